What follows belongs to an exercise in optimizing a design on an open flow for small area; a production flow would make more cautious choices. At most, simulation tests tie the RTL to the original design; equivalence was not proved. Runs are listed by start time; runs that overlapped did not see each other's results, and the first one shown may already differ from the original design. Not every run is shown, and edits may drop behaviour that the tests do not exercise. For run 2, only the layout was checked, not whether the RTL still works. Power figures rest on the tool's default switching activity, not on a simulated workload.

===== config.mk =====
export PLATFORM = sky130hd
export DESIGN_NAME = ProcAltVRTL
export DESIGN_NICKNAME = ProcAltVRTL
export VERILOG_FILES = /design/flow/design.v
export SDC_FILE = /design/flow/constraint.sdc
export NUM_CORES = 8
export LEC_CHECK = 0
export CAP_MARGIN = 20
export CORE_MARGIN = 2
export CORE_UTILIZATION = 30
export PLACE_DENSITY = 0.35
export SLEW_MARGIN = 20

===== constraint.sdc =====
create_clock -name core_clock -period 20.0 [get_ports {clk}]
set_input_delay 4.0000 -clock core_clock [delete_from_list [all_inputs] [get_ports {clk}]]
set_output_delay 4.0000 -clock core_clock [all_outputs]
set_load 0.01 [all_outputs]

===== design.v =====
module rv2isa_InstUnpack
(
  input  [32-1:0]        inst,
  output [7-1:0] opcode,
  output [5-1:0]     rd,
  output [5-1:0]    rs1,
  output [5-1:0]    rs2,
  output [3-1:0] funct3,
  output [7-1:0] funct7,
  output [12-1:0]    csr
);
  assign opcode   = inst[6:0];
  assign rd       = inst[11:7];
  assign rs1      = inst[19:15];
  assign rs2      = inst[24:20];
  assign funct3   = inst[14:12];
  assign funct7   = inst[31:25];
  assign csr      = inst[31:20];
endmodule
module PRF (
    input clk,
    input reset,
    input stall,
    input [5:0] prs1_rfread_alu,
    input [5:0] prs2_rfread_alu,
    output wire [31:0] datars1_ex_alu,
    output wire [31:0] datars2_ex_alu,
    input [5:0] prs1_rfread_jmp,
    input [5:0] prs2_rfread_jmp,
    output wire [31:0] datars1_ex_jmp,
    output wire [31:0] datars2_ex_jmp,
    input req_alu_wb,
    input [31:0] result_alu_wb,
    input [5:0] prd_alu_wb,
    input req_jmp_wb,
    input rd_valid_jmp_wb,
    input [31:0] result_jmp_wb,
    input [5:0] prd_jmp_wb,
    input pc_recover_jmp,
    input [31:0] new_pc_jmp,
    output wire [31:0] cur_pc
);
reg [31:0] RF [0:63];
reg [31:0] PC;
integer i;
assign cur_pc = PC;
assign datars1_ex_alu = RF[prs1_rfread_alu];
assign datars2_ex_alu = RF[prs2_rfread_alu];
assign datars1_ex_jmp = RF[prs1_rfread_jmp];
assign datars2_ex_jmp = RF[prs2_rfread_jmp];
always @(posedge clk ) begin
    if (reset) begin
        for (i = 0; i < 64; i++ ) begin
            RF[i] <= 32'b0;
        end
        PC <= 32'h200;
    end else begin
        if (pc_recover_jmp) begin
            PC <= new_pc_jmp;
        end else if (!stall) begin
            PC <= PC + 32'b1000;   
        end
        if (req_alu_wb) begin
            RF[prd_alu_wb] <= result_alu_wb;
        end
        if (req_jmp_wb && rd_valid_jmp_wb) begin
            RF[prd_jmp_wb] <= result_jmp_wb;
        end
    end
end
endmodule
module RAT (
    input clk,
    input reset,
    input stall_RAT,
    input flush_iq,
    input [1:0] update_aRAT,
    input [4:0] update_pos_aRAT1,
    input [4:0] update_pos_aRAT2,
    input [5:0] update_data_aRAT1,
    input [5:0] update_data_aRAT2,
    input [4:0] raddrRATsr11,
    output wire [5:0] rdataRATsr11,
    input [4:0] raddrRATsr21,
    output wire [5:0] rdataRATsr21,
    input [4:0] raddrRATdest1,
    output wire [5:0] rdataRATdest1,
    input wenRATdest1,
    input [4:0] waddrRATdest1,
    input [5:0] wdataRATdest1,
    input [4:0] raddrRATsr12,
    output wire [5:0] rdataRATsr12,
    input [4:0] raddrRATsr22,
    output wire [5:0] rdataRATsr22,
    input [4:0] raddrRATdest2,
    output wire [5:0] rdataRATdest2,
    input wenRATdest2,
    input [4:0] waddrRATdest2,
    input [5:0] wdataRATdest2
);
reg [5:0] ARAT [0:31];
reg [5:0] SRAT [0:31];
integer i;
assign rdataRATsr11 = SRAT[raddrRATsr11];
assign rdataRATsr21 = SRAT[raddrRATsr21];
assign rdataRATdest1 = SRAT[raddrRATdest1];
assign rdataRATsr12 = SRAT[raddrRATsr12];
assign rdataRATsr22 = SRAT[raddrRATsr22];
assign rdataRATdest2 = SRAT[raddrRATdest2];
always @(posedge clk ) begin
    if (reset) begin
        for (i = 0; i<32 ;i++ ) begin   
            SRAT[i] <= i;
            ARAT[i] <= i;
        end
    end else begin
        if (update_aRAT == 2'b01) begin
            ARAT[update_pos_aRAT1] <= update_data_aRAT1;
        end else if (update_aRAT == 2'b10) begin
            ARAT[update_pos_aRAT1] <= update_data_aRAT1;
            ARAT[update_pos_aRAT2] <= update_data_aRAT2;
        end
        if (!stall_RAT) begin
            if (wenRATdest1) begin
                SRAT[waddrRATdest1] <= wdataRATdest1;
            end
            if (wenRATdest2) begin
                SRAT[waddrRATdest2] <= wdataRATdest2;
            end
        end
        if (flush_iq) begin
            for (i = 0; i < 32; i++) begin
                if (i == update_pos_aRAT1) begin
                    SRAT[update_pos_aRAT1] <= (update_aRAT==2'b01 | update_aRAT==2'b10)?update_data_aRAT1:ARAT[i];
                end else if (i == update_pos_aRAT2) begin
                    SRAT[update_pos_aRAT1] <= (update_aRAT==2'b10)?update_data_aRAT2:ARAT[i];
                end else begin
                    SRAT[i] <= ARAT[i];
                end
            end
        end
    end
end
endmodule
module freelist_RAT (
    input clk,
    input reset,
    input stall_freelist_RAT,
    input flush_iq,
    output wire no_free_pr,
    output wire one_free_pr,   
    input [1:0] pop_fl_RAT,
    output wire [5:0] pop_data_fl_RAT1,
    output wire [5:0] pop_data_fl_RAT2,
    input [1:0] push_fl_RAT,   
    input [5:0] push_data_fl_RAT1,
    input [5:0] push_data_fl_RAT2
);
reg [5:0] aheadp;
integer j;
reg [5:0] freelist [0:63];  
reg [5:0] headp;   
reg [5:0] tailp;   
wire [5:0] headp_next;
wire [5:0] tailp_next;
assign headp_next = headp+6'd1;
assign tailp_next = tailp+6'd1;
integer i;
assign no_free_pr = (headp == tailp)?1'b1:1'b0;
assign one_free_pr = (headp_next == tailp)?1'b1:1'b0;
assign pop_data_fl_RAT1 = freelist[headp];
assign pop_data_fl_RAT2 = freelist[headp_next];
always @(posedge clk ) begin
    if (reset) begin
        for (i = 0;i < 64 ;i++ ) begin
            freelist[i] <= 32+i;
        end
        headp <= 6'b0;
        tailp <= 6'b100000;
        aheadp <= 6'b0;
    end else begin
        if (flush_iq) begin
            if (push_fl_RAT == 2'b01) begin
                headp <= aheadp + 6'd1;
            end else if (push_fl_RAT == 2'b10) begin
                headp <= aheadp + 6'd2;
            end else begin
                headp <= aheadp;
            end
        end
        if (!stall_freelist_RAT) begin
            if (pop_fl_RAT == 2'b01) begin
                headp <= headp + 6'd1;
            end else if (pop_fl_RAT == 2'b10) begin
                headp <= headp + 6'd2;
            end
        end
        if (push_fl_RAT == 2'b01) begin
            freelist[tailp] <= push_data_fl_RAT1;
            tailp <= tailp + 6'd1;
            aheadp <= aheadp + 6'd1;
        end else if (push_fl_RAT == 2'b10) begin
            freelist[tailp] <= push_data_fl_RAT1;
            freelist[tailp_next] <= push_data_fl_RAT2;
            tailp <= tailp + 6'd2;
            aheadp <= aheadp + 6'd2;
        end
    end
end
endmodule
module ROB (
    input clk,
    input reset,
    output wire no_free_rob,
    output wire one_free_rob,   
    input [1:0] ins_valid_rob,
    input rd_valid1_rob,
    input [1:0] type1_rob,
    input [4:0] rd1_rob,
    input [5:0] prd1_rob,
    input [5:0] oprd1_rob,
    input [31:0] pc1_rob,
    input rd_valid2_rob,
    input [1:0] type2_rob,
    input [4:0] rd2_rob,
    input [5:0] prd2_rob,
    input [5:0] oprd2_rob,
    input [31:0] pc2_rob,
    output wire [5:0] pos1_rob,
    output wire [5:0] pos2_rob,
    input req_alu_wb,
    input [5:0] pos_alu_wb,
    input req_jmp_wb,
    input pc_recover_jmp_wb,
    input [5:0] pos_jmp_wb,
    output reg flush_iq,
    output reg [1:0] push_fl_RAT,
    output reg [5:0] push_data_fl_RAT1,
    output reg [5:0] push_data_fl_RAT2,
    output reg [4:0] update_pos_aRAT1,
    output reg [4:0] update_pos_aRAT2,
    output reg [5:0] update_data_aRAT1,
    output reg [5:0] update_data_aRAT2
);
reg Posbit [0:31];
reg [1:0] Type [0:31];
reg [4:0] Areg [0:31];
reg [5:0] Preg [0:31];
reg [5:0] OPreg [0:31];
reg RegVal [0:31];
reg [31:0] PC [0:31];
reg Exception [0:31];
reg Complete [0:31];
reg [5:0] headp;
reg [5:0] tailp;
wire [5:0] headp_next;
wire [5:0] tailp_next;
wire [5:0] headp_next_next;
wire [5:0] tailp_next_next;
assign no_free_rob = (headp[4:0]==tailp[4:0] && headp[5]!=tailp[5])?1'b1:1'b0;
assign one_free_rob = (headp[4:0]==tailp_next[4:0])?1'b1:1'b0;
assign pos1_rob = tailp;
assign pos2_rob = tailp+6'd1;
assign headp_next = headp+6'd1;
assign tailp_next = tailp+6'd1;
assign headp_next_next = headp+6'd2;
assign tailp_next_next = tailp+6'd2;
integer i;
always @(posedge clk ) begin
    if (reset) begin
        for (i = 0; i < 32; i++) begin
            Posbit[i] <= 1'b0;
            Type[i] <= 2'b0;
            Areg[i] <= 5'b0;
            Preg[i] <= 6'b0;
            OPreg[i] <= 6'b0;
            RegVal[i] <= 1'b0;
            Exception[i] <= 1'b0;
            Complete[i] <= 1'b0;
        end
        push_data_fl_RAT1 <= 6'b0;
        push_data_fl_RAT2 <= 6'b0;
        update_pos_aRAT1 <= 5'b0;
        update_pos_aRAT2 <= 5'b0;
        update_data_aRAT1 <= 6'b0;
        update_data_aRAT2 <= 6'b0;
        headp <= 6'b0;
        tailp <= 6'b0;
        push_fl_RAT <= 2'b0;
        Complete[0] <= 1'b0;
        flush_iq <= 1'b0;
    end else begin
        if (ins_valid_rob==2'b01) begin
            Posbit[tailp[4:0]] <= tailp[5];
            Type[tailp[4:0]] <= type1_rob;
            Areg[tailp[4:0]] <= rd1_rob;
            Preg[tailp[4:0]] <= prd1_rob;
            OPreg[tailp[4:0]] <= oprd1_rob;
            RegVal[tailp[4:0]] <= rd_valid1_rob;
            PC[tailp[4:0]] <= pc1_rob;
            Exception[tailp[4:0]] <= 1'b0;
            Complete[tailp[4:0]] <= 1'b0;
            tailp <= tailp + 6'd1;
            Complete[tailp_next[4:0]] <= 1'b0;
        end else if (ins_valid_rob==2'b10) begin
            Posbit[tailp[4:0]] <= tailp[5];
            Type[tailp[4:0]] <= type1_rob;
            Areg[tailp[4:0]] <= rd1_rob;
            Preg[tailp[4:0]] <= prd1_rob;
            OPreg[tailp[4:0]] <= oprd1_rob;
            RegVal[tailp[4:0]] <= rd_valid1_rob;
            PC[tailp[4:0]] <= pc1_rob;
            Exception[tailp[4:0]] <= 1'b0;
            Complete[tailp[4:0]] <= 1'b0;
            Posbit[tailp_next[4:0]] <= tailp_next[5];
            Type[tailp_next[4:0]] <= type2_rob;
            Areg[tailp_next[4:0]] <= rd2_rob;
            Preg[tailp_next[4:0]] <= prd2_rob;
            OPreg[tailp_next[4:0]] <= oprd2_rob;
            RegVal[tailp_next[4:0]] <= rd_valid2_rob;
            PC[tailp_next[4:0]] <= pc2_rob;
            Exception[tailp_next[4:0]] <= 1'b0;
            Complete[tailp_next[4:0]] <= 1'b0;
            tailp <= tailp + 6'd2;
            Complete[tailp_next_next[4:0]] <= 1'b0;
        end
        if (req_alu_wb) begin
            Complete[pos_alu_wb[4:0]] <= 1'b1;
        end
        if (req_jmp_wb) begin
            Complete[pos_jmp_wb[4:0]] <= 1'b1;
            if (pc_recover_jmp_wb) begin
                Exception[pos_jmp_wb[4:0]] <= 1'b1;
            end
        end
        if (Complete[headp[4:0]] == 1'b1) begin
            if (Exception[headp[4:0]] == 1'b1) begin
                flush_iq <= 1'b1;
                headp <= headp_next;
                tailp <= headp_next;
                if (RegVal[headp[4:0]] == 1'b1) begin
                    push_fl_RAT <= 2'b01;
                    push_data_fl_RAT1 <= OPreg[headp[4:0]];
                    update_pos_aRAT1 <= Areg[headp[4:0]];
                    update_data_aRAT1 <= Preg[headp[4:0]];
                end else begin
                    push_fl_RAT <= 2'b00;   
                end        
                Complete[headp_next[4:0]] <= 1'b0;
            end
            else if (Complete[headp_next[4:0]] == 1'b1) begin
                headp <= headp_next_next;
                if (RegVal[headp[4:0]] && RegVal[headp_next[4:0]]) begin
                    push_fl_RAT <= 2'b10;
                    push_data_fl_RAT1 <= OPreg[headp[4:0]];
                    push_data_fl_RAT2 <= OPreg[headp_next[4:0]];
                    update_pos_aRAT1 <= Areg[headp[4:0]];
                    update_pos_aRAT2 <= Areg[headp_next[4:0]];
                    update_data_aRAT1 <= Preg[headp[4:0]];
                    update_data_aRAT2 <= Preg[headp_next[4:0]];
                end else if (RegVal[headp[4:0]] && !RegVal[headp_next[4:0]]) begin
                    push_fl_RAT <= 2'b01;
                    push_data_fl_RAT1 <= OPreg[headp[4:0]];
                    update_pos_aRAT1 <= Areg[headp[4:0]];
                    update_data_aRAT1 <= Preg[headp[4:0]];
                end else if (!RegVal[headp[4:0]] && RegVal[headp_next[4:0]]) begin
                    push_fl_RAT <= 2'b01;
                    push_data_fl_RAT1 <= OPreg[headp_next[4:0]];
                    update_pos_aRAT1 <= Areg[headp_next[4:0]];
                    update_data_aRAT1 <= Preg[headp_next[4:0]];
                end else begin
                    push_fl_RAT <= 2'b00;
                end
                if (Exception[headp_next[4:0]] == 1'b1) begin
                    flush_iq <= 1'b1;
                    tailp <= headp_next_next;
                    Complete[headp_next_next[4:0]] <= 1'b0;   
                end else begin
                    flush_iq <= 1'b0;
                end
            end else begin
                headp <= headp + 6'd1;
                flush_iq <= 1'b0;
                if (RegVal[headp[4:0]]) begin
                    push_fl_RAT <= 2'b01;
                    push_data_fl_RAT1 <= OPreg[headp[4:0]];
                    update_pos_aRAT1 <= Areg[headp[4:0]];
                    update_data_aRAT1 <= Preg[headp[4:0]];
                end else begin
                    push_fl_RAT <= 2'b00;
                end
            end
        end else begin
            push_fl_RAT <= 2'b0;
            flush_iq <= 1'b0;
        end
    end
end
endmodule
module iq_alu (
    input clk,
    input reset,
    input flush_iq,
    output wire no_free_iq_alu,
    output wire one_free_iq_alu,
    input ins_valid1_alu,
    input [5:0] pos1_alu,
    input [5:0] prd1_alu,
    input [5:0] prs11_alu,
    input prs1_valid1_alu,
    input [5:0] prs21_alu,
    input prs2_valid1_alu,
    input [2:0] funct31_alu,
    input [6:0] funct71_alu,
    input isauipc1_alu,
    input [4:0] rs11_alu,
    input [4:0] rs21_alu,
    input [31:0] pc1_alu,
    input ins_valid2_alu,
    input [5:0] pos2_alu,
    input [5:0] prd2_alu,
    input [5:0] prs12_alu,
    input prs1_valid2_alu,
    input [5:0] prs22_alu,
    input prs2_valid2_alu,
    input [2:0] funct32_alu,
    input [6:0] funct72_alu,
    input isauipc2_alu,
    input [4:0] rs12_alu,
    input [4:0] rs22_alu,
    input [31:0] pc2_alu,
    input [5:0] prd1_lsq,
    input ins_valid1_lsq,
    input [5:0] prd2_lsq,
    input ins_valid2_lsq,
    input [5:0] prd1_jmp,
    input ins_valid1_jmp,
    input rd_valid1_jmp,
    input [5:0] prd2_jmp,
    input rd_valid2_jmp,
    input ins_valid2_jmp,
    input req_issue_jmp,
    input [5:0] prd_issue_jmp,
    output reg req_issue,
    output reg [5:0] pos_issue,
    output reg [5:0] prd_issue,
    output reg [5:0] prs1_issue,
    output reg prs1_valid_issue,
    output reg [5:0] prs2_issue,
    output reg prs2_valid_issue,
    output reg [2:0] funct3_issue,
    output reg [6:0] funct7_issue,
    output reg isauipc_issue,
    output reg [4:0] rs1_issue,
    output reg [4:0] rs2_issue,
    output reg [31:0] pc_issue,
    output reg alubypass1_issue,
    output reg alubypass2_issue,
    output reg jmpbypass1_issue,
    output reg jmpbypass2_issue
);
reg [5:0] Pos [0:7];
reg [5:0] Src1 [0:7];
reg Val1 [0:7];
reg Rdy1 [0:7];
reg [5:0] Src2 [0:7];
reg Val2 [0:7];
reg Rdy2 [0:7];
reg [5:0] Dest [0:7];
reg Issued [0:7];
reg [2:0] Funct3 [0:7];
reg [6:0] Funct7 [0:7];
reg Isauipc [0:7];
reg [4:0] RS1 [0:7];
reg [4:0] RS2 [0:7];
reg [31:0] PC [0:7];
integer k;
reg [2:0] FL [0:7];
reg [3:0] headp;   
reg [3:0] tailp;
wire [3:0] headp_next;
integer i;
reg [63:0] RdyTable;
reg [63:0] RdyAluBypass;
reg [63:0] RdyJmpBypass;
integer j, n;
reg Req [0:7];
integer m, s1, s2;
reg req_stage1 [0:3];
reg req_stage2 [0:1];
reg [5:0] age_stage1 [0:3];
reg [5:0] age_stage2 [0:1];
reg [2:0] p_stage1 [0:3];
reg [2:0] p_stage2 [0:1];
reg [2:0] p_issue;
wire [2:0] debug_pin1, debug_pin2;
assign debug_pin1 = FL[headp[2:0]];
assign debug_pin2 = FL[headp_next[2:0]];
wire [2:0] p_stage11,p_stage12,p_stage13,p_stage14;
assign p_stage11 = p_stage1[0];
assign p_stage12 = p_stage1[1];
assign p_stage13 = p_stage1[2];
assign p_stage14 = p_stage1[3];
wire [2:0] p_stage21,p_stage22;
assign p_stage21 = p_stage2[0];
assign p_stage22 = p_stage2[1];
wire [5:0] age_stage11,age_stage12,age_stage13,age_stage14;
assign age_stage11 = age_stage1[0];
assign age_stage12 = age_stage1[1];
assign age_stage13 = age_stage1[2];
assign age_stage14 = age_stage1[3];
wire [5:0] age_stage21,age_stage22;
assign age_stage21 = age_stage2[0];
assign age_stage22 = age_stage2[1];
wire req_stage11,req_stage12,req_stage13,req_stage14;
assign req_stage11 = req_stage1[0];
assign req_stage12 = req_stage1[1];
assign req_stage13 = req_stage1[2];
assign req_stage14 = req_stage1[3];
wire req_stage21,req_stage22;
assign req_stage21 = req_stage2[0];
assign req_stage22 = req_stage2[1];
reg [7:0] debug_val1, debug_val2, debug_req, debug_issued, debug_rdy1, debug_rdy2;
reg [7:0] debug_src1, debug_src2;
integer debug_i;
always @(*) begin
    for (debug_i = 0;debug_i < 8;debug_i++ ) begin
        debug_val1[debug_i] = Val1[debug_i];
        debug_val2[debug_i] = Val2[debug_i];
        debug_req[debug_i] = Req[debug_i];
        debug_issued[debug_i] = Issued[debug_i];
        debug_rdy1[debug_i] = Rdy1[debug_i];
        debug_rdy2[debug_i] = Rdy2[debug_i];
        debug_src1[debug_i] = Src1[debug_i];
        debug_src2[debug_i] = Src2[debug_i];
    end
end
assign no_free_iq_alu = (headp == tailp)?1'b1:1'b0;
assign one_free_iq_alu = (headp+4'd1 == tailp)?1'b1:1'b0;
always @(*) begin
    for (k = 0;k < 8; k++) begin
        Rdy1[k] = RdyTable[Src1[k]];
        Rdy2[k] = RdyTable[Src2[k]];
    end
end
always @(*) begin
    for (m = 0; m < 8; m++) begin
        Req[m] = !Issued[m] & (!Val1[m]|Rdy1[m]) & (!Val2[m]|Rdy2[m]);
    end
    for (s1 = 0; s1 < 4; s1++) begin
        if(Req[s1*2] && !Req[s1*2+1]) begin
            req_stage1[s1] = Req[s1*2];
            age_stage1[s1] = Pos[s1*2];
            p_stage1[s1] = s1*2;
        end
        else if(!Req[s1*2] && Req[s1*2+1]) begin
            req_stage1[s1] = Req[s1*2+1];
            age_stage1[s1] = Pos[s1*2+1];
            p_stage1[s1] = s1*2+1;
        end else begin
            if (Pos[s1*2][5] == Pos[s1*2+1][5]) begin
                req_stage1[s1] = (Pos[s1*2][4:0] < Pos[s1*2+1][4:0])?Req[s1*2]:Req[s1*2+1];
                age_stage1[s1] = (Pos[s1*2][4:0] < Pos[s1*2+1][4:0])?Pos[s1*2]:Pos[s1*2+1];
                p_stage1[s1] = (Pos[s1*2][4:0] < Pos[s1*2+1][4:0])?s1*2:s1*2+1;
            end else begin
                req_stage1[s1] = (Pos[s1*2][4:0] < Pos[s1*2+1][4:0])?Req[s1*2+1]:Req[s1*2];
                age_stage1[s1] = (Pos[s1*2][4:0] < Pos[s1*2+1][4:0])?Pos[s1*2+1]:Pos[s1*2];
                p_stage1[s1] = (Pos[s1*2][4:0] < Pos[s1*2+1][4:0])?s1*2+1:s1*2;
            end
        end
    end
    for (s2 = 0; s2 < 2; s2++) begin
        if(req_stage1[s2*2] && !req_stage1[s2*2+1]) begin
            req_stage2[s2] = req_stage1[s2*2];
            age_stage2[s2] = age_stage1[s2*2];
            p_stage2[s2] = p_stage1[s2*2];
        end else if(!req_stage1[s2*2] && req_stage1[s2*2+1]) begin
            req_stage2[s2] = req_stage1[s2*2+1];
            age_stage2[s2] = age_stage1[s2*2+1];
            p_stage2[s2] = p_stage1[s2*2+1];
        end else begin
            if (age_stage1[s2*2][5] == age_stage1[s2*2+1][5]) begin
                req_stage2[s2] = (age_stage1[s2*2][4:0] < age_stage1[s2*2+1][4:0])?req_stage1[s2*2]:req_stage1[s2*2+1];
                age_stage2[s2] = (age_stage1[s2*2][4:0] < age_stage1[s2*2+1][4:0])?age_stage1[s2*2]:age_stage1[s2*2+1];
                p_stage2[s2] = (age_stage1[s2*2][4:0] < age_stage1[s2*2+1][4:0])?p_stage1[s2*2]:p_stage1[s2*2+1];
            end else begin
                req_stage2[s2] = (age_stage1[s2*2][4:0] < age_stage1[s2*2+1][4:0])?req_stage1[s2*2+1]:req_stage1[s2*2];
                age_stage2[s2] = (age_stage1[s2*2][4:0] < age_stage1[s2*2+1][4:0])?age_stage1[s2*2+1]:age_stage1[s2*2];
                p_stage2[s2] = (age_stage1[s2*2][4:0] < age_stage1[s2*2+1][4:0])?p_stage1[s2*2+1]:p_stage1[s2*2];
            end
        end
    end
    if(req_stage2[0] && !req_stage2[1]) begin
        req_issue = req_stage2[0];
        p_issue = p_stage2[0];
    end else if(!req_stage2[0] && req_stage2[1]) begin
        req_issue = req_stage2[1];
        p_issue = p_stage2[1];
    end else begin
        if (age_stage2[0][5] == age_stage2[1][5]) begin
            req_issue = (age_stage2[0][4:0] < age_stage2[1][4:0])?req_stage2[0]:req_stage2[1];
            p_issue = (age_stage2[0][4:0] < age_stage2[1][4:0])?p_stage2[0]:p_stage2[1];
        end else begin
            req_issue = (age_stage2[0][4:0] < age_stage2[1][4:0])?req_stage2[1]:req_stage2[0];
            p_issue = (age_stage2[0][4:0] < age_stage2[1][4:0])?p_stage2[1]:p_stage2[0];
        end
    end
end
always @(*) begin
    pos_issue = Pos[p_issue];
    prd_issue = Dest[p_issue];
    prs1_issue = Src1[p_issue];
    prs1_valid_issue = Val1[p_issue];
    prs2_issue = Src2[p_issue];
    prs2_valid_issue = Val2[p_issue];
    funct3_issue = Funct3[p_issue];
    funct7_issue = Funct7[p_issue];
    isauipc_issue = Isauipc[p_issue];
    rs1_issue = RS1[p_issue];
    rs2_issue = RS2[p_issue];
    pc_issue = PC[p_issue];
    alubypass1_issue = RdyAluBypass[Src1[p_issue]];
    alubypass2_issue = RdyAluBypass[Src2[p_issue]];
    jmpbypass1_issue = RdyJmpBypass[Src1[p_issue]];
    jmpbypass2_issue = RdyJmpBypass[Src2[p_issue]];
end
assign headp_next = headp+4'd1;
always @(posedge clk ) begin
    if (reset | flush_iq) begin
        if (reset) begin
            for (i = 0; i < 8; i++) begin
                Pos[i] <= 6'b0;
                Src1[i] <= 6'b0;
                Val1[i] <= 1'b0;
                Src2[i] <= 6'b0;
                Val2[i] <= 1'b0;
                Dest[i] <= 6'b0;
                Funct3[i] <= 3'b0;
                Funct7[i] <= 7'b0;
                RS1[i] <= 5'b0;
                RS2[i] <= 5'b0;
                PC[i] <= 32'b0;
                Isauipc[i] <= 1'b0;
            end
        end
        for (i = 0; i < 8; i++) begin
            FL[i] <= i;
            Issued[i] <= 1'b1;
        end
        headp <= 4'b0;
        tailp <= 4'b1000;
        for (j = 0;j < 64; j++) begin
            RdyTable[j] <= 1'b1;
            RdyAluBypass[j] <= 1'b0;
            RdyJmpBypass[j] <= 1'b0;
        end
    end
    else begin
        if (ins_valid1_jmp && rd_valid1_jmp) begin
            RdyTable[prd1_jmp] <= 1'b0;
        end
        if (ins_valid2_jmp && rd_valid2_jmp) begin
            RdyTable[prd2_jmp] <= 1'b0;
        end
        if (req_issue_jmp) begin
            RdyTable[prd_issue_jmp] <= 1'b1;
            RdyJmpBypass[prd_issue_jmp] <= 1'b1;
        end
        if(ins_valid1_alu==1'b1 && ins_valid2_alu==1'b0) begin
            Pos[FL[headp[2:0]]] <= pos1_alu;
            Src1[FL[headp[2:0]]] <= prs11_alu;
            Val1[FL[headp[2:0]]] <= prs1_valid1_alu;
            Src2[FL[headp[2:0]]] <= prs21_alu;
            Val2[FL[headp[2:0]]] <= prs2_valid1_alu;
            Dest[FL[headp[2:0]]] <= prd1_alu;
            Issued[FL[headp[2:0]]] <= 1'b0;
            Funct3[FL[headp[2:0]]] <= funct31_alu;
            Funct7[FL[headp[2:0]]] <= funct71_alu;
            Isauipc[FL[headp[2:0]]] <= isauipc1_alu;
            RS1[FL[headp[2:0]]] <= rs11_alu;
            RS2[FL[headp[2:0]]] <= rs21_alu;
            PC[FL[headp[2:0]]] <= pc1_alu;
            RdyTable[prd1_alu] <= 1'b0;   
            headp <= headp + 4'd1;
        end else if(ins_valid1_alu==1'b0 && ins_valid2_alu==1'b1) begin
            Pos[FL[headp[2:0]]] <= pos2_alu;
            Src1[FL[headp[2:0]]] <= prs12_alu;
            Val1[FL[headp[2:0]]] <= prs1_valid2_alu;
            Src2[FL[headp[2:0]]] <= prs22_alu;
            Val2[FL[headp[2:0]]] <= prs2_valid2_alu;
            Dest[FL[headp[2:0]]] <= prd2_alu;
            Issued[FL[headp[2:0]]] <= 1'b0;
            Funct3[FL[headp[2:0]]] <= funct32_alu;
            Funct7[FL[headp[2:0]]] <= funct72_alu;
            Isauipc[FL[headp[2:0]]] <= isauipc2_alu;
            RS1[FL[headp[2:0]]] <= rs12_alu;
            RS2[FL[headp[2:0]]] <= rs22_alu;
            PC[FL[headp[2:0]]] <= pc2_alu;
            RdyTable[prd2_alu] <= 1'b0;
            headp <= headp + 4'd1;
        end else if (ins_valid1_alu==1'b1 && ins_valid2_alu==1'b1) begin
            Pos[FL[headp[2:0]]] <= pos1_alu;
            Src1[FL[headp[2:0]]] <= prs11_alu;
            Val1[FL[headp[2:0]]] <= prs1_valid1_alu;
            Src2[FL[headp[2:0]]] <= prs21_alu;
            Val2[FL[headp[2:0]]] <= prs2_valid1_alu;
            Dest[FL[headp[2:0]]] <= prd1_alu;
            Issued[FL[headp[2:0]]] <= 1'b0;
            Funct3[FL[headp[2:0]]] <= funct31_alu;
            Funct7[FL[headp[2:0]]] <= funct71_alu;
            Isauipc[FL[headp[2:0]]] <= isauipc1_alu;
            RS1[FL[headp[2:0]]] <= rs11_alu;
            RS2[FL[headp[2:0]]] <= rs21_alu;
            PC[FL[headp[2:0]]] <= pc1_alu;
            RdyTable[prd1_alu] <= 1'b0;
            Pos[FL[headp_next[2:0]]] <= pos2_alu;
            Src1[FL[headp_next[2:0]]] <= prs12_alu;
            Val1[FL[headp_next[2:0]]] <= prs1_valid2_alu;
            Src2[FL[headp_next[2:0]]] <= prs22_alu;
            Val2[FL[headp_next[2:0]]] <= prs2_valid2_alu;
            Dest[FL[headp_next[2:0]]] <= prd2_alu;
            Issued[FL[headp_next[2:0]]] <= 1'b0;
            Funct3[FL[headp_next[2:0]]] <= funct32_alu;
            Funct7[FL[headp_next[2:0]]] <= funct72_alu;
            Isauipc[FL[headp_next[2:0]]] <= isauipc2_alu;
            RS1[FL[headp_next[2:0]]] <= rs12_alu;
            RS2[FL[headp_next[2:0]]] <= rs22_alu;
            PC[FL[headp_next[2:0]]] <= pc2_alu;
            RdyTable[prd2_alu] <= 1'b0;
            headp <= headp + 4'd2;
        end
    end
    if (req_issue && !reset) begin
        RdyTable[Dest[p_issue]] <= 1'b1;
        RdyAluBypass[Dest[p_issue]] <= 1'b1;
    end
    for (n = 0; n < 64; n++) begin
        if (RdyAluBypass[n] == 1'b1) begin
            RdyAluBypass[n] <= 1'b0;
        end
        if (RdyJmpBypass[n] == 1'b1) begin
            RdyJmpBypass[n] <= 1'b0;
        end
    end
    if (req_issue && !reset) begin
        Issued[p_issue] <= 1'b1;
        FL[tailp[2:0]] <= p_issue;
        tailp <= tailp + 4'd1;
    end
end
endmodule
module iq_jmp (
    input clk,
    input reset,
    input flush_iq,
    output wire no_free_iq_jmp,
    output wire one_free_iq_jmp,
    input ins_valid1_jmp,
    input rd_valid1_jmp,
    input [5:0] pos1_jmp,
    input [5:0] prd1_jmp,
    input [5:0] prs11_jmp,
    input prs1_valid1_jmp,
    input [5:0] prs21_jmp,
    input prs2_valid1_jmp,
    input [2:0] funct31_jmp,
    input [6:0] funct71_jmp,
    input [4:0] rs11_jmp,
    input [4:0] rs21_jmp,
    input [4:0] rd1_jmp,
    input [31:0] pc1_jmp,
    input ins_valid2_jmp,
    input rd_valid2_jmp,
    input [5:0] pos2_jmp,
    input [5:0] prd2_jmp,
    input [5:0] prs12_jmp,
    input prs1_valid2_jmp,
    input [5:0] prs22_jmp,
    input prs2_valid2_jmp,
    input [2:0] funct32_jmp,
    input [6:0] funct72_jmp,
    input [4:0] rs12_jmp,
    input [4:0] rs22_jmp,
    input [4:0] rd2_jmp,
    input [31:0] pc2_jmp,
    input pc_grant,
    input [5:0] prd1_alu,
    input ins_valid1_alu,
    input [5:0] prd2_alu,
    input ins_valid2_alu,
    input [5:0] prd1_lsq,
    input ins_valid1_lsq,
    input [5:0] prd2_lsq,
    input ins_valid2_lsq,
    input req_issue_alu,
    input [5:0] prd_issue_alu,
    output reg req_issue,
    output reg [5:0] pos_issue,
    output reg [5:0] prd_issue,
    output reg [5:0] prs1_issue,
    output reg prs1_valid_issue,
    output reg [5:0] prs2_issue,
    output reg prs2_valid_issue,
    output reg [2:0] funct3_issue,
    output reg [6:0] funct7_issue,
    output reg [4:0] rs1_issue,
    output reg [4:0] rs2_issue,
    output reg [4:0] rd_issue,
    output reg [31:0] pc_issue,
    output reg alubypass1_issue,
    output reg alubypass2_issue,
    output reg jmpbypass1_issue,
    output reg jmpbypass2_issue
);
reg issue_grant;
reg [5:0] Pos [0:7];
reg [5:0] Src1 [0:7];
reg Val1 [0:7];
reg Rdy1 [0:7];
reg [5:0] Src2 [0:7];
reg Val2 [0:7];
reg Rdy2 [0:7];
reg [5:0] Dest [0:7];
reg [2:0] Funct3 [0:7];
reg [6:0] Funct7 [0:7];
reg [4:0] RS1 [0:7];
reg [4:0] RS2 [0:7];
reg [4:0] RD [0:7];
reg [31:0] PC [0:7];
integer k;
reg [3:0] headp;   
reg [3:0] tailp;   
wire [3:0] headp_next;
reg empty_free_iq_jmp;
assign headp_next = headp+4'd1;
reg [63:0] RdyTable;
reg [63:0] RdyAluBypass;
reg [63:0] RdyJmpBypass;
integer j, n;
integer i;
assign no_free_iq_jmp = (headp[3]!=tailp[3] && headp[2:0]==tailp[2:0])?1'b1:1'b0;
assign one_free_iq_jmp = (headp_next[2:0] == tailp[2:0])?1'b1:1'b0;
assign empty_free_iq_jmp = (headp == tailp)?1'b1:1'b0;
always @(*) begin
    for (k = 0;k < 8; k++) begin
        Rdy1[k] = RdyTable[Src1[k]];
        Rdy2[k] = RdyTable[Src2[k]];
    end
end
always @(*) begin
    req_issue = (!Val1[tailp]|Rdy1[tailp]) && (!Val2[tailp]|Rdy2[tailp]) && !empty_free_iq_jmp && issue_grant;
    pos_issue = Pos[tailp];
    prd_issue = Dest[tailp];
    prs1_issue = Src1[tailp];
    prs1_valid_issue = Val1[tailp];
    prs2_issue = Src2[tailp];
    prs2_valid_issue = Val2[tailp];
    funct3_issue = Funct3[tailp];
    funct7_issue = Funct7[tailp];
    rs1_issue = RS1[tailp];
    rs2_issue = RS2[tailp];
    rd_issue = RD[tailp];
    pc_issue = PC[tailp];
    alubypass1_issue = RdyAluBypass[Src1[tailp]];
    alubypass2_issue = RdyAluBypass[Src2[tailp]];
    jmpbypass1_issue = RdyJmpBypass[Src1[tailp]];
    jmpbypass2_issue = RdyJmpBypass[Src2[tailp]];
end
always @(posedge clk ) begin
    if (reset | flush_iq) begin
        if (reset) begin
            for (i = 0; i < 8; i++) begin
                Pos[i] <= 6'b0;
                Src1[i] <= 6'b0;
                Val1[i] <= 1'b0;
                Src2[i] <= 6'b0;
                Val2[i] <= 1'b0;
                Dest[i] <= 6'b0;
                Funct3[i] <= 3'b0;
                Funct7[i] <= 7'b0;
                RS1[i] <= 5'b0;
                RS2[i] <= 5'b0;
                PC[i] <= 32'b0;
                RD[i] <= 5'b0;
            end
        end
        headp <= 4'b0;
        tailp <= 4'b0;
        for (j = 0;j < 64; j++) begin
            RdyTable[j] <= 1'b1;
            RdyAluBypass[j] <= 1'b0;
            RdyJmpBypass[j] <= 1'b0;
        end
        issue_grant <= 1'b1;
    end
    else begin
        if (ins_valid1_alu) begin
            RdyTable[prd1_alu] <= 1'b0;
        end
        if (ins_valid2_alu) begin
            RdyTable[prd2_alu] <= 1'b0;
        end
        if (req_issue_alu) begin
            RdyTable[prd_issue_alu] <= 1'b1;
            RdyAluBypass[prd_issue_alu] <= 1'b1;
        end
        if(ins_valid1_jmp==1'b1 && ins_valid2_jmp==1'b0) begin
            Pos[headp[2:0]] <= pos1_jmp;
            Src1[headp[2:0]] <= prs11_jmp;
            Val1[headp[2:0]] <= prs1_valid1_jmp;
            Src2[headp[2:0]] <= prs21_jmp;
            Val2[headp[2:0]] <= prs2_valid1_jmp;
            Dest[headp[2:0]] <= prd1_jmp;
            Funct3[headp[2:0]] <= funct31_jmp;
            Funct7[headp[2:0]] <= funct71_jmp;
            RS1[headp[2:0]] <= rs11_jmp;
            RS2[headp[2:0]] <= rs21_jmp;
            RD[headp[2:0]] <= rd1_jmp;
            PC[headp[2:0]] <= pc1_jmp;
            if (rd_valid1_jmp) begin
                RdyTable[prd1_jmp] <= 1'b0;   
            end
            headp <= headp + 4'd1;
        end else if(ins_valid1_jmp==1'b0 && ins_valid2_jmp==1'b1) begin
            Pos[headp[2:0]] <= pos2_jmp;
            Src1[headp[2:0]] <= prs12_jmp;
            Val1[headp[2:0]] <= prs1_valid2_jmp;
            Src2[headp[2:0]] <= prs22_jmp;
            Val2[headp[2:0]] <= prs2_valid2_jmp;
            Dest[headp[2:0]] <= prd2_jmp;
            Funct3[headp[2:0]] <= funct32_jmp;
            Funct7[headp[2:0]] <= funct72_jmp;
            RS1[headp[2:0]] <= rs12_jmp;
            RS2[headp[2:0]] <= rs22_jmp;
            RD[headp[2:0]] <= rd2_jmp;
            PC[headp[2:0]] <= pc2_jmp;
            if (rd_valid2_jmp) begin
                RdyTable[prd2_jmp] <= 1'b0;
            end
            headp <= headp + 4'd1;
        end else if (ins_valid1_jmp==1'b1 && ins_valid2_jmp==1'b1) begin
            Pos[headp[2:0]] <= pos1_jmp;
            Src1[headp[2:0]] <= prs11_jmp;
            Val1[headp[2:0]] <= prs1_valid1_jmp;
            Src2[headp[2:0]] <= prs21_jmp;
            Val2[headp[2:0]] <= prs2_valid1_jmp;
            Dest[headp[2:0]] <= prd1_jmp;
            Funct3[headp[2:0]] <= funct31_jmp;
            Funct7[headp[2:0]] <= funct71_jmp;
            RS1[headp[2:0]] <= rs11_jmp;
            RS2[headp[2:0]] <= rs21_jmp;
            RD[headp[2:0]] <= rd1_jmp;
            PC[headp[2:0]] <= pc1_jmp;
            if (rd_valid1_jmp) begin
                RdyTable[prd1_jmp] <= 1'b0;
            end
            Pos[headp_next[2:0]] <= pos2_jmp;
            Src1[headp_next[2:0]] <= prs12_jmp;
            Val1[headp_next[2:0]] <= prs1_valid2_jmp;
            Src2[headp_next[2:0]] <= prs22_jmp;
            Val2[headp_next[2:0]] <= prs2_valid2_jmp;
            Dest[headp_next[2:0]] <= prd2_jmp;
            Funct3[headp_next[2:0]] <= funct32_jmp;
            Funct7[headp_next[2:0]] <= funct72_jmp;
            RS1[headp_next[2:0]] <= rs12_jmp;
            RS2[headp_next[2:0]] <= rs22_jmp;
            RD[headp_next[2:0]] <= rd2_jmp;
            PC[headp_next[2:0]] <= pc2_jmp;
            if (rd_valid2_jmp) begin
                RdyTable[prd2_jmp] <= 1'b0;
            end
            headp <= headp + 4'd2;
        end
    end
    if (req_issue && !reset) begin
        RdyTable[Dest[tailp]] <= 1'b1;
        RdyJmpBypass[Dest[tailp]] <= 1'b1;
    end
    for (n = 0; n < 64; n++) begin
        if (RdyAluBypass[n] == 1'b1) begin
            RdyAluBypass[n] <= 1'b0;
        end
        if (RdyJmpBypass[n] == 1'b1) begin
            RdyJmpBypass[n] <= 1'b0;
        end
    end
    if (req_issue && issue_grant && !reset) begin
        tailp <= tailp + 4'd1;
        issue_grant <= 1'b0;
    end
    if (pc_grant && !reset) begin
        issue_grant <= 1'b1;
    end
end
endmodule
module stage_if (
    input clk,
    input reset,
    input stall_if,
    input flush_if,
    input [31:0] fakeinstr1,
    input [31:0] fakeinstr2,
    input [31:0] fakepc1,
    input [31:0] fakepc2,
    output wire [31:0] instr1,
    output wire [31:0] pc1,
    output wire ins_valid1,
    output wire [31:0] instr2,
    output wire [31:0] pc2,
    output wire ins_valid2
);
reg [31:0] instr_buf [0:7];
reg [3:0] headp;
reg [3:0] tailp;
assign instr1 = fakeinstr1;
assign instr2 = fakeinstr2;
assign pc1 = fakepc1;
assign pc2 = fakepc2;
assign ins_valid1 = (reset|(pc1>32'h250))?1'b0:1'b1;
assign ins_valid2 = (reset|(pc2>32'h250))?1'b0:1'b1;
endmodule
module latch_if_id (
    input clk,
    input reset,
    input stall_if_id,
    input flush_if_id,
    input [31:0] instr1_if,
    input [31:0] pc1_if,
    input ins_valid1_if,
    input [31:0] instr2_if,
    input [31:0] pc2_if,
    input ins_valid2_if,
    output reg [31:0] instr1_id,
    output reg [31:0] pc1_id,
    output reg ins_valid1_id,
    output reg [31:0] instr2_id,
    output reg [31:0] pc2_id,
    output reg ins_valid2_id
);
always @(posedge clk) begin
    if (reset | flush_if_id) begin
        instr1_id <= 32'b0;
        pc1_id <= 32'b0;
        ins_valid1_id <= 1'b0;
        instr2_id <= 32'b0;
        pc2_id <= 32'b0;
        ins_valid2_id <= 1'b0;
    end else if (stall_if_id) begin
        instr1_id <= instr1_id;
        pc1_id <= pc1_id;
        ins_valid1_id <= ins_valid1_id;
        instr2_id <= instr2_id;
        pc2_id <= pc2_id;
        ins_valid2_id <= ins_valid2_id;
    end else begin
        instr1_id <= instr1_if;
        pc1_id <= pc1_if;
        ins_valid1_id <= ins_valid1_if;
        instr2_id <= instr2_if;
        pc2_id <= pc2_if;
        ins_valid2_id <= ins_valid2_if;
    end
end
endmodule
module latch_id_renaming (
    input clk,
    input reset,
    input stall_id_renaming,
    input flush_id_renaming,
    input flush_iq,
    input ins_valid1_if,
    output wire pc_recover_stall,
    input [31:0] pc1_id,
    input [6:0] opcode1_id,
    input [4:0] rd1_id,
    input [4:0] rs11_id,
    input [4:0] rs21_id,
    input [2:0] funct31_id,
    input [6:0] funct71_id,
    input [11:0] csr1_id,
    input ins_valid1_id,
    input [31:0] pc2_id,
    input [6:0] opcode2_id,
    input [4:0] rd2_id,
    input [4:0] rs12_id,
    input [4:0] rs22_id,
    input [2:0] funct32_id,
    input [6:0] funct72_id,
    input [11:0] csr2_id,
    input ins_valid2_id,
    output reg [31:0] pc1_renaming,
    output reg [6:0] opcode1_renaming,
    output reg [4:0] rd1_renaming,
    output reg [4:0] rs11_renaming,
    output reg [4:0] rs21_renaming,
    output reg [2:0] funct31_renaming,
    output reg [6:0] funct71_renaming,
    output reg [11:0] csr1_renaming,
    output reg ins_valid1_renaming,
    output reg [31:0] pc2_renaming,
    output reg [6:0] opcode2_renaming,
    output reg [4:0] rd2_renaming,
    output reg [4:0] rs12_renaming,
    output reg [4:0] rs22_renaming,
    output reg [2:0] funct32_renaming,
    output reg [6:0] funct72_renaming,
    output reg [11:0] csr2_renaming,
    output reg ins_valid2_renaming
);
reg [1:0] pc_recover_stall_state;
assign pc_recover_stall = (pc_recover_stall_state==2'b10)?1'b1:1'b0;
always @(posedge clk ) begin
    if (reset | flush_id_renaming) begin
        pc1_renaming <= 32'b0;
        opcode1_renaming <= 7'b0;
        rd1_renaming <= 5'b0;
        rs11_renaming <= 5'b0;
        rs21_renaming <= 5'b0;
        funct31_renaming <= 3'b0;
        funct71_renaming <= 7'b0;
        csr1_renaming <= 12'b0;
        ins_valid1_renaming <= 1'b0;
        pc2_renaming <= 32'b0;
        opcode2_renaming <= 7'b0;
        rd2_renaming <= 5'b0;
        rs12_renaming <= 5'b0;
        rs22_renaming <= 5'b0;
        funct32_renaming <= 3'b0;
        funct72_renaming <= 7'b0;
        csr2_renaming <= 12'b0;
        ins_valid2_renaming <= 1'b0;
        pc_recover_stall_state <= (reset)?2'b00:2'b01;
    end else begin
        if (pc_recover_stall_state==2'b01 && ins_valid1_if) begin
            pc_recover_stall_state <= 2'b10;
        end
        if (flush_iq) begin
            pc_recover_stall_state <= 2'b00;
        end
        if (stall_id_renaming) begin
            pc1_renaming <= pc1_renaming;
            opcode1_renaming <= opcode1_renaming;
            rd1_renaming <= rd1_renaming;
            rs11_renaming <= rs11_renaming;
            rs21_renaming <= rs21_renaming;
            funct31_renaming <= funct31_renaming;
            funct71_renaming <= funct71_renaming;
            csr1_renaming <= csr1_renaming;
            ins_valid1_renaming <= ins_valid1_renaming;
            pc2_renaming <= pc2_renaming;
            opcode2_renaming <= opcode2_renaming;
            rd2_renaming <= rd2_renaming;
            rs12_renaming <= rs12_renaming;
            rs22_renaming <= rs22_renaming;
            funct32_renaming <= funct32_renaming;
            funct72_renaming <= funct72_renaming;
            csr2_renaming <= csr2_renaming;
            ins_valid2_renaming <= ins_valid2_renaming;
        end else begin
            pc1_renaming <= pc1_id;
            opcode1_renaming <= opcode1_id;
            rd1_renaming <= rd1_id;
            rs11_renaming <= rs11_id;
            rs21_renaming <= rs21_id;
            funct31_renaming <= funct31_id;
            funct71_renaming <= funct71_id;
            csr1_renaming <= csr1_id;
            ins_valid1_renaming <= ins_valid1_id;
            pc2_renaming <= pc2_id;
            opcode2_renaming <= opcode2_id;
            rd2_renaming <= rd2_id;
            rs12_renaming <= rs12_id;
            rs22_renaming <= rs22_id;
            funct32_renaming <= funct32_id;
            funct72_renaming <= funct72_id;
            csr2_renaming <= csr2_id;
            ins_valid2_renaming <= ins_valid2_id;
        end
    end 
end
endmodule
module stage_renaming (
    input clk,
    input reset,
    input ins_valid1,
    input [6:0] opcode1,
    input [4:0] rd1,
    input [4:0] rs11,
    input [4:0] rs21,
    input ins_valid2,
    input [6:0] opcode2,
    input [4:0] rd2,
    input [4:0] rs12,
    input [4:0] rs22,
    output reg ins_renamed_valid1,
    output wire rd_valid1,
    output reg [5:0] prd1,   
    output reg [5:0] oprd1,
    output reg [5:0] prs11,
    output reg [5:0] prs21,
    output reg ins_renamed_valid2,
    output wire rd_valid2,
    output reg [5:0] prd2,
    output reg [5:0] oprd2,
    output reg [5:0] prs12,
    output reg [5:0] prs22,
    output reg [4:0] raddrRATsr11,
    input [5:0] rdataRATsr11,
    output reg [4:0] raddrRATsr21,
    input [5:0] rdataRATsr21,
    output reg [4:0] raddrRATdest1,
    input [5:0] rdataRATdest1,
    output reg wenRATdest1,   
    output reg [4:0] waddrRATdest1,
    output reg [5:0] wdataRATdest1,
    output reg [4:0] raddrRATsr12,
    input [5:0] rdataRATsr12,
    output reg [4:0] raddrRATsr22,
    input [5:0] rdataRATsr22,
    output reg [4:0] raddrRATdest2,
    input [5:0] rdataRATdest2,
    output reg wenRATdest2,   
    output reg [4:0] waddrRATdest2,
    output reg [5:0] wdataRATdest2,
    input no_free_pr,
    input one_free_pr,
    output reg [1:0] pop_fl_RAT,   
    input [5:0] pop_data_fl_RAT1,
    input [5:0] pop_data_fl_RAT2,
    output reg stall_renaming   
);
assign rd_valid1 = !(opcode1==7'b1100011 | opcode1==7'b0100011 | (opcode1==7'b1100111&&rd1==5'b0));
assign rd_valid2 = !(opcode2==7'b1100011 | opcode2==7'b0100011 | (opcode2==7'b1100111&&rd2==5'b0));
always @(*) begin
    ins_renamed_valid1 = 1'b0;
    ins_renamed_valid2 = 1'b0;
    prd1 = 6'b0;
    oprd1 = 6'b0;
    prs11 = 6'b0;
    prs21 = 6'b0;
    prd2 = 6'b0;
    oprd2 = 6'b0;
    prs12 = 6'b0;
    prs22 = 6'b0;
    raddrRATsr11 = 5'b0;
    raddrRATsr21 = 5'b0;
    raddrRATdest1 = 5'b0;
    wenRATdest1 = 1'b0;
    waddrRATdest1 = 5'b0;
    wdataRATdest1 = 6'b0;
    raddrRATsr12 = 5'b0;
    raddrRATsr22 = 5'b0;
    raddrRATdest2 = 5'b0;
    wenRATdest2 = 1'b0;
    waddrRATdest2 = 5'b0;
    wdataRATdest2 = 6'b0;
    pop_fl_RAT = 2'b0;
    stall_renaming = 1'b0;
    if (!ins_valid1) begin   
        wenRATdest1 = 1'b0;   
        wenRATdest2 = 1'b0;   
        pop_fl_RAT = 2'b0;   
        ins_renamed_valid1 = 1'b0;   
        ins_renamed_valid2 = 1'b0;   
        stall_renaming = 1'b0;   
    end else if (!ins_valid2) begin   
        wenRATdest2 = 1'b0;   
        ins_renamed_valid2 = 1'b0;   
        if (!rd_valid1) begin
            wenRATdest1 = 1'b0;   
            pop_fl_RAT = 2'b0;   
            ins_renamed_valid1 = 1'b1;   
            stall_renaming = 1'b0;   
            raddrRATsr11 = rs11;
            raddrRATsr21 = rs21;
            prs11 = rdataRATsr11;
            prs21 = rdataRATsr21;
        end
        else if (no_free_pr) begin   
            wenRATdest1 = 1'b0;   
            pop_fl_RAT = 2'b0;   
            ins_renamed_valid1 = 1'b0;   
            stall_renaming = 1'b1;   
        end else begin
            pop_fl_RAT = 2'b01;   
            raddrRATsr11 = rs11;
            raddrRATsr21 = rs21;
            raddrRATdest1 = rd1;
            wenRATdest1 = 1'b1;   
            waddrRATdest1 = rd1;
            wdataRATdest1 = pop_data_fl_RAT1;
            ins_renamed_valid1 = 1'b1;   
            prd1 = pop_data_fl_RAT1;
            oprd1 = rdataRATdest1;
            prs11 = rdataRATsr11;
            prs21 = rdataRATsr21;
            stall_renaming = 1'b0;   
        end
    end else begin   
        if (!rd_valid1 && !rd_valid2) begin   
            wenRATdest2 = 1'b0;   
            pop_fl_RAT = 2'b0;   
            ins_renamed_valid1 = 1'b1;   
            ins_renamed_valid2 = 1'b1;   
            raddrRATsr11 = rs11;
            raddrRATsr21 = rs21;
            raddrRATsr12 = rs12;
            raddrRATsr22 = rs22;
            prs11 = rdataRATsr11;
            prs21 = rdataRATsr21;
            prs12 = rdataRATsr12;
            prs22 = rdataRATsr22;
            wenRATdest1 = 1'b0;   
            stall_renaming = 1'b0;   
        end else if (rd_valid1 && !rd_valid2) begin   
            if (no_free_pr) begin
                wenRATdest1 = 1'b0;   
                wenRATdest2 = 1'b0;   
                pop_fl_RAT = 2'b0;   
                ins_renamed_valid1 = 1'b0;   
                ins_renamed_valid2 = 1'b0;   
                stall_renaming = 1'b1;   
            end else begin
                wenRATdest2 = 1'b0;   
                pop_fl_RAT = 2'b01;   
                ins_renamed_valid1 = 1'b1;   
                ins_renamed_valid2 = 1'b1;   
                raddrRATsr11 = rs11;
                raddrRATsr21 = rs21;
                raddrRATdest1 = rd1;
                raddrRATsr12 = rs12;
                raddrRATsr22 = rs22;
                prs11 = rdataRATsr11;
                prs21 = rdataRATsr21;
                prd1 = pop_data_fl_RAT1;
                oprd1 = rdataRATdest1;
                if (rs12 == rd1) begin
                    prs12 = pop_data_fl_RAT1;
                end else begin
                    prs12 = rdataRATsr12;
                end
                if (rs22 == rd1) begin
                    prs22 = pop_data_fl_RAT1;
                end else begin
                    prs22 = rdataRATsr22;
                end
                wenRATdest1 = 1'b1;   
                waddrRATdest1 = rd1;
                wdataRATdest1 = pop_data_fl_RAT1;
                stall_renaming = 1'b0;   
            end    
        end else if (!rd_valid1 && rd_valid2) begin   
            if (no_free_pr) begin
                wenRATdest1 = 1'b0;   
                wenRATdest2 = 1'b0;   
                pop_fl_RAT = 2'b0;   
                ins_renamed_valid1 = 1'b0;   
                ins_renamed_valid2 = 1'b0;   
                stall_renaming = 1'b1;   
            end else begin
                wenRATdest2 = 1'b1;   
                waddrRATdest2 = rd2;
                pop_fl_RAT = 2'b01;   
                wdataRATdest2 = pop_data_fl_RAT1;
                ins_renamed_valid1 = 1'b1;   
                ins_renamed_valid2 = 1'b1;   
                raddrRATsr11 = rs11;
                raddrRATsr21 = rs21;
                raddrRATsr12 = rs12;
                raddrRATsr22 = rs22;
                raddrRATdest2 = rd2;
                prs11 = rdataRATsr11;
                prs21 = rdataRATsr21;
                prd2 = pop_data_fl_RAT1;
                prs12 = rdataRATsr12;
                prs22 = rdataRATsr22;
                wenRATdest1 = 1'b0;   
                oprd2 = rdataRATdest2;
                stall_renaming = 1'b0;   
            end
        end else begin  
            if (no_free_pr | one_free_pr) begin
                wenRATdest1 = 1'b0;   
                wenRATdest2 = 1'b0;   
                pop_fl_RAT = 2'b0;   
                ins_renamed_valid1 = 1'b0;   
                ins_renamed_valid2 = 1'b0;   
                stall_renaming = 1'b1;   
            end else begin
                wenRATdest2 = 1'b1;   
                waddrRATdest2 = rd2;
                pop_fl_RAT = 2'b10;   
                wdataRATdest2 = pop_data_fl_RAT2;
                ins_renamed_valid1 = 1'b1;   
                ins_renamed_valid2 = 1'b1;   
                raddrRATsr11 = rs11;
                raddrRATsr21 = rs21;
                raddrRATdest1 = rd1;
                raddrRATsr12 = rs12;
                raddrRATsr22 = rs22;
                raddrRATdest2 = rd2;
                prs11 = rdataRATsr11;
                prs21 = rdataRATsr21;
                prd1 = pop_data_fl_RAT1;
                prd2 = pop_data_fl_RAT2;
                oprd1 = rdataRATdest1;
                if (rs12 == rd1) begin
                    prs12 = pop_data_fl_RAT1;
                end else begin
                    prs12 = rdataRATsr12;
                end
                if (rs22 == rd1) begin
                    prs22 = pop_data_fl_RAT1;
                end else begin
                    prs22 = rdataRATsr22;
                end
                if (rd1 == rd2) begin
                    wenRATdest1 = 1'b0;   
                    oprd2 = pop_data_fl_RAT1;
                end else begin
                    wenRATdest1 = 1'b1;   
                    waddrRATdest1 = rd1;
                    wdataRATdest1 = pop_data_fl_RAT1;
                    oprd2 = rdataRATdest2;
                end
                stall_renaming = 1'b0;   
            end
        end
    end
end
endmodule
module latch_renaming_dispatch (
    input clk,
    input reset,
    input stall_renaming_dispatch,
    input flush_renaming_dispatch,
    input [31:0] pc1_renaming,
    input [6:0] opcode1_renaming,
    input [4:0] rd1_renaming,
    input [4:0] rs11_renaming,
    input [4:0] rs21_renaming,
    input [5:0] prd1_renaming,
    input [5:0] oprd1_renaming,
    input [5:0] prs11_renaming,
    input [5:0] prs21_renaming,
    input [2:0] funct31_renaming,
    input [6:0] funct71_renaming,
    input [11:0] csr1_renaming,
    input ins_renamed_valid1_renaming,
    input rd_valid1_renaming,
    input [31:0] pc2_renaming,
    input [6:0] opcode2_renaming,
    input [4:0] rd2_renaming,
    input [4:0] rs12_renaming,
    input [4:0] rs22_renaming,
    input [5:0] prd2_renaming,
    input [5:0] oprd2_renaming,
    input [5:0] prs12_renaming,
    input [5:0] prs22_renaming,
    input [2:0] funct32_renaming,
    input [6:0] funct72_renaming,
    input [11:0] csr2_renaming,
    input ins_renamed_valid2_renaming,
    input rd_valid2_renaming,
    output reg [31:0] pc1_dispatch,
    output reg [6:0] opcode1_dispatch,
    output reg [4:0] rd1_dispatch,
    output reg [4:0] rs11_dispatch,
    output reg [4:0] rs21_dispatch,
    output reg [5:0] prd1_dispatch,
    output reg [5:0] oprd1_dispatch,
    output reg [5:0] prs11_dispatch,
    output reg [5:0] prs21_dispatch,
    output reg [2:0] funct31_dispatch,
    output reg [6:0] funct71_dispatch,
    output reg [11:0] csr1_dispatch,
    output reg ins_valid1_dispatch,
    output reg rd_valid1_dispatch,
    output reg [31:0] pc2_dispatch,
    output reg [6:0] opcode2_dispatch,
    output reg [4:0] rd2_dispatch,
    output reg [4:0] rs12_dispatch,
    output reg [4:0] rs22_dispatch,
    output reg [5:0] prd2_dispatch,
    output reg [5:0] oprd2_dispatch,
    output reg [5:0] prs12_dispatch,
    output reg [5:0] prs22_dispatch,
    output reg [2:0] funct32_dispatch,
    output reg [6:0] funct72_dispatch,
    output reg [11:0] csr2_dispatch,
    output reg ins_valid2_dispatch,
    output reg rd_valid2_dispatch
);
always @(posedge clk) begin
    if (reset | flush_renaming_dispatch) begin
        pc1_dispatch <= 32'b0;
        opcode1_dispatch <= 7'b0;
        rd1_dispatch <= 5'b0;
        rs11_dispatch <= 5'b0;
        rs21_dispatch <= 5'b0;
        prd1_dispatch <= 6'b0;
        oprd1_dispatch <= 6'b0;
        prs11_dispatch <= 6'b0;
        prs21_dispatch <= 6'b0;
        funct31_dispatch <= 3'b0;
        funct71_dispatch <= 7'b0;
        csr1_dispatch <= 12'b0;
        ins_valid1_dispatch <= 1'b0;
        rd_valid1_dispatch <= 1'b0;
        pc2_dispatch <= 32'b0;
        opcode2_dispatch <= 7'b0;
        rd2_dispatch <= 5'b0;
        rs12_dispatch <= 5'b0;
        rs22_dispatch <= 5'b0;
        prd2_dispatch <= 6'b0;
        oprd2_dispatch <= 6'b0;
        prs12_dispatch <= 6'b0;
        prs22_dispatch <= 6'b0;
        funct32_dispatch <= 3'b0;
        funct72_dispatch <= 7'b0;
        csr2_dispatch <= 12'b0;
        ins_valid2_dispatch <= 1'b0;
        rd_valid2_dispatch <= 1'b0;
    end else if (stall_renaming_dispatch) begin
        pc1_dispatch <= pc1_dispatch;
        opcode1_dispatch <= opcode1_dispatch;
        rd1_dispatch <= rd1_dispatch;
        rs11_dispatch <= rs11_dispatch;
        rs21_dispatch <= rs21_dispatch;
        prd1_dispatch <= prd1_dispatch;
        oprd1_dispatch <= oprd1_dispatch;
        prs11_dispatch <= prs11_dispatch;
        prs21_dispatch <= prs21_dispatch;
        funct31_dispatch <= funct31_dispatch;
        funct71_dispatch <= funct71_dispatch;
        csr1_dispatch <= csr1_dispatch;
        ins_valid1_dispatch <= ins_valid1_dispatch;
        rd_valid1_dispatch <= rd_valid1_dispatch;
        pc2_dispatch <= pc2_dispatch;
        opcode2_dispatch <= opcode2_dispatch;
        rd2_dispatch <= rd2_dispatch;
        rs12_dispatch <= rs12_dispatch;
        rs22_dispatch <= rs22_dispatch;
        prd2_dispatch <= prd2_dispatch;
        oprd2_dispatch <= oprd2_dispatch;
        prs12_dispatch <= prs12_dispatch;
        prs22_dispatch <= prs22_dispatch;
        funct32_dispatch <= funct32_dispatch;
        funct72_dispatch <= funct72_dispatch;
        csr2_dispatch <= csr2_dispatch;
        ins_valid2_dispatch <= ins_valid2_dispatch;
        rd_valid2_dispatch <= rd_valid2_dispatch;
    end else begin
        pc1_dispatch <= pc1_renaming;
        opcode1_dispatch <= opcode1_renaming;
        rd1_dispatch <= rd1_renaming;
        rs11_dispatch <= rs11_renaming;
        rs21_dispatch <= rs21_renaming;
        prd1_dispatch <= prd1_renaming;
        oprd1_dispatch <= oprd1_renaming;
        prs11_dispatch <= prs11_renaming;
        prs21_dispatch <= prs21_renaming;
        funct31_dispatch <= funct31_renaming;
        funct71_dispatch <= funct71_renaming;
        csr1_dispatch <= csr1_renaming;
        ins_valid1_dispatch <= ins_renamed_valid1_renaming;
        rd_valid1_dispatch <= rd_valid1_renaming;
        pc2_dispatch <= pc2_renaming;
        opcode2_dispatch <= opcode2_renaming;
        rd2_dispatch <= rd2_renaming;
        rs12_dispatch <= rs12_renaming;
        rs22_dispatch <= rs22_renaming;
        prd2_dispatch <= prd2_renaming;
        oprd2_dispatch <= oprd2_renaming;
        prs12_dispatch <= prs12_renaming;
        prs22_dispatch <= prs22_renaming;
        funct32_dispatch <= funct32_renaming;
        funct72_dispatch <= funct72_renaming;
        csr2_dispatch <= csr2_renaming;
        ins_valid2_dispatch <= ins_renamed_valid2_renaming;
        rd_valid2_dispatch <= rd_valid2_renaming;
    end
end
endmodule
module stage_dispatch (
    input clk,
    input reset,
    input [6:0] opcode1,
    input [2:0] funct31,
    input ins_valid1,
    input [6:0] opcode2,
    input [2:0] funct32,
    input ins_valid2,
    input no_free_iq_alu,
    input one_free_iq_alu,
    output reg ins_valid1_alu,
    output reg prs1_valid1_alu,
    output reg prs2_valid1_alu,
    output reg isauipc1_alu,   
    output reg ins_valid2_alu,
    output reg prs1_valid2_alu,
    output reg prs2_valid2_alu,
    output reg isauipc2_alu,
    input no_free_iq_lsq,
    input one_free_iq_lsq,
    output reg ins_valid1_lsq,
    output reg prd_valid1_lsq,
    output reg prs2_valid1_lsq,
    output reg ins_valid2_lsq,
    output reg prd_valid2_lsq,
    output reg prs2_valid2_lsq,
    input no_free_iq_jmp,
    input one_free_iq_jmp,
    output reg ins_valid1_jmp,
    output reg prs1_valid1_jmp,
    output reg prs2_valid1_jmp,
    output reg ins_valid2_jmp,
    output reg prs1_valid2_jmp,
    output reg prs2_valid2_jmp,
    input no_free_rob,
    input one_free_rob,
    output reg [1:0] ins_valid_rob,
    output reg [1:0] ins1_type_rob,   
    output reg [1:0] ins2_type_rob,
    output reg stall_dispatch
);
always @(*) begin
    ins_valid1_alu = 1'b0;
    ins_valid2_alu = 1'b0;
    ins_valid1_lsq = 1'b0;
    ins_valid2_lsq = 1'b0;
    ins_valid1_jmp = 1'b0;
    ins_valid2_jmp = 1'b0;
    stall_dispatch = 1'b0;
    ins_valid_rob = 2'b00;
    if (!ins_valid1) begin
        ins_valid1_alu = 1'b0;
        ins_valid2_alu = 1'b0;
        ins_valid1_lsq = 1'b0;
        ins_valid2_lsq = 1'b0;
        ins_valid1_jmp = 1'b0;
        ins_valid2_jmp = 1'b0;
        stall_dispatch = 1'b0;
        ins_valid_rob = 2'b00;
    end else if (!ins_valid2) begin   
        ins_valid2_alu = 1'b0;
        ins_valid2_lsq = 1'b0;
        ins_valid2_jmp = 1'b0;
        if (ins1_type_rob == 2'b00) begin   
            ins_valid1_alu = (no_free_iq_alu | no_free_rob)?1'b0:1'b1;
            ins_valid1_lsq = 1'b0;
            ins_valid1_jmp = 1'b0;
            stall_dispatch = (no_free_iq_alu | no_free_rob)?1'b1:1'b0; 
        end else if (ins1_type_rob == 2'b01) begin   
            ins_valid1_alu = 1'b0;
            ins_valid1_lsq = (no_free_iq_lsq | no_free_rob)?1'b0:1'b1;
            ins_valid1_jmp = 1'b0;
            stall_dispatch = (no_free_iq_lsq | no_free_rob)?1'b1:1'b0; 
        end else if (ins1_type_rob == 2'b10) begin   
            ins_valid1_alu = 1'b0;
            ins_valid1_lsq = 1'b0;
            ins_valid1_jmp = (no_free_iq_jmp | no_free_rob)?1'b0:1'b1;
            stall_dispatch = (no_free_iq_jmp | no_free_rob)?1'b1:1'b0; 
        end
    end else begin   
        if (ins1_type_rob == 2'b00 && ins2_type_rob == 2'b00) begin   
            ins_valid1_alu = (no_free_iq_alu | one_free_iq_alu | no_free_rob | one_free_rob)?1'b0:1'b1;
            ins_valid2_alu = (no_free_iq_alu | one_free_iq_alu | no_free_rob | one_free_rob)?1'b0:1'b1;
            ins_valid1_lsq = 1'b0;
            ins_valid2_lsq = 1'b0;
            ins_valid1_jmp = 1'b0;
            ins_valid2_jmp = 1'b0;
            stall_dispatch = (no_free_iq_alu | one_free_iq_alu | no_free_rob | one_free_rob)?1'b1:1'b0;
        end else if (ins1_type_rob == 2'b00 && ins2_type_rob == 2'b01) begin   
            ins_valid1_alu = (no_free_iq_alu | no_free_iq_lsq | no_free_rob | one_free_rob)?1'b0:1'b1;
            ins_valid2_alu = 1'b0;
            ins_valid1_lsq = 1'b0;
            ins_valid2_lsq = (no_free_iq_alu | no_free_iq_lsq | no_free_rob | one_free_rob)?1'b0:1'b1;
            ins_valid1_jmp = 1'b0;
            ins_valid2_jmp = 1'b0;
            stall_dispatch = (no_free_iq_alu | no_free_iq_lsq | no_free_rob | one_free_rob)?1'b1:1'b0;
        end else if (ins1_type_rob == 2'b00 && ins2_type_rob == 2'b10) begin   
            ins_valid1_alu = (no_free_iq_alu | no_free_iq_jmp | no_free_rob | one_free_rob)?1'b0:1'b1;
            ins_valid2_alu = 1'b0;
            ins_valid1_lsq = 1'b0;
            ins_valid2_lsq = 1'b0;
            ins_valid1_jmp = 1'b0;
            ins_valid2_jmp = (no_free_iq_alu | no_free_iq_jmp | no_free_rob | one_free_rob)?1'b0:1'b1;
            stall_dispatch = (no_free_iq_alu | no_free_iq_jmp | no_free_rob | one_free_rob)?1'b1:1'b0;
        end else if (ins1_type_rob == 2'b01 && ins2_type_rob == 2'b00) begin   
            ins_valid1_alu = 1'b0;
            ins_valid2_alu = (no_free_iq_alu | no_free_iq_lsq | no_free_rob | one_free_rob)?1'b0:1'b1;
            ins_valid1_lsq = (no_free_iq_alu | no_free_iq_lsq | no_free_rob | one_free_rob)?1'b0:1'b1;
            ins_valid2_lsq = 1'b0;
            ins_valid1_jmp = 1'b0;
            ins_valid2_jmp = 1'b0;
            stall_dispatch = (no_free_iq_alu | no_free_iq_lsq | no_free_rob | one_free_rob)?1'b1:1'b0;
        end else if (ins1_type_rob == 2'b01 && ins2_type_rob == 2'b01) begin   
            ins_valid1_alu = 1'b0;
            ins_valid2_alu = 1'b0;
            ins_valid1_lsq = (no_free_iq_lsq | one_free_iq_lsq | no_free_rob | one_free_rob)?1'b0:1'b1;
            ins_valid2_lsq = (no_free_iq_lsq | one_free_iq_lsq | no_free_rob | one_free_rob)?1'b0:1'b1;
            ins_valid1_jmp = 1'b0;
            ins_valid2_jmp = 1'b0;
            stall_dispatch = (no_free_iq_lsq | one_free_iq_lsq | no_free_rob | one_free_rob)?1'b1:1'b0;
        end else if (ins1_type_rob == 2'b01 && ins2_type_rob == 2'b10) begin   
            ins_valid1_alu = 1'b0;
            ins_valid2_alu = 1'b0;
            ins_valid1_lsq = (no_free_iq_lsq | no_free_iq_jmp | no_free_rob | one_free_rob)?1'b0:1'b1;
            ins_valid2_lsq = 1'b0;
            ins_valid1_jmp = 1'b0;
            ins_valid2_jmp = (no_free_iq_lsq | no_free_iq_jmp | no_free_rob | one_free_rob)?1'b0:1'b1;
            stall_dispatch = (no_free_iq_lsq | no_free_iq_jmp | no_free_rob | one_free_rob)?1'b1:1'b0;
        end else if (ins1_type_rob == 2'b10 && ins2_type_rob == 2'b00) begin   
            ins_valid1_alu = 1'b0;
            ins_valid2_alu = (no_free_iq_alu | no_free_iq_jmp | no_free_rob | one_free_rob)?1'b0:1'b1;
            ins_valid1_lsq = 1'b0;
            ins_valid2_lsq = 1'b0;
            ins_valid1_jmp = (no_free_iq_alu | no_free_iq_jmp | no_free_rob | one_free_rob)?1'b0:1'b1;
            ins_valid2_jmp = 1'b0;
            stall_dispatch = (no_free_iq_alu | no_free_iq_jmp | no_free_rob | one_free_rob)?1'b1:1'b0;
        end else if (ins1_type_rob == 2'b10 && ins2_type_rob == 2'b01) begin   
            ins_valid1_alu = 1'b0;
            ins_valid2_alu = 1'b0;
            ins_valid1_lsq = 1'b0;
            ins_valid2_lsq = (no_free_iq_lsq | no_free_iq_jmp | no_free_rob | one_free_rob)?1'b0:1'b1;
            ins_valid1_jmp = (no_free_iq_lsq | no_free_iq_jmp | no_free_rob | one_free_rob)?1'b0:1'b1;
            ins_valid2_jmp = 1'b0;
            stall_dispatch = (no_free_iq_lsq | no_free_iq_jmp | no_free_rob | one_free_rob)?1'b1:1'b0;
        end else if (ins1_type_rob == 2'b10 && ins2_type_rob == 2'b10) begin   
            ins_valid1_alu = 1'b0;
            ins_valid2_alu = 1'b0;
            ins_valid1_lsq = 1'b0;
            ins_valid2_lsq = 1'b0;
            ins_valid1_jmp = (no_free_iq_jmp | one_free_iq_jmp | no_free_rob | one_free_rob)?1'b0:1'b1;
            ins_valid2_jmp = (no_free_iq_jmp | one_free_iq_jmp | no_free_rob | one_free_rob)?1'b0:1'b1;
            stall_dispatch = (no_free_iq_jmp | one_free_iq_jmp | no_free_rob | one_free_rob)?1'b1:1'b0;
        end
    end
    if (ins_valid1 && !stall_dispatch) begin
        ins_valid_rob = (ins_valid2)?2'b10:2'b01;
    end
end
always @(*) begin
    ins1_type_rob = 2'b11;
    ins2_type_rob = 2'b11;
    prs1_valid1_alu = 1'b0;
    prs2_valid1_alu = 1'b0;
    isauipc1_alu = 1'b0;
    prs1_valid1_jmp = 1'b0;
    prs2_valid1_jmp = 1'b0;
    prs1_valid2_alu = 1'b0;
    prs2_valid2_alu = 1'b0;
    isauipc2_alu = 1'b0;
    prs1_valid2_jmp = 1'b0;
    prs2_valid2_jmp = 1'b0;
    if (opcode1 == 7'b0110011) begin
        ins1_type_rob = 2'b00;
        prs1_valid1_alu = 1'b1;
        prs2_valid1_alu = 1'b1;
        isauipc1_alu = 1'b0;
    end else if (opcode1 == 7'b0010011) begin
        ins1_type_rob = 2'b00;
        prs1_valid1_alu = 1'b1;
        prs2_valid1_alu = 1'b0;
        isauipc1_alu = 1'b0;
    end else if (opcode1 == 7'b0110111) begin
        ins1_type_rob = 2'b00;
        prs1_valid1_alu = 1'b0;
        prs2_valid1_alu = 1'b0;
        isauipc1_alu = 1'b0;
    end else if (opcode1 == 7'b0010111) begin
        ins1_type_rob = 2'b00;
        prs1_valid1_alu = 1'b0;
        prs2_valid1_alu = 1'b0;
        isauipc1_alu = 1'b1;
    end else if (opcode1 == 7'b1101111) begin   
        ins1_type_rob = 2'b10;
        prs1_valid1_jmp = 1'b0;
        prs2_valid1_jmp = 1'b0;
    end else if (opcode1 == 7'b1100111) begin
        ins1_type_rob = 2'b10;
        prs1_valid1_jmp = 1'b1;
        prs2_valid1_jmp = 1'b0;
    end else if (opcode1 == 7'b1100011) begin
        ins1_type_rob = 2'b10;
        prs1_valid1_jmp = 1'b1;
        prs2_valid1_jmp = 1'b1;
    end
    if (opcode2 == 7'b0110011) begin
        ins2_type_rob = 2'b00;
        prs1_valid2_alu = 1'b1;
        prs2_valid2_alu = 1'b1;
        isauipc2_alu = 1'b0;
    end else if (opcode2 == 7'b0010011) begin
        ins2_type_rob = 2'b00;
        prs1_valid2_alu = 1'b1;
        prs2_valid2_alu = 1'b0;
        isauipc2_alu = 1'b0;
    end else if (opcode2 == 7'b0110111) begin
        ins2_type_rob = 2'b00;
        prs1_valid2_alu = 1'b0;
        prs2_valid2_alu = 1'b0;
        isauipc2_alu = 1'b0;
    end else if (opcode2 == 7'b0010111) begin
        ins2_type_rob = 2'b00;
        prs1_valid2_alu = 1'b0;
        prs2_valid2_alu = 1'b0;
        isauipc2_alu = 1'b1;
    end else if (opcode2 == 7'b1101111) begin   
        ins2_type_rob = 2'b10;
        prs1_valid2_jmp = 1'b0;
        prs2_valid2_jmp = 1'b0;
    end else if (opcode2 == 7'b1100111) begin
        ins2_type_rob = 2'b10;
        prs1_valid2_jmp = 1'b1;
        prs2_valid2_jmp = 1'b0;
    end else if (opcode2 == 7'b1100011) begin
        ins2_type_rob = 2'b10;
        prs1_valid2_jmp = 1'b1;
        prs2_valid2_jmp = 1'b1;
    end
end
endmodule
module stage_rfread_alu (
    input clk,
    input reset,
    input flush_iq,
    input req_issue,
    input [5:0] pos_issue,
    input [5:0] prd_issue,
    input [5:0] prs1_issue,
    input prs1_valid_issue,
    input [5:0] prs2_issue,
    input prs2_valid_issue,
    input [2:0] funct3_issue,
    input [6:0] funct7_issue,
    input isauipc_issue,
    input [4:0] rs1_issue,
    input [4:0] rs2_issue,
    input [31:0] pc_issue,
    input alubypass1_issue,
    input alubypass2_issue,
    input jmpbypass1_issue,
    input jmpbypass2_issue,
    output reg req_ex,
    output reg [5:0] pos_ex,
    output reg [5:0] prd_ex,
    output reg [2:0] funct3_ex,
    output reg [2:0] src1_mux,   
    output reg [2:0] src2_mux,   
    output reg [19:0] imm,
    output reg [31:0] pc_ex,
    output reg [1:0] op_mux,
    output reg [5:0] prs1_rfread,
    output reg [5:0] prs2_rfread
);
reg req_rfread;
reg [5:0] pos_rfread;
reg [5:0] prd_rfread;
reg prs1_valid_rfread;
reg prs2_valid_rfread;
reg [2:0] funct3_rfread;
reg [6:0] funct7_rfread;
reg isauipc_rfread;
reg [4:0] rs1_rfread;
reg [4:0] rs2_rfread;
reg [31:0] pc_rfread;
reg alubypass1_rfread;
reg alubypass2_rfread;
reg jmpbypass1_rfread;
reg jmpbypass2_rfread;
always @(posedge clk) begin
    if (reset | flush_iq) begin
        req_rfread <= 1'b0;
    end else begin
        req_rfread <= req_issue;
        pos_rfread <= pos_issue;
        prd_rfread <= prd_issue;
        prs1_rfread <= prs1_issue;
        prs1_valid_rfread <= prs1_valid_issue;
        prs2_rfread <= prs2_issue;
        prs2_valid_rfread <= prs2_valid_issue;
        funct3_rfread <= funct3_issue;
        funct7_rfread <= funct7_issue;
        isauipc_rfread <= isauipc_issue;
        rs1_rfread <= rs1_issue;
        rs2_rfread <= rs2_issue;
        pc_rfread <= pc_issue;
        alubypass1_rfread <= alubypass1_issue;
        alubypass2_rfread <= alubypass2_issue;
        jmpbypass1_rfread <= jmpbypass1_issue;
        jmpbypass2_rfread <= jmpbypass2_issue;
    end    
end
always @(*) begin
    req_ex = req_rfread;
    pos_ex = pos_rfread;
    prd_ex = prd_rfread;
    imm = {funct7_rfread,rs2_rfread,rs1_rfread,funct3_rfread};
    pc_ex = pc_rfread;
    if (prs1_valid_rfread && prs2_valid_rfread) begin
        src1_mux = (alubypass1_rfread)?3'b100:(jmpbypass1_rfread)?3'b110:3'b0;
        src2_mux = (alubypass2_rfread)?3'b100:(jmpbypass2_rfread)?3'b110:3'b0;
        funct3_ex = funct3_rfread;
        op_mux = {funct7_rfread[5],funct7_rfread[0]};
    end else if (!prs1_valid_rfread && !prs2_valid_rfread) begin
        src1_mux = (isauipc_rfread)?3'b01:3'b10;
        src2_mux = 3'b11;
        funct3_ex = 3'b0;
        op_mux = 2'b0;
    end else begin
        if (funct3_rfread==3'b101 | funct3_rfread==3'b001) begin
            src1_mux = (alubypass1_rfread)?3'b100:(jmpbypass1_rfread)?3'b110:3'b0;
            src2_mux = 3'b10;
            funct3_ex = funct3_rfread;
            op_mux = {funct7_rfread[5],funct7_rfread[0]};
        end else begin
            src1_mux = (alubypass1_rfread)?3'b100:(jmpbypass1_rfread)?3'b110:3'b0;
            src2_mux = 3'b01;
            funct3_ex = funct3_rfread;
            op_mux = {funct7_rfread[5],funct7_rfread[0]};
        end
    end
end
endmodule
module stage_rfread_jmp (
    input clk,
    input reset,
    input flush_iq,
    input req_issue,
    input [5:0] pos_issue,
    input [5:0] prd_issue,
    input [5:0] prs1_issue,
    input prs1_valid_issue,
    input [5:0] prs2_issue,
    input prs2_valid_issue,
    input [2:0] funct3_issue,
    input [6:0] funct7_issue,
    input [4:0] rs1_issue,
    input [4:0] rs2_issue,
    input [4:0] rd_issue,
    input [31:0] pc_issue,
    input alubypass1_issue,
    input alubypass2_issue,
    input jmpbypass1_issue,
    input jmpbypass2_issue,
    output reg req_ex,
    output reg [5:0] pos_ex,
    output reg [5:0] prd_ex,
    output reg [2:0] funct3_ex,
    output reg [1:0] src1_mux,   
    output reg [1:0] src2_mux,
    output reg [19:0] imm,
    output reg [31:0] pc_ex,
    output reg [1:0] op_mux,   
    output reg [5:0] prs1_rfread,
    output reg [5:0] prs2_rfread
);
reg req_rfread;
reg [5:0] pos_rfread;
reg [5:0] prd_rfread;
reg prs1_valid_rfread;
reg prs2_valid_rfread;
reg [2:0] funct3_rfread;
reg [6:0] funct7_rfread;
reg [4:0] rs1_rfread;
reg [4:0] rs2_rfread;
reg [4:0] rd_rfread;
reg [31:0] pc_rfread;
reg alubypass1_rfread;
reg alubypass2_rfread;
reg jmpbypass1_rfread;
reg jmpbypass2_rfread;
always @(posedge clk) begin
    if (reset | flush_iq) begin
        req_rfread <= 1'b0;
    end else begin
        req_rfread <= req_issue;
        pos_rfread <= pos_issue;
        prd_rfread <= prd_issue;
        prs1_rfread <= prs1_issue;
        prs1_valid_rfread <= prs1_valid_issue;
        prs2_rfread <= prs2_issue;
        prs2_valid_rfread <= prs2_valid_issue;
        funct3_rfread <= funct3_issue;
        funct7_rfread <= funct7_issue;
        rs1_rfread <= rs1_issue;
        rs2_rfread <= rs2_issue;
        rd_rfread <= rd_issue;
        pc_rfread <= pc_issue;
        alubypass1_rfread <= alubypass1_issue;
        alubypass2_rfread <= alubypass2_issue;
        jmpbypass1_rfread <= jmpbypass1_issue;
        jmpbypass2_rfread <= jmpbypass2_issue;
    end    
end
always @(*) begin
    req_ex = req_rfread;
    pos_ex = pos_rfread;
    prd_ex = prd_rfread;
    funct3_ex = funct3_rfread;
    pc_ex = pc_rfread;
    src1_mux = (alubypass1_rfread)?2'b01:(jmpbypass1_rfread)?2'b11:2'b0;
    src2_mux = (alubypass2_rfread)?2'b01:(jmpbypass2_rfread)?2'b11:2'b0;
    if (prs1_valid_rfread && prs2_valid_rfread) begin     
        imm = {8'b0,funct7_rfread,rd_rfread};
        op_mux = 2'b11;
    end else if (!prs1_valid_rfread && !prs2_valid_rfread) begin
        imm = {funct7_rfread,rs2_rfread,rs1_rfread,funct3_rfread};
        op_mux = 2'b00;
    end else begin
        if (rd_rfread == 5'b0) begin
            imm = 20'b0;
            op_mux = 2'b01;
        end else begin
            imm = {8'b0,funct7_rfread,rs2_rfread};
            op_mux = 2'b10;
        end
    end
end
endmodule
module stage_ex_alu (
    input clk,
    input reset,
    input req_ex,
    input [2:0] funct3_ex,
    input [1:0] op_mux,
    input [2:0] src1_mux,
    input [2:0] src2_mux,
    input [31:0] datars1_ex_alu,
    input [31:0] datars2_ex_alu,
    input [31:0] pc_ex,
    input [19:0] imm,
    input [31:0] alubypass,
    input [31:0] jmpbypass,
    output reg [31:0] result_ex
);
integer i;
reg [31:0] src1;
reg [31:0] src2;
always @(*) begin
    src1 = 32'b0;
    src2 = 32'b0;
    result_ex = 32'b0;
    if (req_ex) begin
        if (src1_mux == 3'b0) begin
            src1 = datars1_ex_alu;
        end else if (src1_mux == 3'b01) begin
            src1 = pc_ex;
        end else if (src1_mux == 3'b10) begin
            src1 = 32'b0;
        end else if (src1_mux == 3'b100) begin
            src1 = alubypass;
        end else if (src1_mux == 3'b110) begin
            src1 = jmpbypass;
        end
        if (src2_mux == 3'b0) begin
            src2 = datars2_ex_alu;
        end else if (src2_mux == 3'b01) begin
            src2 = {{21{imm[19]}},imm[18:8]};
        end else if (src2_mux == 3'b10) begin
            src2 = {27'b0,imm[12:8]};
        end else if (src2_mux == 3'b11) begin
            src2 = {imm,12'b0};
        end else if (src2_mux == 3'b100) begin
            src2 = alubypass;
        end else if (src2_mux == 3'b110) begin
            src2 = jmpbypass;
        end
        if (funct3_ex == 3'b000) begin
            if (op_mux == 2'b0) begin
                result_ex = src1 + src2;
            end else if (op_mux == 2'b01) begin
                result_ex = ($signed(src1)) * ($signed(src2));
            end else if (op_mux == 2'b10) begin
                result_ex = src1 - src2;
            end
        end else if (funct3_ex == 3'b111) begin
            result_ex = src1 & src2;
        end else if (funct3_ex == 3'b110) begin
            result_ex = src1 | src2;
        end else if (funct3_ex == 3'b100) begin
            result_ex = src1 ^ src2;
        end else if (funct3_ex == 3'b010) begin
            if (src1[31] && !src2[31]) begin   
                result_ex = 32'b1;
            end else if (!src1[31] && src2[31]) begin   
                result_ex = 32'b0;
            end else begin   
                result_ex = (src1 < src2)? 32'b1: 32'b0;
            end
        end else if (funct3_ex == 3'b011) begin
            result_ex = (src1 < src2)? 32'b1: 32'b0;
        end else if (funct3_ex == 3'b101) begin
            if (op_mux == 2'b00) begin
                result_ex = src1 >> src2[4:0];
            end else begin
                result_ex = ($signed(src1)) >>> src2[4:0];
            end
        end else if (funct3_ex == 3'b001) begin
            result_ex = src1 << src2[4:0];
        end
    end
end
endmodule
module stage_ex_jmp (
    input clk,
    input reset,
    input req_ex,
    input [2:0] funct3_ex,
    input [1:0] op_mux,
    input [1:0] src1_mux,
    input [1:0] src2_mux,
    input [31:0] datars1_ex_alu,
    input [31:0] datars2_ex_alu,
    input [31:0] pc_ex,
    input [19:0] imm,
    input [31:0] alubypass,
    input [31:0] jmpbypass,
    output reg rd_valid_ex,
    output reg [31:0] result_ex,
    output reg pc_recover,   
    output reg [31:0] new_pc
);
integer i;
reg [31:0] src1;
reg [31:0] src2;
wire pc_miss_branch;
wire [31:0] pc_branch;
assign pc_miss_branch = (imm[11:0]==12'd4)?1'b0:1'b1;
assign pc_branch = pc_ex + {{21{imm[11]}},imm[10:0]};
wire [31:0] pc_jalr;
assign pc_jalr = src1+{{21{imm[11]}},imm[10:0]};
always @(*) begin
    src1 = 32'b0;
    src2 = 32'b0;
    result_ex = 32'b0;
    rd_valid_ex = 1'b0;
    pc_recover = 1'b0;
    new_pc = 32'b0;
    if (req_ex) begin
        if (src1_mux == 2'b0) begin
            src1 = datars1_ex_alu;
        end else if (src1_mux == 2'b01) begin
            src1 = alubypass;
        end else if (src1_mux == 2'b11) begin
            src1 = jmpbypass;
        end
        if (src2_mux == 2'b0) begin
            src2 = datars2_ex_alu;
        end else if (src2_mux == 2'b01) begin
            src2 = alubypass;
        end else if (src2_mux == 2'b11) begin
            src2 = jmpbypass;
        end
        if (op_mux == 2'b0) begin
            rd_valid_ex = 1'b1;
            result_ex = pc_ex + 32'd4;
            if (imm == 20'd4) begin
                pc_recover = 1'b0;
            end else begin
                pc_recover = 1'b1;
                new_pc = pc_ex + {{13{imm[19]}},imm[18:0]};
            end
        end else if (op_mux == 2'b01) begin
            rd_valid_ex = 1'b0;
            if (src1 == pc_ex+32'd4) begin
                pc_recover = 1'b0;
            end else begin
                pc_recover = 1'b1;
                new_pc = src1; 
            end
        end else if (op_mux == 2'b10) begin
            rd_valid_ex = 1'b1;
            result_ex = pc_ex + 32'd4;
            if ({pc_jalr[31:1],1'b0} == result_ex) begin
                pc_recover = 1'b0;
            end else begin
                pc_recover = 1'b1;
                new_pc = {pc_jalr[31:1],1'b0}; 
            end
        end else if (op_mux == 2'b11) begin
            rd_valid_ex = 1'b0;
            new_pc = pc_branch;
            if (funct3_ex == 3'b000) begin
                pc_recover = (src1==src2 && pc_miss_branch)?1'b1:1'b0;
            end else if (funct3_ex == 3'b001) begin
                pc_recover = (src1!=src2 && pc_miss_branch)?1'b1:1'b0;
            end else if (funct3_ex == 3'b100) begin
                pc_recover = (($signed(src1))<($signed(src2)) && pc_miss_branch)?1'b1:1'b0;
            end else if (funct3_ex == 3'b101) begin
                pc_recover = (($signed(src1))>=($signed(src2)) && pc_miss_branch)?1'b1:1'b0;
            end else if (funct3_ex == 3'b110) begin
                pc_recover = (($unsigned(src1))<($unsigned(src2)) && pc_miss_branch)?1'b1:1'b0;
            end else if (funct3_ex == 3'b111) begin
                pc_recover = (($unsigned(src1))>=($unsigned(src2)) && pc_miss_branch)?1'b1:1'b0;
            end
        end
    end else begin
        pc_recover = 1'b0;
    end
end
endmodule
module stage_wb (
    input clk,
    input reset,
    input flush_iq,
    input req_ex_alu,
    input [31:0] result_ex_alu,
    input [5:0] pos_ex_alu,
    input [5:0] prd_ex_alu,
    output reg req_alu_wb,
    output reg [31:0] result_alu_wb,
    output reg [5:0] pos_alu_wb,
    output reg [5:0] prd_alu_wb,
    input req_ex_jmp,
    input rd_valid_ex_jmp,
    input [31:0] result_ex_jmp,
    input pc_recover_jmp,
    input [5:0] pos_ex_jmp,
    input [5:0] prd_ex_jmp,
    output reg req_jmp_wb,
    output reg rd_valid_jmp_wb,
    output reg [31:0] result_jmp_wb,
    output reg pc_recover_jmp_wb,
    output reg [5:0] pos_jmp_wb,
    output reg [5:0] prd_jmp_wb
);
always @(posedge clk) begin
    if (reset | flush_iq) begin
        req_alu_wb <= 1'b0;
        if (reset) begin
            req_jmp_wb <= 1'b0;
        end
    end else begin
        req_alu_wb <= req_ex_alu;
        result_alu_wb <= result_ex_alu;
        pos_alu_wb <= pos_ex_alu;
        prd_alu_wb <= prd_ex_alu;
        req_jmp_wb <= req_ex_jmp;
        rd_valid_jmp_wb <= rd_valid_ex_jmp;
        result_jmp_wb <= result_ex_jmp;
        pc_recover_jmp_wb <= pc_recover_jmp;
        pos_jmp_wb <= pos_ex_jmp;
        prd_jmp_wb <= prd_ex_jmp;
    end
end
endmodule
module ProcAltVRTL
(
  input  wire        clk,
  input  wire        reset,
  output wire [31:0] fakepc1,
  output wire [31:0] fakepc2,
  input  wire [31:0] fakeinstr1,
  input  wire [31:0] fakeinstr2
);
wire [31:0] cur_pc;
wire [31:0] instr1_if, instr2_if;
wire [31:0] pc1_if, pc2_if;
wire ins_valid1_if, ins_valid2_if;
assign fakepc1 = cur_pc;
assign fakepc2 = cur_pc+32'd4;
wire [31:0] instr1_id, instr2_id;
wire [31:0] pc1_id, pc2_id;
wire ins_valid1_id, ins_valid2_id;
wire [6:0] opcode1_id, opcode2_id;
wire [4:0]     rd1_id, rd2_id;
wire [4:0]    rs11_id, rs12_id;
wire [4:0]    rs21_id, rs22_id;
wire [2:0] funct31_id, funct32_id;
wire [6:0] funct71_id, funct72_id;
wire [11:0]    csr1_id, csr2_id;
wire pc_recover_stall_renaming;
wire ins_valid1_renaming, ins_valid2_renaming;
wire [31:0] pc1_renaming, pc2_renaming;
wire [6:0] opcode1_renaming, opcode2_renaming;
wire [4:0]     rd1_renaming, rd2_renaming;
wire [4:0]    rs11_renaming, rs12_renaming;
wire [4:0]    rs21_renaming, rs22_renaming;
wire [2:0] funct31_renaming, funct32_renaming;
wire [6:0] funct71_renaming, funct72_renaming;
wire [11:0]    csr1_renaming, csr2_renaming;
wire ins_renamed_valid1_renaming, ins_renamed_valid2_renaming;
wire rd_valid1_renaming, rd_valid2_renaming;
wire [5:0] prd1_renaming, prd2_renaming;
wire [5:0] oprd1_renaming, oprd2_renaming;
wire [5:0] prs11_renaming, prs12_renaming;
wire [5:0] prs21_renaming, prs22_renaming;
wire [4:0] raddrRATsr11_renaming, raddrRATsr12_renaming;
wire [5:0] rdataRATsr11_renaming, rdataRATsr12_renaming;
wire [4:0] raddrRATsr21_renaming, raddrRATsr22_renaming;
wire [5:0] rdataRATsr21_renaming, rdataRATsr22_renaming;
wire [4:0] raddrRATdest1_renaming, raddrRATdest2_renaming;
wire [5:0] rdataRATdest1_renaming, rdataRATdest2_renaming;
wire wenRATdest1_renaming, wenRATdest2_renaming;
wire [4:0] waddrRATdest1_renaming, waddrRATdest2_renaming;
wire [5:0] wdataRATdest1_renaming, wdataRATdest2_renaming;
wire no_free_pr_renaming, one_free_pr_renaming;
wire [1:0] pop_fl_RAT_renaming;
wire [5:0] pop_data_fl_RAT1_renaming;
wire [5:0] pop_data_fl_RAT2_renaming;
wire stall_renaming;
wire ins_valid1_dispatch, ins_valid2_dispatch;
wire rd_valid1_dispatch, rd_valid2_dispatch;
wire [1:0] ins1_type_dispatch, ins2_type_dispatch;
wire [31:0] pc1_dispatch, pc2_dispatch;
wire [6:0] opcode1_dispatch, opcode2_dispatch;
wire [4:0] rd1_dispatch, rd2_dispatch;
wire [4:0] rs11_dispatch, rs12_dispatch;
wire [4:0] rs21_dispatch, rs22_dispatch;
wire [5:0]     prd1_dispatch, prd2_dispatch;
wire [5:0]     oprd1_dispatch, oprd2_dispatch;
wire [5:0]    prs11_dispatch, prs12_dispatch;
wire [5:0]    prs21_dispatch, prs22_dispatch;
wire [2:0] funct31_dispatch, funct32_dispatch;
wire [6:0] funct71_dispatch, funct72_dispatch;
wire [11:0]    csr1_dispatch, csr2_dispatch;
wire no_free_iq_alu_dispatch, one_free_iq_alu_dispatch;
wire ins_valid1_alu_dispatch, ins_valid2_alu_dispatch;
wire prs1_valid1_alu_dispatch, prs1_valid2_alu_dispatch;
wire prs2_valid1_alu_dispatch, prs2_valid2_alu_dispatch;
wire isauipc1_alu_dispatch, isauipc2_alu_dispatch;
wire no_free_iq_lsq_dispatch, one_free_iq_lsq_dispatch;
wire ins_valid1_lsq_dispatch, ins_valid2_lsq_dispatch;
wire prd_valid1_lsq_dispatch, prd_valid2_lsq_dispatch;
wire prs2_valid1_lsq_dispatch, prs2_valid2_lsq_dispatch;
wire no_free_iq_jmp_dispatch, one_free_iq_jmp_dispatch;
wire ins_valid1_jmp_dispatch, ins_valid2_jmp_dispatch;
wire prs1_valid1_jmp_dispatch, prs1_valid2_jmp_dispatch;
wire prs2_valid1_jmp_dispatch, prs2_valid2_jmp_dispatch;
wire no_free_rob_dispatch, one_free_rob_dispatch;
wire [1:0] ins_valid_rob_dispatch;
wire [1:0] ins1_type_rob_dispatch, ins2_type_rob_dispatch;
wire [5:0] pos1_rob_dispatch, pos2_rob_dispatch;
wire stall_dispatch;
assign no_free_iq_lsq_dispatch = 1'b0;
assign one_free_iq_lsq_dispatch = 1'b0;
wire req_issue_alu;
wire [5:0] pos_issue_alu;
wire [5:0] prd_issue_alu;
wire [5:0] prs1_issue_alu, prs2_issue_alu;
wire prs1_valid_issue_alu, prs2_valid_issue_alu;
wire [2:0] funct3_issue_alu;
wire [6:0] funct7_issue_alu;
wire isauipc_issue_alu;
wire [4:0] rs1_issue_alu, rs2_issue_alu;
wire [31:0] pc_issue_alu;
wire alubypass1_issue_alu, alubypass2_issue_alu;
wire jmpbypass1_issue_alu, jmpbypass2_issue_alu;
wire req_issue_jmp;
wire [5:0] pos_issue_jmp;
wire [5:0] prd_issue_jmp;
wire [5:0] prs1_issue_jmp, prs2_issue_jmp;
wire prs1_valid_issue_jmp, prs2_valid_issue_jmp;
wire [2:0] funct3_issue_jmp;
wire [6:0] funct7_issue_jmp;
wire [4:0] rs1_issue_jmp, rs2_issue_jmp, rd_issue_jmp;
wire [31:0] pc_issue_jmp;
wire alubypass1_issue_jmp, alubypass2_issue_jmp;
wire jmpbypass1_issue_jmp, jmpbypass2_issue_jmp;
wire [5:0] prs1_rfread_alu, prs2_rfread_alu;
wire [5:0] prs1_rfread_jmp, prs2_rfread_jmp;
wire req_ex_alu;
wire [5:0] pos_ex_alu;
wire [5:0] prd_ex_alu;
wire [2:0] funct3_ex_alu;
wire [2:0] src1_mux_ex_alu, src2_mux_ex_alu;
wire [19:0] imm_ex_alu;
wire [31:0] pc_ex_alu;
wire [1:0] op_mux_ex_alu;
wire [31:0] datars1_ex_alu, datars2_ex_alu;
wire [31:0] result_ex_alu;
wire req_ex_jmp;
wire [5:0] pos_ex_jmp;
wire [5:0] prd_ex_jmp;
wire [2:0] funct3_ex_jmp;
wire [1:0] src1_mux_ex_jmp, src2_mux_ex_jmp;
wire [19:0] imm_ex_jmp;
wire [31:0] pc_ex_jmp;
wire [1:0] op_mux_ex_jmp;
wire [31:0] datars1_ex_jmp, datars2_ex_jmp;
wire rd_valid_ex_jmp, pc_recover_jmp;
wire [31:0] result_ex_jmp, new_pc_jmp;
wire req_alu_wb, req_jmp_wb;
wire [5:0] pos_alu_wb, pos_jmp_wb;
wire [31:0] result_alu_wb, result_jmp_wb;
wire [5:0] prd_alu_wb, prd_jmp_wb;
wire rd_valid_jmp_wb, pc_recover_jmp_wb;
wire [1:0] push_fl_RAT_commit;
wire [5:0] push_data_fl_RAT1_commit, push_data_fl_RAT2_commit;
wire [4:0] update_pos_aRAT1_commit, update_pos_aRAT2_commit;
wire [5:0] update_data_aRAT1_commit, update_data_aRAT2_commit;
wire flush_iq_commit;
PRF PRF(
  .clk(clk),
  .reset(reset),
  .stall(stall_renaming | stall_dispatch | pc_recover_stall_renaming),
  .prs1_rfread_alu(prs1_rfread_alu),
  .prs2_rfread_alu(prs2_rfread_alu),
  .datars1_ex_alu(datars1_ex_alu),
  .datars2_ex_alu(datars2_ex_alu),
  .prs1_rfread_jmp(prs1_rfread_jmp),
  .prs2_rfread_jmp(prs2_rfread_jmp),
  .datars1_ex_jmp(datars1_ex_jmp),
  .datars2_ex_jmp(datars2_ex_jmp),
  .req_alu_wb(req_alu_wb),
  .result_alu_wb(result_alu_wb),
  .prd_alu_wb(prd_alu_wb),
  .req_jmp_wb(req_jmp_wb),
  .rd_valid_jmp_wb(rd_valid_jmp_wb),
  .result_jmp_wb(result_jmp_wb),
  .prd_jmp_wb(prd_jmp_wb),
  .pc_recover_jmp(pc_recover_jmp),
  .new_pc_jmp(new_pc_jmp),
  .cur_pc(cur_pc)
);
RAT RAT(
  .clk(clk),
  .reset(reset),
  .stall_RAT(stall_dispatch),   
  .flush_iq(flush_iq_commit),
  .update_aRAT(push_fl_RAT_commit),
  .update_pos_aRAT1(update_pos_aRAT1_commit),
  .update_pos_aRAT2(update_pos_aRAT2_commit),
  .update_data_aRAT1(update_data_aRAT1_commit),
  .update_data_aRAT2(update_data_aRAT2_commit),
  .raddrRATsr11(raddrRATsr11_renaming),
  .rdataRATsr11(rdataRATsr11_renaming),
  .raddrRATsr21(raddrRATsr21_renaming),
  .rdataRATsr21(rdataRATsr21_renaming),
  .raddrRATdest1(raddrRATdest1_renaming),
  .rdataRATdest1(rdataRATdest1_renaming),
  .wenRATdest1(wenRATdest1_renaming),
  .waddrRATdest1(waddrRATdest1_renaming),
  .wdataRATdest1(wdataRATdest1_renaming),
  .raddrRATsr12(raddrRATsr12_renaming),
  .rdataRATsr12(rdataRATsr12_renaming),
  .raddrRATsr22(raddrRATsr22_renaming),
  .rdataRATsr22(rdataRATsr22_renaming),
  .raddrRATdest2(raddrRATdest2_renaming),
  .rdataRATdest2(rdataRATdest2_renaming),
  .wenRATdest2(wenRATdest2_renaming),
  .waddrRATdest2(waddrRATdest2_renaming),
  .wdataRATdest2(wdataRATdest2_renaming)
);
freelist_RAT freelist_RAT(
  .clk(clk),
  .reset(reset),
  .stall_freelist_RAT(stall_dispatch),   
  .flush_iq(flush_iq_commit),
  .no_free_pr(no_free_pr_renaming),
  .one_free_pr(one_free_pr_renaming),
  .pop_fl_RAT(pop_fl_RAT_renaming),
  .pop_data_fl_RAT1(pop_data_fl_RAT1_renaming),
  .pop_data_fl_RAT2(pop_data_fl_RAT2_renaming),
  .push_fl_RAT(push_fl_RAT_commit),   
  .push_data_fl_RAT1(push_data_fl_RAT1_commit),
  .push_data_fl_RAT2(push_data_fl_RAT2_commit)
);
ROB ROB (
  .clk(clk),
  .reset(reset),
  .no_free_rob(no_free_rob_dispatch),
  .one_free_rob(one_free_rob_dispatch),
  .ins_valid_rob(ins_valid_rob_dispatch),
  .rd_valid1_rob(rd_valid1_dispatch),
  .type1_rob(ins1_type_rob_dispatch),
  .rd1_rob(rd1_dispatch),
  .prd1_rob(prd1_dispatch),
  .oprd1_rob(oprd1_dispatch),
  .pc1_rob(pc1_dispatch),
  .rd_valid2_rob(rd_valid2_dispatch),
  .type2_rob(ins2_type_rob_dispatch),
  .rd2_rob(rd2_dispatch),
  .prd2_rob(prd2_dispatch),
  .oprd2_rob(oprd2_dispatch),
  .pc2_rob(pc2_dispatch),
  .pos1_rob(pos1_rob_dispatch),
  .pos2_rob(pos2_rob_dispatch),
  .req_alu_wb(req_alu_wb),
  .pos_alu_wb(pos_alu_wb),
  .req_jmp_wb(req_jmp_wb),
  .pc_recover_jmp_wb(pc_recover_jmp_wb),
  .pos_jmp_wb(pos_jmp_wb),
  .flush_iq(flush_iq_commit),
  .push_fl_RAT(push_fl_RAT_commit),
  .push_data_fl_RAT1(push_data_fl_RAT1_commit),
  .push_data_fl_RAT2(push_data_fl_RAT2_commit),
  .update_pos_aRAT1(update_pos_aRAT1_commit),
  .update_pos_aRAT2(update_pos_aRAT2_commit),
  .update_data_aRAT1(update_data_aRAT1_commit),
  .update_data_aRAT2(update_data_aRAT2_commit)
);
stage_if stage_if(
  .clk(clk),
  .reset(reset),
  .stall_if(pc_recover_stall_renaming),
  .flush_if(pc_recover_jmp),
  .fakeinstr1(fakeinstr1),
  .fakeinstr2(fakeinstr2),
  .fakepc1(fakepc1),
  .fakepc2(fakepc2),
  .instr1(instr1_if),
  .pc1(pc1_if),
  .ins_valid1(ins_valid1_if),
  .instr2(instr2_if),
  .pc2(pc2_if),
  .ins_valid2(ins_valid2_if)
);
latch_if_id latch_if_id(
  .clk(clk),
  .reset(reset),
  .stall_if_id(stall_renaming | stall_dispatch | pc_recover_stall_renaming),
  .flush_if_id(pc_recover_jmp),
  .instr1_if(instr1_if),
  .pc1_if(pc1_if),
  .ins_valid1_if(ins_valid1_if),
  .instr2_if(instr2_if),
  .pc2_if(pc2_if),
  .ins_valid2_if(ins_valid2_if),
  .instr1_id(instr1_id),
  .pc1_id(pc1_id),
  .ins_valid1_id(ins_valid1_id),
  .instr2_id(instr2_id),
  .pc2_id(pc2_id),
  .ins_valid2_id(ins_valid2_id)
);
rv2isa_InstUnpack stage_id1(
  .inst(instr1_id),
  .opcode(opcode1_id),
  .rd(rd1_id),
  .rs1(rs11_id),
  .rs2(rs21_id),
  .funct3(funct31_id),
  .funct7(funct71_id),
  .csr(csr1_id)
);
rv2isa_InstUnpack stage_id2(
  .inst(instr2_id),
  .opcode(opcode2_id),
  .rd(rd2_id),
  .rs1(rs12_id),
  .rs2(rs22_id),
  .funct3(funct32_id),
  .funct7(funct72_id),
  .csr(csr2_id)
);
latch_id_renaming latch_id_renaming(
  .clk(clk),
  .reset(reset),
  .stall_id_renaming(stall_renaming | stall_dispatch | pc_recover_stall_renaming),
  .flush_id_renaming(pc_recover_jmp),
  .flush_iq(flush_iq_commit),
  .ins_valid1_if(ins_valid1_if),
  .pc_recover_stall(pc_recover_stall_renaming),
  .pc1_id(pc1_id),
  .opcode1_id(opcode1_id),
  .rd1_id(rd1_id),
  .rs11_id(rs11_id),
  .rs21_id(rs21_id),
  .funct31_id(funct31_id),
  .funct71_id(funct71_id),
  .csr1_id(csr1_id),
  .ins_valid1_id(ins_valid1_id),
  .pc2_id(pc2_id),
  .opcode2_id(opcode2_id),
  .rd2_id(rd2_id),
  .rs12_id(rs12_id),
  .rs22_id(rs22_id),
  .funct32_id(funct32_id),
  .funct72_id(funct72_id),
  .csr2_id(csr2_id),
  .ins_valid2_id(ins_valid2_id),
  .pc1_renaming(pc1_renaming),
  .opcode1_renaming(opcode1_renaming),
  .rd1_renaming(rd1_renaming),
  .rs11_renaming(rs11_renaming),
  .rs21_renaming(rs21_renaming),
  .funct31_renaming(funct31_renaming),
  .funct71_renaming(funct71_renaming),
  .csr1_renaming(csr1_renaming),
  .ins_valid1_renaming(ins_valid1_renaming),
  .pc2_renaming(pc2_renaming),
  .opcode2_renaming(opcode2_renaming),
  .rd2_renaming(rd2_renaming),
  .rs12_renaming(rs12_renaming),
  .rs22_renaming(rs22_renaming),
  .funct32_renaming(funct32_renaming),
  .funct72_renaming(funct72_renaming),
  .csr2_renaming(csr2_renaming),
  .ins_valid2_renaming(ins_valid2_renaming)
);
stage_renaming stage_renaming(
  .clk(clk),
  .reset(reset),
  .ins_valid1(ins_valid1_renaming),
  .opcode1(opcode1_renaming),
  .rd1(rd1_renaming),
  .rs11(rs11_renaming),
  .rs21(rs21_renaming),
  .ins_valid2(ins_valid2_renaming),
  .opcode2(opcode2_renaming),
  .rd2(rd2_renaming),
  .rs12(rs12_renaming),
  .rs22(rs22_renaming),
  .ins_renamed_valid1(ins_renamed_valid1_renaming),
  .rd_valid1(rd_valid1_renaming),
  .prd1(prd1_renaming),
  .oprd1(oprd1_renaming),
  .prs11(prs11_renaming),
  .prs21(prs21_renaming),
  .ins_renamed_valid2(ins_renamed_valid2_renaming),
  .rd_valid2(rd_valid2_renaming),
  .prd2(prd2_renaming),
  .oprd2(oprd2_renaming),
  .prs12(prs12_renaming),
  .prs22(prs22_renaming),
  .raddrRATsr11(raddrRATsr11_renaming),
  .rdataRATsr11(rdataRATsr11_renaming),
  .raddrRATsr21(raddrRATsr21_renaming),
  .rdataRATsr21(rdataRATsr21_renaming),
  .raddrRATdest1(raddrRATdest1_renaming),
  .rdataRATdest1(rdataRATdest1_renaming),
  .wenRATdest1(wenRATdest1_renaming),
  .waddrRATdest1(waddrRATdest1_renaming),
  .wdataRATdest1(wdataRATdest1_renaming),
  .raddrRATsr12(raddrRATsr12_renaming),
  .rdataRATsr12(rdataRATsr12_renaming),
  .raddrRATsr22(raddrRATsr22_renaming),
  .rdataRATsr22(rdataRATsr22_renaming),
  .raddrRATdest2(raddrRATdest2_renaming),
  .rdataRATdest2(rdataRATdest2_renaming),
  .wenRATdest2(wenRATdest2_renaming),
  .waddrRATdest2(waddrRATdest2_renaming),
  .wdataRATdest2(wdataRATdest2_renaming),
  .no_free_pr(no_free_pr_renaming),
  .one_free_pr(one_free_pr_renaming),
  .pop_fl_RAT(pop_fl_RAT_renaming),
  .pop_data_fl_RAT1(pop_data_fl_RAT1_renaming),
  .pop_data_fl_RAT2(pop_data_fl_RAT2_renaming),
  .stall_renaming(stall_renaming)
);
latch_renaming_dispatch latch_renaming_dispatch(
  .clk(clk),
  .reset(reset),
  .stall_renaming_dispatch(stall_dispatch),   
  .flush_renaming_dispatch(pc_recover_jmp),
  .pc1_renaming(pc1_renaming),
  .opcode1_renaming(opcode1_renaming),
  .rd1_renaming(rd1_renaming),
  .rs11_renaming(rs11_renaming),
  .rs21_renaming(rs21_renaming),
  .prd1_renaming(prd1_renaming),
  .oprd1_renaming(oprd1_renaming),
  .prs11_renaming(prs11_renaming),
  .prs21_renaming(prs21_renaming),
  .funct31_renaming(funct31_renaming),
  .funct71_renaming(funct71_renaming),
  .csr1_renaming(csr1_renaming),
  .ins_renamed_valid1_renaming(ins_renamed_valid1_renaming),
  .rd_valid1_renaming(rd_valid1_renaming),
  .pc2_renaming(pc2_renaming),
  .opcode2_renaming(opcode2_renaming),
  .rd2_renaming(rd2_renaming),
  .rs12_renaming(rs12_renaming),
  .rs22_renaming(rs22_renaming),
  .prd2_renaming(prd2_renaming),
  .oprd2_renaming(oprd2_renaming),
  .prs12_renaming(prs12_renaming),
  .prs22_renaming(prs22_renaming),
  .funct32_renaming(funct32_renaming),
  .funct72_renaming(funct72_renaming),
  .csr2_renaming(csr2_renaming),
  .ins_renamed_valid2_renaming(ins_renamed_valid2_renaming),
  .rd_valid2_renaming(rd_valid2_renaming),
  .pc1_dispatch(pc1_dispatch),
  .opcode1_dispatch(opcode1_dispatch),
  .rd1_dispatch(rd1_dispatch),
  .rs11_dispatch(rs11_dispatch),
  .rs21_dispatch(rs21_dispatch),
  .prd1_dispatch(prd1_dispatch),
  .oprd1_dispatch(oprd1_dispatch),
  .prs11_dispatch(prs11_dispatch),
  .prs21_dispatch(prs21_dispatch),
  .funct31_dispatch(funct31_dispatch),
  .funct71_dispatch(funct71_dispatch),
  .csr1_dispatch(csr1_dispatch),
  .ins_valid1_dispatch(ins_valid1_dispatch),
  .rd_valid1_dispatch(rd_valid1_dispatch),
  .pc2_dispatch(pc2_dispatch),
  .opcode2_dispatch(opcode2_dispatch),
  .rd2_dispatch(rd2_dispatch),
  .rs12_dispatch(rs12_dispatch),
  .rs22_dispatch(rs22_dispatch),
  .prd2_dispatch(prd2_dispatch),
  .oprd2_dispatch(oprd2_dispatch),
  .prs12_dispatch(prs12_dispatch),
  .prs22_dispatch(prs22_dispatch),
  .funct32_dispatch(funct32_dispatch),
  .funct72_dispatch(funct72_dispatch),
  .csr2_dispatch(csr2_dispatch),
  .ins_valid2_dispatch(ins_valid2_dispatch),
  .rd_valid2_dispatch(rd_valid2_dispatch)
);
stage_dispatch stage_dispatch (
  .clk(clk),
  .reset(reset),
  .opcode1(opcode1_dispatch),
  .funct31(funct31_dispatch),
  .ins_valid1(ins_valid1_dispatch),
  .opcode2(opcode2_dispatch),
  .funct32(funct32_dispatch),
  .ins_valid2(ins_valid2_dispatch),
  .no_free_iq_alu(no_free_iq_alu_dispatch),
  .one_free_iq_alu(one_free_iq_alu_dispatch),
  .ins_valid1_alu(ins_valid1_alu_dispatch),
  .prs1_valid1_alu(prs1_valid1_alu_dispatch),
  .prs2_valid1_alu(prs2_valid1_alu_dispatch),
  .isauipc1_alu(isauipc1_alu_dispatch),
  .ins_valid2_alu(ins_valid2_alu_dispatch),
  .prs1_valid2_alu(prs1_valid2_alu_dispatch),
  .prs2_valid2_alu(prs2_valid2_alu_dispatch),
  .isauipc2_alu(isauipc2_alu_dispatch),
  .no_free_iq_lsq(no_free_iq_lsq_dispatch),
  .one_free_iq_lsq(one_free_iq_lsq_dispatch),
  .ins_valid1_lsq(ins_valid1_lsq_dispatch),
  .prd_valid1_lsq(prd_valid1_lsq_dispatch),
  .prs2_valid1_lsq(prs2_valid1_lsq_dispatch),
  .ins_valid2_lsq(ins_valid2_lsq_dispatch),
  .prd_valid2_lsq(prd_valid2_lsq_dispatch),
  .prs2_valid2_lsq(prs2_valid2_lsq_dispatch),
  .no_free_iq_jmp(no_free_iq_jmp_dispatch),
  .one_free_iq_jmp(one_free_iq_jmp_dispatch),
  .ins_valid1_jmp(ins_valid1_jmp_dispatch),
  .prs1_valid1_jmp(prs1_valid1_jmp_dispatch),
  .prs2_valid1_jmp(prs2_valid1_jmp_dispatch),
  .ins_valid2_jmp(ins_valid2_jmp_dispatch),
  .prs1_valid2_jmp(prs1_valid2_jmp_dispatch),
  .prs2_valid2_jmp(prs2_valid2_jmp_dispatch),
  .no_free_rob(no_free_rob_dispatch),
  .one_free_rob(one_free_rob_dispatch),
  .ins_valid_rob(ins_valid_rob_dispatch),
  .ins1_type_rob(ins1_type_rob_dispatch),
  .ins2_type_rob(ins2_type_rob_dispatch),
  .stall_dispatch(stall_dispatch)
);
iq_alu iq_alu(
  .clk(clk),
  .reset(reset),
  .flush_iq(flush_iq_commit),
  .no_free_iq_alu(no_free_iq_alu_dispatch),
  .one_free_iq_alu(one_free_iq_alu_dispatch),
  .ins_valid1_alu(ins_valid1_alu_dispatch),
  .pos1_alu(pos1_rob_dispatch),
  .prd1_alu(prd1_dispatch),
  .prs11_alu(prs11_dispatch),
  .prs1_valid1_alu(prs1_valid1_alu_dispatch),
  .prs21_alu(prs21_dispatch),
  .prs2_valid1_alu(prs2_valid1_alu_dispatch),
  .funct31_alu(funct31_dispatch),
  .funct71_alu(funct71_dispatch),
  .isauipc1_alu(isauipc1_alu_dispatch),
  .rs11_alu(rs11_dispatch),
  .rs21_alu(rs21_dispatch),
  .pc1_alu(pc1_dispatch),
  .ins_valid2_alu(ins_valid2_alu_dispatch),
  .pos2_alu(pos2_rob_dispatch),
  .prd2_alu(prd2_dispatch),
  .prs12_alu(prs12_dispatch),
  .prs1_valid2_alu(prs1_valid2_alu_dispatch),
  .prs22_alu(prs22_dispatch),
  .prs2_valid2_alu(prs2_valid2_alu_dispatch),
  .funct32_alu(funct32_dispatch),
  .funct72_alu(funct72_dispatch),
  .isauipc2_alu(isauipc2_alu_dispatch),
  .rs12_alu(rs12_dispatch),
  .rs22_alu(rs22_dispatch),
  .pc2_alu(pc2_dispatch),
  .prd1_lsq(),
  .ins_valid1_lsq(),
  .prd2_lsq(),
  .ins_valid2_lsq(),
  .prd1_jmp(prd1_dispatch),
  .rd_valid1_jmp(rd_valid1_dispatch),
  .ins_valid1_jmp(ins_valid1_jmp_dispatch),
  .prd2_jmp(prd2_dispatch),
  .rd_valid2_jmp(rd_valid2_dispatch),
  .ins_valid2_jmp(ins_valid2_jmp_dispatch),
  .req_issue_jmp(req_issue_jmp),
  .prd_issue_jmp(prd_issue_jmp),
  .req_issue(req_issue_alu),
  .pos_issue(pos_issue_alu),
  .prd_issue(prd_issue_alu),
  .prs1_issue(prs1_issue_alu),
  .prs1_valid_issue(prs1_valid_issue_alu),
  .prs2_issue(prs2_issue_alu),
  .prs2_valid_issue(prs2_valid_issue_alu),
  .funct3_issue(funct3_issue_alu),
  .funct7_issue(funct7_issue_alu),
  .isauipc_issue(isauipc_issue_alu),
  .rs1_issue(rs1_issue_alu),
  .rs2_issue(rs2_issue_alu),
  .pc_issue(pc_issue_alu),
  .alubypass1_issue(alubypass1_issue_alu),
  .alubypass2_issue(alubypass2_issue_alu),
  .jmpbypass1_issue(jmpbypass1_issue_alu),
  .jmpbypass2_issue(jmpbypass2_issue_alu)
);
stage_rfread_alu stage_rfread_alu(
  .clk(clk),
  .reset(reset),
  .flush_iq(flush_iq_commit),
  .req_issue(req_issue_alu),
  .pos_issue(pos_issue_alu),
  .prd_issue(prd_issue_alu),
  .prs1_issue(prs1_issue_alu),
  .prs1_valid_issue(prs1_valid_issue_alu),
  .prs2_issue(prs2_issue_alu),
  .prs2_valid_issue(prs2_valid_issue_alu),
  .funct3_issue(funct3_issue_alu),
  .funct7_issue(funct7_issue_alu),
  .isauipc_issue(isauipc_issue_alu),
  .rs1_issue(rs1_issue_alu),
  .rs2_issue(rs2_issue_alu),
  .pc_issue(pc_issue_alu),
  .alubypass1_issue(alubypass1_issue_alu),
  .alubypass2_issue(alubypass2_issue_alu),
  .jmpbypass1_issue(jmpbypass1_issue_alu),
  .jmpbypass2_issue(jmpbypass2_issue_alu),
  .req_ex(req_ex_alu),
  .pos_ex(pos_ex_alu),
  .prd_ex(prd_ex_alu),
  .funct3_ex(funct3_ex_alu),
  .src1_mux(src1_mux_ex_alu),
  .src2_mux(src2_mux_ex_alu),
  .imm(imm_ex_alu),
  .pc_ex(pc_ex_alu),
  .op_mux(op_mux_ex_alu),
  .prs1_rfread(prs1_rfread_alu),
  .prs2_rfread(prs2_rfread_alu)
);
stage_ex_alu stage_ex_alu(
  .clk(clk),
  .reset(reset),
  .req_ex(req_ex_alu),
  .funct3_ex(funct3_ex_alu),
  .op_mux(op_mux_ex_alu),
  .src1_mux(src1_mux_ex_alu),
  .src2_mux(src2_mux_ex_alu),
  .datars1_ex_alu(datars1_ex_alu),
  .datars2_ex_alu(datars2_ex_alu),
  .pc_ex(pc_ex_alu),
  .imm(imm_ex_alu),
  .alubypass(result_alu_wb),
  .jmpbypass(result_jmp_wb),
  .result_ex(result_ex_alu)
);
iq_jmp iq_jmp(
  .clk(clk),
  .reset(reset),
  .flush_iq(flush_iq_commit),
  .no_free_iq_jmp(no_free_iq_jmp_dispatch),
  .one_free_iq_jmp(one_free_iq_jmp_dispatch),
  .ins_valid1_jmp(ins_valid1_jmp_dispatch),
  .rd_valid1_jmp(rd_valid1_dispatch),
  .pos1_jmp(pos1_rob_dispatch),
  .prd1_jmp(prd1_dispatch),
  .prs11_jmp(prs11_dispatch),
  .prs1_valid1_jmp(prs1_valid1_jmp_dispatch),
  .prs21_jmp(prs21_dispatch),
  .prs2_valid1_jmp(prs2_valid1_jmp_dispatch),
  .funct31_jmp(funct31_dispatch),
  .funct71_jmp(funct71_dispatch),
  .rs11_jmp(rs11_dispatch),
  .rs21_jmp(rs21_dispatch),
  .rd1_jmp(rd1_dispatch),
  .pc1_jmp(pc1_dispatch),
  .ins_valid2_jmp(ins_valid2_jmp_dispatch),
  .rd_valid2_jmp(rd_valid2_dispatch),
  .pos2_jmp(pos2_rob_dispatch),
  .prd2_jmp(prd2_dispatch),
  .prs12_jmp(prs12_dispatch),
  .prs1_valid2_jmp(prs1_valid2_jmp_dispatch),
  .prs22_jmp(prs22_dispatch),
  .prs2_valid2_jmp(prs2_valid2_jmp_dispatch),
  .funct32_jmp(funct32_dispatch),
  .funct72_jmp(funct72_dispatch),
  .rs12_jmp(rs12_dispatch),
  .rs22_jmp(rs22_dispatch),
  .rd2_jmp(rd2_dispatch),
  .pc2_jmp(pc2_dispatch),
  .pc_grant(!pc_recover_jmp && req_ex_jmp),   
  .prd1_alu(prd1_dispatch),
  .ins_valid1_alu(ins_valid1_alu_dispatch),
  .prd2_alu(prd2_dispatch),
  .ins_valid2_alu(ins_valid2_alu_dispatch),
  .prd1_lsq(),
  .ins_valid1_lsq(),
  .prd2_lsq(),
  .ins_valid2_lsq(),
  .req_issue_alu(req_issue_alu),
  .prd_issue_alu(prd_issue_alu),
  .req_issue(req_issue_jmp),
  .pos_issue(pos_issue_jmp),
  .prd_issue(prd_issue_jmp),
  .prs1_issue(prs1_issue_jmp),
  .prs1_valid_issue(prs1_valid_issue_jmp),
  .prs2_issue(prs2_issue_jmp),
  .prs2_valid_issue(prs2_valid_issue_jmp),
  .funct3_issue(funct3_issue_jmp),
  .funct7_issue(funct7_issue_jmp),
  .rs1_issue(rs1_issue_jmp),
  .rs2_issue(rs2_issue_jmp),
  .rd_issue(rd_issue_jmp),
  .pc_issue(pc_issue_jmp),
  .alubypass1_issue(alubypass1_issue_jmp),
  .alubypass2_issue(alubypass2_issue_jmp),
  .jmpbypass1_issue(jmpbypass1_issue_jmp),
  .jmpbypass2_issue(jmpbypass2_issue_jmp)
);
stage_rfread_jmp stage_rfread_jmp(
  .clk(clk),
  .reset(reset),
  .flush_iq(flush_iq_commit),
  .req_issue(req_issue_jmp),
  .pos_issue(pos_issue_jmp),
  .prd_issue(prd_issue_jmp),
  .prs1_issue(prs1_issue_jmp),
  .prs1_valid_issue(prs1_valid_issue_jmp),
  .prs2_issue(prs2_issue_jmp),
  .prs2_valid_issue(prs2_valid_issue_jmp),
  .funct3_issue(funct3_issue_jmp),
  .funct7_issue(funct7_issue_jmp),
  .rs1_issue(rs1_issue_jmp),
  .rs2_issue(rs2_issue_jmp),
  .rd_issue(rd_issue_jmp),
  .pc_issue(pc_issue_jmp),
  .alubypass1_issue(alubypass1_issue_jmp),
  .alubypass2_issue(alubypass2_issue_jmp),
  .jmpbypass1_issue(jmpbypass1_issue_jmp),
  .jmpbypass2_issue(jmpbypass2_issue_jmp),
  .req_ex(req_ex_jmp),
  .pos_ex(pos_ex_jmp),
  .prd_ex(prd_ex_jmp),
  .funct3_ex(funct3_ex_jmp),
  .src1_mux(src1_mux_ex_jmp),
  .src2_mux(src2_mux_ex_jmp),
  .imm(imm_ex_jmp),
  .pc_ex(pc_ex_jmp),
  .op_mux(op_mux_ex_jmp),
  .prs1_rfread(prs1_rfread_jmp),
  .prs2_rfread(prs2_rfread_jmp)
);
stage_ex_jmp stage_ex_jmp(
  .clk(clk),
  .reset(reset),
  .req_ex(req_ex_jmp),
  .funct3_ex(funct3_ex_jmp),
  .op_mux(op_mux_ex_jmp),
  .src1_mux(src1_mux_ex_jmp),
  .src2_mux(src2_mux_ex_jmp),
  .datars1_ex_alu(datars1_ex_jmp),
  .datars2_ex_alu(datars2_ex_jmp),
  .pc_ex(pc_ex_jmp),
  .imm(imm_ex_jmp),
  .alubypass(result_alu_wb),
  .jmpbypass(result_jmp_wb),
  .rd_valid_ex(rd_valid_ex_jmp),
  .result_ex(result_ex_jmp),
  .pc_recover(pc_recover_jmp),
  .new_pc(new_pc_jmp)
);
stage_wb stage_wb(
  .clk(clk),
  .reset(reset),
  .flush_iq(flush_iq_commit),
  .req_ex_alu(req_ex_alu),
  .result_ex_alu(result_ex_alu),
  .pos_ex_alu(pos_ex_alu),
  .prd_ex_alu(prd_ex_alu),
  .req_alu_wb(req_alu_wb),
  .result_alu_wb(result_alu_wb),
  .pos_alu_wb(pos_alu_wb),
  .prd_alu_wb(prd_alu_wb),
  .req_ex_jmp(req_ex_jmp),
  .rd_valid_ex_jmp(rd_valid_ex_jmp),
  .result_ex_jmp(result_ex_jmp),
  .pc_recover_jmp(pc_recover_jmp),
  .pos_ex_jmp(pos_ex_jmp),
  .prd_ex_jmp(prd_ex_jmp),
  .req_jmp_wb(req_jmp_wb),
  .rd_valid_jmp_wb(rd_valid_jmp_wb),
  .result_jmp_wb(result_jmp_wb),
  .pc_recover_jmp_wb(pc_recover_jmp_wb),
  .pos_jmp_wb(pos_jmp_wb),
  .prd_jmp_wb(prd_jmp_wb)
);
endmodule

===== run.sh =====
#!/bin/bash
# synth_recipe.tcl (not shown) runs the flow's synth.tcl, then flattens the netlist and writes it again
# the make line also repeats each setting of config.mk as NAME=value (left out here)
make -C /OpenROAD-flow-scripts/flow DESIGN_CONFIG=/design/flow/config.mk WORK_HOME=/design/flow/orfs CLKGATE_MAP_FILE= SYNTH_SCRIPT=/design/flow/synth_recipe.tcl finish

==> run notes, run 1 <==
status=timing/DRC/antenna clean; clk buf depth=5; post-synthesis cell count=40,600; Max Clk Rate=71.7 MHz; MaxCap Viol Count=0; area grow syn2layout=12.2%; RSZ-0062 raised after global routing=false; Setup Total Neg Slack=0 ns; leakage=154 nW; Simple-Gate Fraction of Synth Area=13.5%; Die Width=1.19 mm; Antenna Violating Nets Remaining=0; routed vias=376,000; critical path endpoint category=flop; Syn Nets=41,500; # setup viols final=0; DRT Pass-1 Iters=9; Syn Area/Cell=10.3 µm²; I/O pin count=130; slowest CP cell=o21ai_4; Hold Crit Class=reg2reg; crit path setup slack, layout=6.05 ns; crit share post-route=69.7%; routed length per instance=45.3 µm; layout cell share with drive strength beyond 1=19.3%; Post-Syn Area=419,000 µm²; synthesis-stage register bit count=6,004; nets=39,700; xor/xnor share of the synthesized area=0.952%; dominant synthesized flop cell=edfxtp_1; flop2flop setup slack=6.05 ns; Starting Density=30.0%; Crit Reg-Reg Endpoint=stage_wb.result_alu_wb[31]; Hold Path Stages=0; DRT iter0 DRCs=56,100; global route total overflow=0; CTS tree=done; Die ar.=1,410,000 µm²; vias in the first global route=354,000; Synth cell types=119; clock latency on the worst-skew pair=1.30 ns; worst slack, placed=6.19 ns; # Post-CTS Setup Buffers=0; Vias/cell=6.47; Synth Area in Adders=3.38%; Die H=1.19 mm; final hold vios=0; CTS root buf=clkbuf_16; HPWL Detailed=1750 mm; CTS Buf Count=781; CP Max Fanout=39; pin count of the biggest net entering global routing=127; GRT Overall Usage=36.1%; first-pass GRT wire length=3450 mm; # port buffers=129; core area=1,390,000 µm²; pwr dens=200 nW/µm²; H-Tree Depth=6; post_cts resized=0; largest family of logic cells by synthesized area=multiplexers; Worst Hold Launch=stage_rfread_jmp.pos_rfread[4]; Worst-Margin Slew=1.36 ns; final wirelength=2630 mm; post-synthesis async set-or-reset flop share=0%; Worst-path clk slew=0.06 ns; Worst Hold Path EP=stage_wb.pos_jmp_wb[4]; worst rel slew slack=9.04%; Post-synth EDFFs=4,863; VDD IR max=1.59 mV; synthesis warning total=29; Worst R2R Path Depth=40; CP required=20.90 ns; FP Rows=434; Clock Sinks=6,004; Slew Viols, Final=0; CP max stage delay=0.89 ns; fin crit period=13.95 ns; hold buffers post-CTS=0; Critical Path Start Type=flop; Worst Path Arrival=14.85 ns; sequential area share after synthesis=40.3%; post-synthesis compound-gate area fraction=14.4%; mux contribution to synthesized area=22.6%; # DRC=0; initial antenna violation count=279; clk_skew=0.133 ns; Setup CP Type=reg2reg; routability cong.=0.971
## per-stage QoR
step / utilization [%] / power (mW) / hold slack (ns) / instance area (µm²) / std cells
after floorplan: - / 55.4 / 0.400 / 419000 / 40600
after global placement: 31.8 / 78.8 / 0.402 / 443000 / 56500
after detailed placement: 31.8 / 78.7 / 0.405 / 444000 / 56500
after CTS: 33.7 / 93.6 / 0.417 / 470000 / 57900
after global routing: 33.7 / 98.0 / 0.422 / 470000 / 58000
final: 33.7 / 94.0 / 0.415 / 470000 / 58100
## final cells by class
| cell class | instances | area (µm²) |
|---|---|---|
| Tap cell | 18500 | 23200 |
| Multi-Input combinational cell | 29200 | 234000 |
| Antenna cell | 165 | 413 |
| Sequential cell | 6004 | 169000 |
| Clock inverter | 393 | 4240 |
| Inverter | 935 | 3540 |
| Timing Repair Buffer | 1799 | 14700 |
| Clock buffer | 1052 | 21400 |
| Fill cell | 140000 | 924000 |
## cells in the final DEF, fill, tap and decap left out, types with 460 or more instances in the layout
master     synthesis  final
nand2_1         8758   8707
edfxtp_1        4863   4863
mux4_2          3766   3766
o21ai_0         3516   3472
a21oi_1         1912   1895
nor2_1          2106   1875
buf_4             21   1598
a22o_1          1279   1279
dfxtp_1         1141   1043
inv_1            897    886
clkbuf_16          0    799
nand3_1          781    775
mux2i_1          762    743
nor3_1           708    670
ha_1             463    460
## state kept, by name, summed over array words and instances (netlist names), 56 cells and up, named ones only
signal	cells
PRF.RF	2048
RAT.ARAT	192
RAT.SRAT	192
ROB.Areg	160
ROB.OPreg	192
ROB.Preg	192
freelist_RAT.freelist	384
iq_alu.Funct7	56
iq_alu.PC	256
iq_alu.RdyAluBypass	64
iq_alu.RdyJmpBypass	64
iq_alu.RdyTable	64
iq_jmp.Funct7	56
iq_jmp.PC	256
iq_jmp.RdyAluBypass	64
iq_jmp.RdyJmpBypass	64
iq_jmp.RdyTable	64
## cell families after synthesis
kind of cell | count (synthesis)
XOR/XNOR | 445
AO/OA/AOI/OAI | 9544
adder cells (fa/ha/maj) | 887
AND/OR/NAND/NOR | 13600
buffers and inverters | 5322
multiplexers | 4733
flip-flops | 6004
## power by group
part           switching (mW)  total [mW]  internal, mW  leakage (nW)
clock                    6.45        14.8          8.37          12.5
combinational            41.0        63.4          22.4          83.9
sequential               1.46        15.8          14.4          57.7
total                    48.9        94.0          45.1           154
## worst max-delay path: cells and delay by family, from the launching register on
kind / cells / cell delay [ns]
muxes: 3 / 1.60
buffers and inverters: 8 / 2.10
xor gates and xnor gates: 1 / 0.17
DFF: 1 / 0.87
and+or+nand+nor: 3 / 0.42
adders and majority gates: 9 / 3.71
AOI/OAI and AO/OA: 16 / 4.58
## synthesized netlist by cell type, drive strengths merged, types with 176 or more instances
master / count / area share (%)
and3: 190 / 0.28
clkbuf: 3604 / 3.2
nand3: 782 / 0.94
dfxtp: 1141 / 5.5
nor2b: 201 / 0.30
a22o: 1279 / 2.7
xnor2: 263 / 0.55
a22oi: 357 / 0.64
ha: 463 / 1.4
xor2: 176 / 0.37
a211oi: 379 / 0.68
inv: 906 / 0.81
nand2: 8760 / 7.8
buf: 783 / 0.78
o22ai: 460 / 0.69
nor2: 2109 / 1.9
mux2i: 763 / 1.8
or3: 202 / 0.30
o221ai: 195 / 0.41
mux2: 204 / 0.55
o211ai: 191 / 0.34
o21ai: 3578 / 4.3
edfxtp: 4863 / 35
a31oi: 232 / 0.35
fa: 412 / 2.0
a21oi: 1916 / 2.3
mux4: 3766 / 20
nor3: 709 / 0.85
## layer usage
metal  wire (µm)  part of all wire [%]  vias up  global-route usage, %
met4      204000                   7.7      130                   23.1
li1            -                     -   149000                      -
met3      264000                    10     6063                   9.40
met1     1010000                    38   196000                   45.6
met2     1160000                    44    25200                   55.0
met5         927                 0.035        -                 0.0370
## worst max path at each step
stage	from	to	slack [ns]	cells past startpoint
floorplan	reset	iq_jmp.RdyTable[0]	6.97	8
global placement	flop	stage_wb.result_alu_wb[30]	5.52	43
detailed placement	flop	stage_wb.result_alu_wb[31]	6.19	41
CTS	flop	stage_wb.result_alu_wb[31]	6.12	41
global route	flop	stage_wb.result_alu_wb[31]	5.45	41
finish	flop	stage_wb.result_alu_wb[31]	6.05	40
==> run 2: too many edits to list; what changed since run 1 <==
design.v: 3000 -> 2989 lines; modules unchanged: 0
  rv2isa_Compress: new, 6 lines
  PRF: edited, 52 -> 45 lines
  RAT: edited, 73 -> 72 lines
  freelist_RAT: edited, 66 -> 75 lines
  ROB: edited, 189 -> 178 lines
  iq_alu: edited, 352 -> 187 lines, not shown
  iq_jmp: edited, 244 -> 145 lines
  stage_if: edited, 26 -> 26 lines
  latch_if_id: edited, 43 -> 31 lines
  latch_id_renaming: edited, 117 -> 45 lines
  stage_renaming: edited, 250 -> 56 lines
  latch_renaming_dispatch: edited, 153 -> 61 lines
  stage_dispatch: edited, 240 -> 31 lines
  stage_rfread_alu: edited, 102 -> 48 lines
  stage_rfread_jmp: edited, 96 -> 64 lines
  stage_ex_alu: edited, 84 -> 62 lines
  mul32lo: new, 1493 lines, not shown
  stage_ex_jmp: edited, 98 -> 62 lines
  stage_wb: edited, 45 -> 45 lines
  ProcAltVRTL: edited, 751 -> 257 lines, not shown
  removed: rv2isa_InstUnpack
==> module rv2isa_Compress as of run 2 <==
module rv2isa_Compress (
    input [31:0] inst,
    output [28:0] c
);
assign c = {inst[31:7], inst[6], inst[5], inst[3], inst[2]};
endmodule
==> module PRF as of run 2 <==
module PRF (
    input clk,
    input reset,
    input [5:0] ra1,
    input [5:0] ra2,
    input [5:0] rj,
    output [31:0] da1,
    output [31:0] da2,
    output [31:0] dj,
    input wa,
    input [5:0] wpa,
    input [31:0] wda,
    input wj,
    input [5:0] wpj,
    input [9:0] wdj
);
reg [21:0] HI [0:63];
reg [9:0] LO [0:63];
reg [63:0] Z;
genvar g;
generate
    for (g = 0; g < 64; g = g + 1) begin : e
        wire sa = wa && (wpa == g);
        wire sj = wj && (wpj == g);
        always @(posedge clk) begin
            if (sa) begin
                HI[g] <= wda[31:10];
            end
            if (reset) begin
                LO[g] <= 10'b0;
                Z[g] <= 1'b1;
            end else if (sj) begin
                LO[g] <= wdj;
                Z[g] <= 1'b1;
            end else if (sa) begin
                LO[g] <= wda[9:0];
                Z[g] <= 1'b0;
            end
        end
    end
endgenerate
assign da1 = {HI[ra1] & {22{!Z[ra1]}}, LO[ra1]};
assign da2 = {HI[ra2] & {22{!Z[ra2]}}, LO[ra2]};
assign dj = {HI[rj] & {22{!Z[rj]}}, LO[rj]};
endmodule
==> module RAT as of run 2 <==
module RAT (
    input clk,
    input reset,
    input stall_RAT,
    input flush_iq,
    input [1:0] update_aRAT,
    input [4:0] update_pos_aRAT1,
    input [4:0] update_pos_aRAT2,
    input [5:0] update_data_aRAT1,
    input [5:0] update_data_aRAT2,
    input [4:0] raddrRATsr11,
    output [5:0] rdataRATsr11,
    input [4:0] raddrRATsr21,
    output [5:0] rdataRATsr21,
    input [4:0] raddrRATdest1,
    output [5:0] rdataRATdest1,
    input wenRATdest1,
    input [4:0] waddrRATdest1,
    input [5:0] wdataRATdest1,
    input [4:0] raddrRATsr12,
    output [5:0] rdataRATsr12,
    input [4:0] raddrRATsr22,
    output [5:0] rdataRATsr22,
    input [4:0] raddrRATdest2,
    output [5:0] rdataRATdest2,
    input wenRATdest2,
    input [4:0] waddrRATdest2,
    input [5:0] wdataRATdest2
);
reg [5:0] ARAT [0:31];
reg [5:0] SRAT [0:31];
assign rdataRATsr11 = SRAT[raddrRATsr11];
assign rdataRATsr21 = SRAT[raddrRATsr21];
assign rdataRATdest1 = SRAT[raddrRATdest1];
assign rdataRATsr12 = SRAT[raddrRATsr12];
assign rdataRATsr22 = SRAT[raddrRATsr22];
assign rdataRATdest2 = SRAT[raddrRATdest2];
wire [4:0] p1 = update_pos_aRAT1;
wire [4:0] p2 = update_pos_aRAT2;
wire u1 = (update_aRAT == 2'b01) | (update_aRAT == 2'b10);
wire u2 = (update_aRAT == 2'b10);
wire [5:0] flush_p1 = (p2 > p1) ? (u2 ? update_data_aRAT2 : ARAT[p2])
                                : (u1 ? update_data_aRAT1 : ARAT[p1]);
wire w1 = !stall_RAT && wenRATdest1;
wire w2 = !stall_RAT && wenRATdest2;
genvar g;
generate
    for (g = 0; g < 32; g = g + 1) begin : e
        wire [5:0] sr = (w2 && waddrRATdest2 == g) ? wdataRATdest2 :
                        (w1 && waddrRATdest1 == g) ? wdataRATdest1 : SRAT[g];
        always @(posedge clk) begin
            if (reset) begin
                SRAT[g] <= g;
                ARAT[g] <= g;
            end else begin
                if (u2 && p2 == g) begin
                    ARAT[g] <= update_data_aRAT2;
                end else if (u1 && p1 == g) begin
                    ARAT[g] <= update_data_aRAT1;
                end
                if (flush_iq && p1 == g) begin
                    SRAT[g] <= flush_p1;
                end else if (flush_iq && p2 != g) begin
                    SRAT[g] <= ARAT[g];
                end else begin
                    SRAT[g] <= sr;
                end
            end
        end
    end
endgenerate
endmodule
==> module freelist_RAT as of run 2 <==
module freelist_RAT (
    input clk,
    input reset,
    input stall_freelist_RAT,
    input flush_iq,
    output no_free_pr,
    output one_free_pr,
    input [1:0] pop_fl_RAT,
    output [5:0] pop_data_fl_RAT1,
    output [5:0] pop_data_fl_RAT2,
    input [1:0] push_fl_RAT,
    input [5:0] push_data_fl_RAT1,
    input [5:0] push_data_fl_RAT2
);
reg [5:0] freelist [0:63];
reg [5:0] headp;
reg [5:0] tailp;
wire [5:0] aheadp = {~tailp[5], tailp[4:0]};   
wire [5:0] headp_next = headp + 6'd1;
wire [5:0] tailp_next = tailp + 6'd1;
assign no_free_pr = (headp == tailp);
assign one_free_pr = (headp_next == tailp);
wire [4:0] hi_odd = headp[5:1];
wire [4:0] hi_even = headp[5:1] + {4'b0, headp[0]};
wire [5:0] rd_odd = freelist[{hi_odd, 1'b1}];
wire [5:0] rd_even = freelist[{hi_even, 1'b0}];
assign pop_data_fl_RAT1 = headp[0] ? rd_odd : rd_even;
assign pop_data_fl_RAT2 = headp[0] ? rd_even : rd_odd;
wire push1 = (push_fl_RAT == 2'b01) | (push_fl_RAT == 2'b10);
wire push2 = (push_fl_RAT == 2'b10);
wire [5:0] wd_even = tailp[0] ? push_data_fl_RAT2 : push_data_fl_RAT1;
wire [5:0] wd_odd  = tailp[0] ? push_data_fl_RAT1 : push_data_fl_RAT2;
genvar g;
generate
    for (g = 0; g < 64; g = g + 1) begin : e
        wire wt = push1 && tailp == g;
        wire wn = push2 && tailp_next == g;
        always @(posedge clk) begin
            if (reset) begin
                if (g < 32) freelist[g] <= 32 + g;
            end else if (wt | wn) begin
                freelist[g] <= (g % 2 == 1) ? wd_odd : wd_even;
            end
        end
    end
endgenerate
always @(posedge clk) begin
    if (reset) begin
        headp <= 6'b0;
        tailp <= 6'b100000;
    end else begin
        if (flush_iq) begin
            if (push_fl_RAT == 2'b01) begin
                headp <= aheadp + 6'd1;
            end else if (push_fl_RAT == 2'b10) begin
                headp <= aheadp + 6'd2;
            end else begin
                headp <= aheadp;
            end
        end
        if (!stall_freelist_RAT) begin
            if (pop_fl_RAT == 2'b01) begin
                headp <= headp + 6'd1;
            end else if (pop_fl_RAT == 2'b10) begin
                headp <= headp + 6'd2;
            end
        end
        if (push_fl_RAT == 2'b01) begin
            tailp <= tailp + 6'd1;
        end else if (push_fl_RAT == 2'b10) begin
            tailp <= tailp + 6'd2;
        end
    end
end
endmodule
==> module ROB as of run 2 <==
module ROB (
    input clk,
    input reset,
    output no_free_rob,
    output one_free_rob,
    input [1:0] ins_valid_rob,
    input rd_valid1_rob,
    input [4:0] rd1_rob,
    input [5:0] prd1_rob,
    input [5:0] oprd1_rob,
    input rd_valid2_rob,
    input [4:0] rd2_rob,
    input [5:0] prd2_rob,
    input [5:0] oprd2_rob,
    output [5:0] pos1_rob,
    output [5:0] pos2_rob,
    input req_alu_wb,
    input [4:0] pos_alu_wb,
    input req_jmp_wb,
    input pc_recover_jmp_wb,
    input [4:0] pos_jmp_wb,
    output reg flush_iq,
    output reg [1:0] push_fl_RAT,
    output reg [5:0] push_data_fl_RAT1,
    output reg [5:0] push_data_fl_RAT2,
    output reg [4:0] update_pos_aRAT1,
    output reg [4:0] update_pos_aRAT2,
    output reg [5:0] update_data_aRAT1,
    output reg [5:0] update_data_aRAT2
);
reg [17:0] Dat [0:31];
reg [31:0] Exception;
reg [31:0] Complete;
reg [5:0] headp;
reg [5:0] tailp;
wire [5:0] headp_next = headp + 6'd1;
wire [5:0] tailp_next = tailp + 6'd1;
wire [5:0] headp_next_next = headp + 6'd2;
wire [5:0] tailp_next_next = tailp + 6'd2;
assign no_free_rob = (headp[4:0] == tailp[4:0] && headp[5] != tailp[5]);
assign one_free_rob = (headp[4:0] == tailp_next[4:0]);
assign pos1_rob = tailp;
assign pos2_rob = tailp_next;
wire alloc1 = (ins_valid_rob == 2'b01) | (ins_valid_rob == 2'b10);
wire alloc2 = (ins_valid_rob == 2'b10);
wire [17:0] d1 = {rd_valid1_rob, rd1_rob, prd1_rob, oprd1_rob};
wire [17:0] d2 = {rd_valid2_rob, rd2_rob, prd2_rob, oprd2_rob};
wire [17:0] wd_even = tailp[0] ? d2 : d1;
wire [17:0] wd_odd  = tailp[0] ? d1 : d2;
wire [3:0] hi_odd = headp[4:1];
wire [3:0] hi_even = headp[4:1] + {3'b0, headp[0]};
wire [17:0] rd_odd = Dat[{hi_odd, 1'b1}];
wire [17:0] rd_even = Dat[{hi_even, 1'b0}];
wire c_odd = Complete[{hi_odd, 1'b1}];
wire c_even = Complete[{hi_even, 1'b0}];
wire e_odd = Exception[{hi_odd, 1'b1}];
wire e_even = Exception[{hi_even, 1'b0}];
wire [17:0] h0 = headp[0] ? rd_odd : rd_even;
wire [17:0] h1 = headp[0] ? rd_even : rd_odd;
wire hc0 = headp[0] ? c_odd : c_even;
wire hc1 = headp[0] ? c_even : c_odd;
wire he0 = headp[0] ? e_odd : e_even;
wire he1 = headp[0] ? e_even : e_odd;
wire hv0 = h0[17];
wire hv1 = h1[17];
genvar g;
generate
    for (g = 0; g < 32; g = g + 1) begin : e
        wire wt = alloc1 && tailp[4:0] == g;
        wire wn = alloc2 && tailp_next[4:0] == g;
        always @(posedge clk) begin
            if (!reset && (wt | wn)) begin
                Dat[g] <= (g % 2 == 1) ? wd_odd : wd_even;
            end
        end
    end
endgenerate
always @(posedge clk) begin
    if (reset) begin
        Exception <= 32'b0;
        Complete <= 32'b0;
        push_data_fl_RAT1 <= 6'b0;
        push_data_fl_RAT2 <= 6'b0;
        update_pos_aRAT1 <= 5'b0;
        update_pos_aRAT2 <= 5'b0;
        update_data_aRAT1 <= 6'b0;
        update_data_aRAT2 <= 6'b0;
        headp <= 6'b0;
        tailp <= 6'b0;
        push_fl_RAT <= 2'b0;
        flush_iq <= 1'b0;
    end else begin
        if (alloc1) begin
            Exception[tailp[4:0]] <= 1'b0;
            Complete[tailp[4:0]] <= 1'b0;
            Complete[tailp_next[4:0]] <= 1'b0;
        end
        if (alloc2) begin
            Exception[tailp_next[4:0]] <= 1'b0;
            Complete[tailp_next_next[4:0]] <= 1'b0;
        end
        if (ins_valid_rob == 2'b01) begin
            tailp <= tailp + 6'd1;
        end else if (ins_valid_rob == 2'b10) begin
            tailp <= tailp + 6'd2;
        end
        if (req_alu_wb) begin
            Complete[pos_alu_wb] <= 1'b1;
        end
        if (req_jmp_wb) begin
            Complete[pos_jmp_wb] <= 1'b1;
            if (pc_recover_jmp_wb) begin
                Exception[pos_jmp_wb] <= 1'b1;
            end
        end
        if (hc0) begin
            if (he0) begin
                flush_iq <= 1'b1;
                headp <= headp_next;
                tailp <= headp_next;
                if (hv0) begin
                    push_fl_RAT <= 2'b01;
                    push_data_fl_RAT1 <= h0[5:0];
                    update_pos_aRAT1 <= h0[16:12];
                    update_data_aRAT1 <= h0[11:6];
                end else begin
                    push_fl_RAT <= 2'b00;
                end
                Complete[headp_next[4:0]] <= 1'b0;
            end else if (hc1) begin
                headp <= headp_next_next;
                if (hv0 && hv1) begin
                    push_fl_RAT <= 2'b10;
                    push_data_fl_RAT1 <= h0[5:0];
                    push_data_fl_RAT2 <= h1[5:0];
                    update_pos_aRAT1 <= h0[16:12];
                    update_pos_aRAT2 <= h1[16:12];
                    update_data_aRAT1 <= h0[11:6];
                    update_data_aRAT2 <= h1[11:6];
                end else if (hv0 && !hv1) begin
                    push_fl_RAT <= 2'b01;
                    push_data_fl_RAT1 <= h0[5:0];
                    update_pos_aRAT1 <= h0[16:12];
                    update_data_aRAT1 <= h0[11:6];
                end else if (!hv0 && hv1) begin
                    push_fl_RAT <= 2'b01;
                    push_data_fl_RAT1 <= h1[5:0];
                    update_pos_aRAT1 <= h1[16:12];
                    update_data_aRAT1 <= h1[11:6];
                end else begin
                    push_fl_RAT <= 2'b00;
                end
                if (he1) begin
                    flush_iq <= 1'b1;
                    tailp <= headp_next_next;
                    Complete[headp_next_next[4:0]] <= 1'b0;
                end else begin
                    flush_iq <= 1'b0;
                end
            end else begin
                headp <= headp + 6'd1;
                flush_iq <= 1'b0;
                if (hv0) begin
                    push_fl_RAT <= 2'b01;
                    push_data_fl_RAT1 <= h0[5:0];
                    update_pos_aRAT1 <= h0[16:12];
                    update_data_aRAT1 <= h0[11:6];
                end else begin
                    push_fl_RAT <= 2'b00;
                end
            end
        end else begin
            push_fl_RAT <= 2'b0;
            flush_iq <= 1'b0;
        end
    end
end
endmodule
==> module iq_jmp as of run 2 <==
module iq_jmp (
    input clk,
    input reset,
    input flush_iq,
    output no_free_iq_jmp,
    output one_free_iq_jmp,
    input ins_valid1_jmp,
    input rd_valid1_jmp,
    input [5:0] pos1,
    input [5:0] prd1,
    input [5:0] src11,
    input val11,
    input [5:0] src21,
    input val21,
    input [5:0] dst1,
    input [9:0] f1,
    input [9:0] pc1,
    input ins_valid2_jmp,
    input rd_valid2_jmp,
    input [5:0] pos2,
    input [5:0] prd2,
    input [5:0] src12,
    input val12,
    input [5:0] src22,
    input val22,
    input [5:0] dst2,
    input [9:0] f2,
    input [9:0] pc2,
    input pc_grant,
    input ins_valid1_alu,
    input ins_valid2_alu,
    input req_issue_alu,
    input [5:0] prd_issue_alu,
    output req_issue,
    output [5:0] pos_issue,
    output [5:0] prd_issue,
    output [5:0] src1_issue,
    output val1_issue,
    output [5:0] src2_issue,
    output val2_issue,
    output [5:0] dst_issue,
    output [9:0] f_issue,
    output [9:0] pc_issue,
    output alubypass1_issue,
    output alubypass2_issue,
    output jmpbypass1_issue,
    output jmpbypass2_issue
);
reg issue_grant;
reg [5:0] Pos [0:7];
reg [5:0] Src1 [0:7];
reg Val1 [0:7];
reg [5:0] Src2 [0:7];
reg Val2 [0:7];
reg [5:0] Dst [0:7];
reg [9:0] F [0:7];
reg [9:0] PC [0:7];
reg [3:0] headp;
reg [3:0] tailp;
wire [3:0] headp_next = headp + 4'd1;
wire empty_free_iq_jmp = (headp == tailp);
reg [63:0] RdyTable;
reg ab_v, jb_v;
reg [5:0] ab_t, jb_t;
assign no_free_iq_jmp = (headp[3] != tailp[3] && headp[2:0] == tailp[2:0]);
assign one_free_iq_jmp = (headp_next[2:0] == tailp[2:0]);
wire [2:0] t = tailp[2:0];
wire is_br = Val1[t] & Val2[t];
wire [5:0] dest_t = is_br ? 6'b0 : Dst[t];
assign req_issue = (!Val1[t] | RdyTable[Src1[t]]) && (!Val2[t] | RdyTable[Src2[t]]) && !empty_free_iq_jmp && issue_grant;
assign pos_issue = Pos[t];
assign prd_issue = dest_t;
assign src1_issue = Src1[t];
assign val1_issue = Val1[t];
assign src2_issue = Src2[t];
assign val2_issue = Val2[t];
assign dst_issue = Dst[t];
assign f_issue = F[t];
assign pc_issue = PC[t];
assign alubypass1_issue = ab_v && ab_t == Src1[t];
assign alubypass2_issue = ab_v && ab_t == Src2[t];
assign jmpbypass1_issue = jb_v && jb_t == Src1[t];
assign jmpbypass2_issue = jb_v && jb_t == Src2[t];
wire any_disp = ins_valid1_jmp | ins_valid2_jmp;
wire both = ins_valid1_jmp & ins_valid2_jmp;
wire [2:0] hA = headp[2:0];
wire [2:0] hB = headp_next[2:0];
wire wr_even = (any_disp && !hA[0]) || (both && !hB[0]);
wire wr_odd = (any_disp && hA[0]) || (both && hB[0]);
wire [1:0] hE = hA[0] ? hB[2:1] : hA[2:1];
wire [1:0] hO = hA[0] ? hA[2:1] : hB[2:1];
wire wsel_even = !ins_valid1_jmp | hA[0];
wire wsel_odd = !ins_valid1_jmp | !hA[0];
always @(posedge clk) begin
    if (reset | flush_iq) begin
        headp <= 4'b0;
        tailp <= 4'b0;
        RdyTable <= {64{1'b1}};
        issue_grant <= 1'b1;
    end else begin
        if (ins_valid1_alu) RdyTable[prd1] <= 1'b0;
        if (ins_valid2_alu) RdyTable[prd2] <= 1'b0;
        if (req_issue_alu) RdyTable[prd_issue_alu] <= 1'b1;
        if (ins_valid1_jmp && rd_valid1_jmp) RdyTable[prd1] <= 1'b0;
        if (ins_valid2_jmp && rd_valid2_jmp) RdyTable[prd2] <= 1'b0;
        if (any_disp | (ins_valid1_jmp & ins_valid2_jmp)) begin
            if (wr_even) begin
                Pos[{hE, 1'b0}] <= wsel_even ? pos2 : pos1;
                Src1[{hE, 1'b0}] <= wsel_even ? src12 : src11;
                Val1[{hE, 1'b0}] <= wsel_even ? val12 : val11;
                Src2[{hE, 1'b0}] <= wsel_even ? src22 : src21;
                Val2[{hE, 1'b0}] <= wsel_even ? val22 : val21;
                Dst[{hE, 1'b0}] <= wsel_even ? dst2 : dst1;
                F[{hE, 1'b0}] <= wsel_even ? f2 : f1;
                PC[{hE, 1'b0}] <= wsel_even ? pc2 : pc1;
            end
            if (wr_odd) begin
                Pos[{hO, 1'b1}] <= wsel_odd ? pos2 : pos1;
                Src1[{hO, 1'b1}] <= wsel_odd ? src12 : src11;
                Val1[{hO, 1'b1}] <= wsel_odd ? val12 : val11;
                Src2[{hO, 1'b1}] <= wsel_odd ? src22 : src21;
                Val2[{hO, 1'b1}] <= wsel_odd ? val22 : val21;
                Dst[{hO, 1'b1}] <= wsel_odd ? dst2 : dst1;
                F[{hO, 1'b1}] <= wsel_odd ? f2 : f1;
                PC[{hO, 1'b1}] <= wsel_odd ? pc2 : pc1;
            end
        end
        headp <= headp + {2'b0, ins_valid1_jmp & ins_valid2_jmp, ins_valid1_jmp ^ ins_valid2_jmp};
    end
    if (req_issue && !reset) begin
        RdyTable[dest_t] <= 1'b1;
    end
    if (req_issue && !reset) begin
        tailp <= tailp + 4'd1;
        issue_grant <= 1'b0;
    end
    if (pc_grant && !reset) begin
        issue_grant <= 1'b1;
    end
    ab_v <= !(reset | flush_iq) && req_issue_alu && !(ab_v && ab_t == prd_issue_alu);
    ab_t <= prd_issue_alu;
    jb_v <= req_issue && !reset && !(jb_v && jb_t == dest_t);
    jb_t <= dest_t;
end
endmodule
==> module stage_if as of run 2 <==
module stage_if (
    input clk,
    input reset,
    input stall,
    input recover,
    input [31:0] new_pc,
    output [31:0] pc,
    output [31:0] pc_plus4,
    output ins_valid1,
    output ins_valid2
);
reg [31:0] PC;
assign pc = PC;
assign pc_plus4 = PC + 32'd4;
assign ins_valid1 = !reset && !(PC > 32'h250);
assign ins_valid2 = !reset && !(pc_plus4 > 32'h250);
always @(posedge clk) begin
    if (reset) begin
        PC <= 32'h200;
    end else if (recover) begin
        PC <= new_pc;
    end else if (!stall) begin
        PC <= PC + 32'd8;
    end
end
endmodule
==> module latch_if_id as of run 2 <==
module latch_if_id (
    input clk,
    input reset,
    input stall,
    input flush,
    input [28:0] i1_if,
    input [28:0] i2_if,
    input [9:0] pc_if,
    input v1_if,
    input v2_if,
    output reg [28:0] i1,
    output reg [28:0] i2,
    output reg [9:0] pc,
    output reg v1,
    output reg v2
);
always @(posedge clk) begin
    if (reset | flush) begin
        v1 <= 1'b0;
        v2 <= 1'b0;
    end else if (!stall) begin
        v1 <= v1_if;
        v2 <= v2_if;
    end
    if (!stall) begin
        i1 <= i1_if;
        i2 <= i2_if;
        pc <= pc_if;
    end
end
endmodule
==> module latch_id_renaming as of run 2 <==
module latch_id_renaming (
    input clk,
    input reset,
    input stall,
    input flush,
    input flush_iq,
    input ins_valid1_if,
    output pc_recover_stall,
    input [28:0] i1_id,
    input [28:0] i2_id,
    input [9:0] pc_id,
    input v1_id,
    input v2_id,
    output reg [28:0] i1,
    output reg [28:0] i2,
    output reg [9:0] pc,
    output reg v1,
    output reg v2
);
reg [1:0] st;
assign pc_recover_stall = (st == 2'b10);
always @(posedge clk) begin
    if (reset | flush) begin
        v1 <= 1'b0;
        v2 <= 1'b0;
        st <= reset ? 2'b00 : 2'b01;
    end else begin
        if (st == 2'b01 && ins_valid1_if) begin
            st <= 2'b10;
        end
        if (flush_iq) begin
            st <= 2'b00;
        end
        if (!stall) begin
            v1 <= v1_id;
            v2 <= v2_id;
        end
    end
    if (!stall) begin
        i1 <= i1_id;
        i2 <= i2_id;
        pc <= pc_id;
    end
end
endmodule
==> module stage_renaming as of run 2 <==
module stage_renaming (
    input v1,
    input v2,
    input [28:0] i1,
    input [28:0] i2,
    input [5:0] rd_s11,
    input [5:0] rd_s21,
    input [5:0] rd_d1,
    input [5:0] rd_s12,
    input [5:0] rd_s22,
    input [5:0] rd_d2,
    input no_free_pr,
    input one_free_pr,
    input [5:0] pop1,
    input [5:0] pop2,
    output stall_renaming,
    output rv1,
    output rv2,
    output rdv1,
    output rdv2,
    output [5:0] prd1,
    output [5:0] oprd1,
    output [5:0] prs11,
    output [5:0] prs21,
    output [5:0] prd2,
    output [5:0] oprd2,
    output [5:0] prs12,
    output [5:0] prs22,
    output wen1,
    output wen2,
    output [5:0] wdata2,
    output [1:0] pop
);
wire [4:0] rd1 = i1[8:4];
wire [4:0] rd2 = i2[8:4];
wire [4:0] rs12 = i2[16:12];
wire [4:0] rs22 = i2[21:17];
assign rdv1 = !((i1[3] == 1'b1 && i1[0] == 1'b0) | (i1[3:0] == 4'b1101 && rd1 == 5'b0));
assign rdv2 = !((i2[3] == 1'b1 && i2[0] == 1'b0) | (i2[3:0] == 4'b1101 && rd2 == 5'b0));
assign stall_renaming = v1 && ((v2 && rdv1 && rdv2) ? (no_free_pr | one_free_pr)
                                                    : ((rdv1 | (v2 && rdv2)) && no_free_pr));
assign rv1 = v1 && !stall_renaming;
assign rv2 = v1 && v2 && !stall_renaming;
assign prd1 = rdv1 ? pop1 : 6'b0;
assign prd2 = rdv2 ? (rdv1 ? pop2 : pop1) : 6'b0;
assign prs11 = rd_s11;
assign prs21 = rd_s21;
assign prs12 = (rdv1 && rs12 == rd1) ? pop1 : rd_s12;
assign prs22 = (rdv1 && rs22 == rd1) ? pop1 : rd_s22;
assign oprd1 = rd_d1;
assign oprd2 = (rdv1 && rd1 == rd2) ? pop1 : rd_d2;
assign wen1 = rv1 && rdv1 && !(v2 && rdv2 && rd1 == rd2);
assign wen2 = rv2 && rdv2;
assign wdata2 = rdv1 ? pop2 : pop1;
assign pop = !rv1 ? 2'b00 : (v2 && rdv1 && rdv2) ? 2'b10 : (rdv1 | (v2 && rdv2)) ? 2'b01 : 2'b00;
endmodule
==> module latch_renaming_dispatch as of run 2 <==
module latch_renaming_dispatch (
    input clk,
    input reset,
    input stall,
    input flush,
    input [9:0] pc_r,
    input [28:0] i1_r,
    input rv1_r,
    input rdv1_r,
    input [5:0] prd1_r,
    input [5:0] oprd1_r,
    input [5:0] prs11_r,
    input [5:0] prs21_r,
    input [28:0] i2_r,
    input rv2_r,
    input rdv2_r,
    input [5:0] prd2_r,
    input [5:0] oprd2_r,
    input [5:0] prs12_r,
    input [5:0] prs22_r,
    output reg [9:0] pc,
    output reg [28:0] i1,
    output reg v1,
    output reg rdv1,
    output reg [5:0] prd1,
    output reg [5:0] oprd1,
    output reg [5:0] prs11,
    output reg [5:0] prs21,
    output reg [28:0] i2,
    output reg v2,
    output reg rdv2,
    output reg [5:0] prd2,
    output reg [5:0] oprd2,
    output reg [5:0] prs12,
    output reg [5:0] prs22
);
always @(posedge clk) begin
    if (reset | flush) begin
        v1 <= 1'b0;
        v2 <= 1'b0;
    end else if (!stall) begin
        v1 <= rv1_r;
        v2 <= rv2_r;
    end
    if (!stall) begin
        pc <= pc_r;
        i1 <= i1_r;
        rdv1 <= rdv1_r;
        prd1 <= prd1_r;
        oprd1 <= oprd1_r;
        prs11 <= prs11_r;
        prs21 <= prs21_r;
        i2 <= i2_r;
        rdv2 <= rdv2_r;
        prd2 <= prd2_r;
        oprd2 <= oprd2_r;
        prs12 <= prs12_r;
        prs22 <= prs22_r;
    end
end
endmodule
==> module stage_dispatch as of run 2 <==
module stage_dispatch (
    input v1,
    input v2,
    input jmp1,         
    input jmp2,
    input no_free_iq_alu,
    input one_free_iq_alu,
    input no_free_iq_jmp,
    input one_free_iq_jmp,
    input no_free_rob,
    input one_free_rob,
    output ins_valid1_alu,
    output ins_valid2_alu,
    output ins_valid1_jmp,
    output ins_valid2_jmp,
    output [1:0] ins_valid_rob,
    output stall_dispatch
);
wire full1 = jmp1 ? no_free_iq_jmp : no_free_iq_alu;
wire both_full = (!jmp1 && !jmp2) ? (no_free_iq_alu | one_free_iq_alu) :
                 ( jmp1 &&  jmp2) ? (no_free_iq_jmp | one_free_iq_jmp) :
                                    (no_free_iq_alu | no_free_iq_jmp);
assign stall_dispatch = v1 && (v2 ? (both_full | no_free_rob | one_free_rob)
                                  : (full1 | no_free_rob));
wire go = v1 && !stall_dispatch;
assign ins_valid1_alu = go && !jmp1;
assign ins_valid1_jmp = go && jmp1;
assign ins_valid2_alu = go && v2 && !jmp2;
assign ins_valid2_jmp = go && v2 && jmp2;
assign ins_valid_rob = go ? (v2 ? 2'b10 : 2'b01) : 2'b00;
endmodule
==> module stage_rfread_alu as of run 2 <==
module stage_rfread_alu (
    input clk,
    input reset,
    input flush_iq,
    input req_issue,
    input [5:0] pos_issue,
    input [5:0] prd_issue,
    input [5:0] src1_issue,
    input val1_issue,
    input [5:0] src2_issue,
    input val2_issue,
    input [19:0] imm_issue,
    input alubypass1_issue,
    input alubypass2_issue,
    input jmpbypass1_issue,
    input jmpbypass2_issue,
    output reg req_ex,
    output reg [4:0] pos_ex,
    output reg [5:0] prd_ex,
    output reg [5:0] src1,
    output reg val1,
    output reg [5:0] src2,
    output reg val2,
    output reg [19:0] imm,
    output reg abyp1,
    output reg abyp2,
    output reg jbyp1,
    output reg jbyp2
);
always @(posedge clk) begin
    if (reset | flush_iq) begin
        req_ex <= 1'b0;
    end else begin
        req_ex <= req_issue;
    end
    pos_ex <= pos_issue[4:0];
    prd_ex <= prd_issue;
    src1 <= src1_issue;
    val1 <= val1_issue;
    src2 <= src2_issue;
    val2 <= val2_issue;
    imm <= imm_issue;
    abyp1 <= alubypass1_issue;
    abyp2 <= alubypass2_issue;
    jbyp1 <= jmpbypass1_issue;
    jbyp2 <= jmpbypass2_issue;
end
endmodule
==> module stage_rfread_jmp as of run 2 <==
module stage_rfread_jmp (
    input clk,
    input reset,
    input flush_iq,
    input req_issue,
    input [5:0] pos_issue,
    input [5:0] prd_issue,
    input [5:0] src1_issue,
    input val1_issue,
    input [5:0] src2_issue,
    input val2_issue,
    input [5:0] dst_issue,
    input [9:0] f_issue,
    input [9:0] pc_issue,
    input alubypass1_issue,
    input alubypass2_issue,
    input jmpbypass1_issue,
    input jmpbypass2_issue,
    input [31:0] prf_data,
    input wa,
    input [5:0] wpa,
    input [31:0] wda,
    input wj,
    input [5:0] wpj,
    input [9:0] wdj,
    output reg [31:0] op1,
    output reg req_ex,
    output reg [4:0] pos_ex,
    output reg [5:0] prd_ex,
    output reg [5:0] src1,
    output reg val1,
    output reg [5:0] src2,
    output reg val2,
    output reg [4:0] dst,
    output reg [9:0] f,
    output reg [9:0] pc,
    output reg abyp1,
    output reg abyp2,
    output reg jbyp1,
    output reg jbyp2
);
always @(posedge clk) begin
    if (reset | flush_iq) begin
        req_ex <= 1'b0;
    end else begin
        req_ex <= req_issue;
    end
    pos_ex <= pos_issue[4:0];
    prd_ex <= prd_issue;
    src1 <= src1_issue;
    val1 <= val1_issue;
    src2 <= src2_issue;
    val2 <= val2_issue;
    dst <= dst_issue[4:0];
    f <= f_issue;
    pc <= pc_issue;
    abyp1 <= alubypass1_issue;
    abyp2 <= alubypass2_issue;
    jbyp1 <= jmpbypass1_issue;
    jbyp2 <= jmpbypass2_issue;
    op1 <= (wj && wpj == src1_issue) ? {22'b0, wdj} :
           (wa && wpa == src1_issue) ? wda : prf_data;
end
endmodule
==> module stage_ex_alu as of run 2 <==
module stage_ex_alu (
    input req_ex,
    input val1,
    input val2,
    input [5:0] src1,
    input [5:0] src2,
    input [19:0] imm,
    input abyp1,
    input abyp2,
    input jbyp1,
    input jbyp2,
    input [31:0] datars1,
    input [31:0] datars2,
    input [31:0] alubypass,
    input [31:0] jmpbypass,
    output reg [31:0] result_ex
);
wire [2:0] f3 = imm[2:0];
wire [1:0] op = {imm[18], imm[13]};
wire [31:0] a = abyp1 ? alubypass : jbyp1 ? jmpbypass : datars1;
wire [31:0] r2 = abyp2 ? alubypass : jbyp2 ? jmpbypass : datars2;
wire shift_op = (f3 == 3'b101) | (f3 == 3'b001);
wire [31:0] b = val2 ? r2 : shift_op ? {27'b0, imm[12:8]} : {{20{imm[19]}}, imm[19:8]};
wire sub = (f3 != 3'b000) | op[1];
wire [32:0] sum = {1'b0, a} + {1'b0, sub ? ~b : b} + {32'b0, sub};
wire ltu = !sum[32];
wire lt = (a[31] != b[31]) ? a[31] : ltu;
wire [4:0] sh = b[4:0];
wire left = (f3 == 3'b001);
reg [31:0] a_rev;
integer k;
always @(*) begin
    for (k = 0; k < 32; k = k + 1) a_rev[k] = a[31-k];
end
wire [31:0] sh_in = left ? a_rev : a;
wire sh_fill = !left && (op != 2'b00) && a[31];
wire [31:0] sh_out = $signed({sh_fill, sh_in}) >>> sh;
reg [31:0] sh_res;
always @(*) begin
    for (k = 0; k < 32; k = k + 1) sh_res[k] = left ? sh_out[31-k] : sh_out[k];
end
wire [31:0] prod;
mul32lo mul (.a(a), .b(b), .y(prod));
always @(*) begin
    result_ex = 32'b0;
    if (req_ex) begin
        if (!val1 && !val2) begin
            result_ex = {imm, 2'b00, src1[3:0], src2};
        end else begin
            case (f3)
                3'b000: result_ex = (op == 2'b01) ? prod : (op == 2'b11) ? 32'b0 : sum[31:0];
                3'b111: result_ex = a & b;
                3'b110: result_ex = a | b;
                3'b100: result_ex = a ^ b;
                3'b010: result_ex = {31'b0, lt};
                3'b011: result_ex = {31'b0, ltu};
                default: result_ex = sh_res;
            endcase
        end
    end
end
endmodule
==> module stage_ex_jmp as of run 2 <==
module stage_ex_jmp (
    input req_ex,
    input val1,
    input val2,
    input [5:0] src1,
    input [5:0] src2,
    input [4:0] dst,
    input [9:0] f,
    input [9:0] pc,
    input abyp1,
    input abyp2,
    input jbyp1,
    input jbyp2,
    input [31:0] datars1,
    input [31:0] datars2,
    input [31:0] alubypass,
    input [31:0] jmpbypass,
    output rd_valid_ex,
    output [9:0] result_ex,
    output pc_recover,
    output [31:0] new_pc
);
wire [6:0] f7 = f[9:3];
wire [2:0] f3 = f[2:0];
wire is_jal = !val1 && !val2;
wire is_br = val1 && val2;
wire is_jalr = val1 && !val2;
wire rdz = f[0];
wire [31:0] a = abyp1 ? alubypass : jbyp1 ? jmpbypass : datars1;
wire [31:0] b = abyp2 ? alubypass : jbyp2 ? jmpbypass : datars2;
wire [9:0] pc4 = pc + 10'd4;
wire [19:0] imm20 = {f7, src2[4:0], src1[4:0], f3};
wire [11:0] imm12 = {f7, dst};
wire [31:0] off = is_jal ? {{12{imm20[19]}}, imm20} : {{20{imm12[11]}}, imm12};
wire [31:0] pc_rel = {22'b0, pc} + off;
wire [11:0] jimm = {f7, src2[4:0]};
wire [31:0] opb = is_br ? ~b : {{20{jimm[11]}}, jimm};
wire [32:0] sum = {1'b0, a} + {1'b0, opb} + {32'b0, is_br};
wire ltu = !sum[32];
wire lt = (a[31] != b[31]) ? a[31] : ltu;
wire eq = (sum[31:0] == 32'b0);
reg cond;
always @(*) begin
    case (f3)
        3'b000: cond = eq;
        3'b001: cond = !eq;
        3'b100: cond = lt;
        3'b101: cond = !lt;
        3'b110: cond = ltu;
        3'b111: cond = !ltu;
        default: cond = 1'b0;
    endcase
end
wire [31:0] jalr_t = rdz ? a : {sum[31:1], 1'b0};
wire jalr_miss = (jalr_t != {22'b0, pc4});
assign pc_recover = req_ex && (is_jal ? (imm20 != 20'd4) :
                               is_br  ? (cond && imm12 != 12'd4) :
                                        jalr_miss);
assign new_pc = (is_jal | is_br) ? pc_rel : jalr_t;
assign rd_valid_ex = req_ex && (is_jal || (is_jalr && !rdz));
assign result_ex = rd_valid_ex ? pc4 : 10'b0;
endmodule
==> module stage_wb as of run 2 <==
module stage_wb (
    input clk,
    input reset,
    input flush_iq,
    input req_ex_alu,
    input [31:0] result_ex_alu,
    input [4:0] pos_ex_alu,
    input [5:0] prd_ex_alu,
    output reg req_alu_wb,
    output reg [31:0] result_alu_wb,
    output reg [4:0] pos_alu_wb,
    output reg [5:0] prd_alu_wb,
    input req_ex_jmp,
    input rd_valid_ex_jmp,
    input [9:0] result_ex_jmp,
    input pc_recover_jmp,
    input [4:0] pos_ex_jmp,
    input [5:0] prd_ex_jmp,
    output reg req_jmp_wb,
    output reg rd_valid_jmp_wb,
    output reg [9:0] result_jmp_wb,
    output reg pc_recover_jmp_wb,
    output reg [4:0] pos_jmp_wb,
    output reg [5:0] prd_jmp_wb
);
always @(posedge clk) begin
    if (reset | flush_iq) begin
        req_alu_wb <= 1'b0;
        if (reset) begin
            req_jmp_wb <= 1'b0;
        end
    end else begin
        req_alu_wb <= req_ex_alu;
        result_alu_wb <= result_ex_alu;
        req_jmp_wb <= req_ex_jmp;
        rd_valid_jmp_wb <= rd_valid_ex_jmp;
        result_jmp_wb <= result_ex_jmp;
        pc_recover_jmp_wb <= pc_recover_jmp;
        pos_jmp_wb <= pos_ex_jmp;
        prd_jmp_wb <= prd_ex_jmp;
    end
    pos_alu_wb <= pos_ex_alu;
    prd_alu_wb <= prd_ex_alu;
end
endmodule
--- a/config.mk
+++ b/config.mk
@@ -7,6 +7,8 @@
 export LEC_CHECK = 0
 export CAP_MARGIN = 20
 export CORE_MARGIN = 2
-export CORE_UTILIZATION = 30
-export PLACE_DENSITY = 0.35
+export CORE_UTILIZATION = 55
+export CTS_BUF_LIST = sky130_fd_sc_hd__clkbuf_8
+export CTS_CLUSTER_SIZE = 20
+export PLACE_DENSITY = 0.65
 export SLEW_MARGIN = 20
==> run 2 against run 1 <==
Synthesized cell count is 29% lower. The flow now stops in global routing. Synthesized area is 31% lower.
==> run notes, run 2 <==
status=stopped before the end; Stop stage=global routing; Log Error=[ERROR GRT-0116] Global routing finished with congestion. Check the congestion regions in the DRC Viewer.; share of the synthesized area in the top cell type=33.8% (-1.1 points); largest cells by area after synthesis=edfxtp_1 (34%), dfxtp_1 (12%), a22oi_1 (7.8%), nand2_1 (4.0%), nor2_1 (3.8%); HPWL Detailed=1440 mm (-18%); routability cong.=1.43 (+47%); Syn Nets=29,700 (-28%); Post-Syn Area=289,000 µm² (-31%); Post-synth EDFFs=3,248 (-33%); CTS Buf Count=824 (+5.5%); sequential area share after synthesis=45.8% (+5.5 points); library cell with the highest instance count after synthesis=edfxtp_1; Clock Sinks=4,991 (-17%); post-synthesis cell count=28,900 (-29%); FP Rows=266 (-39%); Placed Cells=36,900 (-35%); Synth cell types=106 (-11%); Syn Area/Cell=9.99 µm² (-3.3%); CTS root buf=clkbuf_8; post-synthesis async set-or-reset flop share=0% (unchanged); H-Tree Depth=6 (unchanged); Starting Density=55.2% (+25 points); dominant synthesized flop cell=edfxtp_1; hold buffers post-CTS=0 (unchanged); # port buffers=123 (-4.7%); I/O pin count=130 (unchanged); Die H=729 µm (-39%); clk buf depth=4 (-1); Die Width=729 µm (-39%); pin count of the biggest net entering global routing=113; synthesis warning total=28 (-3.4%); Synth area leader=edfxtp_1; Synth top cells by count=edfxtp_1 (3,248), nand2_1 (3,064), a22oi_1 (2,989); synthesis-stage register bit count=4,991 (-17%)
## run 2: cell types whose count changed after synthesis, moves of 700 or more
| cell | before | now |
|---|---|---|
| nor2_1 | 2106 | 2915 |
| mux4_2 | 3766 | 427 |
| clkbuf_1 | 3603 | 2263 |
| edfxtp_1 | 4863 | 3248 |
| a22o_1 | 1279 | 579 |
| a22oi_1 | 357 | 2989 |
| nand2_1 | 8758 | 3064 |
| a21oi_1 | 1912 | 1090 |
| o21ai_0 | 3516 | 626 |
## run 2: cell families after synthesis
| kind of cell | count (synthesis) | synth area share (%) |
|---|---|---|
| fa+ha+maj | 749 | 4.38 |
| compound gates | 8445 | 21.4 |
| flops | 4991 | 45.8 |
| mux | 1850 | 8.42 |
| buf+inv | 3505 | 4.62 |
| simple gates | 8873 | 13.8 |
| xor+xnor | 513 | 1.56 |
## run 2: power groups by stage
stage	Clock (mW)	Combinational, mW	Sequential (mW)
2_1_floorplan	0	4.07	12.0
3_3_place_gp	0	7.64	12.3
3_5_place_dp	0	7.78	12.3
4_1_cts	9.59	7.89	12.1
## run 2: per-stage QoR
step	instance area [µm²]	setup WS, ns	TNS [ns]	util (%)
2_1_floorplan	290000	-16.06	-106.48	-
3_3_place_gp	319000	-19.48	-145.90	60.9
3_5_place_dp	319000	-19.33	-144.28	60.9
4_1_cts	337000	-18.32	-128.55	64.3
## run 2: worst max-delay path by stage
stage	from	to	slack [ns]	cells past startpoint
after CTS	stage_rfread_alu.src1[2]	stage_wb.result_alu_wb[31]	-18.32	140
after detailed placement	stage_rfread_alu.src2[3]	stage_wb.result_alu_wb[31]	-19.33	138
after global placement	stage_rfread_alu.src2[3]	stage_wb.result_alu_wb[31]	-19.48	138
after floorplan	stage_rfread_alu.src2[3]	stage_wb.result_alu_wb[31]	-16.06	142
## run 2: what timing repair did
action | in CTS
gates resized for setup | 136
endpoints found under the setup margin | 15
buffers inserted | 16
gates cloned | 1
pin swaps | 51

-- static timing again, ports no longer ideal --
Ports are ideal in the flow. The routed layout listed here was re-timed in OpenROAD. Step 1 assumes that a clkbuf_16 drives the clock port and a buf_2 every other input. Step 2 adds t to the input delays and takes it off the output delays; t is the mean of the earliest and latest rising clock arrival at the registers after step 1. Input paths then give back, and output paths get back, about the clock's delay inside the block. a / b / c = ideal / step 1 / step 2; a / b = the first two.
run: run 1
t (ns): 1.435
setup slack, ns: 6.055 / 6.055 / 6.055
clock arrival spread, ns: 0.148 / 0.149
After both steps setup and hold are still met in run 1. The setup slack of run 1 moves by 0.000 ns with the drivers and by 0.000 ns with both steps.
